This is an optimization exercise on Yosys and OpenROAD, whose aim is small area and a short achievable clock period, not a production implementation. Only simulation tests tie the RTL to the original design; equivalence was not proved. Order is by start time. A run may have started before the one above it ended, and the first run may already hold edits. The series may have gaps, and a smaller design here may also do less where the tests do not look. Power is estimated from default activity; no workload was simulated.

==> flow/design.v <==
`timescale 1ns / 1ps
module mux_32bit(input select,
					  input [31:0] a,
					  input [31:0] b,
					  output [31:0] out
    );
	assign out = select?b:a;
endmodule
`timescale 1ns / 1ps
module sign_extend(
    input [15:0] in,
    output [31:0] out
    );
	wire [15:0] a = {16{in[15]}};
	assign out = {a , in};
endmodule
`timescale 1ns / 1ps
module sign_extend_26to32(
   input [25:0] in,
   output [31:0] out
    );
	wire [5:0] a = {6{in[25]}};
	assign out = {a , in};
endmodule
`timescale 1ns / 1ps
module instr_decoder(
    input [31:0] instr,
    input clk,
	 input start,
    output reg Branch,
    output reg MemRead,
    output reg MemtoReg,
    output reg ALUop,
    output reg MemWrite,
    output reg ALUsrc,
    output reg RegWrite,
	 output reg ra_RegWrite
    );
	always@(*)
	begin
		if (start == 1)
		begin
			Branch=0;		 
			MemRead=0;
			MemtoReg=0;
			ALUop=0;
			MemWrite=0;
			ALUsrc=0;
			RegWrite=0;
			ra_RegWrite=0;
			case (instr[31:26])
				6'b000000: begin			 
								Branch=0;
								MemRead=0;
								MemtoReg=0;
								ALUop=1;
								MemWrite=0;
								ALUsrc=0;
								RegWrite=1;
								ra_RegWrite=0;
							  end
				6'b000100: begin			 
								Branch=0;
								MemRead=0;
								MemtoReg=0;
								ALUop=1;
								MemWrite=0;
								ALUsrc=1;
								RegWrite=1;
								ra_RegWrite=0;
							  end
				6'b000101: begin			 
								Branch=0;
								MemRead=0;
								MemtoReg=0;
								ALUop=1;
								MemWrite=0;
								ALUsrc=1;
								RegWrite=1;
								ra_RegWrite=0;
							  end
			  6'b000010: begin			 
								Branch=0;
								MemRead=1;
								MemtoReg=1;
								ALUop=0;
								MemWrite=0;
								ALUsrc=1;
								RegWrite=1;
								ra_RegWrite=0;
							  end
			 6'b000011: begin				 
								Branch=0;
								MemRead=0;
								MemtoReg=0;
								ALUop=0;
								MemWrite=1;
								ALUsrc=1;
								RegWrite=0;
								ra_RegWrite=0;
							  end
				6'b010000: begin			 
								Branch=1;
								MemRead=0;
								MemtoReg=0;
								ALUop=0;
								MemWrite=0;
								ALUsrc=0;
								RegWrite=0;
								ra_RegWrite=0;
							  end
				6'b010001: begin			 
								Branch=1;
								MemRead=0;
								MemtoReg=0;
								ALUop=0;
								MemWrite=0;
								ALUsrc=0;
								RegWrite=0;
								ra_RegWrite=0;
							  end
				6'b010010: begin			 
								Branch=1;
								MemRead=0;
								MemtoReg=0;
								ALUop=0;
								MemWrite=0;
								ALUsrc=0;
								RegWrite=0;
								ra_RegWrite=0;
							  end
				6'b010011: begin			 
								Branch=1;
								MemRead=0;
								MemtoReg=0;
								ALUop=0;
								MemWrite=0;
								ALUsrc=0;
								RegWrite=0;
								ra_RegWrite=0;
							  end
				6'b010100: begin			 
								Branch=1;
								MemRead=0;
								MemtoReg=0;
								ALUop=0;
								MemWrite=0;
								ALUsrc=0;
								RegWrite=0;
								ra_RegWrite=0;
							  end
				6'b010101: begin			 
								Branch=1;
								MemRead=0;
								MemtoReg=0;
								ALUop=0;
								MemWrite=0;
								ALUsrc=0;
								RegWrite=0;
								ra_RegWrite=0;
							end
				6'b010110: begin			 
								Branch=1;
								MemRead=0;
								MemtoReg=0;
								ALUop=0;
								MemWrite=0;
								ALUsrc=0;
								RegWrite=0;
								ra_RegWrite=0;
							  end
				6'b010111: begin			 
								Branch=1;
								MemRead=0;
								MemtoReg=0;
								ALUop=0;
								MemWrite=0;
								ALUsrc=0;
								RegWrite=0;
								ra_RegWrite=0;
							  end
				6'b011000: begin			 
								Branch=1;
								MemRead=0;
								MemtoReg=0;
								ALUop=0;
								MemWrite=0;
								ALUsrc=0;
								RegWrite=0;
								ra_RegWrite=0;
							  end
				6'b011001: begin			 
								Branch=1;
								MemRead=0;
								MemtoReg=0;
								ALUop=0;
								MemWrite=0;
								ALUsrc=0;
								RegWrite=0;
								ra_RegWrite=0;
							  end
				6'b000110: begin			 
								Branch=1;
								MemRead=0;
								MemtoReg=0;
								ALUop=0;
								MemWrite=0;
								ALUsrc=0;
								RegWrite=0;
								ra_RegWrite=1;
							  end
				6'b000111: begin			 
								Branch=1;
								MemRead=0;
								MemtoReg=0;
								ALUop=0;
								MemWrite=0;
								ALUsrc=0;
								RegWrite=0;
								ra_RegWrite=0;
							  end
				endcase
			end
			else	 
			begin	
				Branch=0;
				MemRead=0;
				MemtoReg=0;
				ALUop=0;
				MemWrite=0;
				ALUsrc=0;
				RegWrite=0;
				ra_RegWrite=0;
			end
		end
endmodule
`timescale 1ns / 1ps
module RegBank( input [4:0] rr1,
					  input [4:0] rr2,
					  input clk,
					  input we,
					  input ra_we,
					  input mem,
					  input [4:0] wr,
					  input [31:0] data,
					  input [31:0] pc_4,
					  input start,
					  output [31:0] rd1,
					  output [31:0] rd2,
					  output [31:0] ra,
					  output [31:0] write_data,
					  output reg stop
					);
	reg [31:0] register [31:0];
	assign rd1 = mem?register[rr2]:register[rr1];	 
	assign rd2 = register[rr2];
	assign ra = register[31];		 
	assign write_data = register[rr1];
	always@(posedge clk)
	begin
		if((register[1]<register[2]) && (register[2]<register[3]) && (register[3]<register[4]))
			stop <= 1;
		else
			stop <= 0;
	end
	always@(posedge clk)
	begin
		if(start)
		begin
			if(we)	 
				register[wr] <= data;
			if(ra_we)
				register[31] <= pc_4;
		end
		else
		begin		 
			register[0] <= 0;
			register[1] <= 0;
			register[2] <= 0;
			register[3] <= 0;
			register[4] <= 0;
			register[5] <= 0;
			register[6] <= 0;
			register[7] <= 0;
			register[8] <= 0;
			register[9] <= 0;
			register[10] <= 0;
			register[11] <= 0;
			register[12] <= 0;
			register[13] <= 0;
			register[14] <= 0;
			register[15] <= 0;
			register[16] <= 0;
			register[17] <= 0;
			register[18] <= 0;
			register[19] <= 0;
			register[20] <= 0;
			register[21] <= 0;
			register[22] <= 0;
			register[23] <= 0;
			register[24] <= 0;
			register[25] <= 0;
			register[26] <= 0;
			register[27] <= 0;
			register[28] <= 0;
			register[29] <= 0;
			register[30] <= 0;
			register[31] <= 0;
		end
	end
endmodule
`timescale 1ns / 1ps
module alu( input clk,
				input start,
				input ALUop,
				input ALUsrc,
				input ac, 
				input signed [31:0] x,
				input signed [31:0] y,
				input [3:0] func,
				input [4:0] shamt,
				output reg [31:0] out,
				output reg carryflag,
				output reg zflag,
				output reg overflowflag,
				output reg signflag,
				output [31:0] DA
			);
reg unsigned [31:0] X,Y;
reg c_n, z_n, v_n, s_n;		 
reg upd_cv, upd_zs;			 
assign DA = x+y;
always@(*)
begin
	X=x;
	Y=y;
	out=32'b0;
	c_n=carryflag;
	z_n=zflag;
	v_n=overflowflag;
	s_n=signflag;
	upd_cv=0;
	upd_zs=0;
	if(ALUop)
	begin
		if(!ALUsrc)
		begin
			case(func)
			  4'b0000 : begin 	 
								X=x;
								Y=y;
								{c_n,out} = X + Y;
								z_n = (out == 32'b0)? 1'b1 : 1'b0 ;
								s_n = out[31];
								upd_zs = 1;
								v_n = ((x[31]==y[31]) && (out[31] != x[31])) ? 1'b1 : 1'b0 ;
								upd_cv = 1;
							end
			  4'b0001 : begin 	 
								out = ~y+1;
								z_n = (out == 32'b0)? 1'b1 : 1'b0 ;
								s_n = out[31];
								upd_zs = 1;
							end
			  4'b0010 : begin 	 
								out = x & y;
								z_n = (out == 32'b0)? 1'b1 : 1'b0 ;
								s_n = out[31];
								upd_zs = 1;
							end
			  4'b0011 : begin		 
								out = x ^ y;
								z_n = (out == 32'b0)? 1'b1 : 1'b0 ;
								s_n = out[31];
								upd_zs = 1;
							end
			  4'b0100 : begin		 
								out = x << shamt;
								z_n = (out == 32'b0)? 1'b1 : 1'b0 ;
								s_n = out[31];
								upd_zs = 1;
							end
			  4'b0101 : begin		 
								out = x >> shamt;
								z_n = (out == 32'b0)? 1'b1 : 1'b0 ;
								s_n = out[31];
								upd_zs = 1;
							end
			  4'b0110 : begin		 
								out = x << y;
								z_n = (out == 32'b0)? 1'b1 : 1'b0 ;
								s_n = out[31];
								upd_zs = 1;
							end
			  4'b0111 : begin		 
								out = x >> y;
								z_n = (out == 32'b0)? 1'b1 : 1'b0 ;
								s_n = out[31];
								upd_zs = 1;
							end
			  4'b1000 : begin		 
								out = x >>> shamt;
								z_n = (out == 32'b0)? 1'b1 : 1'b0 ;
								s_n = out[31];
								upd_zs = 1;
							end
			  4'b1001 : begin 	 
								out = x >>> y;
								z_n = (out == 32'b0)? 1'b1 : 1'b0 ;
								s_n = out[31];
								upd_zs = 1;
							end
			endcase
		end
		else
		begin
			case(ac)
				0: begin		 
						X=x;
						Y=y;
						{c_n,out} = X + Y;
						z_n = (out == 32'b0)? 1'b1 : 1'b0 ;
						s_n = out[31];
						upd_zs = 1;
						v_n = ((x[31]==y[31]) && (out[31] != x[31])) ? 1'b1 : 1'b0 ;
						upd_cv = 1;
					end
				1: begin		 
						out = ~y+1;
						z_n = (out == 32'b0)? 1'b1 : 1'b0 ;
						s_n = out[31];
						upd_zs = 1;
					end
			endcase
		end
	end
end
always@(posedge clk)
begin
	if(!start)
	begin
		carryflag <= 1'b0;
		zflag <= 1'b0;
		overflowflag <= 1'b0;
		signflag <= 1'b0;
	end
	else
	begin
		if(upd_cv)
		begin
			carryflag <= c_n;
			overflowflag <= v_n;
		end
		if(upd_zs)
		begin
			zflag <= z_n;
			signflag <= s_n;
		end
	end
end
endmodule
`timescale 1ns / 1ps
module branch( input clk,
					input branch,
					input [5:0] instr,
					input [31:0] rd1,
					input [31:0] ra,
					input [31:0] label,
					input zflag,
				   input carryflag,
				   input overflowflag,
				   input signflag,
					input start,
					output reg [31:0] PC,
					output [31:0] pc_4
    );
	assign pc_4 = PC+4;	 
	always@(posedge clk)
	begin
		if(!start)
			PC <= 32'b0;
		else
		begin
			case (instr)
				6'b010000:	 
					begin
						PC<=label;
					end
				6'b010001:	 
					begin
						PC<=rd1;
					end
				6'b010010:	 
					begin
						if(zflag)
							PC<=label;
						else
							PC<=PC+4;
					end
				6'b010011:	 
					begin
						if(!zflag)
							PC<=label;
						else
							PC<=PC+4;
					end
				6'b010100:	 
					begin
						if(carryflag)
							PC<=label;
						else
							PC<=PC+4;
					end
				6'b010101:	 
					begin
						if(!carryflag)
							PC<=label;
						else
							PC<=PC+4;
					end
				6'b010110:	 
					begin
						if(signflag)
							PC<=label;
						else
							PC<=PC+4;
					end
				6'b010111:	 
					begin
						if(!signflag)
							PC<=label;
						else
							PC<=PC+4;
					end
				6'b011000:	 
					begin
						if(overflowflag)
							PC<=label;
						else
							PC<=PC+4;
					end
				6'b011001:	 
					begin
						if(!overflowflag)
							PC<=label;
						else
							PC<=PC+4;
					end
				6'b000110:   
					begin
						PC<=label;
					end
				6'b000111:    
					begin
						PC<=ra;
					end
				default:
					begin
						PC<=PC+4;
					end	
			endcase
		end
	end
endmodule
`timescale 1ns / 1ps
module kgp_risc(
	 input [31:0] instr,
	 input [31:0] doutd,
	 input start,
    input clk,
	 output [31:0] PC,
	 output [31:0] DA,
	 output [31:0] write_data,
	 output [3:0] wea,
	 output stop
	 );
	wire [31:0] rd1, rd2, ra, rd, ra1;
	wire [4:0] rr1;
	wire [31:0] data;
	wire [31:0] pc_4;
	wire [31:0] alu_data;
	wire [31:0] sign_extended_imm;
	wire [31:0] label;
	wire [31:0] alu_out;
	wire carryflag;
	wire zflag;
	wire overflowflag;
	wire signflag;
	wire Branch;		 
	wire MemRead;		 
	wire MemtoReg;    
	wire ALUop;			 
	wire MemWrite;   
	wire ALUsrc;     
	wire RegWrite;		 
	wire ra_RegWrite;    
	assign wea = {4{MemWrite}};	 
	instr_decoder D(instr, clk, start, Branch, MemRead, MemtoReg, ALUop, MemWrite, ALUsrc, RegWrite, ra_RegWrite);
	RegBank R(instr[25:21], instr[20:16], clk, RegWrite, ra_RegWrite, (MemtoReg || MemWrite), instr[25:21], data, pc_4, start, rd1, rd2, ra, write_data, stop);
	sign_extend S1(instr[15:0], sign_extended_imm);
	mux_32bit M2(ALUsrc, rd2, sign_extended_imm, alu_data);	 
	alu A(clk, start, ALUop, ALUsrc, instr[26], rd1, alu_data, instr[3:0], instr[10:6], alu_out, carryflag, zflag, overflowflag, signflag, DA);
	mux_32bit M3(MemtoReg, alu_out, doutd, data);	 
	sign_extend_26to32 S2(instr[25:0], label);
	branch B(clk, Branch, instr[31:26], rd1, ra, label, zflag, carryflag, overflowflag, signflag, start, PC, pc_4);	 
endmodule
==> flow/run.sh <==
#!/bin/bash
# synth_recipe.tcl (not shown) runs the flow's synth.tcl, then flattens the netlist and writes it again
# the make line also repeats each setting of config.mk as NAME=value (left out here)
make -C /OpenROAD-flow-scripts/flow DESIGN_CONFIG=/design/flow/config.mk WORK_HOME=/design/flow/orfs CLKGATE_MAP_FILE= SYNTH_SCRIPT=/design/flow/synth_recipe.tcl finish
==> flow/config.mk <==
export PLATFORM = sky130hd
export DESIGN_NAME = kgp_risc
export DESIGN_NICKNAME = kgp_risc
export VERILOG_FILES = /design/flow/design.v
export SDC_FILE = /design/flow/constraint.sdc
export NUM_CORES = 4
export LEC_CHECK = 0
export CAP_MARGIN = 20
export CORE_MARGIN = 2
export CORE_UTILIZATION = 40
export SLEW_MARGIN = 20
==> flow/constraint.sdc <==
create_clock -name core_clock -period 12.5 [get_ports {clk}]
set_input_delay 2.5000 -clock core_clock [delete_from_list [all_inputs] [get_ports {clk}]]
set_output_delay 2.5000 -clock core_clock [all_outputs]
set_load 0.01 [all_outputs]
==> impl_metrics.yaml, run 1 <==
outcome:
  status: "no timing/DRC/antenna violations"
global_routing:
  grt_pass1_vias: 68300
  antenna_found_initial: 46
  grt-ovfl-total: 0
  grt_pass1_wl_um: 580000
  grt_max_degree: 129
  grt_util_all_layers: 0.459
yosys:
  ys_seq_area_frac: 0.307
  synthCells: 8339
  synthMuxAreaShare: 0.198
  synth_top_family_by_area: "compound AO/OA/AOI/OAI gates"
  synth_seq_cells: 1061
  synth_compound_area_frac: 0.271
  yosysWarningCount: 4
  synthAdderAreaFrac: 0.0229
  async_flop_share: 0
  synthSimpleGateAreaFrac: 0.123
  syn_nets: 8533
  synth_area_per_cell_um2: 8.42
  synth_edf_count: 32
  netlist-cell-type-count: 119
  synthFlopType: "dfxtp_1"
  synthXorXnorAreaFrac: 0.0119
  synth_area_um2: 70200
place:
  port_buffers: 166
  gp_congestion: 1.05
  dpl_cell_area_um2: 75000
  dp_hpwl_um: 311000
sta:
  maxSlewViolCount: 0
  max_freq_ghz: 0.0816
  fin_worst_skew_ns: 0.0957
  hold_violations: 0
  tightest_slew_ns: 1.36
  layout_min_cycle_time_ns: 12.26
  tns_ns: 0
  whs_ns: 0.513
  relSlewSlack: 0.0891
  setup_violations: 0
  period_share: 0.981
  rsz0062_at_grt: "false"
die:
  die_w_um: 423
  dieArea_um2: 179000
  std_cell_rows: 153
  ios: 167
  initial_core_util: 0.403
  placeableCoreArea_um2: 174000
  die_height_um: 423
clock_tree:
  cts-root-buf: "clkbuf_16"
  post_cts_resize_count: 0
  clk_pin_slew_worst_paths_ns: 0.06
  hold_buffers: 0
  cts_num_sinks: 1061
  insertion_delay_ns: 0.84
  clk_path_buf_depth: 3
  cts_tree: "yes"
  cts_buffers: 115
  ctsHtreeMaxLevel: 3
final_layout:
  n_fill_cell: 17200
  final_area_um2: 79100
  drive_gt1_frac: 0.127
  nNetsFinal: 8374
  syn2layout_area_growth_pct: 12.7
worst_setup_path:
  worstRegToRegCells: 16
  cp_data_arrival_time_ns: 9.76
  critPathLaunchType: "input port"
  cp_max_fo: 21
  cp-end-kind: "output pin"
  r2r_end: "R.register[26][4]"
  cp.required_ns: 10.00
  r2r_slack_ns: 4.46
  crit_type: "in -> out"
  rr_startpoint: "R.register[31][24]"
hold_path:
  hp-start: "R.register[18][23]"
  hold_path.class: "reg -> reg"
  min_to: "R.register[18][23]"
  hold_depth: 2
detailed_routing:
  drc_errors: 0
  wirelength_um: 428000
  drt_iter0_drc: 11700
  wire_per_inst_um: 40.3
  via_count: 74100
  dr.pass1.iters: 6
  vias_per_cell: 6.98
  drtAntennaViolNets: 0
power_and_ir_drop:
  finalPower_mw: 8.73
  pwr_density_cell_nw_per_um2: 110
  leakage_nw: 28.5
  irDropWorstVdd_v: 0.000111
flow_run:
  drv_cap: 0
## worst max-delay path, cell delays in order
cell and delay, ns:
clkdlybuf4s50_1 1.05, nand4_1 0.86, o22ai_1 0.40, nor4_1 0.12, a21oi_1 0.30, a21oi_1 0.12, inv_1 0.17, ha_1 0.32
a2111oi_0 0.53, o21ai_0 0.32, a31o_2 0.34, a21bo_2 0.26, a41oi_1 0.61, a21oi_1 0.17, o22a_1 0.24, a21oi_1 0.17
nor2b_1 0.07, nor4_1 0.18, nor3_1 0.12, xor2_1 0.59, buf_4 0.28
## sequential cells by signal, indices dropped and copies added (netlist names)
| name | count |
|---|---|
| R.register | 1024 |
| B.PC | 32 |
| A.carryflag | 1 |
| A.overflowflag | 1 |
| A.signflag | 1 |
| A.zflag | 1 |
| R.stop | 1 |
## power breakdown
group	internal, mW	switching (mW)
Sequential	3.41	0.0385
Combinational	0.457	1.12
Clock	2.15	1.55
Total	6.02	2.71
## cells in the mapped netlist (46+ instances only)
cell | count | area [um2]
a211oi_1 | 716 | 5380
nand2_1 | 325 | 1220
a221oi_1 | 77 | 674
mux2_2 | 46 | 518
o21ai_0 | 496 | 2480
xnor2_1 | 61 | 534
nand3_1 | 133 | 666
nor3_1 | 66 | 330
ha_1 | 127 | 1590
dfxtp_1 | 1029 | 20600
buf_2 | 184 | 921
nor2_1 | 1001 | 3760
o22ai_1 | 321 | 2010
mux2i_1 | 1010 | 10100
a21oi_1 | 603 | 3020
a22oi_1 | 211 | 1580
inv_1 | 160 | 601
clkbuf_1 | 588 | 2210
nor4_1 | 111 | 694
a21o_1 | 56 | 420
mux4_2 | 141 | 3180
## cell usage in the layout, fill, tap and decap left out, types with 46 or more instances in the layout
cell	instances
a211oi_1	716
a21o_1	56
a21oi_1	588
a221oi_1	77
a22oi_1	204
buf_4	413
clkbuf_16	115
clkdlybuf4s50_1	152
dfxtp_1	1029
ha_1	127
inv_1	159
mux2_2	46
mux2i_1	1008
mux4_2	141
nand2_1	324
nand3_1	133
nor2_1	961
nor3_1	57
nor4_1	109
o21ai_0	492
o22ai_1	321
xnor2_1	61
## routing by layer
| metal | part of all wire | up-vias | GRT usage | wire length [um] |
|---|---|---|---|---|
| met1 | 0.40 | 36500 | 0.602 | 170000 |
| met4 | 0.078 | 32 | 0.287 | 33600 |
| met5 | 0.00053 | - | 0 | 225 |
| met3 | 0.12 | 1225 | 0.143 | 51500 |
| li1 | - | 31100 | - | - |
| met2 | 0.40 | 5232 | 0.650 | 172000 |
## logic make-up after synthesis
kind of cell    after synthesis
mux                        1205
fa+ha+maj                   128
compound gates             2893
flops                      1061
simple gates               1902
buf+inv                    1055
xor+xnor                     95
## cell type report
| class | count | area [um2] | share of cell area |
|---|---|---|---|
| clock buffer | 175 | 3440 | 0.0435 |
| multi-input combinational | 6223 | 44700 | 0.564 |
| clock inverter | 39 | 618 | 0.00781 |
| antenna | 17 | 42.5 | 0.000538 |
| timing repair buffer | 606 | 5250 | 0.0663 |
| sequential | 1061 | 21600 | 0.272 |
| inverter | 173 | 661 | 0.00835 |
| tap | 2325 | 2910 | 0.0368 |
## worst max-delay path by stage
stage	from	end	slack [ns]
3_3_place_gp	instr[22]	DA[30]	0.55
2_1_floorplan	instr[31]	DA[30]	2.35
3_5_place_dp	instr[22]	DA[30]	0.47
4_1_cts	instr[22]	DA[30]	0.44
5_1_grt	instr[22]	DA[30]	0.03
6_report	instr[22]	DA[30]	0.24
## through the flow
| step | utilization | setup slack [ns] | instances |
|---|---|---|---|
| 6_report | 0.454 | 0.240 | 10600 |
| 5_1_grt | 0.454 | 0.0310 | 10600 |
| 4_1_cts | 0.454 | 0.442 | 10600 |
| 3_5_place_dp | 0.430 | 0.467 | 10400 |
| 3_3_place_gp | 0.430 | 0.549 | 10400 |
| 2_1_floorplan | - | 2.35 | 8339 |
## repair_timing
action	4_1_cts	5_1_grt
endpoints found under the setup margin	0	1
endpoints found under the hold margin	0	0
setup buffers	0	3
==> run 2: changes to the inputs <==
==> flow/design.v (replaced) <==
`timescale 1ns / 1ps
module kgp_risc(
	input [31:0] instr,
	input [31:0] doutd,
	input start,
	input clk,
	output reg [31:0] PC,
	output [31:0] DA,
	output [31:0] write_data,
	output [3:0] wea,
	output reg stop
	);
	wire [5:0] op = instr[31:26];
	wire [4:0] rs = instr[25:21];
	wire [4:0] rt = instr[20:16];
	wire [3:0] func = instr[3:0];
	wire [31:0] imm = {{16{instr[15]}}, instr[15:0]};
	wire [31:0] label = {{6{instr[25]}}, instr[25:0]};
	wire is_r = (op == 6'b000000);
	wire is_addi = (op == 6'b000100);
	wire is_compi = (op == 6'b000101);
	wire is_lw = (op == 6'b000010);
	wire is_sw = (op == 6'b000011);
	wire is_call = (op == 6'b000110);
	wire is_ret = (op == 6'b000111);
	wire is_b = (op == 6'b010000);
	wire is_br = (op == 6'b010001);
	wire is_cond = (op[5:4] == 2'b01) && ((op[3:1] == 3'b001) || (op[3:1] == 3'b010) ||
			(op[3:1] == 3'b011) || (op[3:1] == 3'b100));
	reg [31:0] register [0:31];
	wire [1023:0] regs_flat;
	genvar g;
	generate for (g = 0; g < 32; g = g + 1) begin : flat
		assign regs_flat[32*g +: 32] = register[g];
	end endgenerate
	wire [31:0] A, B;
	rf_read RA(.sel(32'b1 << rs), .regs(regs_flat), .out(A));
	rf_read RB(.sel(32'b1 << rt), .regs(regs_flat), .out(B));
	assign write_data = A;
	add32 DADD(.a(B), .b(imm), .s(DA));
	wire [31:0] res;
	wire c_n, v_n, upd_cv, upd_zs;
	alu_core ALU(.is_r(is_r), .is_addi(is_addi), .is_compi(is_compi), .func(func),
		.shamt(instr[10:6]), .A(A), .B(B), .imm(imm), .res(res), .c_n(c_n), .v_n(v_n),
		.upd_cv(upd_cv), .upd_zs(upd_zs));
	reg carryflag, zflag, overflowflag, signflag;
	always @(posedge clk) begin
		if (!start) begin
			carryflag <= 1'b0;
			zflag <= 1'b0;
			overflowflag <= 1'b0;
			signflag <= 1'b0;
		end else begin
			if (upd_cv) begin
				carryflag <= c_n;
				overflowflag <= v_n;
			end
			if (upd_zs) begin
				zflag <= (res == 32'b0);
				signflag <= res[31];
			end
		end
	end
	wire [31:0] pc_4;
	inc30 PCINC(.a(PC), .s(pc_4));
	wire wr_rs = is_r || is_addi || is_compi || is_lw;
	wire [31:0] wdata = is_lw ? doutd : (is_call ? pc_4 : res);
	wire [31:0] wd = start ? wdata : 32'b0;
	integer k;
	always @(posedge clk) begin
		for (k = 0; k < 32; k = k + 1)
			if (!start || (wr_rs && rs == k) || (is_call && k == 31))
				register[k] <= wd;
	end
	wire lt12, lt23, lt34;
	lt32 C12(.a(register[1]), .b(register[2]), .lt(lt12));
	lt32 C23(.a(register[2]), .b(register[3]), .lt(lt23));
	lt32 C34(.a(register[3]), .b(register[4]), .lt(lt34));
	always @(posedge clk)
		stop <= lt12 && lt23 && lt34;
	reg flag_sel;
	always @(*) begin
		case (op[3:1])
			3'b001: flag_sel = zflag;
			3'b010: flag_sel = carryflag;
			3'b011: flag_sel = signflag;
			default: flag_sel = overflowflag;
		endcase
	end
	wire taken = is_cond && (flag_sel ^ op[0]);
	always @(posedge clk) begin
		if (!start)
			PC <= 32'b0;
		else if (is_b || is_call || taken)
			PC <= label;
		else if (is_br)
			PC <= A;
		else if (is_ret)
			PC <= register[31];
		else
			PC <= pc_4;
	end
	assign wea = {4{start && is_sw}};
endmodule
module rf_read(
	input [31:0] sel,
	input [1023:0] regs,
	output reg [31:0] out
	);
	integer j;
	always @(*) begin
		out = 32'b0;
		for (j = 0; j < 32; j = j + 1)
			out = out | ({32{sel[j]}} & regs[32*j +: 32]);
	end
endmodule
module add32(
	input [31:0] a,
	input [31:0] b,
	output [31:0] s
	);
	assign s = a + b;
endmodule
module inc30(
	input [31:0] a,
	output [31:0] s
	);
	assign s = {a[31:2] + 30'd1, a[1:0]};
endmodule
module lt32(
	input [31:0] a,
	input [31:0] b,
	output lt
	);
	assign lt = a < b;
endmodule
module alu_core(
	input is_r,
	input is_addi,
	input is_compi,
	input [3:0] func,
	input [4:0] shamt,
	input [31:0] A,
	input [31:0] B,
	input [31:0] imm,
	output [31:0] res,
	output c_n,
	output v_n,
	output upd_cv,
	output upd_zs
	);
	wire r_add = is_r && (func == 4'd0);
	wire r_neg = is_r && (func == 4'd1);
	wire r_and = is_r && (func == 4'd2);
	wire r_xor = is_r && (func == 4'd3);
	wire r_sh = is_r && (func >= 4'd4) && (func <= 4'd9);
	wire neg = r_neg || is_compi;
	wire [31:0] y = is_r ? B : imm;
	wire [31:0] ax = neg ? 32'b0 : A;
	wire [31:0] ay = neg ? ~y : y;
	wire [32:0] sum = {1'b0, ax} + {1'b0, ay} + {32'b0, neg};
	assign c_n = sum[32];
	assign v_n = (A[31] == y[31]) && (sum[31] != A[31]);
	wire [31:0] sh_out;
	shifter SH(.func(func), .shamt(shamt), .A(A), .B(B), .out(sh_out));
	wire use_sum = r_add || r_neg || is_addi || is_compi;
	assign res = ({32{use_sum}} & sum[31:0]) |
			({32{r_and}} & (A & B)) |
			({32{r_xor}} & (A ^ B)) |
			({32{r_sh}} & sh_out);
	assign upd_cv = r_add || is_addi;
	assign upd_zs = r_add || r_neg || r_and || r_xor || r_sh || is_addi || is_compi;
endmodule
module shifter(
	input [3:0] func,
	input [4:0] shamt,
	input [31:0] A,
	input [31:0] B,
	output reg [31:0] out
	);
	wire sh_var = (func == 4'd6) || (func == 4'd7) || (func == 4'd9);
	wire sh_left = (func == 4'd4) || (func == 4'd6);
	wire sh_arith = (func == 4'd8) || (func == 4'd9);
	wire [4:0] amt = sh_var ? B[4:0] : shamt;
	wire big = sh_var && (|B[31:5]);
	wire fill = sh_arith && A[31];
	reg [31:0] sh_in;
	integer i;
	always @(*) begin
		for (i = 0; i < 32; i = i + 1)
			sh_in[i] = sh_left ? A[31-i] : A[i];
	end
	wire [63:0] sh_wide = {{32{fill}}, sh_in} >> amt;
	wire [31:0] sh_r = big ? {32{fill}} : sh_wide[31:0];
	always @(*) begin
		for (i = 0; i < 32; i = i + 1)
			out[i] = sh_left ? sh_r[31-i] : sh_r[i];
	end
endmodule
--- a/flow/config.mk
+++ b/flow/config.mk
@@ -9,3 +9,6 @@
 export CORE_MARGIN = 2
-export CORE_UTILIZATION = 40
+export CORE_UTILIZATION = 55
+export PLACE_DENSITY = 0.7
+export SETUP_SLACK_MARGIN = 4
 export SLEW_MARGIN = 20
+export SYNTH_HIERARCHICAL = 1
==> impl_metrics.yaml, run 2 <==
sta:
  max_freq_ghz: 0.109
  layout_min_cycle_time_ns: 9.17
  relSlewSlack: 0.182
  hold_violations: 0
  fin_worst_skew_ns: 0.0543
  rsz0062_at_grt: "true"
  setup_violations: 0
  tns_ns: 0
  tightest_slew_ns: 1.23
  period_share: 0.733
  maxSlewViolCount: 0
hold_path:
  hold_depth: 2
  hold_path.class: "reg -> reg"
  hp-start: "zflag"
worst_setup_path:
  cp_max_fo: 16
  cp_common_cell: "buf_6"
  critPathLaunchType: "input port"
  crit_start: "instr[20]"
  worstSetupPathDepth: 17
  cp-end-kind: "output pin"
  path_cells: "buf_6 -> nand3b_1 -> buf_6 -> nor2_4 -> bufbuf_16 -> a22oi_1 -> nand4_1 -> or4_4 -> ha_2 -> nand2_1 -> a21o_1 -> a22oi_4 -> a311oi_4 -> buf_4 -> o311a_1 -> or3_1 -> buf_6"
  cp_top_family: "simple AND/OR/NAND/NOR gates"
  rr_startpoint: "register[3][15]"
  worstRegToRegCells: 19
  cp_data_arrival_time_ns: 6.67
  crit_type: "in -> out"
  cp.required_ns: 10.00
  max_stage_delay_ns: 0.63
  crit_slowest_cell: "or4_4"
  cp_num_buf_inv: 5
detailed_routing:
  via_count: 49700
  wl_met2_um: 104000
  route.top_layer_used: "met5"
  wire_per_inst_um: 36.9
  dr.pass1.iters: 7
  wirelength_um: 240000
  drc_errors: 0
  wl_met3_um: 35500
  wl_met1_um: 83200
  vias_per_cell: 7.62
  drt_iter0_drc: 9468
  drtAntennaViolNets: 0
yosys:
  synth_top_area_share: 0.536
  synth_edf_count: 1024
  synthFlopType: "edfxtp_1"
  syn_nets: 5055
  synth_area_per_cell_um2: 12.0
  ys_seq_area_frac: 0.549
  ys_top_cells_by_count: "a22oi_1 (1044), edfxtp_1 (1024), nand4_1 (290)"
  synth_largest_area_cell: "edfxtp_1"
  netlist-cell-type-count: 112
  synth_seq_cells: 1061
  synth_area_leaders: "edfxtp_1 (54%), a22oi_1 (14%), ha_1 (4.1%)"
  synthCells: 4799
  yosysWarningCount: 11
  synth_most_common_cell: "a22oi_1"
  async_flop_share: 0
  synth_area_um2: 57400
die:
  std_cell_rows: 118
  placeableCoreArea_um2: 103000
  dieArea_um2: 107000
  die_height_um: 327
  initial_core_util: 0.555
  ios: 167
  die_w_um: 327
final_layout:
  drive_gt1_frac: 0.180
  largest_register: "register"
  final_util: 0.652
  n_fill_cell: 7661
  final_cell_mix: "edfxtp_1 (1024), a22oi_1 (1004), nand4_1 (290)"
  nNetsFinal: 5301
  syn2layout_area_growth_pct: 17.6
  top_regs: "register: 1024 flops, PC: 32 flops"
  largest_reg_flops: 1024
  layout_commonest_cell: "edfxtp_1"
global_routing:
  grt_pass1_vias: 46200
  grt_max_degree: 72
  grt-ovfl-total: 0
  grt_util_all_layers: 0.436
  grt_pass1_wl_um: 336000
  antenna_found_initial: 10
power_and_ir_drop:
  pwr_density_cell_nw_per_um2: 136
  leakage_nw: 23.9
  finalPower_mw: 9.19
  irDropWorstVdd_v: 0.000127
clock_tree:
  insertion_delay_ns: 0.73
  ctsHtreeMaxLevel: 3
  cts_tree: "yes"
  cts-root-buf: "clkbuf_16"
  clk_path_buf_depth: 3
  cts_num_sinks: 1061
  clk_pin_slew_worst_paths_ns: 0.06
  cts_buffers: 106
place:
  gp_congestion: 1.03
  dp_hpwl_um: 158000
  port_buffers: 166
outcome:
  status: "no timing/DRC/antenna violations"
flow_run:
  drv_cap: 0
==> run 2: cell count changes after synthesis, sizes merged, moves of 316 or more <==
| cell | delta |
|---|---|
| a211oi | -691 |
| a21oi | -509 |
| a22oi | +830 |
| clkbuf | -407 |
| dfxtp | -992 |
| edfxtp | +992 |
| mux2i | -866 |
| nor2 | -846 |
| o21ai | -389 |
| o22ai | -316 |
==> run 2: path summary, 6_finish.rpt <==
kind | end | slack (ns)
worst max-delay path | DA[31] | 3.33
worst min-delay path | zflag | 0.48
worst max register to register | register[16][29] | 5.90
worst min register to register | zflag | 0.48
==> run 2: power breakdown <==
part           switching, mW  internal, mW  total (mW)
logic                   1.17         0.674        1.84
registers              0.126          4.07        4.20
clock network           1.40          1.74        3.14
total                   2.70          6.49        9.19
==> run 2: worst reg2reg max path: stages (launching register included) <==
cell	delay [ns]
edfxtp_1	0.47
a22oi_1	0.24
nand4_1	0.27
or4_4	0.73
buf_4	0.21
nor4_2	0.53
nand4_1	0.39
o31a_1	0.61
nor2_1	0.34
buf_4	0.27
nand2_1	0.15
a2bb2oi_1	0.18
o211a_1	0.16
o21ai_1	0.50
a21oi_1	0.19
o31ai_1	0.18
mux2i_1	0.18
nand2_1	0.14
o211a_1	0.16
buf_4	0.37
==> run 2: layout make-up <==
class / instances / area, um2 / area share
well taps: 1380 / 1730 / 0.0256
diodes: 2 / 5.00 / 0.0000741
inverters: 115 / 432 / 0.00639
clock inverters: 65 / 574 / 0.00851
multi-input cells: 3275 / 25700 / 0.381
repair buffers: 486 / 4800 / 0.0710
flip-flops and latches: 1061 / 31500 / 0.466
clock buffers: 134 / 2780 / 0.0412
==> run 2: through the flow <==
stage	hold slack, ns	instance area (um2)	worst slack (ns)	std cells
after global placement	0.478	60800	1.74	6170
after global routing	0.511	67500	3.31	6516
after floorplan	0.442	57400	4.03	4799
final	0.481	67500	3.33	6518
after detailed placement	0.470	60900	1.69	6171
after CTS	0.480	66600	3.36	6473
==> run 2: cells by family after synthesis <==
kind of cell,synth area share
DFF,0.549
buffers and inverters,0.0393
AOI/OAI and AO/OA,0.216
adders and majority gates,0.0417
xor gates and xnor gates,0.0175
muxes,0.0309
and+or+nand+nor,0.106
==> run 2: repair_timing <==
item                                    4_1_cts  5_1_grt
gates resized for setup                     394      135
endpoints found under the setup margin     1092      896
hold buffers                                  0        0
cloned                                       15        1
setup buffers                                88       40
pin swaps                                    91      107
==> run 2: Yosys stat by module (local to each module, per instance) <==
| module | cell area (um2) | copies in the design |
|---|---|---|
| alu_core | 3750 | 1 |
| lt32 | 777 | 3 |
| add32 | 1740 | 1 |
| kgp_risc | 34700 | 1 |
| rf_read | 5380 | 2 |
| shifter | 3480 | 1 |
| inc30 | 581 | 1 |
==> run 2: routing by layer <==
layer / vias up / track usage
met5: - / 0.00843
met2: 4384 / 0.654
met4: 12 / 0.251
met3: 905 / 0.136
met1: 24200 / 0.559
li1: 20200 / -
==> run 3: changes to the inputs <==
--- a/flow/design.v
+++ b/flow/design.v
@@ -107,10 +107,27 @@
 	input [1023:0] regs,
-	output reg [31:0] out
-	);
-	integer j;
-	always @(*) begin
-		out = 32'b0;
-		for (j = 0; j < 32; j = j + 1)
-			out = out | ({32{sel[j]}} & regs[32*j +: 32]);
-	end
+	output [31:0] out
+	);
+	genvar b, g;
+	generate for (b = 0; b < 32; b = b + 1) begin : bits
+		wire [10:0] y;
+		for (g = 0; g < 10; g = g + 1) begin : grp
+			aoi222 u(.a1(sel[3*g]), .a2(regs[32*(3*g) + b]),
+				.b1(sel[3*g+1]), .b2(regs[32*(3*g+1) + b]),
+				.c1(sel[3*g+2]), .c2(regs[32*(3*g+2) + b]), .y(y[g]));
+		end
+		aoi22 u10(.a1(sel[30]), .a2(regs[32*30 + b]), .b1(sel[31]), .b2(regs[32*31 + b]), .y(y[10]));
+		assign out[b] = ~&y;
+	end endgenerate
+endmodule
+module aoi222(
+	input a1, a2, b1, b2, c1, c2,
+	output y
+	);
+	assign y = ~((a1 & a2) | (b1 & b2) | (c1 & c2));
+endmodule
+module aoi22(
+	input a1, a2, b1, b2,
+	output y
+	);
+	assign y = ~((a1 & a2) | (b1 & b2));
 endmodule
--- a/flow/config.mk
+++ b/flow/config.mk
@@ -14 +14,2 @@
 export SYNTH_HIERARCHICAL = 1
+export TNS_END_PERCENT = 5
==> impl_metrics.yaml, run 3 <==
final_layout:
  nNetsFinal: 4972
  syn2layout_area_growth_pct: 18.8
  fin_cells: 6106
  final_cell_mix: "edfxtp_1 (1024), a222oi_1 (641), buf_4 (273)"
  top_regs: "register: 1024 flops, PC: 32 flops"
  layout_commonest_cell: "edfxtp_1"
  drive_gt1_frac: 0.189
  largest_register: "register"
  largest_reg_flops: 1024
hold_path:
  hold_path.class: "reg -> reg"
  hp-start: "zflag"
sta:
  tightest_slew_ns: 1.28
  period_share: 0.739
  max_freq_ghz: 0.108
  fin_ws_ns: 3.27
  tns_ns: 0
  relSlewSlack: 0.150
  rsz0062_at_grt: "true"
  layout_min_cycle_time_ns: 9.23
  hold_violations: 0
  fin_worst_skew_ns: 0.0520
  maxSlewViolCount: 0
  setup_violations: 0
yosys:
  synth_area_um2: 55700
  synth_area_per_cell_um2: 13.1
  synth_seq_cells: 1061
  synth_largest_area_cell: "edfxtp_1"
  yosysWarningCount: 10
  synth_top_area_share: 0.552
  netlist-cell-type-count: 119
  synthFlopType: "edfxtp_1"
  synth_area_leaders: "edfxtp_1 (55%), a222oi_1 (12%), ha_1 (4.2%)"
  synth_most_common_cell: "edfxtp_1"
  ys_top_cells_by_count: "edfxtp_1 (1024), a222oi_1 (641), nand2_1 (247)"
  ys_seq_area_frac: 0.566
  synth_edf_count: 1024
  synthCells: 4257
  syn_nets: 4513
  async_flop_share: 0
clock_tree:
  cts-root-buf: "clkbuf_16"
  cts_num_sinks: 1061
  ctsHtreeMaxLevel: 3
  cts_tree: "yes"
  hold_buffers: 0
  clk_pin_slew_worst_paths_ns: 0.07
  insertion_delay_ns: 0.72
  cts_buffers: 101
  clk_path_buf_depth: 3
detailed_routing:
  drtAntennaViolNets: 0
  drt_iter0_drc: 12400
  vias_per_cell: 8.10
  via_count: 49400
  wire_per_inst_um: 39.5
  dr.pass1.iters: 14
  drc_errors: 0
  wirelength_um: 241000
worst_setup_path:
  crit_type: "in -> out"
  rr_startpoint: "register[12][1]"
  cp_top_family: "compound AO/OA/AOI/OAI gates"
  cp_data_arrival_time_ns: 6.73
  path_cells: "buf_8 -> or3b_4 -> nor2_4 -> buf_12 -> buf_6 -> a222oi_1 -> nand4_1 -> or3_4 -> ha_4 -> nand4_4 -> a21o_1 -> a211o_1 -> a2111o_1 -> a211o_1 -> o311ai_2 -> buf_2"
  critPathLaunchType: "input port"
  cp_max_fo: 6
  cp_common_cell: "a211o_1"
  cp-end-kind: "output pin"
  cp_num_buf_inv: 4
  crit_start: "instr[16]"
  r2r_slack_ns: 5.63
  max_stage_delay_ns: 0.63
  cp.required_ns: 10.00
  crit_slowest_cell: "or3_4"
global_routing:
  grt_util_all_layers: 0.452
  grt_pass1_wl_um: 333000
  grt_pass1_vias: 45100
  grt_max_degree: 66
  antenna_found_initial: 13
  grt-ovfl-total: 0
die:
  initial_core_util: 0.556
  ios: 167
  die_w_um: 322
  die_height_um: 322
  std_cell_rows: 116
  dieArea_um2: 104000
  placeableCoreArea_um2: 100000
place:
  port_buffers: 166
  dp_slack_ns: 1.82
  place_inst: 5736
  gp_congestion: 1.04
  dp_hpwl_um: 151000
flow_run:
  drv_cap: 0
power_and_ir_drop:
  leakage_nw: 23.7
  finalPower_mw: 9.05
  pwr_density_cell_nw_per_um2: 137
  irDropWorstVdd_v: 0.000158
outcome:
  status: "no timing/DRC/antenna violations"
run 3: stage by stage:
stage / utilization / cell area (um2) / hold WS (ns)
2_1_floorplan: - / 55900 / 0.442
3_3_place_gp: 0.600 / 60100 / 0.481
3_5_place_dp: 0.600 / 60100 / 0.481
4_1_cts: 0.656 / 65700 / 0.490
5_1_grt: 0.660 / 66100 / 0.510
6_report: 0.660 / 66100 / 0.494
run 3: layer usage:
layer	global-route usage	up-vias	wire [um]
met2	0.656	5089	100000
li1	-	19600	-
met4	0.319	14	21800
met3	0.159	1092	42200
met5	0	-	113
met1	0.566	23600	76600
run 3: path summary, 6_finish.rpt:
check,to,depth (start not counted)
worst max-delay path,DA[25],16
worst min-delay path,zflag,2
worst max register to register,register[0][16],16
worst min register to register,zflag,2
run 3: power by group:
group          leakage, nW  total, mW  internal (mW)  switching [mW]
clock network         1.54       3.01           1.62            1.39
registers             10.9       4.19           4.07           0.116
logic                 11.2       1.85          0.661            1.18
total                 23.7       9.05           6.36            2.69
run 3: cell families after synthesis:
family | synth area share
adders and majority gates | 0.0430
muxes | 0.0324
AOI/OAI and AO/OA | 0.216
DFF | 0.566
buffers and inverters | 0.0237
and+or+nand+nor | 0.102
xor gates and xnor gates | 0.0173
run 3: cell type report:
type | count | area [um2]
inverter | 120 | 450
sequential | 1061 | 31500
clock inverter | 60 | 593
clock buffer | 118 | 2590
tap | 1298 | 1620
fill | 7280 | 34000
timing repair buffer | 501 | 4760
multi-input combinational | 2931 | 24600
antenna | 17 | 42.5
run 3: worst reg2reg max path, cell delays in order, from the launching register on:
cell and delay (ns):
edfxtp_1 0.40, a222oi_1 0.38, nand4_1 0.41, or3_4 0.59, buf_4 0.20, nor3b_2 0.22
o21a_1 0.68, nor2_1 0.47, mux2_2 0.45, o211a_1 0.21, o21ai_0 0.62, a2bb2oi_1 0.16
nand2_1 0.14, o221ai_1 0.36, mux2i_1 0.46, nand2_1 0.10, o211a_1 0.55
run 3: repair_timing:
item,CTS,global route
setup buffers,128,27
pin swaps,199,29
gates cloned,20,0
gates resized for setup,340,38
setup endpoints to repair,1092,1077
run 3: modules after synthesis (local to each module, per instance), excerpt:
module   flip-flops and latches  cells inside  cell area, um2
lt32                          0           108             777
rf_read                       0           128             761
inc30                         0            83             581
aoi222                        0             1            10.0
aoi22                         0             1            12.5
add32                         0           275            2050
==> run 4: changes to the inputs <==
==> flow/flow/run.sh (new file) <==
#!/bin/bash
# Own layout flow: the standard synthesis, then the standard layout
# with two changes: ports are buffered with plain buffer cells instead of the
# delay cells the resizer picks by default, and delay cells are not used.
set -euo pipefail
DU="sky130_fd_sc_hd__probe_p_8 sky130_fd_sc_hd__probec_p_8 sky130_fd_sc_hd__lpflow_bleeder_1 sky130_fd_sc_hd__lpflow_clkbufkapwr_1 sky130_fd_sc_hd__lpflow_clkbufkapwr_16 sky130_fd_sc_hd__lpflow_clkbufkapwr_2 sky130_fd_sc_hd__lpflow_clkbufkapwr_4 sky130_fd_sc_hd__lpflow_clkbufkapwr_8 sky130_fd_sc_hd__lpflow_clkinvkapwr_1 sky130_fd_sc_hd__lpflow_clkinvkapwr_16 sky130_fd_sc_hd__lpflow_clkinvkapwr_2 sky130_fd_sc_hd__lpflow_clkinvkapwr_4 sky130_fd_sc_hd__lpflow_clkinvkapwr_8 sky130_fd_sc_hd__lpflow_decapkapwr_12 sky130_fd_sc_hd__lpflow_decapkapwr_3 sky130_fd_sc_hd__lpflow_decapkapwr_4 sky130_fd_sc_hd__lpflow_decapkapwr_6 sky130_fd_sc_hd__lpflow_decapkapwr_8 sky130_fd_sc_hd__lpflow_inputiso0n_1 sky130_fd_sc_hd__lpflow_inputiso0p_1 sky130_fd_sc_hd__lpflow_inputiso1n_1 sky130_fd_sc_hd__lpflow_inputiso1p_1 sky130_fd_sc_hd__lpflow_inputisolatch_1 sky130_fd_sc_hd__lpflow_isobufsrc_1 sky130_fd_sc_hd__lpflow_isobufsrc_16 sky130_fd_sc_hd__lpflow_isobufsrc_2 sky130_fd_sc_hd__lpflow_isobufsrc_4 sky130_fd_sc_hd__lpflow_isobufsrc_8 sky130_fd_sc_hd__lpflow_isobufsrckapwr_16 sky130_fd_sc_hd__lpflow_lsbuf_lh_hl_isowell_tap_1 sky130_fd_sc_hd__lpflow_lsbuf_lh_hl_isowell_tap_2 sky130_fd_sc_hd__lpflow_lsbuf_lh_hl_isowell_tap_4 sky130_fd_sc_hd__lpflow_lsbuf_lh_isowell_4 sky130_fd_sc_hd__lpflow_lsbuf_lh_isowell_tap_1 sky130_fd_sc_hd__lpflow_lsbuf_lh_isowell_tap_2 sky130_fd_sc_hd__lpflow_lsbuf_lh_isowell_tap_4"
DU="$DU sky130_fd_sc_hd__clkdlybuf4s15_1 sky130_fd_sc_hd__clkdlybuf4s15_2 sky130_fd_sc_hd__clkdlybuf4s18_1 sky130_fd_sc_hd__clkdlybuf4s18_2 sky130_fd_sc_hd__clkdlybuf4s25_1 sky130_fd_sc_hd__clkdlybuf4s25_2 sky130_fd_sc_hd__clkdlybuf4s50_1 sky130_fd_sc_hd__clkdlybuf4s50_2"
DU="$DU sky130_fd_sc_hd__dlygate4sd1_1 sky130_fd_sc_hd__dlygate4sd2_1 sky130_fd_sc_hd__dlygate4sd3_1 sky130_fd_sc_hd__dlymetal6s2s_1 sky130_fd_sc_hd__dlymetal6s4s_1 sky130_fd_sc_hd__dlymetal6s6s_1"
bash standard.sh synth > synth.log 2>&1
bash standard.sh "DONT_USE_CELLS=$DU" "BUFFER_PORTS_ARGS=-buffer_cell sky130_fd_sc_hd__buf_2" finish > layout.log 2>&1
==> flow/standard.sh (new file) <==
#!/bin/bash
# synth_recipe.tcl (not shown) runs the flow's synth.tcl, then flattens the netlist and writes it again
# the make line also repeats each setting of config.mk as NAME=value (left out here)
make -C /OpenROAD-flow-scripts/flow DESIGN_CONFIG=/design/flow/config.mk WORK_HOME=/design/flow/orfs CLKGATE_MAP_FILE= SYNTH_SCRIPT=/design/flow/synth_recipe.tcl "${@:-finish}"
removed: flow/run.sh
==> impl_metrics.yaml, run 4 <==
outcome:
  status: "no timing/DRC/antenna violations"
detailed_routing:
  vias_per_cell: 8.18
  drc_errors: 0
  via_count: 50800
  drt_iter0_drc: 13300
  wire_per_inst_um: 40.8
  drtAntennaViolNets: 0
  dr.pass1.iters: 14
  wirelength_um: 253000
final_layout:
  multi_input_area_um2: 24700
  syn2layout_area_growth_pct: 17.5
  largest_register: "register"
  final_util: 0.653
  drive_gt1_frac: 0.202
  seq_area_um2: 31500
  final_cell_mix: "edfxtp_1 (1024), a222oi_1 (641), buf_2 (260)"
  n_fill_cell: 7396
  largest_reg_flops: 1024
  layout_commonest_cell: "edfxtp_1"
  nNetsFinal: 5060
  top_regs: "register: 1024 flops, PC: 32 flops"
power_and_ir_drop:
  pwr_density_cell_nw_per_um2: 142
  finalPower_mw: 9.32
  leakage_nw: 23.6
  irDropWorstVdd_v: 0.000181
sta:
  setup_violations: 0
  fin_worst_skew_ns: 0.0474
  max_freq_ghz: 0.106
  tns_ns: 0
  fin_ws_ns: 3.07
  rsz0062_at_grt: "true"
  layout_min_cycle_time_ns: 9.43
  hold_violations: 0
  tightest_slew_ns: 1.25
  relSlewSlack: 0.166
  maxSlewViolCount: 0
  whs_ns: 0.497
  period_share: 0.755
worst_setup_path:
  worstRegToRegCells: 18
  r2r_slack_ns: 5.44
  cp_max_fo: 8
  crit_type: "in -> out"
  cp.required_ns: 10.00
  critPathLaunchType: "input port"
  cp-end-kind: "output pin"
  cp_data_arrival_time_ns: 6.93
place:
  gp_congestion: 1.09
  port_buffers: 166
  dp_slack_ns: 1.90
  dp_hpwl_um: 164000
clock_tree:
  clk_pin_slew_worst_paths_ns: 0.07
  cts-root-buf: "clkbuf_16"
  cts_num_sinks: 1061
  hold_buffers: 0
  ctsHtreeMaxLevel: 3
  insertion_delay_ns: 0.72
  cts_tree: "yes"
  cts_buffers: 103
  clk_path_buf_depth: 3
yosys:
  synth_seq_cells: 1061
  synth_largest_area_cell: "edfxtp_1"
  async_flop_share: 0
  synth_top_area_share: 0.552
  ys_seq_area_frac: 0.566
  synth_area_per_cell_um2: 13.1
  netlist-cell-type-count: 119
  synth_area_um2: 55700
  yosysWarningCount: 10
  syn_nets: 4513
  synthFlopType: "edfxtp_1"
  ys_top_cells_by_count: "edfxtp_1 (1024), a222oi_1 (641), nand2_1 (247)"
  synth_edf_count: 1024
  synth_most_common_cell: "edfxtp_1"
  synth_area_leaders: "edfxtp_1 (55%), a222oi_1 (12%), ha_1 (4.2%)"
  synthCells: 4257
die:
  std_cell_rows: 116
  ios: 167
  initial_core_util: 0.556
  die_height_um: 322
  placeableCoreArea_um2: 100000
  die_w_um: 322
  dieArea_um2: 104000
global_routing:
  grt-ovfl-total: 0
  antenna_found_initial: 21
  grt_pass1_wl_um: 347000
  grt_max_degree: 89
  grt_util_all_layers: 0.471
  grt_pass1_vias: 46200
hold_path:
  hold_depth: 2
  hold_path.class: "reg -> reg"
flow_run:
  drv_cap: 0
## run 4: cell counts after synthesis
No cell type changed its count.
## run 4: modules after synthesis, one instance, submodules excluded
module	cells inside	cell area, um2
aoi222	1	10.0
add32	275	2050
shifter	527	3480
aoi22	1	12.5
kgp_risc	1596	34700
rf_read	128	761
alu_core	492	3750
lt32	108	777
inc30	83	581
## run 4: area by class of cell
class / instances / share of cell area
Timing Repair Buffer: 583 / 0.0552
Sequential cell: 1061 / 0.481
Inverter: 120 / 0.00689
Antenna cell: 14 / 0.000536
Clock inverter: 76 / 0.0129
Clock buffer: 118 / 0.0411
Tap cell: 1298 / 0.0248
Multi-Input combinational cell: 2935 / 0.377
## run 4: cells by family (layout without fill, tap and decap cells)
logic type / count (synthesis) / in the layout / share of synthesized area
buffers and inverters: 276 / 897 / 0.0237
DFF: 1061 / 1061 / 0.566
other: 0 / 14 / 0
and+or+nand+nor: 1074 / 1088 / 0.102
AOI/OAI and AO/OA: 1375 / 1376 / 0.216
muxes: 171 / 171 / 0.0324
xor gates and xnor gates: 110 / 110 / 0.0173
adders and majority gates: 190 / 190 / 0.0430
## run 4: worst paths after layout
kind             to      startpoint
max          DA[27]       instr[18]
min reg2reg   zflag           zflag
min           zflag           zflag
max reg2reg   zflag  register[3][1]
## run 4: power breakdown
part	internal, mW	switching (mW)	leakage, nW
clock	1.83	1.45	1.72
sequential	4.07	0.121	10.9
combinational	0.583	1.26	11.0
## run 4: per-stage QoR
step / area [um2] / instances
detailed placement: 58900 / 5737
CTS: 64700 / 6131
finish: 65400 / 6205
global route: 65400 / 6197
global placement: 58800 / 5732
floorplan: 55900 / 4257
## run 4: layer usage
layer,GRT usage,up-vias,share of wire
li1,-,19800,-
met1,0.584,24300,0.32
met2,0.666,5374,0.40
met3,0.188,1271,0.17
met4,0.345,18,0.10
met5,0,-,0.00050
## run 4: what timing repair did
action	CTS	global route
pin swaps	174	32
setup endpoints to repair	1069	1035
gates cloned	15	4
resized for setup	255	73
setup buffers	185	52
## run 4: critical path, stage by stage
cell and delay [ns]:
buf_12 0.11, nand3b_1 0.16, buf_1 0.15, buf_2 0.19, nor2_4 0.13, buf_8 0.20, a222oi_1 0.34, nand4_1 0.44
or3_4 0.56, buf_1 0.14, ha_1 0.31, a211oi_2 0.19, o21a_2 0.21, buf_1 0.14, buf_6 0.11, a21o_4 0.13
a21oi_4 0.07, or2_1 0.28, a311oi_2 0.34, buf_2 0.19
==> run 5: changes to the inputs <==
--- a/flow/design.v
+++ b/flow/design.v
@@ -195,3 +195,3 @@
 	input [31:0] B,
-	output reg [31:0] out
+	output [31:0] out
 	);
@@ -203,14 +203,27 @@
 	wire fill = sh_arith && A[31];
-	reg [31:0] sh_in;
-	integer i;
-	always @(*) begin
-		for (i = 0; i < 32; i = i + 1)
-			sh_in[i] = sh_left ? A[31-i] : A[i];
-	end
-	wire [63:0] sh_wide = {{32{fill}}, sh_in} >> amt;
-	wire [31:0] sh_r = big ? {32{fill}} : sh_wide[31:0];
-	always @(*) begin
-		for (i = 0; i < 32; i = i + 1)
-			out[i] = sh_left ? sh_r[31-i] : sh_r[i];
-	end
-endmodule
+	wire fill_n = ~fill;
+	wire [31:0] st [0:7];
+	genvar i, k;
+	generate for (i = 0; i < 32; i = i + 1) begin : rin
+		mxi m(.s(sh_left), .a(A[i]), .b(A[31-i]), .y(st[0][i]));
+	end
+	for (k = 0; k < 5; k = k + 1) begin : stage
+		for (i = 0; i < 32; i = i + 1) begin : b
+			if (i + (1 << k) < 32) begin : m
+				mxi m(.s(amt[k]), .a(st[k][i]), .b(st[k][i + (1 << k)]), .y(st[k+1][i]));
+			end else begin : f
+				mxi m(.s(amt[k]), .a(st[k][i]), .b((k % 2 == 0) ? fill_n : fill), .y(st[k+1][i]));
+			end
+		end
+	end
+	for (i = 0; i < 32; i = i + 1) begin : rout
+		mxi m(.s(sh_left), .a(st[5][i]), .b(st[5][31-i]), .y(st[6][i]));
+		mxi bg(.s(big), .a(st[6][i]), .b(fill_n), .y(out[i]));
+	end endgenerate
+endmodule
+module mxi(
+	input s, a, b,
+	output y
+	);
+	assign y = ~(s ? b : a);
+endmodule
--- a/flow/config.mk
+++ b/flow/config.mk
@@ -9,4 +9,5 @@
 export CORE_MARGIN = 2
-export CORE_UTILIZATION = 55
-export PLACE_DENSITY = 0.7
+export CORE_UTILIZATION = 60
+export CTS_CLUSTER_SIZE = 30
+export PLACE_DENSITY = 0.72
 export SETUP_SLACK_MARGIN = 4
==> impl_metrics.yaml, run 5 <==
yosys:
  yosysWarningCount: 10
  synth_seq_cells: 1061
  syn_nets: 4262
  synthCells: 4006
  synth_area_leaders: "edfxtp_1 (56%), a222oi_1 (12%), mux2i_1 (7.1%)"
  synthFlopType: "edfxtp_1"
  synth_most_common_cell: "edfxtp_1"
  ys_top_cells_by_count: "edfxtp_1 (1024), a222oi_1 (640), mux2i_1 (392)"
  async_flop_share: 0
  synth_area_um2: 54900
  synth_area_per_cell_um2: 13.7
  ys_seq_area_frac: 0.573
  synth_largest_area_cell: "edfxtp_1"
  netlist-cell-type-count: 96
  synth_edf_count: 1024
  synth_top_area_share: 0.560
sta:
  tns_ns: 0
  layout_min_cycle_time_ns: 9.47
  max_freq_ghz: 0.106
  fin_worst_skew_ns: 0.0430
  setup_violations: 0
  whs_ns: 0.483
  maxSlewViolCount: 0
  tightest_slew_ns: 1.28
  rsz0062_at_grt: "true"
  fin_ws_ns: 3.03
  period_share: 0.758
  relSlewSlack: 0.148
  hold_violations: 0
power_and_ir_drop:
  leakage_nw: 23.7
  p_clk_frac: 0.350
  switching_power_mw: 2.70
  power_frac_comb: 0.193
  p_int_mw: 6.48
  irDropWorstVdd_v: 0.000150
  pwr_density_cell_nw_per_um2: 141
  seq_power_share: 0.457
  swShare: 0.294
place:
  dp_slack_ns: 1.97
  place_inst: 5389
  port_buffers: 166
  dpl_cell_area_um2: 58200
  gp_congestion: 1.06
  dp_hpwl_um: 148000
global_routing:
  grt_max_degree: 88
  grt-ovfl-total: 0
  grt_pass1_wl_um: 323000
  grt_pass1_vias: 44700
  grt_util_all_layers: 0.481
  antenna_found_initial: 20
die:
  die_w_um: 307
  placeableCoreArea_um2: 90400
  dieArea_um2: 94000
  std_cell_rows: 110
  initial_core_util: 0.608
  ios: 167
  die_height_um: 307
final_layout:
  largest_reg_flops: 1024
  top_regs: "register: 1024 flops, PC: 32 flops"
  fin_cells: 5907
  final_area_um2: 64900
  largest_register: "register"
  drive_gt1_frac: 0.205
  syn2layout_area_growth_pct: 18.2
  final_cell_mix: "edfxtp_1 (1024), a222oi_1 (640), mux2i_1 (392)"
  layout_commonest_cell: "edfxtp_1"
  nNetsFinal: 4886
clock_tree:
  cts_tree: "yes"
  clk_path_buf_depth: 3
  cts_num_sinks: 1061
  ctsHtreeMaxLevel: 3
  cts-root-buf: "clkbuf_16"
  cts_buffers: 105
  insertion_delay_ns: 0.72
  clk_pin_slew_worst_paths_ns: 0.05
  hold_buffers: 0
detailed_routing:
  wirelength_um: 233000
  drc_errors: 0
  via_count: 48200
  dr.pass1.iters: 17
  wire_per_inst_um: 39.4
  vias_per_cell: 8.16
  drt_iter0_drc: 12800
  drtAntennaViolNets: 0
worst_setup_path:
  cp.required_ns: 10.00
  path_cells: "buf_12 -> or3b_4 -> clkbuf_2 -> buf_2 -> nor2_4 -> a222oi_1 -> nand4_1 -> or3_4 -> ha_4 -> and3_4 -> a211o_1 -> o311ai_4 -> buf_2 -> o21ai_2 -> a221oi_1 -> nand3_4 -> buf_6"
  cp_data_arrival_time_ns: 6.97
  cp_max_fo: 12
  cp-end-kind: "output pin"
  cp_common_cell: "buf_2"
  crit_slowest_cell: "or3_4"
  cp_top_family: "simple AND/OR/NAND/NOR gates"
  critPathLaunchType: "input port"
  cp_num_buf_inv: 5
  crit_type: "in -> out"
  max_stage_delay_ns: 0.67
outcome:
  status: "no timing/DRC/antenna violations"
hold_path:
  hold_path.class: "reg -> reg"
flow_run:
  drv_cap: 0
[run 5: cell types whose count changed in the layout (fill, tap and decap cells not counted), sizes merged, moves of 19 or more]
cell	change
o21ai	-40
buf	+20
a21oi	-31
mux2i	+240
nand3	-25
a211oi	-19
a22oi	-22
nand2	-81
nor2	-33
[run 5: metrics by stage]
step                utilization  total power, mW
finish                    0.718             9.17
floorplan                     -             5.13
detailed placement        0.643             5.74
global placement          0.643             5.73
CTS                       0.708             8.99
global route              0.718             9.34
[run 5: worst paths after layout]
path | from | cells past startpoint | endpoint | slack, ns
min reg2reg | zflag | 2 | zflag | 0.48
max | instr[18] | 17 | DA[26] | 3.03
min | zflag | 2 | zflag | 0.48
max reg2reg | register[21][0] | 22 | zflag | 5.26
[run 5: modules after synthesis (local to each module, per instance)]
module,flip-flops and latches,copies in the design,cells inside
kgp_risc,1061,1,1596
alu_core,0,1,492
add32,0,1,275
lt32,0,3,108
rf_read,0,2,128
inc30,0,1,83
shifter,0,1,20
aoi22,0,64,1
aoi222,0,640,1
mxi,0,256,1
[run 5: cell families (layout without fill, tap and decap cells)]
group,count (synthesis),in the layout,synth area share
other,0,11,0
AND/OR/NAND/NOR,869,890,0.0853
buffers and inverters,225,918,0.0186
multiplexers,401,401,0.0736
AO/OA/AOI/OAI,1150,1150,0.188
XOR/XNOR,110,110,0.0175
flip-flops,1061,1061,0.573
adder cells (fa/ha/maj),190,190,0.0435
[run 5: worst register-to-register path, delay by kind of cell (launching register included)]
family	cells	cell delay, ns
AOI/OAI and AO/OA	9	3.29
xor gates and xnor gates	1	0.17
muxes	2	0.51
DFF	1	0.41
buffers and inverters	2	0.28
and+or+nand+nor	7	2.07
adders and majority gates	1	0.42
[run 5: final cells by class]
cell class	instances	area, um2
Tap cell	1176	1470
Sequential cell	1061	31500
Antenna cell	11	27.5
Clock inverter	68	669
Multi-Input combinational cell	2741	24400
Fill cell	6044	25500
Clock buffer	129	2740
Inverter	118	443
Timing Repair Buffer	603	3690
[run 5: routing by layer]
| metal | GRT usage | routed length, um |
|---|---|---|
| met5 | 0 | 212 |
| met3 | 0.201 | 42600 |
| met4 | 0.342 | 22300 |
| met1 | 0.606 | 74600 |
| met2 | 0.667 | 93300 |
[run 5: power by group through the flow]
stage | clock network (mW) | registers (mW) | logic (mW)
detailed placement | 0 | 4.26 | 1.49
CTS | 3.16 | 4.18 | 1.64
global placement | 0 | 4.25 | 1.48
finish | 3.21 | 4.19 | 1.77
global route | 3.31 | 4.20 | 1.83
floorplan | 0 | 4.23 | 0.900
[run 5: what timing repair did]
| action | 4_1_cts | 5_1_grt |
|---|---|---|
| buffers inserted | 196 | 87 |
| gates resized for setup | 286 | 85 |
| gates cloned | 20 | 2 |
| pin swaps | 199 | 85 |
| setup endpoints to repair | 1082 | 1050 |
| hold endpoints to repair | 0 | 0 |
==> run 6: changes to the inputs <==
--- a/flow/config.mk
+++ b/flow/config.mk
@@ -10,7 +10,8 @@
 export CORE_UTILIZATION = 60
+export CTS_CLUSTER_DIAMETER = 100
 export CTS_CLUSTER_SIZE = 30
 export PLACE_DENSITY = 0.72
-export SETUP_SLACK_MARGIN = 4
+export SETUP_SLACK_MARGIN = 5
 export SLEW_MARGIN = 20
 export SYNTH_HIERARCHICAL = 1
-export TNS_END_PERCENT = 5
+export TNS_END_PERCENT = 10
==> impl_metrics.yaml, run 6 <==
outcome:
  status: "no timing/DRC/antenna violations"
clock_tree:
  cts-root-buf: "clkbuf_16"
  cts_num_sinks: 1061
  clk_pin_slew_worst_paths_ns: 0.10
  cts_tree: "yes"
  ctsHtreeMaxLevel: 2
  clk_path_buf_depth: 3
  hold_buffers: 0
  insertion_delay_ns: 0.76
  cts_buffers: 43
global_routing:
  grt-ovfl-total: 0
  grt_pass1_wl_um: 329000
  grt_util_all_layers: 0.493
  antenna_found_initial: 17
  grt_pass1_vias: 44600
  grt_max_degree: 105
die:
  ios: 167
  initial_core_util: 0.608
  die_w_um: 307
  std_cell_rows: 110
  die_height_um: 307
  dieArea_um2: 94000
  placeableCoreArea_um2: 90400
power_and_ir_drop:
  leakage_nw: 23.1
  pwr_density_cell_nw_per_um2: 123
  irDropWorstVdd_v: 0.000166
yosys:
  async_flop_share: 0
  synth_area_per_cell_um2: 13.7
  yosysWarningCount: 10
  syn_nets: 4262
  synth_edf_count: 1024
  synth_largest_area_cell: "edfxtp_1"
  synthFlopType: "edfxtp_1"
  synth_area_um2: 54900
  synth_seq_cells: 1061
  netlist-cell-type-count: 96
  synth_most_common_cell: "edfxtp_1"
  ys_seq_area_frac: 0.573
  synth_top_area_share: 0.560
  synthCells: 4006
  synth_area_leaders: "edfxtp_1 (56%), a222oi_1 (12%), mux2i_1 (7.1%)"
  ys_top_cells_by_count: "edfxtp_1 (1024), a222oi_1 (640), mux2i_1 (392)"
worst_setup_path:
  cp_top_family: "simple AND/OR/NAND/NOR gates"
  cp_data_arrival_time_ns: 6.77
  critPathLaunchType: "input port"
  max_stage_delay_ns: 0.57
  cp-end-kind: "output pin"
  r2r_slack_ns: 6.14
  cp_num_buf_inv: 5
  cp.required_ns: 10.00
  cp_common_cell: "buf_6"
  crit_type: "in -> out"
  cp_max_fo: 5
  crit_slowest_cell: "a222oi_1"
  path_cells: "buf_12 -> or3b_4 -> buf_6 -> buf_6 -> nor2_4 -> a222oi_1 -> nand3_1 -> or3_4 -> ha_4 -> fa_2 -> a21o_4 -> a311oi_2 -> or4_4 -> a2111oi_4 -> buf_6 -> or4_4 -> nand4_1 -> buf_2"
sta:
  maxSlewViolCount: 0
  max_freq_ghz: 0.108
  setup_violations: 0
  tightest_slew_ns: 1.22
  fin_worst_skew_ns: 0.0826
  layout_min_cycle_time_ns: 9.27
  tns_ns: 0
  fin_ws_ns: 3.23
  period_share: 0.742
  rsz0062_at_grt: "true"
  relSlewSlack: 0.189
  hold_violations: 0
final_layout:
  nNetsFinal: 4918
  largest_register: "register"
  syn2layout_area_growth_pct: 16.5
  n_fill_cell: 6335
  largest_reg_flops: 1024
  final_cell_mix: "edfxtp_1 (1024), a222oi_1 (640), mux2i_1 (392)"
  top_regs: "register: 1024 flops, PC: 32 flops"
  layout_commonest_cell: "edfxtp_1"
  drive_gt1_frac: 0.211
place:
  port_buffers: 166
  dp_slack_ns: 2.21
  dp_hpwl_um: 149000
  gp_congestion: 1.03
detailed_routing:
  drtAntennaViolNets: 0
  wire_per_inst_um: 41.1
  dr.pass1.iters: 17
  drt_iter0_drc: 12200
  vias_per_cell: 8.27
  via_count: 48500
  wirelength_um: 241000
  drc_errors: 0
flow_run:
  drv_cap: 0
hold_path:
  hold_path.class: "reg -> reg"
==> run 6: cell count changes in the layout (fill, tap and decap cells not counted), sizes merged <==
cell      previous run  this run
inv                122       121
clkinvlp             3         0
or2                  7         8
diode               11         7
buf                579       646
bufinv              12         0
bufbuf               0         2
o211a               33        50
clkinv              49         3
nor2               147       150
clkbuf             153        89
==> run 6: cell families after synthesis <==
| logic type | count (synthesis) | synth area share |
|---|---|---|
| AOI/OAI and AO/OA | 1150 | 0.188 |
| xor gates and xnor gates | 110 | 0.0175 |
| adders and majority gates | 190 | 0.0435 |
| buffers and inverters | 225 | 0.0186 |
| DFF | 1061 | 0.573 |
| muxes | 401 | 0.0736 |
| and+or+nand+nor | 869 | 0.0853 |
==> run 6: repair_timing <==
item,CTS,global route
gates cloned,36,8
endpoints found under the hold margin,0,0
setup endpoints to repair,1092,1089
gates resized for setup,320,151
buffers inserted,247,109
pin swaps,174,78
==> run 6: power breakdown <==
| group | switching (mW) | internal [mW] |
|---|---|---|
| Combinational | 1.20 | 0.628 |
| Sequential | 0.115 | 4.07 |
| Clock | 1.15 | 0.680 |
==> run 6: path summary, 6_finish.rpt <==
path | start | end | depth (start not counted)
worst max-delay path | instr[16] | DA[30] | 18
worst min-delay path | zflag | zflag | 2
worst max register to register | register[12][2] | register[0][19] | 20
worst min register to register | zflag | zflag | 2
==> run 6: tightest hold or removal path: cells and delay by family, from the launching register on <==
kind | cells | cell delay [ns]
flops | 1 | 0.33
compound gates | 1 | 0.06
simple gates | 1 | 0.06
==> run 6: metal layers <==
layer,part of all wire,GRT usage,vias to the layer above
li1,-,-,19000
met1,0.32,0.626,23100
met2,0.40,0.692,5053
met3,0.18,0.194,1271
met4,0.10,0.348,20
met5,0.00056,0,-
==> run 6: metrics by stage <==
step / cells / hold slack (ns) / power (mW) / util / cell area [um2]
final: 5867 / 0.481 / 7.85 / 0.708 / 64000
after global routing: 5860 / 0.502 / 7.98 / 0.708 / 64000
after CTS: 5735 / 0.479 / 7.62 / 0.693 / 62700
after detailed placement: 5385 / 0.464 / 5.77 / 0.645 / 58300
after global placement: 5385 / 0.460 / 5.75 / 0.645 / 58300
after floorplan: 4006 / 0.442 / 5.15 / - / 55600
==> run 6: cell type report <==
| class | count | area, um2 | share of cell area |
|---|---|---|---|
| flip-flops and latches | 1061 | 31500 | 0.492 |
| diodes | 7 | 17.5 | 0.000274 |
| repair buffers | 676 | 4240 | 0.0663 |
| well taps | 1176 | 1470 | 0.0230 |
| clock buffers | 61 | 1160 | 0.0182 |
| inverters | 118 | 443 | 0.00692 |
| clock inverters | 6 | 133 | 0.00207 |
| multi-input cells | 2762 | 25000 | 0.391 |
==> run 6: per-module statistics from Yosys, one instance, submodules excluded <==
| module | cell area [um2] | cells inside | copies in the design |
|---|---|---|---|
| shifter | 203 | 20 | 1 |
| add32 | 2050 | 275 | 1 |
| kgp_risc | 34700 | 1596 | 1 |
| alu_core | 3750 | 492 | 1 |
| inc30 | 581 | 83 | 1 |
| aoi222 | 10.0 | 1 | 640 |
| lt32 | 777 | 108 | 3 |
| aoi22 | 12.5 | 1 | 64 |
| rf_read | 761 | 128 | 2 |
| mxi | 10.0 | 1 | 256 |
==> run 7: changes to the inputs <==
--- a/flow/design.v
+++ b/flow/design.v
@@ -36,4 +36,4 @@
 	wire [31:0] A, B;
-	rf_read RA(.sel(32'b1 << rs), .regs(regs_flat), .out(A));
-	rf_read RB(.sel(32'b1 << rt), .regs(regs_flat), .out(B));
+	rf_read_fast RA(.sel(32'b1 << rs), .regs(regs_flat), .out(A));
+	rf_read_fast RB(.sel(32'b1 << rt), .regs(regs_flat), .out(B));
 	assign write_data = A;
@@ -104,37 +104,1100 @@
 endmodule
-module rf_read(
+module rf_read_fast(
 	input [31:0] sel,
 	input [1023:0] regs,
-	output [31:0] out
+	output reg [31:0] out
 	);
-	genvar b, g;
-	generate for (b = 0; b < 32; b = b + 1) begin : bits
-		wire [10:0] y;
-		for (g = 0; g < 10; g = g + 1) begin : grp
-			aoi222 u(.a1(sel[3*g]), .a2(regs[32*(3*g) + b]),
-				.b1(sel[3*g+1]), .b2(regs[32*(3*g+1) + b]),
-				.c1(sel[3*g+2]), .c2(regs[32*(3*g+2) + b]), .y(y[g]));
-		end
-		aoi22 u10(.a1(sel[30]), .a2(regs[32*30 + b]), .b1(sel[31]), .b2(regs[32*31 + b]), .y(y[10]));
-		assign out[b] = ~&y;
-	end endgenerate
-endmodule
-module aoi222(
-	input a1, a2, b1, b2, c1, c2,
-	output y
-	);
-	assign y = ~((a1 & a2) | (b1 & b2) | (c1 & c2));
+	integer j;
+	always @(*) begin
+		out = 32'b0;
+		for (j = 0; j < 32; j = j + 1)
+			out = out | ({32{sel[j]}} & regs[32*j +: 32]);
+	end
 endmodule
-module aoi22(
-	input a1, a2, b1, b2,
-	output y
+module add32(
+	input [31:0] a,
+	input [31:0] b,
+	output [31:0] s
 	);
-	assign y = ~((a1 & a2) | (b1 & b2));
+	wire [31:0] p0, g0;
+	genvar i;
+	generate for (i = 0; i < 32; i = i + 1) begin : pg
+		g_xor2 x(.a(a[i]), .b(b[i]), .y(p0[i]));
+		g_and2 n(.a(a[i]), .b(b[i]), .y(g0[i]));
+	end endgenerate
+	wire G1_1;
+	g_aoi21 u1(.a1(p0[1]), .a2(g0[0]), .b(g0[1]), .y(G1_1));
+	wire G1_2;
+	g_aoi21 u2(.a1(p0[2]), .a2(g0[1]), .b(g0[2]), .y(G1_2));
+	wire P1_2;
+	g_nand2 u3(.a(p0[2]), .b(p0[1]), .y(P1_2));
+	wire G1_3;
+	g_aoi21 u4(.a1(p0[3]), .a2(g0[2]), .b(g0[3]), .y(G1_3));
+	wire P1_3;
+	g_nand2 u5(.a(p0[3]), .b(p0[2]), .y(P1_3));
+	wire G1_4;
+	g_aoi21 u6(.a1(p0[4]), .a2(g0[3]), .b(g0[4]), .y(G1_4));
+	wire P1_4;
+	g_nand2 u7(.a(p0[4]), .b(p0[3]), .y(P1_4));
+	wire G1_5;
+	g_aoi21 u8(.a1(p0[5]), .a2(g0[4]), .b(g0[5]), .y(G1_5));
+	wire P1_5;
+	g_nand2 u9(.a(p0[5]), .b(p0[4]), .y(P1_5));
+	wire G1_6;
+	g_aoi21 u10(.a1(p0[6]), .a2(g0[5]), .b(g0[6]), .y(G1_6));
+	wire P1_6;
+	g_nand2 u11(.a(p0[6]), .b(p0[5]), .y(P1_6));
+	wire G1_7;
+	g_aoi21 u12(.a1(p0[7]), .a2(g0[6]), .b(g0[7]), .y(G1_7));
+	wire P1_7;
+	g_nand2 u13(.a(p0[7]), .b(p0[6]), .y(P1_7));
+	wire G1_8;
+	g_aoi21 u14(.a1(p0[8]), .a2(g0[7]), .b(g0[8]), .y(G1_8));
+	wire P1_8;
+	g_nand2 u15(.a(p0[8]), .b(p0[7]), .y(P1_8));
+	wire G1_9;
+	g_aoi21 u16(.a1(p0[9]), .a2(g0[8]), .b(g0[9]), .y(G1_9));
+	wire P1_9;
+	g_nand2 u17(.a(p0[9]), .b(p0[8]), .y(P1_9));
+	wire G1_10;
+	g_aoi21 u18(.a1(p0[10]), .a2(g0[9]), .b(g0[10]), .y(G1_10));
+	wire P1_10;
+	g_nand2 u19(.a(p0[10]), .b(p0[9]), .y(P1_10));
+	wire G1_11;
+	g_aoi21 u20(.a1(p0[11]), .a2(g0[10]), .b(g0[11]), .y(G1_11));
+	wire P1_11;
+	g_nand2 u21(.a(p0[11]), .b(p0[10]), .y(P1_11));
+	wire G1_12;
+	g_aoi21 u22(.a1(p0[12]), .a2(g0[11]), .b(g0[12]), .y(G1_12));
+	wire P1_12;
+	g_nand2 u23(.a(p0[12]), .b(p0[11]), .y(P1_12));
+	wire G1_13;
+	g_aoi21 u24(.a1(p0[13]), .a2(g0[12]), .b(g0[13]), .y(G1_13));
+	wire P1_13;
+	g_nand2 u25(.a(p0[13]), .b(p0[12]), .y(P1_13));
+	wire G1_14;
+	g_aoi21 u26(.a1(p0[14]), .a2(g0[13]), .b(g0[14]), .y(G1_14));
+	wire P1_14;
+	g_nand2 u27(.a(p0[14]), .b(p0[13]), .y(P1_14));
+	wire G1_15;
+	g_aoi21 u28(.a1(p0[15]), .a2(g0[14]), .b(g0[15]), .y(G1_15));
+	wire P1_15;
+	g_nand2 u29(.a(p0[15]), .b(p0[14]), .y(P1_15));
+	wire G1_16;
+	g_aoi21 u30(.a1(p0[16]), .a2(g0[15]), .b(g0[16]), .y(G1_16));
+	wire P1_16;
+	g_nand2 u31(.a(p0[16]), .b(p0[15]), .y(P1_16));
+	wire G1_17;
+	g_aoi21 u32(.a1(p0[17]), .a2(g0[16]), .b(g0[17]), .y(G1_17));
+	wire P1_17;
+	g_nand2 u33(.a(p0[17]), .b(p0[16]), .y(P1_17));
+	wire G1_18;
+	g_aoi21 u34(.a1(p0[18]), .a2(g0[17]), .b(g0[18]), .y(G1_18));
+	wire P1_18;
+	g_nand2 u35(.a(p0[18]), .b(p0[17]), .y(P1_18));
+	wire G1_19;
+	g_aoi21 u36(.a1(p0[19]), .a2(g0[18]), .b(g0[19]), .y(G1_19));
+	wire P1_19;
+	g_nand2 u37(.a(p0[19]), .b(p0[18]), .y(P1_19));
+	wire G1_20;
+	g_aoi21 u38(.a1(p0[20]), .a2(g0[19]), .b(g0[20]), .y(G1_20));
+	wire P1_20;
+	g_nand2 u39(.a(p0[20]), .b(p0[19]), .y(P1_20));
+	wire G1_21;
+	g_aoi21 u40(.a1(p0[21]), .a2(g0[20]), .b(g0[21]), .y(G1_21));
+	wire P1_21;
+	g_nand2 u41(.a(p0[21]), .b(p0[20]), .y(P1_21));
+	wire G1_22;
+	g_aoi21 u42(.a1(p0[22]), .a2(g0[21]), .b(g0[22]), .y(G1_22));
+	wire P1_22;
+	g_nand2 u43(.a(p0[22]), .b(p0[21]), .y(P1_22));
+	wire G1_23;
+	g_aoi21 u44(.a1(p0[23]), .a2(g0[22]), .b(g0[23]), .y(G1_23));
+	wire P1_23;
+	g_nand2 u45(.a(p0[23]), .b(p0[22]), .y(P1_23));
+	wire G1_24;
+	g_aoi21 u46(.a1(p0[24]), .a2(g0[23]), .b(g0[24]), .y(G1_24));
+	wire P1_24;
+	g_nand2 u47(.a(p0[24]), .b(p0[23]), .y(P1_24));
+	wire G1_25;
+	g_aoi21 u48(.a1(p0[25]), .a2(g0[24]), .b(g0[25]), .y(G1_25));
+	wire P1_25;
+	g_nand2 u49(.a(p0[25]), .b(p0[24]), .y(P1_25));
+	wire G1_26;
+	g_aoi21 u50(.a1(p0[26]), .a2(g0[25]), .b(g0[26]), .y(G1_26));
+	wire P1_26;
+	g_nand2 u51(.a(p0[26]), .b(p0[25]), .y(P1_26));
+	wire G1_27;
+	g_aoi21 u52(.a1(p0[27]), .a2(g0[26]), .b(g0[27]), .y(G1_27));
+	wire P1_27;
+	g_nand2 u53(.a(p0[27]), .b(p0[26]), .y(P1_27));
+	wire G1_28;
+	g_aoi21 u54(.a1(p0[28]), .a2(g0[27]), .b(g0[28]), .y(G1_28));
+	wire P1_28;
+	g_nand2 u55(.a(p0[28]), .b(p0[27]), .y(P1_28));
+	wire G1_29;
+	g_aoi21 u56(.a1(p0[29]), .a2(g0[28]), .b(g0[29]), .y(G1_29));
+	wire P1_29;
+	g_nand2 u57(.a(p0[29]), .b(p0[28]), .y(P1_29));
+	wire G1_30;
+	g_aoi21 u58(.a1(p0[30]), .a2(g0[29]), .b(g0[30]), .y(G1_30));
+	wire P1_30;
+	g_nand2 u59(.a(p0[30]), .b(p0[29]), .y(P1_30));
+	wire G1_31;
+	g_aoi21 u60(.a1(p0[31]), .a2(g0[30]), .b(g0[31]), .y(G1_31));
+	wire P1_31;
+	g_nand2 u61(.a(p0[31]), .b(p0[30]), .y(P1_31));
+	wire n_inv62;
+	g_inv u_inv62(.a(g0[0]), .y(n_inv62));
+	wire G2_2;
+	g_oai21 u63(.a1(P1_2), .a2(n_inv62), .b(G1_2), .y(G2_2));
+	wire G2_3;
+	g_oai21 u64(.a1(P1_3), .a2(G1_1), .b(G1_3), .y(G2_3));
+	wire G2_4;
+	g_oai21 u65(.a1(P1_4), .a2(G1_2), .b(G1_4), .y(G2_4));
+	wire P2_4;
+	g_nor2 u66(.a(P1_4), .b(P1_2), .y(P2_4));
+	wire G2_5;
+	g_oai21 u67(.a1(P1_5), .a2(G1_3), .b(G1_5), .y(G2_5));
+	wire P2_5;
+	g_nor2 u68(.a(P1_5), .b(P1_3), .y(P2_5));
+	wire G2_6;
+	g_oai21 u69(.a1(P1_6), .a2(G1_4), .b(G1_6), .y(G2_6));
+	wire P2_6;
+	g_nor2 u70(.a(P1_6), .b(P1_4), .y(P2_6));
+	wire G2_7;
+	g_oai21 u71(.a1(P1_7), .a2(G1_5), .b(G1_7), .y(G2_7));
+	wire P2_7;
+	g_nor2 u72(.a(P1_7), .b(P1_5), .y(P2_7));
+	wire G2_8;
+	g_oai21 u73(.a1(P1_8), .a2(G1_6), .b(G1_8), .y(G2_8));
+	wire P2_8;
+	g_nor2 u74(.a(P1_8), .b(P1_6), .y(P2_8));
+	wire G2_9;
+	g_oai21 u75(.a1(P1_9), .a2(G1_7), .b(G1_9), .y(G2_9));
+	wire P2_9;
+	g_nor2 u76(.a(P1_9), .b(P1_7), .y(P2_9));
+	wire G2_10;
+	g_oai21 u77(.a1(P1_10), .a2(G1_8), .b(G1_10), .y(G2_10));
+	wire P2_10;
+	g_nor2 u78(.a(P1_10), .b(P1_8), .y(P2_10));
+	wire G2_11;
+	g_oai21 u79(.a1(P1_11), .a2(G1_9), .b(G1_11), .y(G2_11));
+	wire P2_11;
+	g_nor2 u80(.a(P1_11), .b(P1_9), .y(P2_11));
+	wire G2_12;
+	g_oai21 u81(.a1(P1_12), .a2(G1_10), .b(G1_12), .y(G2_12));
+	wire P2_12;
+	g_nor2 u82(.a(P1_12), .b(P1_10), .y(P2_12));
+	wire G2_13;
+	g_oai21 u83(.a1(P1_13), .a2(G1_11), .b(G1_13), .y(G2_13));
+	wire P2_13;
+	g_nor2 u84(.a(P1_13), .b(P1_11), .y(P2_13));
+	wire G2_14;
+	g_oai21 u85(.a1(P1_14), .a2(G1_12), .b(G1_14), .y(G2_14));
+	wire P2_14;
+	g_nor2 u86(.a(P1_14), .b(P1_12), .y(P2_14));
+	wire G2_15;
+	g_oai21 u87(.a1(P1_15), .a2(G1_13), .b(G1_15), .y(G2_15));
+	wire P2_15;
+	g_nor2 u88(.a(P1_15), .b(P1_13), .y(P2_15));
+	wire G2_16;
+	g_oai21 u89(.a1(P1_16), .a2(G1_14), .b(G1_16), .y(G2_16));
+	wire P2_16;
+	g_nor2 u90(.a(P1_16), .b(P1_14), .y(P2_16));
+	wire G2_17;
+	g_oai21 u91(.a1(P1_17), .a2(G1_15), .b(G1_17), .y(G2_17));
+	wire P2_17;
+	g_nor2 u92(.a(P1_17), .b(P1_15), .y(P2_17));
+	wire G2_18;
+	g_oai21 u93(.a1(P1_18), .a2(G1_16), .b(G1_18), .y(G2_18));
+	wire P2_18;
+	g_nor2 u94(.a(P1_18), .b(P1_16), .y(P2_18));
+	wire G2_19;
+	g_oai21 u95(.a1(P1_19), .a2(G1_17), .b(G1_19), .y(G2_19));
+	wire P2_19;
+	g_nor2 u96(.a(P1_19), .b(P1_17), .y(P2_19));
+	wire G2_20;
+	g_oai21 u97(.a1(P1_20), .a2(G1_18), .b(G1_20), .y(G2_20));
+	wire P2_20;
+	g_nor2 u98(.a(P1_20), .b(P1_18), .y(P2_20));
+	wire G2_21;
+	g_oai21 u99(.a1(P1_21), .a2(G1_19), .b(G1_21), .y(G2_21));
+	wire P2_21;
+	g_nor2 u100(.a(P1_21), .b(P1_19), .y(P2_21));
+	wire G2_22;
+	g_oai21 u101(.a1(P1_22), .a2(G1_20), .b(G1_22), .y(G2_22));
+	wire P2_22;
+	g_nor2 u102(.a(P1_22), .b(P1_20), .y(P2_22));
+	wire G2_23;
+	g_oai21 u103(.a1(P1_23), .a2(G1_21), .b(G1_23), .y(G2_23));
+	wire P2_23;
+	g_nor2 u104(.a(P1_23), .b(P1_21), .y(P2_23));
+	wire G2_24;
+	g_oai21 u105(.a1(P1_24), .a2(G1_22), .b(G1_24), .y(G2_24));
+	wire P2_24;
+	g_nor2 u106(.a(P1_24), .b(P1_22), .y(P2_24));
+	wire G2_25;
+	g_oai21 u107(.a1(P1_25), .a2(G1_23), .b(G1_25), .y(G2_25));
+	wire P2_25;
+	g_nor2 u108(.a(P1_25), .b(P1_23), .y(P2_25));
+	wire G2_26;
+	g_oai21 u109(.a1(P1_26), .a2(G1_24), .b(G1_26), .y(G2_26));
+	wire P2_26;
+	g_nor2 u110(.a(P1_26), .b(P1_24), .y(P2_26));
+	wire G2_27;
+	g_oai21 u111(.a1(P1_27), .a2(G1_25), .b(G1_27), .y(G2_27));
+	wire P2_27;
+	g_nor2 u112(.a(P1_27), .b(P1_25), .y(P2_27));
+	wire G2_28;
+	g_oai21 u113(.a1(P1_28), .a2(G1_26), .b(G1_28), .y(G2_28));
+	wire P2_28;
+	g_nor2 u114(.a(P1_28), .b(P1_26), .y(P2_28));
+	wire G2_29;
+	g_oai21 u115(.a1(P1_29), .a2(G1_27), .b(G1_29), .y(G2_29));
+	wire P2_29;
+	g_nor2 u116(.a(P1_29), .b(P1_27), .y(P2_29));
+	wire G2_30;
+	g_oai21 u117(.a1(P1_30), .a2(G1_28), .b(G1_30), .y(G2_30));
+	wire P2_30;
+	g_nor2 u118(.a(P1_30), .b(P1_28), .y(P2_30));
+	wire G2_31;
+	g_oai21 u119(.a1(P1_31), .a2(G1_29), .b(G1_31), .y(G2_31));
+	wire P2_31;
+	g_nor2 u120(.a(P1_31), .b(P1_29), .y(P2_31));
+	wire G3_4;
+	g_aoi21 u121(.a1(P2_4), .a2(g0[0]), .b(G2_4), .y(G3_4));
+	wire n_inv122;
+	g_inv u_inv122(.a(G1_1), .y(n_inv122));
+	wire G3_5;
+	g_aoi21 u123(.a1(P2_5), .a2(n_inv122), .b(G2_5), .y(G3_5));
+	wire G3_6;
+	g_aoi21 u124(.a1(P2_6), .a2(G2_2), .b(G2_6), .y(G3_6));
+	wire G3_7;
+	g_aoi21 u125(.a1(P2_7), .a2(G2_3), .b(G2_7), .y(G3_7));
+	wire G3_8;
+	g_aoi21 u126(.a1(P2_8), .a2(G2_4), .b(G2_8), .y(G3_8));
+	wire P3_8;
+	g_nand2 u127(.a(P2_8), .b(P2_4), .y(P3_8));
+	wire G3_9;
+	g_aoi21 u128(.a1(P2_9), .a2(G2_5), .b(G2_9), .y(G3_9));
+	wire P3_9;
+	g_nand2 u129(.a(P2_9), .b(P2_5), .y(P3_9));
+	wire G3_10;
+	g_aoi21 u130(.a1(P2_10), .a2(G2_6), .b(G2_10), .y(G3_10));
+	wire P3_10;
+	g_nand2 u131(.a(P2_10), .b(P2_6), .y(P3_10));
+	wire G3_11;
+	g_aoi21 u132(.a1(P2_11), .a2(G2_7), .b(G2_11), .y(G3_11));
+	wire P3_11;
+	g_nand2 u133(.a(P2_11), .b(P2_7), .y(P3_11));
+	wire G3_12;
+	g_aoi21 u134(.a1(P2_12), .a2(G2_8), .b(G2_12), .y(G3_12));
+	wire P3_12;
+	g_nand2 u135(.a(P2_12), .b(P2_8), .y(P3_12));
+	wire G3_13;
+	g_aoi21 u136(.a1(P2_13), .a2(G2_9), .b(G2_13), .y(G3_13));
+	wire P3_13;
+	g_nand2 u137(.a(P2_13), .b(P2_9), .y(P3_13));
+	wire G3_14;
+	g_aoi21 u138(.a1(P2_14), .a2(G2_10), .b(G2_14), .y(G3_14));
+	wire P3_14;
+	g_nand2 u139(.a(P2_14), .b(P2_10), .y(P3_14));
+	wire G3_15;
+	g_aoi21 u140(.a1(P2_15), .a2(G2_11), .b(G2_15), .y(G3_15));
+	wire P3_15;
+	g_nand2 u141(.a(P2_15), .b(P2_11), .y(P3_15));
+	wire G3_16;
+	g_aoi21 u142(.a1(P2_16), .a2(G2_12), .b(G2_16), .y(G3_16));
+	wire P3_16;
+	g_nand2 u143(.a(P2_16), .b(P2_12), .y(P3_16));
+	wire G3_17;
+	g_aoi21 u144(.a1(P2_17), .a2(G2_13), .b(G2_17), .y(G3_17));
+	wire P3_17;
+	g_nand2 u145(.a(P2_17), .b(P2_13), .y(P3_17));
+	wire G3_18;
+	g_aoi21 u146(.a1(P2_18), .a2(G2_14), .b(G2_18), .y(G3_18));
+	wire P3_18;
+	g_nand2 u147(.a(P2_18), .b(P2_14), .y(P3_18));
+	wire G3_19;
+	g_aoi21 u148(.a1(P2_19), .a2(G2_15), .b(G2_19), .y(G3_19));
+	wire P3_19;
+	g_nand2 u149(.a(P2_19), .b(P2_15), .y(P3_19));
+	wire G3_20;
+	g_aoi21 u150(.a1(P2_20), .a2(G2_16), .b(G2_20), .y(G3_20));
+	wire P3_20;
+	g_nand2 u151(.a(P2_20), .b(P2_16), .y(P3_20));
+	wire G3_21;
+	g_aoi21 u152(.a1(P2_21), .a2(G2_17), .b(G2_21), .y(G3_21));
+	wire P3_21;
+	g_nand2 u153(.a(P2_21), .b(P2_17), .y(P3_21));
+	wire G3_22;
+	g_aoi21 u154(.a1(P2_22), .a2(G2_18), .b(G2_22), .y(G3_22));
+	wire P3_22;
+	g_nand2 u155(.a(P2_22), .b(P2_18), .y(P3_22));
+	wire G3_23;
+	g_aoi21 u156(.a1(P2_23), .a2(G2_19), .b(G2_23), .y(G3_23));
+	wire P3_23;
+	g_nand2 u157(.a(P2_23), .b(P2_19), .y(P3_23));
+	wire G3_24;
+	g_aoi21 u158(.a1(P2_24), .a2(G2_20), .b(G2_24), .y(G3_24));
+	wire P3_24;
+	g_nand2 u159(.a(P2_24), .b(P2_20), .y(P3_24));
+	wire G3_25;
+	g_aoi21 u160(.a1(P2_25), .a2(G2_21), .b(G2_25), .y(G3_25));
+	wire P3_25;
+	g_nand2 u161(.a(P2_25), .b(P2_21), .y(P3_25));
+	wire G3_26;
+	g_aoi21 u162(.a1(P2_26), .a2(G2_22), .b(G2_26), .y(G3_26));
+	wire P3_26;
+	g_nand2 u163(.a(P2_26), .b(P2_22), .y(P3_26));
+	wire G3_27;
+	g_aoi21 u164(.a1(P2_27), .a2(G2_23), .b(G2_27), .y(G3_27));
+	wire P3_27;
+	g_nand2 u165(.a(P2_27), .b(P2_23), .y(P3_27));
+	wire G3_28;
+	g_aoi21 u166(.a1(P2_28), .a2(G2_24), .b(G2_28), .y(G3_28));
+	wire P3_28;
+	g_nand2 u167(.a(P2_28), .b(P2_24), .y(P3_28));
+	wire G3_29;
+	g_aoi21 u168(.a1(P2_29), .a2(G2_25), .b(G2_29), .y(G3_29));
+	wire P3_29;
+	g_nand2 u169(.a(P2_29), .b(P2_25), .y(P3_29));
+	wire G3_30;
+	g_aoi21 u170(.a1(P2_30), .a2(G2_26), .b(G2_30), .y(G3_30));
+	wire P3_30;
+	g_nand2 u171(.a(P2_30), .b(P2_26), .y(P3_30));
+	wire G3_31;
+	g_aoi21 u172(.a1(P2_31), .a2(G2_27), .b(G2_31), .y(G3_31));
+	wire P3_31;
+	g_nand2 u173(.a(P2_31), .b(P2_27), .y(P3_31));
+	wire n_inv174;
+	g_inv u_inv174(.a(g0[0]), .y(n_inv174));
+	wire G4_8;
+	g_oai21 u175(.a1(P3_8), .a2(n_inv174), .b(G3_8), .y(G4_8));
+	wire G4_9;
+	g_oai21 u176(.a1(P3_9), .a2(G1_1), .b(G3_9), .y(G4_9));
+	wire n_inv177;
+	g_inv u_inv177(.a(G2_2), .y(n_inv177));
+	wire G4_10;
+	g_oai21 u178(.a1(P3_10), .a2(n_inv177), .b(G3_10), .y(G4_10));
+	wire n_inv179;
+	g_inv u_inv179(.a(G2_3), .y(n_inv179));
+	wire G4_11;
+	g_oai21 u180(.a1(P3_11), .a2(n_inv179), .b(G3_11), .y(G4_11));
+	wire G4_12;
+	g_oai21 u181(.a1(P3_12), .a2(G3_4), .b(G3_12), .y(G4_12));
+	wire G4_13;
+	g_oai21 u182(.a1(P3_13), .a2(G3_5), .b(G3_13), .y(G4_13));
+	wire G4_14;
+	g_oai21 u183(.a1(P3_14), .a2(G3_6), .b(G3_14), .y(G4_14));
+	wire G4_15;
+	g_oai21 u184(.a1(P3_15), .a2(G3_7), .b(G3_15), .y(G4_15));
+	wire G4_16;
+	g_oai21 u185(.a1(P3_16), .a2(G3_8), .b(G3_16), .y(G4_16));
+	wire P4_16;
+	g_nor2 u186(.a(P3_16), .b(P3_8), .y(P4_16));
+	wire G4_17;
+	g_oai21 u187(.a1(P3_17), .a2(G3_9), .b(G3_17), .y(G4_17));
+	wire P4_17;
+	g_nor2 u188(.a(P3_17), .b(P3_9), .y(P4_17));
+	wire G4_18;
+	g_oai21 u189(.a1(P3_18), .a2(G3_10), .b(G3_18), .y(G4_18));
+	wire P4_18;
+	g_nor2 u190(.a(P3_18), .b(P3_10), .y(P4_18));
+	wire G4_19;
+	g_oai21 u191(.a1(P3_19), .a2(G3_11), .b(G3_19), .y(G4_19));
+	wire P4_19;
+	g_nor2 u192(.a(P3_19), .b(P3_11), .y(P4_19));
+	wire G4_20;
+	g_oai21 u193(.a1(P3_20), .a2(G3_12), .b(G3_20), .y(G4_20));
+	wire P4_20;
+	g_nor2 u194(.a(P3_20), .b(P3_12), .y(P4_20));
+	wire G4_21;
+	g_oai21 u195(.a1(P3_21), .a2(G3_13), .b(G3_21), .y(G4_21));
+	wire P4_21;
+	g_nor2 u196(.a(P3_21), .b(P3_13), .y(P4_21));
+	wire G4_22;
+	g_oai21 u197(.a1(P3_22), .a2(G3_14), .b(G3_22), .y(G4_22));
+	wire P4_22;
+	g_nor2 u198(.a(P3_22), .b(P3_14), .y(P4_22));
+	wire G4_23;
+	g_oai21 u199(.a1(P3_23), .a2(G3_15), .b(G3_23), .y(G4_23));
+	wire P4_23;
+	g_nor2 u200(.a(P3_23), .b(P3_15), .y(P4_23));
+	wire G4_24;
+	g_oai21 u201(.a1(P3_24), .a2(G3_16), .b(G3_24), .y(G4_24));
+	wire P4_24;
+	g_nor2 u202(.a(P3_24), .b(P3_16), .y(P4_24));
+	wire G4_25;
+	g_oai21 u203(.a1(P3_25), .a2(G3_17), .b(G3_25), .y(G4_25));
+	wire P4_25;
+	g_nor2 u204(.a(P3_25), .b(P3_17), .y(P4_25));
+	wire G4_26;
+	g_oai21 u205(.a1(P3_26), .a2(G3_18), .b(G3_26), .y(G4_26));
+	wire P4_26;
+	g_nor2 u206(.a(P3_26), .b(P3_18), .y(P4_26));
+	wire G4_27;
+	g_oai21 u207(.a1(P3_27), .a2(G3_19), .b(G3_27), .y(G4_27));
+	wire P4_27;
+	g_nor2 u208(.a(P3_27), .b(P3_19), .y(P4_27));
+	wire G4_28;
+	g_oai21 u209(.a1(P3_28), .a2(G3_20), .b(G3_28), .y(G4_28));
+	wire P4_28;
+	g_nor2 u210(.a(P3_28), .b(P3_20), .y(P4_28));
+	wire G4_29;
+	g_oai21 u211(.a1(P3_29), .a2(G3_21), .b(G3_29), .y(G4_29));
+	wire P4_29;
+	g_nor2 u212(.a(P3_29), .b(P3_21), .y(P4_29));
+	wire G4_30;
+	g_oai21 u213(.a1(P3_30), .a2(G3_22), .b(G3_30), .y(G4_30));
+	wire P4_30;
+	g_nor2 u214(.a(P3_30), .b(P3_22), .y(P4_30));
+	wire G4_31;
+	g_oai21 u215(.a1(P3_31), .a2(G3_23), .b(G3_31), .y(G4_31));
+	wire P4_31;
+	g_nor2 u216(.a(P3_31), .b(P3_23), .y(P4_31));
+	wire G5_16;
+	g_aoi21 u217(.a1(P4_16), .a2(g0[0]), .b(G4_16), .y(G5_16));
+	wire n_inv218;
+	g_inv u_inv218(.a(G1_1), .y(n_inv218));
+	wire G5_17;
+	g_aoi21 u219(.a1(P4_17), .a2(n_inv218), .b(G4_17), .y(G5_17));
+	wire G5_18;
+	g_aoi21 u220(.a1(P4_18), .a2(G2_2), .b(G4_18), .y(G5_18));
+	wire G5_19;
+	g_aoi21 u221(.a1(P4_19), .a2(G2_3), .b(G4_19), .y(G5_19));
+	wire n_inv222;
+	g_inv u_inv222(.a(G3_4), .y(n_inv222));
+	wire G5_20;
+	g_aoi21 u223(.a1(P4_20), .a2(n_inv222), .b(G4_20), .y(G5_20));
+	wire n_inv224;
+	g_inv u_inv224(.a(G3_5), .y(n_inv224));
+	wire G5_21;
+	g_aoi21 u225(.a1(P4_21), .a2(n_inv224), .b(G4_21), .y(G5_21));
+	wire n_inv226;
+	g_inv u_inv226(.a(G3_6), .y(n_inv226));
+	wire G5_22;
+	g_aoi21 u227(.a1(P4_22), .a2(n_inv226), .b(G4_22), .y(G5_22));
+	wire n_inv228;
+	g_inv u_inv228(.a(G3_7), .y(n_inv228));
+	wire G5_23;
+	g_aoi21 u229(.a1(P4_23), .a2(n_inv228), .b(G4_23), .y(G5_23));
+	wire G5_24;
+	g_aoi21 u230(.a1(P4_24), .a2(G4_8), .b(G4_24), .y(G5_24));
+	wire G5_25;
+	g_aoi21 u231(.a1(P4_25), .a2(G4_9), .b(G4_25), .y(G5_25));
+	wire G5_26;
+	g_aoi21 u232(.a1(P4_26), .a2(G4_10), .b(G4_26), .y(G5_26));
+	wire G5_27;
+	g_aoi21 u233(.a1(P4_27), .a2(G4_11), .b(G4_27), .y(G5_27));
+	wire G5_28;
+	g_aoi21 u234(.a1(P4_28), .a2(G4_12), .b(G4_28), .y(G5_28));
+	wire G5_29;
+	g_aoi21 u235(.a1(P4_29), .a2(G4_13), .b(G4_29), .y(G5_29));
+	wire G5_30;
+	g_aoi21 u236(.a1(P4_30), .a2(G4_14), .b(G4_30), .y(G5_30));
+	wire G5_31;
+	g_aoi21 u237(.a1(P4_31), .a2(G4_15), .b(G4_31), .y(G5_31));
+	assign s[0] = p0[0];
+	g_xor2 u238(.a(p0[1]), .b(g0[0]), .y(s[1]));
+	g_xnor2 u239(.a(p0[2]), .b(G1_1), .y(s[2]));
+	g_xor2 u240(.a(p0[3]), .b(G2_2), .y(s[3]));
+	g_xor2 u241(.a(p0[4]), .b(G2_3), .y(s[4]));
+	g_xnor2 u242(.a(p0[5]), .b(G3_4), .y(s[5]));
+	g_xnor2 u243(.a(p0[6]), .b(G3_5), .y(s[6]));
+	g_xnor2 u244(.a(p0[7]), .b(G3_6), .y(s[7]));
+	g_xnor2 u245(.a(p0[8]), .b(G3_7), .y(s[8]));
+	g_xor2 u246(.a(p0[9]), .b(G4_8), .y(s[9]));
+	g_xor2 u247(.a(p0[10]), .b(G4_9), .y(s[10]));
+	g_xor2 u248(.a(p0[11]), .b(G4_10), .y(s[11]));
+	g_xor2 u249(.a(p0[12]), .b(G4_11), .y(s[12]));
+	g_xor2 u250(.a(p0[13]), .b(G4_12), .y(s[13]));
+	g_xor2 u251(.a(p0[14]), .b(G4_13), .y(s[14]));
+	g_xor2 u252(.a(p0[15]), .b(G4_14), .y(s[15]));
+	g_xor2 u253(.a(p0[16]), .b(G4_15), .y(s[16]));
+	g_xnor2 u254(.a(p0[17]), .b(G5_16), .y(s[17]));
+	g_xnor2 u255(.a(p0[18]), .b(G5_17), .y(s[18]));
+	g_xnor2 u256(.a(p0[19]), .b(G5_18), .y(s[19]));
+	g_xnor2 u257(.a(p0[20]), .b(G5_19), .y(s[20]));
+	g_xnor2 u258(.a(p0[21]), .b(G5_20), .y(s[21]));
+	g_xnor2 u259(.a(p0[22]), .b(G5_21), .y(s[22]));
+	g_xnor2 u260(.a(p0[23]), .b(G5_22), .y(s[23]));
+	g_xnor2 u261(.a(p0[24]), .b(G5_23), .y(s[24]));
+	g_xnor2 u262(.a(p0[25]), .b(G5_24), .y(s[25]));
+	g_xnor2 u263(.a(p0[26]), .b(G5_25), .y(s[26]));
+	g_xnor2 u264(.a(p0[27]), .b(G5_26), .y(s[27]));
+	g_xnor2 u265(.a(p0[28]), .b(G5_27), .y(s[28]));
+	g_xnor2 u266(.a(p0[29]), .b(G5_28), .y(s[29]));
+	g_xnor2 u267(.a(p0[30]), .b(G5_29), .y(s[30]));
+	g_xnor2 u268(.a(p0[31]), .b(G5_30), .y(s[31]));
 endmodule
-module add32(
+module add32c(
 	input [31:0] a,
 	input [31:0] b,
+	input cin,
+	output cout,
 	output [31:0] s
 	);
-	assign s = a + b;
+	wire [31:0] p0, g0;
+	genvar i;
+	generate for (i = 0; i < 32; i = i + 1) begin : pg
+		g_xor2 x(.a(a[i]), .b(b[i]), .y(p0[i]));
+		g_and2 n(.a(a[i]), .b(b[i]), .y(g0[i]));
+	end endgenerate
+	wire G1_1;
+	g_aoi21 u1(.a1(p0[0]), .a2(cin), .b(g0[0]), .y(G1_1));
+	wire G1_2;
+	g_aoi21 u2(.a1(p0[1]), .a2(g0[0]), .b(g0[1]), .y(G1_2));
+	wire P1_2;
+	g_nand2 u3(.a(p0[1]), .b(p0[0]), .y(P1_2));
+	wire G1_3;
+	g_aoi21 u4(.a1(p0[2]), .a2(g0[1]), .b(g0[2]), .y(G1_3));
+	wire P1_3;
+	g_nand2 u5(.a(p0[2]), .b(p0[1]), .y(P1_3));
+	wire G1_4;
+	g_aoi21 u6(.a1(p0[3]), .a2(g0[2]), .b(g0[3]), .y(G1_4));
+	wire P1_4;
+	g_nand2 u7(.a(p0[3]), .b(p0[2]), .y(P1_4));
+	wire G1_5;
+	g_aoi21 u8(.a1(p0[4]), .a2(g0[3]), .b(g0[4]), .y(G1_5));
+	wire P1_5;
+	g_nand2 u9(.a(p0[4]), .b(p0[3]), .y(P1_5));
+	wire G1_6;
+	g_aoi21 u10(.a1(p0[5]), .a2(g0[4]), .b(g0[5]), .y(G1_6));
+	wire P1_6;
+	g_nand2 u11(.a(p0[5]), .b(p0[4]), .y(P1_6));
+	wire G1_7;
+	g_aoi21 u12(.a1(p0[6]), .a2(g0[5]), .b(g0[6]), .y(G1_7));
+	wire P1_7;
+	g_nand2 u13(.a(p0[6]), .b(p0[5]), .y(P1_7));
+	wire G1_8;
+	g_aoi21 u14(.a1(p0[7]), .a2(g0[6]), .b(g0[7]), .y(G1_8));
+	wire P1_8;
+	g_nand2 u15(.a(p0[7]), .b(p0[6]), .y(P1_8));
+	wire G1_9;
+	g_aoi21 u16(.a1(p0[8]), .a2(g0[7]), .b(g0[8]), .y(G1_9));
+	wire P1_9;
+	g_nand2 u17(.a(p0[8]), .b(p0[7]), .y(P1_9));
+	wire G1_10;
+	g_aoi21 u18(.a1(p0[9]), .a2(g0[8]), .b(g0[9]), .y(G1_10));
+	wire P1_10;
+	g_nand2 u19(.a(p0[9]), .b(p0[8]), .y(P1_10));
+	wire G1_11;
+	g_aoi21 u20(.a1(p0[10]), .a2(g0[9]), .b(g0[10]), .y(G1_11));
+	wire P1_11;
+	g_nand2 u21(.a(p0[10]), .b(p0[9]), .y(P1_11));
+	wire G1_12;
+	g_aoi21 u22(.a1(p0[11]), .a2(g0[10]), .b(g0[11]), .y(G1_12));
+	wire P1_12;
+	g_nand2 u23(.a(p0[11]), .b(p0[10]), .y(P1_12));
+	wire G1_13;
+	g_aoi21 u24(.a1(p0[12]), .a2(g0[11]), .b(g0[12]), .y(G1_13));
+	wire P1_13;
+	g_nand2 u25(.a(p0[12]), .b(p0[11]), .y(P1_13));
+	wire G1_14;
+	g_aoi21 u26(.a1(p0[13]), .a2(g0[12]), .b(g0[13]), .y(G1_14));
+	wire P1_14;
+	g_nand2 u27(.a(p0[13]), .b(p0[12]), .y(P1_14));
+	wire G1_15;
+	g_aoi21 u28(.a1(p0[14]), .a2(g0[13]), .b(g0[14]), .y(G1_15));
+	wire P1_15;
+	g_nand2 u29(.a(p0[14]), .b(p0[13]), .y(P1_15));
+	wire G1_16;
+	g_aoi21 u30(.a1(p0[15]), .a2(g0[14]), .b(g0[15]), .y(G1_16));
+	wire P1_16;
+	g_nand2 u31(.a(p0[15]), .b(p0[14]), .y(P1_16));
+	wire G1_17;
+	g_aoi21 u32(.a1(p0[16]), .a2(g0[15]), .b(g0[16]), .y(G1_17));
+	wire P1_17;
+	g_nand2 u33(.a(p0[16]), .b(p0[15]), .y(P1_17));
+	wire G1_18;
+	g_aoi21 u34(.a1(p0[17]), .a2(g0[16]), .b(g0[17]), .y(G1_18));
+	wire P1_18;
+	g_nand2 u35(.a(p0[17]), .b(p0[16]), .y(P1_18));
+	wire G1_19;
+	g_aoi21 u36(.a1(p0[18]), .a2(g0[17]), .b(g0[18]), .y(G1_19));
+	wire P1_19;
+	g_nand2 u37(.a(p0[18]), .b(p0[17]), .y(P1_19));
+	wire G1_20;
+	g_aoi21 u38(.a1(p0[19]), .a2(g0[18]), .b(g0[19]), .y(G1_20));
+	wire P1_20;
+	g_nand2 u39(.a(p0[19]), .b(p0[18]), .y(P1_20));
+	wire G1_21;
+	g_aoi21 u40(.a1(p0[20]), .a2(g0[19]), .b(g0[20]), .y(G1_21));
+	wire P1_21;
+	g_nand2 u41(.a(p0[20]), .b(p0[19]), .y(P1_21));
+	wire G1_22;
+	g_aoi21 u42(.a1(p0[21]), .a2(g0[20]), .b(g0[21]), .y(G1_22));
+	wire P1_22;
+	g_nand2 u43(.a(p0[21]), .b(p0[20]), .y(P1_22));
+	wire G1_23;
+	g_aoi21 u44(.a1(p0[22]), .a2(g0[21]), .b(g0[22]), .y(G1_23));
+	wire P1_23;
+	g_nand2 u45(.a(p0[22]), .b(p0[21]), .y(P1_23));
+	wire G1_24;
+	g_aoi21 u46(.a1(p0[23]), .a2(g0[22]), .b(g0[23]), .y(G1_24));
+	wire P1_24;
+	g_nand2 u47(.a(p0[23]), .b(p0[22]), .y(P1_24));
+	wire G1_25;
+	g_aoi21 u48(.a1(p0[24]), .a2(g0[23]), .b(g0[24]), .y(G1_25));
+	wire P1_25;
+	g_nand2 u49(.a(p0[24]), .b(p0[23]), .y(P1_25));
+	wire G1_26;
+	g_aoi21 u50(.a1(p0[25]), .a2(g0[24]), .b(g0[25]), .y(G1_26));
+	wire P1_26;
+	g_nand2 u51(.a(p0[25]), .b(p0[24]), .y(P1_26));
+	wire G1_27;
+	g_aoi21 u52(.a1(p0[26]), .a2(g0[25]), .b(g0[26]), .y(G1_27));
+	wire P1_27;
+	g_nand2 u53(.a(p0[26]), .b(p0[25]), .y(P1_27));
+	wire G1_28;
+	g_aoi21 u54(.a1(p0[27]), .a2(g0[26]), .b(g0[27]), .y(G1_28));
+	wire P1_28;
+	g_nand2 u55(.a(p0[27]), .b(p0[26]), .y(P1_28));
+	wire G1_29;
+	g_aoi21 u56(.a1(p0[28]), .a2(g0[27]), .b(g0[28]), .y(G1_29));
+	wire P1_29;
+	g_nand2 u57(.a(p0[28]), .b(p0[27]), .y(P1_29));
+	wire G1_30;
+	g_aoi21 u58(.a1(p0[29]), .a2(g0[28]), .b(g0[29]), .y(G1_30));
+	wire P1_30;
+	g_nand2 u59(.a(p0[29]), .b(p0[28]), .y(P1_30));
+	wire G1_31;
+	g_aoi21 u60(.a1(p0[30]), .a2(g0[29]), .b(g0[30]), .y(G1_31));
+	wire P1_31;
+	g_nand2 u61(.a(p0[30]), .b(p0[29]), .y(P1_31));
+	wire G1_32;
+	g_aoi21 u62(.a1(p0[31]), .a2(g0[30]), .b(g0[31]), .y(G1_32));
+	wire P1_32;
+	g_nand2 u63(.a(p0[31]), .b(p0[30]), .y(P1_32));
+	wire n_inv64;
+	g_inv u_inv64(.a(cin), .y(n_inv64));
+	wire G2_2;
+	g_oai21 u65(.a1(P1_2), .a2(n_inv64), .b(G1_2), .y(G2_2));
+	wire G2_3;
+	g_oai21 u66(.a1(P1_3), .a2(G1_1), .b(G1_3), .y(G2_3));
+	wire G2_4;
+	g_oai21 u67(.a1(P1_4), .a2(G1_2), .b(G1_4), .y(G2_4));
+	wire P2_4;
+	g_nor2 u68(.a(P1_4), .b(P1_2), .y(P2_4));
+	wire G2_5;
+	g_oai21 u69(.a1(P1_5), .a2(G1_3), .b(G1_5), .y(G2_5));
+	wire P2_5;
+	g_nor2 u70(.a(P1_5), .b(P1_3), .y(P2_5));
+	wire G2_6;
+	g_oai21 u71(.a1(P1_6), .a2(G1_4), .b(G1_6), .y(G2_6));
+	wire P2_6;
+	g_nor2 u72(.a(P1_6), .b(P1_4), .y(P2_6));
+	wire G2_7;
+	g_oai21 u73(.a1(P1_7), .a2(G1_5), .b(G1_7), .y(G2_7));
+	wire P2_7;
+	g_nor2 u74(.a(P1_7), .b(P1_5), .y(P2_7));
+	wire G2_8;
+	g_oai21 u75(.a1(P1_8), .a2(G1_6), .b(G1_8), .y(G2_8));
+	wire P2_8;
+	g_nor2 u76(.a(P1_8), .b(P1_6), .y(P2_8));
+	wire G2_9;
+	g_oai21 u77(.a1(P1_9), .a2(G1_7), .b(G1_9), .y(G2_9));
+	wire P2_9;
+	g_nor2 u78(.a(P1_9), .b(P1_7), .y(P2_9));
+	wire G2_10;
+	g_oai21 u79(.a1(P1_10), .a2(G1_8), .b(G1_10), .y(G2_10));
+	wire P2_10;
+	g_nor2 u80(.a(P1_10), .b(P1_8), .y(P2_10));
+	wire G2_11;
+	g_oai21 u81(.a1(P1_11), .a2(G1_9), .b(G1_11), .y(G2_11));
+	wire P2_11;
+	g_nor2 u82(.a(P1_11), .b(P1_9), .y(P2_11));
+	wire G2_12;
+	g_oai21 u83(.a1(P1_12), .a2(G1_10), .b(G1_12), .y(G2_12));
+	wire P2_12;
+	g_nor2 u84(.a(P1_12), .b(P1_10), .y(P2_12));
+	wire G2_13;
+	g_oai21 u85(.a1(P1_13), .a2(G1_11), .b(G1_13), .y(G2_13));
+	wire P2_13;
+	g_nor2 u86(.a(P1_13), .b(P1_11), .y(P2_13));
+	wire G2_14;
+	g_oai21 u87(.a1(P1_14), .a2(G1_12), .b(G1_14), .y(G2_14));
+	wire P2_14;
+	g_nor2 u88(.a(P1_14), .b(P1_12), .y(P2_14));
+	wire G2_15;
+	g_oai21 u89(.a1(P1_15), .a2(G1_13), .b(G1_15), .y(G2_15));
+	wire P2_15;
+	g_nor2 u90(.a(P1_15), .b(P1_13), .y(P2_15));
+	wire G2_16;
+	g_oai21 u91(.a1(P1_16), .a2(G1_14), .b(G1_16), .y(G2_16));
+	wire P2_16;
+	g_nor2 u92(.a(P1_16), .b(P1_14), .y(P2_16));
+	wire G2_17;
+	g_oai21 u93(.a1(P1_17), .a2(G1_15), .b(G1_17), .y(G2_17));
+	wire P2_17;
+	g_nor2 u94(.a(P1_17), .b(P1_15), .y(P2_17));
+	wire G2_18;
+	g_oai21 u95(.a1(P1_18), .a2(G1_16), .b(G1_18), .y(G2_18));
+	wire P2_18;
+	g_nor2 u96(.a(P1_18), .b(P1_16), .y(P2_18));
+	wire G2_19;
+	g_oai21 u97(.a1(P1_19), .a2(G1_17), .b(G1_19), .y(G2_19));
+	wire P2_19;
+	g_nor2 u98(.a(P1_19), .b(P1_17), .y(P2_19));
+	wire G2_20;
+	g_oai21 u99(.a1(P1_20), .a2(G1_18), .b(G1_20), .y(G2_20));
+	wire P2_20;
+	g_nor2 u100(.a(P1_20), .b(P1_18), .y(P2_20));
+	wire G2_21;
+	g_oai21 u101(.a1(P1_21), .a2(G1_19), .b(G1_21), .y(G2_21));
+	wire P2_21;
+	g_nor2 u102(.a(P1_21), .b(P1_19), .y(P2_21));
+	wire G2_22;
+	g_oai21 u103(.a1(P1_22), .a2(G1_20), .b(G1_22), .y(G2_22));
+	wire P2_22;
+	g_nor2 u104(.a(P1_22), .b(P1_20), .y(P2_22));
+	wire G2_23;
+	g_oai21 u105(.a1(P1_23), .a2(G1_21), .b(G1_23), .y(G2_23));
+	wire P2_23;
+	g_nor2 u106(.a(P1_23), .b(P1_21), .y(P2_23));
+	wire G2_24;
+	g_oai21 u107(.a1(P1_24), .a2(G1_22), .b(G1_24), .y(G2_24));
+	wire P2_24;
+	g_nor2 u108(.a(P1_24), .b(P1_22), .y(P2_24));
+	wire G2_25;
+	g_oai21 u109(.a1(P1_25), .a2(G1_23), .b(G1_25), .y(G2_25));
+	wire P2_25;
+	g_nor2 u110(.a(P1_25), .b(P1_23), .y(P2_25));
+	wire G2_26;
+	g_oai21 u111(.a1(P1_26), .a2(G1_24), .b(G1_26), .y(G2_26));
+	wire P2_26;
+	g_nor2 u112(.a(P1_26), .b(P1_24), .y(P2_26));
+	wire G2_27;
+	g_oai21 u113(.a1(P1_27), .a2(G1_25), .b(G1_27), .y(G2_27));
+	wire P2_27;
+	g_nor2 u114(.a(P1_27), .b(P1_25), .y(P2_27));
+	wire G2_28;
+	g_oai21 u115(.a1(P1_28), .a2(G1_26), .b(G1_28), .y(G2_28));
+	wire P2_28;
+	g_nor2 u116(.a(P1_28), .b(P1_26), .y(P2_28));
+	wire G2_29;
+	g_oai21 u117(.a1(P1_29), .a2(G1_27), .b(G1_29), .y(G2_29));
+	wire P2_29;
+	g_nor2 u118(.a(P1_29), .b(P1_27), .y(P2_29));
+	wire G2_30;
+	g_oai21 u119(.a1(P1_30), .a2(G1_28), .b(G1_30), .y(G2_30));
+	wire P2_30;
+	g_nor2 u120(.a(P1_30), .b(P1_28), .y(P2_30));
+	wire G2_31;
+	g_oai21 u121(.a1(P1_31), .a2(G1_29), .b(G1_31), .y(G2_31));
+	wire P2_31;
+	g_nor2 u122(.a(P1_31), .b(P1_29), .y(P2_31));
+	wire G2_32;
+	g_oai21 u123(.a1(P1_32), .a2(G1_30), .b(G1_32), .y(G2_32));
+	wire P2_32;
+	g_nor2 u124(.a(P1_32), .b(P1_30), .y(P2_32));
+	wire G3_4;
+	g_aoi21 u125(.a1(P2_4), .a2(cin), .b(G2_4), .y(G3_4));
+	wire n_inv126;
+	g_inv u_inv126(.a(G1_1), .y(n_inv126));
+	wire G3_5;
+	g_aoi21 u127(.a1(P2_5), .a2(n_inv126), .b(G2_5), .y(G3_5));
+	wire G3_6;
+	g_aoi21 u128(.a1(P2_6), .a2(G2_2), .b(G2_6), .y(G3_6));
+	wire G3_7;
+	g_aoi21 u129(.a1(P2_7), .a2(G2_3), .b(G2_7), .y(G3_7));
+	wire G3_8;
+	g_aoi21 u130(.a1(P2_8), .a2(G2_4), .b(G2_8), .y(G3_8));
+	wire P3_8;
+	g_nand2 u131(.a(P2_8), .b(P2_4), .y(P3_8));
+	wire G3_9;
+	g_aoi21 u132(.a1(P2_9), .a2(G2_5), .b(G2_9), .y(G3_9));
+	wire P3_9;
+	g_nand2 u133(.a(P2_9), .b(P2_5), .y(P3_9));
+	wire G3_10;
+	g_aoi21 u134(.a1(P2_10), .a2(G2_6), .b(G2_10), .y(G3_10));
+	wire P3_10;
+	g_nand2 u135(.a(P2_10), .b(P2_6), .y(P3_10));
+	wire G3_11;
+	g_aoi21 u136(.a1(P2_11), .a2(G2_7), .b(G2_11), .y(G3_11));
+	wire P3_11;
+	g_nand2 u137(.a(P2_11), .b(P2_7), .y(P3_11));
+	wire G3_12;
+	g_aoi21 u138(.a1(P2_12), .a2(G2_8), .b(G2_12), .y(G3_12));
+	wire P3_12;
+	g_nand2 u139(.a(P2_12), .b(P2_8), .y(P3_12));
+	wire G3_13;
+	g_aoi21 u140(.a1(P2_13), .a2(G2_9), .b(G2_13), .y(G3_13));
+	wire P3_13;
+	g_nand2 u141(.a(P2_13), .b(P2_9), .y(P3_13));
+	wire G3_14;
+	g_aoi21 u142(.a1(P2_14), .a2(G2_10), .b(G2_14), .y(G3_14));
+	wire P3_14;
+	g_nand2 u143(.a(P2_14), .b(P2_10), .y(P3_14));
+	wire G3_15;
+	g_aoi21 u144(.a1(P2_15), .a2(G2_11), .b(G2_15), .y(G3_15));
+	wire P3_15;
+	g_nand2 u145(.a(P2_15), .b(P2_11), .y(P3_15));
+	wire G3_16;
+	g_aoi21 u146(.a1(P2_16), .a2(G2_12), .b(G2_16), .y(G3_16));
+	wire P3_16;
+	g_nand2 u147(.a(P2_16), .b(P2_12), .y(P3_16));
+	wire G3_17;
+	g_aoi21 u148(.a1(P2_17), .a2(G2_13), .b(G2_17), .y(G3_17));
+	wire P3_17;
+	g_nand2 u149(.a(P2_17), .b(P2_13), .y(P3_17));
+	wire G3_18;
+	g_aoi21 u150(.a1(P2_18), .a2(G2_14), .b(G2_18), .y(G3_18));
+	wire P3_18;
+	g_nand2 u151(.a(P2_18), .b(P2_14), .y(P3_18));
+	wire G3_19;
+	g_aoi21 u152(.a1(P2_19), .a2(G2_15), .b(G2_19), .y(G3_19));
+	wire P3_19;
+	g_nand2 u153(.a(P2_19), .b(P2_15), .y(P3_19));
+	wire G3_20;
+	g_aoi21 u154(.a1(P2_20), .a2(G2_16), .b(G2_20), .y(G3_20));
+	wire P3_20;
+	g_nand2 u155(.a(P2_20), .b(P2_16), .y(P3_20));
+	wire G3_21;
+	g_aoi21 u156(.a1(P2_21), .a2(G2_17), .b(G2_21), .y(G3_21));
+	wire P3_21;
+	g_nand2 u157(.a(P2_21), .b(P2_17), .y(P3_21));
+	wire G3_22;
+	g_aoi21 u158(.a1(P2_22), .a2(G2_18), .b(G2_22), .y(G3_22));
+	wire P3_22;
+	g_nand2 u159(.a(P2_22), .b(P2_18), .y(P3_22));
+	wire G3_23;
+	g_aoi21 u160(.a1(P2_23), .a2(G2_19), .b(G2_23), .y(G3_23));
+	wire P3_23;
+	g_nand2 u161(.a(P2_23), .b(P2_19), .y(P3_23));
+	wire G3_24;
+	g_aoi21 u162(.a1(P2_24), .a2(G2_20), .b(G2_24), .y(G3_24));
+	wire P3_24;
+	g_nand2 u163(.a(P2_24), .b(P2_20), .y(P3_24));
+	wire G3_25;
+	g_aoi21 u164(.a1(P2_25), .a2(G2_21), .b(G2_25), .y(G3_25));
+	wire P3_25;
+	g_nand2 u165(.a(P2_25), .b(P2_21), .y(P3_25));
+	wire G3_26;
+	g_aoi21 u166(.a1(P2_26), .a2(G2_22), .b(G2_26), .y(G3_26));
+	wire P3_26;
+	g_nand2 u167(.a(P2_26), .b(P2_22), .y(P3_26));
+	wire G3_27;
+	g_aoi21 u168(.a1(P2_27), .a2(G2_23), .b(G2_27), .y(G3_27));
+	wire P3_27;
+	g_nand2 u169(.a(P2_27), .b(P2_23), .y(P3_27));
+	wire G3_28;
+	g_aoi21 u170(.a1(P2_28), .a2(G2_24), .b(G2_28), .y(G3_28));
+	wire P3_28;
+	g_nand2 u171(.a(P2_28), .b(P2_24), .y(P3_28));
+	wire G3_29;
+	g_aoi21 u172(.a1(P2_29), .a2(G2_25), .b(G2_29), .y(G3_29));
+	wire P3_29;
+	g_nand2 u173(.a(P2_29), .b(P2_25), .y(P3_29));
+	wire G3_30;
+	g_aoi21 u174(.a1(P2_30), .a2(G2_26), .b(G2_30), .y(G3_30));
+	wire P3_30;
+	g_nand2 u175(.a(P2_30), .b(P2_26), .y(P3_30));
+	wire G3_31;
+	g_aoi21 u176(.a1(P2_31), .a2(G2_27), .b(G2_31), .y(G3_31));
+	wire P3_31;
+	g_nand2 u177(.a(P2_31), .b(P2_27), .y(P3_31));
+	wire G3_32;
+	g_aoi21 u178(.a1(P2_32), .a2(G2_28), .b(G2_32), .y(G3_32));
+	wire P3_32;
+	g_nand2 u179(.a(P2_32), .b(P2_28), .y(P3_32));
+	wire n_inv180;
+	g_inv u_inv180(.a(cin), .y(n_inv180));
+	wire G4_8;
+	g_oai21 u181(.a1(P3_8), .a2(n_inv180), .b(G3_8), .y(G4_8));
+	wire G4_9;
+	g_oai21 u182(.a1(P3_9), .a2(G1_1), .b(G3_9), .y(G4_9));
+	wire n_inv183;
+	g_inv u_inv183(.a(G2_2), .y(n_inv183));
+	wire G4_10;
+	g_oai21 u184(.a1(P3_10), .a2(n_inv183), .b(G3_10), .y(G4_10));
+	wire n_inv185;
+	g_inv u_inv185(.a(G2_3), .y(n_inv185));
+	wire G4_11;
+	g_oai21 u186(.a1(P3_11), .a2(n_inv185), .b(G3_11), .y(G4_11));
+	wire G4_12;
+	g_oai21 u187(.a1(P3_12), .a2(G3_4), .b(G3_12), .y(G4_12));
+	wire G4_13;
+	g_oai21 u188(.a1(P3_13), .a2(G3_5), .b(G3_13), .y(G4_13));
+	wire G4_14;
+	g_oai21 u189(.a1(P3_14), .a2(G3_6), .b(G3_14), .y(G4_14));
+	wire G4_15;
+	g_oai21 u190(.a1(P3_15), .a2(G3_7), .b(G3_15), .y(G4_15));
+	wire G4_16;
+	g_oai21 u191(.a1(P3_16), .a2(G3_8), .b(G3_16), .y(G4_16));
+	wire P4_16;
+	g_nor2 u192(.a(P3_16), .b(P3_8), .y(P4_16));
+	wire G4_17;
+	g_oai21 u193(.a1(P3_17), .a2(G3_9), .b(G3_17), .y(G4_17));
+	wire P4_17;
+	g_nor2 u194(.a(P3_17), .b(P3_9), .y(P4_17));
+	wire G4_18;
+	g_oai21 u195(.a1(P3_18), .a2(G3_10), .b(G3_18), .y(G4_18));
+	wire P4_18;
+	g_nor2 u196(.a(P3_18), .b(P3_10), .y(P4_18));
+	wire G4_19;
+	g_oai21 u197(.a1(P3_19), .a2(G3_11), .b(G3_19), .y(G4_19));
+	wire P4_19;
+	g_nor2 u198(.a(P3_19), .b(P3_11), .y(P4_19));
+	wire G4_20;
+	g_oai21 u199(.a1(P3_20), .a2(G3_12), .b(G3_20), .y(G4_20));
+	wire P4_20;
+	g_nor2 u200(.a(P3_20), .b(P3_12), .y(P4_20));
+	wire G4_21;
+	g_oai21 u201(.a1(P3_21), .a2(G3_13), .b(G3_21), .y(G4_21));
+	wire P4_21;
+	g_nor2 u202(.a(P3_21), .b(P3_13), .y(P4_21));
+	wire G4_22;
+	g_oai21 u203(.a1(P3_22), .a2(G3_14), .b(G3_22), .y(G4_22));
+	wire P4_22;
+	g_nor2 u204(.a(P3_22), .b(P3_14), .y(P4_22));
+	wire G4_23;
+	g_oai21 u205(.a1(P3_23), .a2(G3_15), .b(G3_23), .y(G4_23));
+	wire P4_23;
+	g_nor2 u206(.a(P3_23), .b(P3_15), .y(P4_23));
+	wire G4_24;
+	g_oai21 u207(.a1(P3_24), .a2(G3_16), .b(G3_24), .y(G4_24));
+	wire P4_24;
+	g_nor2 u208(.a(P3_24), .b(P3_16), .y(P4_24));
+	wire G4_25;
+	g_oai21 u209(.a1(P3_25), .a2(G3_17), .b(G3_25), .y(G4_25));
+	wire P4_25;
+	g_nor2 u210(.a(P3_25), .b(P3_17), .y(P4_25));
+	wire G4_26;
+	g_oai21 u211(.a1(P3_26), .a2(G3_18), .b(G3_26), .y(G4_26));
+	wire P4_26;
+	g_nor2 u212(.a(P3_26), .b(P3_18), .y(P4_26));
+	wire G4_27;
+	g_oai21 u213(.a1(P3_27), .a2(G3_19), .b(G3_27), .y(G4_27));
+	wire P4_27;
+	g_nor2 u214(.a(P3_27), .b(P3_19), .y(P4_27));
+	wire G4_28;
+	g_oai21 u215(.a1(P3_28), .a2(G3_20), .b(G3_28), .y(G4_28));
+	wire P4_28;
+	g_nor2 u216(.a(P3_28), .b(P3_20), .y(P4_28));
+	wire G4_29;
+	g_oai21 u217(.a1(P3_29), .a2(G3_21), .b(G3_29), .y(G4_29));
+	wire P4_29;
+	g_nor2 u218(.a(P3_29), .b(P3_21), .y(P4_29));
+	wire G4_30;
+	g_oai21 u219(.a1(P3_30), .a2(G3_22), .b(G3_30), .y(G4_30));
+	wire P4_30;
+	g_nor2 u220(.a(P3_30), .b(P3_22), .y(P4_30));
+	wire G4_31;
+	g_oai21 u221(.a1(P3_31), .a2(G3_23), .b(G3_31), .y(G4_31));
+	wire P4_31;
+	g_nor2 u222(.a(P3_31), .b(P3_23), .y(P4_31));
+	wire G4_32;
+	g_oai21 u223(.a1(P3_32), .a2(G3_24), .b(G3_32), .y(G4_32));
+	wire P4_32;
+	g_nor2 u224(.a(P3_32), .b(P3_24), .y(P4_32));
+	wire G5_16;
+	g_aoi21 u225(.a1(P4_16), .a2(cin), .b(G4_16), .y(G5_16));
+	wire n_inv226;
+	g_inv u_inv226(.a(G1_1), .y(n_inv226));
+	wire G5_17;
+	g_aoi21 u227(.a1(P4_17), .a2(n_inv226), .b(G4_17), .y(G5_17));
+	wire G5_18;
+	g_aoi21 u228(.a1(P4_18), .a2(G2_2), .b(G4_18), .y(G5_18));
+	wire G5_19;
+	g_aoi21 u229(.a1(P4_19), .a2(G2_3), .b(G4_19), .y(G5_19));
+	wire n_inv230;
+	g_inv u_inv230(.a(G3_4), .y(n_inv230));
+	wire G5_20;
+	g_aoi21 u231(.a1(P4_20), .a2(n_inv230), .b(G4_20), .y(G5_20));
+	wire n_inv232;
+	g_inv u_inv232(.a(G3_5), .y(n_inv232));
+	wire G5_21;
+	g_aoi21 u233(.a1(P4_21), .a2(n_inv232), .b(G4_21), .y(G5_21));
+	wire n_inv234;
+	g_inv u_inv234(.a(G3_6), .y(n_inv234));
+	wire G5_22;
+	g_aoi21 u235(.a1(P4_22), .a2(n_inv234), .b(G4_22), .y(G5_22));
+	wire n_inv236;
+	g_inv u_inv236(.a(G3_7), .y(n_inv236));
+	wire G5_23;
+	g_aoi21 u237(.a1(P4_23), .a2(n_inv236), .b(G4_23), .y(G5_23));
+	wire G5_24;
+	g_aoi21 u238(.a1(P4_24), .a2(G4_8), .b(G4_24), .y(G5_24));
+	wire G5_25;
+	g_aoi21 u239(.a1(P4_25), .a2(G4_9), .b(G4_25), .y(G5_25));
+	wire G5_26;
+	g_aoi21 u240(.a1(P4_26), .a2(G4_10), .b(G4_26), .y(G5_26));
+	wire G5_27;
+	g_aoi21 u241(.a1(P4_27), .a2(G4_11), .b(G4_27), .y(G5_27));
+	wire G5_28;
+	g_aoi21 u242(.a1(P4_28), .a2(G4_12), .b(G4_28), .y(G5_28));
+	wire G5_29;
+	g_aoi21 u243(.a1(P4_29), .a2(G4_13), .b(G4_29), .y(G5_29));
+	wire G5_30;
+	g_aoi21 u244(.a1(P4_30), .a2(G4_14), .b(G4_30), .y(G5_30));
+	wire G5_31;
+	g_aoi21 u245(.a1(P4_31), .a2(G4_15), .b(G4_31), .y(G5_31));
+	wire G5_32;
+	g_aoi21 u246(.a1(P4_32), .a2(G4_16), .b(G4_32), .y(G5_32));
+	wire P5_32;
+	g_nand2 u247(.a(P4_32), .b(P4_16), .y(P5_32));
+	wire n_inv248;
+	g_inv u_inv248(.a(cin), .y(n_inv248));
+	wire G6_32;
+	g_oai21 u249(.a1(P5_32), .a2(n_inv248), .b(G5_32), .y(G6_32));
+	g_xor2 u250(.a(p0[0]), .b(cin), .y(s[0]));
+	g_xnor2 u251(.a(p0[1]), .b(G1_1), .y(s[1]));
+	g_xor2 u252(.a(p0[2]), .b(G2_2), .y(s[2]));
+	g_xor2 u253(.a(p0[3]), .b(G2_3), .y(s[3]));
+	g_xnor2 u254(.a(p0[4]), .b(G3_4), .y(s[4]));
+	g_xnor2 u255(.a(p0[5]), .b(G3_5), .y(s[5]));
+	g_xnor2 u256(.a(p0[6]), .b(G3_6), .y(s[6]));
+	g_xnor2 u257(.a(p0[7]), .b(G3_7), .y(s[7]));
+	g_xor2 u258(.a(p0[8]), .b(G4_8), .y(s[8]));
+	g_xor2 u259(.a(p0[9]), .b(G4_9), .y(s[9]));
+	g_xor2 u260(.a(p0[10]), .b(G4_10), .y(s[10]));
+	g_xor2 u261(.a(p0[11]), .b(G4_11), .y(s[11]));
+	g_xor2 u262(.a(p0[12]), .b(G4_12), .y(s[12]));
+	g_xor2 u263(.a(p0[13]), .b(G4_13), .y(s[13]));
+	g_xor2 u264(.a(p0[14]), .b(G4_14), .y(s[14]));
+	g_xor2 u265(.a(p0[15]), .b(G4_15), .y(s[15]));
+	g_xnor2 u266(.a(p0[16]), .b(G5_16), .y(s[16]));
+	g_xnor2 u267(.a(p0[17]), .b(G5_17), .y(s[17]));
+	g_xnor2 u268(.a(p0[18]), .b(G5_18), .y(s[18]));
+	g_xnor2 u269(.a(p0[19]), .b(G5_19), .y(s[19]));
+	g_xnor2 u270(.a(p0[20]), .b(G5_20), .y(s[20]));
+	g_xnor2 u271(.a(p0[21]), .b(G5_21), .y(s[21]));
+	g_xnor2 u272(.a(p0[22]), .b(G5_22), .y(s[22]));
+	g_xnor2 u273(.a(p0[23]), .b(G5_23), .y(s[23]));
+	g_xnor2 u274(.a(p0[24]), .b(G5_24), .y(s[24]));
+	g_xnor2 u275(.a(p0[25]), .b(G5_25), .y(s[25]));
+	g_xnor2 u276(.a(p0[26]), .b(G5_26), .y(s[26]));
+	g_xnor2 u277(.a(p0[27]), .b(G5_27), .y(s[27]));
+	g_xnor2 u278(.a(p0[28]), .b(G5_28), .y(s[28]));
+	g_xnor2 u279(.a(p0[29]), .b(G5_29), .y(s[29]));
+	g_xnor2 u280(.a(p0[30]), .b(G5_30), .y(s[30]));
+	g_xnor2 u281(.a(p0[31]), .b(G5_31), .y(s[31]));
+	assign cout = G6_32;
+endmodule
+module g_xor2(input a, b, output y);
+	assign y = a ^ b;
+endmodule
+module g_xnor2(input a, b, output y);
+	assign y = ~(a ^ b);
+endmodule
+module g_and2(input a, b, output y);
+	assign y = a & b;
+endmodule
+module g_nand2(input a, b, output y);
+	assign y = ~(a & b);
+endmodule
+module g_nor2(input a, b, output y);
+	assign y = ~(a | b);
+endmodule
+module g_inv(input a, output y);
+	assign y = ~a;
+endmodule
+module g_aoi21(input a1, a2, b, output y);
+	assign y = ~((a1 & a2) | b);
+endmodule
+module g_oai21(input a1, a2, b, output y);
+	assign y = ~((a1 | a2) & b);
 endmodule
@@ -177,4 +1240,4 @@
 	wire [31:0] ay = neg ? ~y : y;
-	wire [32:0] sum = {1'b0, ax} + {1'b0, ay} + {32'b0, neg};
-	assign c_n = sum[32];
+	wire [31:0] sum;
+	add32c ADD(.a(ax), .b(ay), .cin(neg), .s(sum), .cout(c_n));
 	assign v_n = (A[31] == y[31]) && (sum[31] != A[31]);
--- a/flow/config.mk
+++ b/flow/config.mk
@@ -10,4 +10,4 @@
 export CORE_UTILIZATION = 60
-export CTS_CLUSTER_DIAMETER = 100
-export CTS_CLUSTER_SIZE = 30
+export CTS_CLUSTER_DIAMETER = 80
+export CTS_CLUSTER_SIZE = 25
 export PLACE_DENSITY = 0.72
==> impl_metrics.yaml, run 7 <==
outcome:
  status: "no timing/DRC/antenna violations"
sta:
  max_freq_ghz: 0.116
  fin_worst_skew_ns: 0.0513
  relSlewSlack: 0.172
  setup_violations: 0
  maxSlewViolCount: 0
  hold_violations: 0
  rsz0062_at_grt: "true"
  fin_ws_ns: 3.89
  whs_ns: 0.548
  layout_min_cycle_time_ns: 8.61
  tns_ns: 0
  tightest_slew_ns: 1.24
  period_share: 0.689
global_routing:
  grt_max_degree: 76
  grt_pass1_wl_um: 322000
  grt_util_all_layers: 0.456
  grt_pass1_vias: 45400
  grt-ovfl-total: 0
  antenna_found_initial: 8
place:
  dp_slack_ns: 2.23
  gp_congestion: 1.06
  dp_hpwl_um: 158000
  port_buffers: 166
  dpl_cell_area_um2: 60000
worst_setup_path:
  cp.required_ns: 10.00
  crit_slowest_cell: "or4_4"
  cp_data_arrival_time_ns: 6.11
  max_stage_delay_ns: 0.71
  path_cells: "buf_12 -> or3b_4 -> nor2_4 -> buf_12 -> buf_6 -> a22oi_2 -> nand4_1 -> or4_4 -> xor2_4 -> a21oi_4 -> o21ai_4 -> buf_6 -> a21oi_4 -> o21ai_2 -> a21oi_2 -> xnor2_2 -> buf_2"
  cp-end-kind: "output pin"
  crit_type: "in -> out"
  cp_max_fo: 8
  critPathLaunchType: "input port"
power_and_ir_drop:
  pwr_density_cell_nw_per_um2: 124
  irDropWorstVdd_v: 0.000155
  leakage_nw: 23.2
yosys:
  synthFlopType: "edfxtp_1"
  ys_seq_area_frac: 0.547
  syn_nets: 4940
  synth_top_area_share: 0.534
  async_flop_share: 0
  ys_top_cells_by_count: "a22oi_1 (1024), edfxtp_1 (1024), mux2i_1 (387)"
  yosysWarningCount: 11
  synth_area_per_cell_um2: 12.1
  netlist-cell-type-count: 63
  synth_area_leaders: "edfxtp_1 (53%), a22oi_1 (13%), mux2i_1 (6.7%)"
  synth_edf_count: 1024
  synth_largest_area_cell: "edfxtp_1"
  synth_area_um2: 57600
  synthCells: 4748
  synth_seq_cells: 1061
final_layout:
  multi_input_area_um2: 27300
  largest_reg_flops: 1024
  final_area_um2: 66200
  nNetsFinal: 5257
  syn2layout_area_growth_pct: 14.9
  n_fill_cell: 6780
  layout_commonest_cell: "edfxtp_1"
  drive_gt1_frac: 0.215
  top_regs: "register: 1024 flops, PC: 32 flops"
  final_cell_mix: "edfxtp_1 (1024), a22oi_1 (992), mux2i_1 (379)"
  seq_area_um2: 31500
  largest_register: "register"
clock_tree:
  hold_buffers: 0
  cts_num_sinks: 1061
  cts_tree: "yes"
  clk_path_buf_depth: 3
  cts_buffers: 52
  ctsHtreeMaxLevel: 2
  insertion_delay_ns: 0.73
  clk_pin_slew_worst_paths_ns: 0.07
  cts-root-buf: "clkbuf_16"
die:
  dieArea_um2: 98500
  std_cell_rows: 113
  ios: 167
  die_height_um: 314
  die_w_um: 314
  initial_core_util: 0.606
  placeableCoreArea_um2: 95000
detailed_routing:
  drt_iter0_drc: 8670
  drc_errors: 0
  wire_per_inst_um: 36.7
  vias_per_cell: 7.61
  wirelength_um: 233000
  drtAntennaViolNets: 0
  dr.pass1.iters: 8
  via_count: 48400
hold_path:
  hold_path.class: "reg -> reg"
flow_run:
  drv_cap: 0
## run 7: cell count changes after synthesis, sizes merged, moves of 82 or more
cell | before | now
a222oi | 640 | 0
nand4 | 157 | 277
buf | 33 | 138
a22oi | 65 | 1025
a21oi | 96 | 184
o21ai | 107 | 189
## run 7: Yosys stat by module, one instance, submodules excluded, a selection
module,cells inside,area (um2),copies in the design
mxi,1,10.0,256
alu_core,265,2220,1
kgp_risc,1596,34700,1
shifter,20,203,1
g_xor2,1,8.76,86
g_aoi21,1,8.76,150
g_oai21,1,5.00,109
g_inv,1,3.75,21
lt32,108,777,3
## run 7: metrics by stage
stage / std cells / utilization / total power [mW]
finish: 6357 / 0.696 / 8.22
global route: 6351 / 0.696 / 8.39
CTS: 6285 / 0.682 / 7.99
detailed placement: 6022 / 0.632 / 5.86
global placement: 6022 / 0.632 / 5.85
floorplan: 4748 / - / 5.20
## run 7: layer usage
layer | part of all wire | vias up | track usage
li1 | - | 19800 | -
met2 | 0.44 | 4133 | 0.703
met1 | 0.34 | 23700 | 0.574
met3 | 0.15 | 839 | 0.144
met5 | 0.00031 | - | 0
met4 | 0.075 | 10 | 0.253
## run 7: cell families (layout without fill, tap and decap cells)
kind of cell             after synthesis  in the layout  share of synthesized area
other                                  0              7                          0
flip-flops                          1061           1061                      0.547
adder cells (fa/ha/maj)              126            126                     0.0274
buffers and inverters                411            744                     0.0346
AO/OA/AOI/OAI                       1535           1537                      0.197
multiplexers                         393            394                     0.0688
XOR/XNOR                             187            187                     0.0284
AND/OR/NAND/NOR                     1035           1036                     0.0967
## run 7: critical path, delay by kind of cell
kind	cells	cell delay (ns)
simple gates	4	1.52
compound gates	6	0.99
buf+inv	5	0.68
xor+xnor	2	0.40
## run 7: cell type report
type                       count  share of cell area
inverter                     121             0.00686
sequential                  1061               0.476
antenna                        7            0.000265
multi-input combinational   3280               0.412
tap                         1265              0.0239
clock inverter                14             0.00350
clock buffer                  60              0.0204
timing repair buffer         549              0.0567
## run 7: report_power, final
group          switching [mW]  total [mW]  internal (mW)
Combinational            1.36        2.01          0.650
Sequential              0.123        4.19           4.07
Clock                    1.18        2.02          0.839
Total                    2.67        8.22           5.56
## run 7: final timing paths
| kind | from | endpoint | slack [ns] | cells after the start |
|---|---|---|---|---|
| min | signflag | signflag | 0.55 | 2 |
| max reg2reg | register[31][0] | register[25][23] | 6.29 | 16 |
| max | instr[16] | DA[31] | 3.89 | 17 |
| min reg2reg | signflag | signflag | 0.55 | 2 |
## run 7: what timing repair did
item,in CTS,in global routing
endpoints found under the setup margin,1091,1068
buffers inserted,184,56
gates cloned,5,6
resized for setup,446,216
pin swaps,146,103
==> run 8: changes to the inputs <==
--- a/flow/design.v
+++ b/flow/design.v
@@ -36,6 +36,10 @@
 	wire [31:0] A, B;
-	rf_read_fast RA(.sel(32'b1 << rs), .regs(regs_flat), .out(A));
-	rf_read_fast RB(.sel(32'b1 << rt), .regs(regs_flat), .out(B));
+	rf_read RA(.sel(32'b1 << rs), .regs(regs_flat), .out(A));
+	wire [127:0] B_part;
+	wire [31:0] B_da;
+	rf_part RBP(.sel(32'b1 << rt), .regs(regs_flat), .part(B_part));
+	or4w RB(.part(B_part), .out(B));
+	or4w RBD(.part(B_part), .out(B_da));
 	assign write_data = A;
-	add32 DADD(.a(B), .b(imm), .s(DA));
+	add32 DADD(.a(B_da), .b(imm), .s(DA));
 	wire [31:0] res;
@@ -104,2 +108,38 @@
 endmodule
+module rf_read(
+	input [31:0] sel,
+	input [1023:0] regs,
+	output [31:0] out
+	);
+	genvar b, g;
+	generate for (b = 0; b < 32; b = b + 1) begin : bits
+		wire [10:0] y;
+		for (g = 0; g < 10; g = g + 1) begin : grp
+			aoi222 u(.a1(sel[3*g]), .a2(regs[32*(3*g) + b]),
+				.b1(sel[3*g+1]), .b2(regs[32*(3*g+1) + b]),
+				.c1(sel[3*g+2]), .c2(regs[32*(3*g+2) + b]), .y(y[g]));
+		end
+		aoi22 u10(.a1(sel[30]), .a2(regs[32*30 + b]), .b1(sel[31]), .b2(regs[32*31 + b]), .y(y[10]));
+		assign out[b] = ~&y;
+	end endgenerate
+endmodule
+module rf_part(
+	input [31:0] sel,
+	input [1023:0] regs,
+	output reg [127:0] part
+	);
+	integer j, q;
+	always @(*) begin
+		part = 128'b0;
+		for (q = 0; q < 4; q = q + 1)
+			for (j = 8*q; j < 8*q + 8; j = j + 1)
+				part[32*q +: 32] = part[32*q +: 32] | ({32{sel[j]}} & regs[32*j +: 32]);
+	end
+endmodule
+module or4w(
+	input [127:0] part,
+	output [31:0] out
+	);
+	assign out = part[31:0] | part[63:32] | part[95:64] | part[127:96];
+endmodule
 module rf_read_fast(
@@ -116,2 +156,14 @@
 endmodule
+module aoi222(
+	input a1, a2, b1, b2, c1, c2,
+	output y
+	);
+	assign y = ~((a1 & a2) | (b1 & b2) | (c1 & c2));
+endmodule
+module aoi22(
+	input a1, a2, b1, b2,
+	output y
+	);
+	assign y = ~((a1 & a2) | (b1 & b2));
+endmodule
 module add32(
==> impl_metrics.yaml, run 8 <==
yosys:
  syn_nets: 4701
  synthFlopType: "edfxtp_1"
  synth_area_per_cell_um2: 12.7
  synth_largest_area_cell: "edfxtp_1"
  synthCells: 4509
  ys_top_cells_by_count: "edfxtp_1 (1024), a22oi_1 (511), mux2i_1 (387)"
  synth_edf_count: 1024
  ys_seq_area_frac: 0.551
  synth_area_leaders: "edfxtp_1 (54%), mux2i_1 (6.8%), a22oi_1 (6.7%)"
  netlist-cell-type-count: 66
  synth_most_common_cell: "edfxtp_1"
  async_flop_share: 0
  yosysWarningCount: 11
  synth_seq_cells: 1061
  synth_area_um2: 57100
  synth_top_area_share: 0.538
detailed_routing:
  via_count: 47600
  drt_iter0_drc: 9262
  wirelength_um: 221000
  wl_met3_um: 28900
  dr.pass1.iters: 14
  vias_per_cell: 7.66
  wl_met1_um: 77700
  drtAntennaViolNets: 0
  route.top_layer_used: "met5"
  wire_per_inst_um: 35.6
  drc_errors: 0
  wl_met2_um: 97100
global_routing:
  antenna_found_initial: 4
  grt_pass1_wl_um: 309000
  grt_max_degree: 85
  grt_util_all_layers: 0.434
  grt_pass1_vias: 44400
  grt-ovfl-total: 0
place:
  dp_hpwl_um: 160000
  dpl_cell_area_um2: 60400
  gp_congestion: 1.09
  port_buffers: 166
  dp_slack_ns: 2.40
  place_inst: 5867
worst_setup_path:
  rr_startpoint: "register[4][5]"
  crit_end: "DA[30]"
  crit_start: "instr[19]"
  cp.required_ns: 10.00
  r2r_end: "register[18][10]"
  crit_slowest_cell: "nor2_4"
  path_cells: "buf_12 -> or2_4 -> buf_12 -> buf_6 -> buf_6 -> nor2_4 -> buf_12 -> buf_1 -> a22oi_1 -> nand4_1 -> buf_6 -> or4_4 -> xor2_2 -> buf_1 -> nand2_1 -> nor2_1 -> nand2_1 -> o21ai_1 -> a21oi_2 -> xnor2_2 -> buf_2"
  worstSetupPathDepth: 21
  cp_max_fo: 7
  max_stage_delay_ns: 0.40
  cp_data_arrival_time_ns: 5.93
  critPathLaunchType: "input port"
  cp-end-kind: "output pin"
  crit_type: "in -> out"
  cp_num_buf_inv: 9
  cp_top_family: "simple AND/OR/NAND/NOR gates"
  worstRegToRegCells: 13
  r2r_slack_ns: 6.37
final_layout:
  largest_register: "register"
  layout_commonest_cell: "edfxtp_1"
  final_cell_mix: "edfxtp_1 (1024), a22oi_1 (399), mux2i_1 (374)"
  largest_reg_flops: 1024
  syn2layout_area_growth_pct: 16.8
  final_area_um2: 66800
  top_regs: "register: 1024 flops, PC: 32 flops"
  final_util: 0.705
  fin_cells: 6205
  nNetsFinal: 5108
  drive_gt1_frac: 0.250
hold_path:
  hold_path.class: "reg -> reg"
die:
  placeableCoreArea_um2: 94700
  die_height_um: 313
  initial_core_util: 0.603
  dieArea_um2: 97700
  std_cell_rows: 113
  die_w_um: 313
  ios: 167
clock_tree:
  clk_path_buf_depth: 3
  cts_num_sinks: 1061
  ctsHtreeMaxLevel: 2
  hold_buffers: 0
  cts_tree: "yes"
  cts_buffers: 52
  cts-root-buf: "clkbuf_16"
  clk_pin_slew_worst_paths_ns: 0.09
  insertion_delay_ns: 0.69
sta:
  tightest_slew_ns: 1.17
  hold_violations: 0
  layout_min_cycle_time_ns: 8.43
  maxSlewViolCount: 0
  relSlewSlack: 0.220
  rsz0062_at_grt: "true"
  max_freq_ghz: 0.119
  setup_violations: 0
  fin_ws_ns: 4.07
  tns_ns: 0
  whs_ns: 0.529
  period_share: 0.675
  fin_worst_skew_ns: 0.0494
power_and_ir_drop:
  finalPower_mw: 8.13
  pwr_density_cell_nw_per_um2: 122
  irDropWorstVdd_v: 0.000148
  leakage_nw: 23.5
outcome:
  status: "no timing/DRC/antenna violations"
flow_run:
  drv_cap: 0
-- run 8: cell types whose count changed in the layout (fill, tap and decap cells not counted), sizes merged, moves of 11 or more --
cell,change
a22oi,-480
buf,-11
or3,+32
a222oi,+320
nand4,-63
nand3,+36
-- run 8: worst min path at each step --
stage	startpoint	endpoint	slack [ns]	cells after the start
floorplan	zflag	zflag	0.45	2
global placement	carryflag	carryflag	0.50	2
detailed placement	overflowflag	overflowflag	0.51	2
CTS	overflowflag	overflowflag	0.53	2
global route	carryflag	carryflag	0.57	2
finish	overflowflag	overflowflag	0.53	2
-- run 8: repair_timing --
item | CTS | global route
pin swaps | 259 | 53
endpoints found under the setup margin | 1091 | 1089
buffers inserted | 209 | 18
gates resized for setup | 481 | 117
gates cloned | 16 | 8
-- run 8: where the power goes --
part | total, mW | switching [mW] | internal (mW)
logic | 1.96 | 1.30 | 0.654
clock network | 1.97 | 1.16 | 0.812
registers | 4.19 | 0.126 | 4.07
total | 8.13 | 2.59 | 5.53
-- run 8: cell families (layout without fill, tap and decap cells) --
logic type | after synthesis | count (layout) | synth area share
and+or+nand+nor | 1048 | 1052 | 0.0977
AOI/OAI and AO/OA | 1375 | 1383 | 0.195
DFF | 1061 | 1061 | 0.551
buffers and inverters | 319 | 735 | 0.0304
adders and majority gates | 126 | 126 | 0.0276
xor gates and xnor gates | 187 | 187 | 0.0287
muxes | 393 | 393 | 0.0693
other | 0 | 3 | 0
-- run 8: layout make-up --
type	instances	area, um2
flip-flops and latches	1061	31500
fillers	6578	28000
multi-input cells	3141	27600
repair buffers	538	4060
well taps	1265	1580
clock buffers	61	1350
inverters	122	462
clock inverters	14	203
diodes	3	7.51
-- run 8: layer usage --
metal	global-route usage	vias up
met5	0	-
met4	0.267	2
met3	0.0966	716
met2	0.645	3917
met1	0.585	23300
li1	-	19600
-- run 8: modules after synthesis, one instance, submodules excluded, a selection --
module / area, um2 / cells / flops+latches / times used
alu_core: 2220 / 265 / 0 / 1
aoi22: 12.5 / 1 / 0 / 32
g_and2: 6.26 / 1 / 0 / 63
g_aoi21: 8.76 / 1 / 0 / 150
g_inv: 3.75 / 1 / 0 / 21
g_nand2: 3.75 / 1 / 0 / 109
g_nor2: 3.75 / 1 / 0 / 88
g_oai21: 5.00 / 1 / 0 / 109
g_xnor2: 8.76 / 1 / 0 / 41
lt32: 777 / 108 / 0 / 3
mxi: 10.0 / 1 / 0 / 256
shifter: 203 / 20 / 0 / 1
-- run 8: worst reg2reg max path, cell delays in order, from the launching register on --
cell	delay (ns)
edfxtp_1	0.49
a22oi_2	0.23
nand4_1	0.13
buf_6	0.16
or4_1	0.72
nor4_1	0.68
and4_1	0.46
a41oi_4	0.36
buf_2	0.46
mux2i_1	0.75
a221o_1	0.36
mux2i_1	0.12
nand2_1	0.11
o211a_1	0.77
==> run 9: changes to the inputs <==
--- a/flow/config.mk
+++ b/flow/config.mk
@@ -10,4 +10,4 @@
 export CORE_UTILIZATION = 60
-export CTS_CLUSTER_DIAMETER = 80
-export CTS_CLUSTER_SIZE = 25
+export CTS_CLUSTER_DIAMETER = 90
+export CTS_CLUSTER_SIZE = 28
 export PLACE_DENSITY = 0.72
==> impl_metrics.yaml, run 9 <==
clock_tree:
  cts_num_sinks: 1061
  ctsHtreeMaxLevel: 2
  hold_buffers: 0
  cts-root-buf: "clkbuf_16"
  cts_buffers: 45
  insertion_delay_ns: 0.66
  clk_path_buf_depth: 3
  cts_tree: "yes"
  clk_pin_slew_worst_paths_ns: 0.11
flow_run:
  drv_cap: 0
die:
  initial_core_util: 0.603
  placeableCoreArea_um2: 94700
  die_height_um: 313
  die_w_um: 313
  dieArea_um2: 97700
  std_cell_rows: 113
  ios: 167
global_routing:
  grt_pass1_vias: 44000
  grt-ovfl-total: 0
  grt_max_degree: 85
  grt_pass1_wl_um: 305000
  antenna_found_initial: 5
  grt_util_all_layers: 0.428
hold_path:
  hold_path.class: "reg -> reg"
  hp-start: "carryflag"
  min_to: "carryflag"
  hold_depth: 2
power_and_ir_drop:
  p_int_mw: 5.43
  switching_power_mw: 2.52
  leakage_nw: 23.3
  swShare: 0.317
  p_clk_frac: 0.229
  power_frac_comb: 0.243
  seq_power_share: 0.528
  pwr_density_cell_nw_per_um2: 120
  irDropWorstVdd_v: 0.000146
worst_setup_path:
  max_stage_delay_ns: 0.66
  cp_top_family: "simple AND/OR/NAND/NOR gates"
  crit_type: "in -> out"
  r2r_slack_ns: 6.41
  cp_max_fo: 18
  rr_startpoint: "register[8][7]"
  cp_num_buf_inv: 6
  cp-end-kind: "output pin"
  worstRegToRegCells: 12
  crit_slowest_cell: "or4_4"
  path_cells: "buf_12 -> or2_4 -> buf_1 -> buf_6 -> nor2_4 -> buf_6 -> a22oi_1 -> nand4_1 -> buf_6 -> or4_4 -> xor2_4 -> a21oi_4 -> o21ai_2 -> a21oi_2 -> o21ai_2 -> a21oi_2 -> xnor2_2 -> buf_2"
  cp_data_arrival_time_ns: 5.87
  r2r_end: "register[2][10]"
  cp_common_cell: "buf_6"
  critPathLaunchType: "input port"
  cp.required_ns: 10.00
yosys:
  synthCells: 4509
  synth_area_leaders: "edfxtp_1 (54%), mux2i_1 (6.8%), a22oi_1 (6.7%)"
  yosysWarningCount: 11
  synth_area_um2: 57100
  synth_top_area_share: 0.538
  synth_most_common_cell: "edfxtp_1"
  syn_nets: 4701
  synth_edf_count: 1024
  async_flop_share: 0
  ys_top_cells_by_count: "edfxtp_1 (1024), a22oi_1 (511), mux2i_1 (387)"
  netlist-cell-type-count: 66
  synth_area_per_cell_um2: 12.7
  ys_seq_area_frac: 0.551
  synth_seq_cells: 1061
  synthFlopType: "edfxtp_1"
  synth_largest_area_cell: "edfxtp_1"
final_layout:
  syn2layout_area_growth_pct: 15.7
  top_regs: "register: 1024 flops, PC: 32 flops"
  fin_cells: 6188
  nNetsFinal: 5086
  multi_input_area_um2: 27500
  largest_register: "register"
  largest_reg_flops: 1024
  layout_commonest_cell: "edfxtp_1"
  seq_area_um2: 31500
  final_area_um2: 66100
  final_cell_mix: "edfxtp_1 (1024), a22oi_1 (416), mux2i_1 (374)"
  drive_gt1_frac: 0.244
  n_fill_cell: 6680
sta:
  layout_min_cycle_time_ns: 8.37
  tightest_slew_ns: 1.20
  period_share: 0.669
  relSlewSlack: 0.199
  setup_violations: 0
  fin_worst_skew_ns: 0.0451
  tns_ns: 0
  maxSlewViolCount: 0
  whs_ns: 0.536
  rsz0062_at_grt: "true"
  fin_ws_ns: 4.13
  max_freq_ghz: 0.119
  hold_violations: 0
place:
  dp_slack_ns: 2.40
  port_buffers: 166
  place_inst: 5867
  dp_hpwl_um: 160000
  dpl_cell_area_um2: 60400
  gp_congestion: 1.09
detailed_routing:
  wirelength_um: 219000
  drt_iter0_drc: 9091
  dr.pass1.iters: 13
  via_count: 47400
  drtAntennaViolNets: 0
  wire_per_inst_um: 35.4
  drc_errors: 0
  vias_per_cell: 7.66
outcome:
  status: "no timing/DRC/antenna violations"
## run 9: cell counts after synthesis
Identical to the previous run, type by type.
## run 9: worst max path at each step
stage / start / end / slack, ns / depth (start not counted)
floorplan: instr[17] / DA[31] / 4.96 / 14
global placement: instr[25] / zflag / 2.43 / 21
detailed placement: instr[25] / zflag / 2.40 / 21
CTS: instr[17] / DA[23] / 4.29 / 16
global route: instr[16] / DA[20] / 4.10 / 18
finish: instr[16] / DA[29] / 4.13 / 18
## run 9: per-layer routing
metal / global-route usage / share of wire / up-vias
li1: - / - / 19600
met1: 0.580 / 0.36 / 23300
met2: 0.648 / 0.44 / 3822
met3: 0.0812 / 0.12 / 702
met4: 0.254 / 0.080 / 0
met5: 0 / 0 / -
## run 9: logic make-up after synthesis
group	Yosys count	synth area share
compound gates	1375	0.195
flops	1061	0.551
simple gates	1048	0.0977
mux	393	0.0693
buf+inv	319	0.0304
xor+xnor	187	0.0287
fa+ha+maj	126	0.0276
## run 9: repair_timing
action,CTS,global route
resized for setup,416,139
hold endpoints to repair,0,0
cloned,11,9
pin swaps,226,86
setup endpoints to repair,1091,1088
buffers inserted,185,32
## run 9: stage by stage
step                      power (mW)   util
after detailed placement        5.92  0.638
after floorplan                 5.27      -
after CTS                       7.79  0.686
after global routing            8.13  0.698
final                           7.95  0.698
after global placement          5.90  0.635
## run 9: final cells by class
class,count,share of cell area
clock buffer,67,0.0189
timing repair buffer,522,0.0571
inverter,122,0.00698
multi-input combinational,3142,0.416
clock inverter,7,0.00129
antenna,2,0.0000757
sequential,1061,0.476
tap,1265,0.0239
## run 9: tightest hold or removal path, cell delays in order (launching register included)
cell and delay (ns):
dfxtp_1 0.33, mux2i_1 0.12, nor2b_1 0.06
## run 9: power by group through the flow
stage | logic, mW | registers, mW | clock network (mW)
finish | 1.93 | 4.19 | 1.82
floorplan | 1.04 | 4.23 | 0
global placement | 1.64 | 4.26 | 0
detailed placement | 1.66 | 4.26 | 0
global route | 2.01 | 4.21 | 1.91
CTS | 1.81 | 4.19 | 1.80
## run 9: per-module statistics from Yosys (local to each module, per instance), excerpt
module	area [um2]	flops+latches
or4w	240	0
kgp_risc	34900	1061
mxi	10.0	0
g_oai21	5.00	0
g_nand2	3.75	0
rf_read	761	0
g_and2	6.26	0
alu_core	2220	0
g_xnor2	8.76	0
inc30	581	0
g_nor2	3.75	0

-- afterwards: timing with drivers on the ports --
In the flow no input, the clock included, has a driving cell. The finished layouts below were timed again as built, in two steps. Step 1 assumes that a clkbuf_16 drives the clock port and a buf_2 every other input. Step 2 moves the port delays by t, midway between the first and last clock arrival at a register: inputs arrive t later, outputs are due t later. That takes back most of the time a late clock gives input paths. Three values: no drivers, after step 1, after step 2; two values: the first two.
run | shift t [ns] | slack for setup (ns) | worst hold slack (ns) | latest minus earliest clock arrival (ns) | slew at the worst register clock pin (ns)
run 1 | 0.872 | 0.240 / -0.050 / -0.050 | 0.513 / 0.513 / 0.513 | 0.096 / 0.096 | 0.08 / 0.08
run 2 | 0.768 | 3.333 / 3.219 / 2.936 | 0.481 / 0.481 / 0.481 | 0.054 / 0.054 | 0.07 / 0.07
run 3 | 0.764 | 3.266 / 3.133 / 2.439 | 0.494 / 0.494 / 0.494 | 0.052 / 0.052 | 0.07 / 0.07
run 4 | 0.770 | 3.067 / 2.863 / 2.285 | 0.497 / 0.497 / 0.497 | 0.047 / 0.048 | 0.07 / 0.07
run 5 | 0.768 | 3.026 / 2.831 / 2.505 | 0.483 / 0.483 / 0.483 | 0.043 / 0.043 | 0.07 / 0.07
run 6 | 0.792 | 3.229 / 3.032 / 3.032 | 0.481 / 0.481 / 0.481 | 0.083 / 0.083 | 0.12 / 0.12
run 7 | 0.772 | 3.891 / 3.749 / 3.377 | 0.548 / 0.548 / 0.548 | 0.051 / 0.051 | 0.11 / 0.11
run 8 | 0.742 | 4.069 / 4.019 / 3.504 | 0.529 / 0.529 / 0.529 | 0.051 / 0.050 | 0.11 / 0.11
run 9 | 0.708 | 4.131 / 4.067 / 3.548 | 0.536 / 0.536 / 0.536 | 0.048 / 0.047 | 0.12 / 0.12
Met with ideal ports but missed after step 2: setup timing in run 1. The setup slack of run 3, which loses most, moves by -0.133 ns with the drivers and by -0.827 ns with both steps.
